Background: an optimization exercise with open tools, aiming at small area, a short achievable clock period and few clock cycles. Do not read the settings as production practice.
Where RTL was checked, it was by simulation tests only, not by an equivalence proof against the original.
Runs are listed by start time; runs that overlapped did not see each other's results, and the first one shown may already differ from the original design.
The series may have gaps, and a smaller design here may also do less where the tests do not look.
Only the layout flow was run in runs 6, 7 and 18 to 24; the RTL was not checked for function there.
The clock cells of runs 6 to 26 come from the design's own scripts or RTL, not from TritonCTS.
The clock port is modelled as an ideal driver, which makes a skipped or thinned clock tree look cheaper than it is; a real chip needs a root buffer or a tree.
Power and IR drop assume default switching activity.

===== flow/constraint.sdc =====
create_clock -name core_clock -period 8.5 [get_ports {clk}]
set_input_delay 1.7000 -clock core_clock [delete_from_list [all_inputs] [get_ports {clk}]]
set_output_delay 1.7000 -clock core_clock [all_outputs]
set_load 0.01 [all_outputs]

===== flow/design.v =====
`timescale 1ns/10ps
module ELA(clk, rst, ready, in_data, data_rd, req, wen, addr, data_wr, done);
	input				clk;
	input				rst;
	input				ready;
	input		[7:0]	in_data;
	input		[7:0]	data_rd;
	output reg			req;
	output reg			wen;
	output reg	[12:0]	addr;
	output reg	[7:0]	data_wr;
	output reg			done;
localparam IDLE = 2'd0, STR = 2'd1, ODD = 2'd2, FIN = 2'd3;
reg [1:0] mode;
reg [7:0] k;		 
reg [1:0] p;		 
reg [4:0] cur;		 
reg       rdL;		 
reg [1:0] mode_n;
reg [7:0] k_n;
reg [1:0] p_n;
reg [4:0] cur_n;
always @(*) begin
	mode_n = mode;
	k_n = k;
	p_n = p;
	cur_n = cur;
	case(mode)
		IDLE: if(ready) begin
			mode_n = STR;
			k_n = 8'd0;
		end
		STR: begin
			k_n = k + 8'd1;
			if(k[6:0] == 7'd127) begin
				k_n = 8'd0;
				p_n = 2'd0;
				if(cur == 5'd0)
					cur_n = 5'd1;
				else
					mode_n = ODD;
			end
		end
		ODD: begin
			if(p == 2'd0)
				p_n = 2'd1;
			else if(p == 2'd1 && k[7:1] != 7'd0)
				p_n = 2'd2;
			else begin
				p_n = 2'd0;
				k_n = k + 8'd1;
				if(k == 8'd129) begin
					k_n = 8'd0;
					if(cur == 5'd31)
						mode_n = FIN;
					else begin
						mode_n = STR;
						cur_n = cur + 5'd1;
					end
				end
			end
		end
		default: ;
	endcase
end
always @(posedge clk or posedge rst) begin
	if(rst) begin
		mode <= IDLE;
		k <= 8'd0;
		p <= 2'd0;
		cur <= 5'd0;
		req <= 1'b0;
		wen <= 1'b0;
		done <= 1'b0;
		rdL <= 1'b0;
	end
	else begin
		mode <= mode_n;
		k <= k_n;
		p <= p_n;
		cur <= cur_n;
		req <= (mode_n == STR) && (k_n == 8'd0);
		wen <= (mode == STR) || (mode == ODD && p == 2'd2);
		done <= (mode == FIN);
		rdL <= (mode == ODD) && (p == 2'd1) && (k <= 8'd128);
	end
end
wire [4:0] prev = cur - 5'd1;
wire [6:0] wcol = k[6:0] - 7'd2;
always @(posedge clk) begin
	if(mode == STR)
		addr <= {cur, 1'b0, k[6:0]};
	else if(p == 2'd0)
		addr <= {prev, 1'b0, k[6:0]};
	else if(p == 2'd1)
		addr <= {cur, 1'b0, k[6:0]};
	else
		addr <= {prev, 1'b1, wcol};
end
function [7:0] avg;
	input [7:0] a, b;
	reg [8:0] s;
	begin
		s = {1'b0, a} + {1'b0, b};
		avg = s[8:1];
	end
endfunction
function [7:0] absd;
	input [7:0] a, b;
	begin
		absd = (a >= b) ? a - b : b - a;
	end
endfunction
reg [7:0] T;				 
reg [7:0] U0, U1, U2;		 
reg [7:0] L0, L1, L2;		 
reg [7:0] D1, D2, D3;
reg       xlty;
reg [7:0] m;
always @(posedge clk) begin
	T <= data_rd;
	if(rdL) begin
		U0 <= U1; U1 <= U2; U2 <= T;
		L0 <= L1; L1 <= L2; L2 <= data_rd;
	end
	D1 <= absd(U0, L2);
	D2 <= absd(U1, L1);
	D3 <= absd(U2, L0);
	xlty <= (U1 < L1);
end
wire edge_col = (k == 8'd2) || (k == 8'd129);
always @(posedge clk) begin
	if(edge_col || ((D2 <= D1) && (D2 <= D3)))
		m <= avg(U1, L1);
	else if(D1 <= D3)
		m <= avg(U0, L2);
	else
		m <= avg(U2, L0);
end
wire [7:0] x = U1, y = L1;
wire xgem = (x >= m);
wire ygem = (y >= m);
wire xeqy = (D2 == 8'd0);
wire yltx = !xlty && !xeqy;
reg [7:0] blue;
always @(*) begin
	if(xgem == xlty)
		blue = x;
	else if(ygem == yltx)
		blue = y;
	else
		blue = m;
end
always @(posedge clk) begin
	if(mode == STR)
		data_wr <= in_data;
	else
		data_wr <= blue;
end
endmodule

===== flow/run.sh =====
#!/bin/bash
# synth_recipe.tcl (not shown) runs the flow's synth.tcl, then flattens the netlist and writes it again
# the make line also repeats each setting of config.mk as NAME=value (left out here)
make -C /OpenROAD-flow-scripts/flow DESIGN_CONFIG=/design/flow/config.mk WORK_HOME=/design/flow/orfs CLKGATE_MAP_FILE= SYNTH_SCRIPT=/design/flow/synth_recipe.tcl finish

===== flow/config.mk =====
export PLATFORM = sky130hd
export DESIGN_NAME = ELA
export DESIGN_NICKNAME = ELA
export VERILOG_FILES = /design/flow/design.v
export SDC_FILE = /design/flow/constraint.sdc
export NUM_CORES = 4
export LEC_CHECK = 0
export CAP_MARGIN = 20
export CORE_MARGIN = 2
export CORE_UTILIZATION = 40
export SLEW_MARGIN = 20

==> results of run 1 <==
-- final cells by class --
cell class | count | area (um^2) | share of cell area [%]
sequential | 131 | 3209 | 33.45
clock buffer | 20 | 436.7 | 4.551
clock inverter | 12 | 110.1 | 1.147
timing repair buffer | 45 | 455.4 | 4.746
inverter | 100 | 375.4 | 3.912
tap | 270 | 337.8 | 3.521
multi-input combinational | 574 | 4671 | 48.68
-- state kept, by name, summed over array words and instances (netlist names), 5 cells and up --
name	count
D1	8
D2	8
D3	8
L0	8
L1	8
L2	8
T	8
U0	8
U1	8
U2	8
addr	13
cur	5
data_wr	8
k	8
m	8
-- layer usage --
metal	routed length, um	vias up	part of all wire (%)
li1	-	2991	-
met1	8602	2729	47
met2	8737	74	48
met3	489	20	2.7
met4	327	0	1.8
met5	0	-	0
-- kinds of logic after synthesis --
family | Yosys count | share of synthesized area (%)
buffers and inverters | 126 | 5.947
flip-flops | 131 | 38.31
adder cells (fa/ha/maj) | 128 | 19.93
AO/OA/AOI/OAI | 175 | 14.33
AND/OR/NAND/NOR | 180 | 11.18
multiplexers | 48 | 5.798
XOR/XNOR | 43 | 4.498
-- power by group --
part | leakage, nW | internal [mW] | switching, mW
Combinational | 2.83 | 0.157 | 0.146
Clock | 0.265 | 0.403 | 0.283
Sequential | 1.21 | 0.712 | 0.0678
Total | 4.31 | 1.27 | 0.497
-- through the flow --
stage                     setup WS (ps)  power [mW]  std cells  cell area, um^2
final                              5325       1.768       1152             9595
after CTS                          5335       1.783       1151             9572
after floorplan                    5480      0.9670        831             8373
after detailed placement           4887       1.095       1119             9025
after global placement             4916       1.097       1119             9025
after global routing               5121       1.854       1152             9595
-- path summary, 6_finish.rpt --
path                       cells after the start   from    end
max in group asynchronous                      2    rst    rdL
max                                            7  ready    req
min in group asynchronous                      2    rst   k[2]
min reg2reg                                    0   T[4]  U2[4]
max reg2reg                                   11  U2[0]  D3[6]
min                                            0   T[4]  U2[4]
-- cell usage in the layout (no fill, tap or decap), types with 5 or more instances in the layout --
master           netlist  routed
ha_1                 119     119
inv_1                100     100
dfxtp_1               62      62
edfxtp_1              48      48
nand2_1               47      47
mux2i_1               44      44
a21oi_1               43      42
clkdlybuf4s50_1        0      42
nor2_1                40      40
o21ai_0               37      37
xnor2_1               30      30
o211ai_1              21      21
dfrtp_1               21      20
clkbuf_16              0      17
a21o_1                15      15
nand3_1               14      14
xor2_1                13      13
nand2b_1              12      12
nor3_1                12      12
nor2b_1               12      12
nand4_1               11      11
fa_1                   9       9
o21a_1                 8       8
o21bai_1               7       7
o31ai_1                5       5
==> qor.yml, run 1 <==
start_kind: "input pin"
period_share_pct: 37.35
dp_hpwl_um: 14300
syn-num-nets: 978
ctsHtreeMaxLevel: 4
top_usage_layer: "met2"
synth_area_um2: 8373
finalHoldViolCount: 0
layout.nets: 1016
peakVddDrop_uv: 177.1
path_clk_slew_ps: 60
fmax_ghz: 0.3149
critical_path_required_ps: 8860
p_per_area_nw_per_um2: 184.3
synthesis.instances: 831
path_buf_inv: 1
port_buffers: 42
cts.sinks: 131
ys_ff_latch: 131
crit_chain: "clkdlybuf4s50_1 > nor3_1 > or3_4 > a22o_1 > or3b_1 > nor3_2 > and4b_1"
antenna_found_initial: 0
drt_iter0_drc: 309
globalRouteTotalUtil_pct: 17.18
synth.largest_area_cell: "ha_1"
antenna_cells: 0
fin_skew_ps: 8.233
antenna_left: 0
worstSetupEndpointType: "flip-flop"
synth_top_area_share_pct: 17.78
synth_flop_cell: "dfxtp_1"
synthToLayoutAreaGrowth_pct: 14.60
gp_congestion: 0.8688
setup_viol: 0
die_x_um: 148.7
clock_path_buffers: 2
cts_root_buffer: "clkbuf_16"
r2r_setup_slack_ps: 5330
utilization_pct: 47.12
cts_resized: 0
grt-ovfl-total: 0
cts_setup_buffers: 0
rsz0062_at_grt: "no"
hold_slack_ps: 403.5
grt_max_degree: 49
use_met1_pct: 22.40
synth_common_cells: "119 x ha_1, 100 x inv_1, 62 x dfxtp_1"
setup_tns_ps: 0
clkLatencyLatePin_ps: 420
drv_slew: 0
synthArstFlopShare_pct: 16.03
max_stage_delay_ps: 480
cts_tree: "built"
drive_gt1_share_pct: 6.463
vias: 5814
grt_pass1_wl_um: 29660
cts_buffers: 17
fillers: 1919
grtUsageMet3_pct: 3.282
wire_per_inst_um: 15.76
path_delay_family: "simple AND/OR/NAND/NOR gates"
start_util_pct: 41.12
yosysSeqAreaShare_pct: 38.31
cp_slowest_cell: "clkdlybuf4s50_1"
globalRouteMet2Util_pct: 28.82
routed_wl_um: 18160
drcViolationCount: 0
yosysUniqueCellTypes: 69
die-area_um2: 22110
drt_pass1_iterations: 4
synth_area_leaders: "ha_1 18%, edfxtp_1 17%, dfxtp_1 15%, dfrtp_1 6.3%, mux2i_1 5.3%"
ys_warn_count: 1
die_h_um: 148.7
core_area_um2: 20360
arrival_ps: 3530
viasPerCell: 5.047
cap_violations: 0
avgSynthCellArea_um2: 10.08
grt_pass1_vias: 5764
p_leak_nw: 4.307
io_pins: 43
synth_edf_count: 48
period_needed_ps: 3175
path_class: "input pin to flip-flop"
cts_hold_buf: 0
tightest_slew_ps: 1023
status: "no timing/DRC/antenna violations"
num_rows: 52
yosysMostFrequentCell: "ha_1"
path_max_fanout: 4
hold_class: "flip-flop to flip-flop"
slew_headroom_pct: 31.59
Testbench counts, summed over its fixed seeds: cycles 258,032.
==> run 2: changes to the inputs <==
==> flow/design.v (replaced) <==
`timescale 1ns/10ps
module ELA(clk, rst, ready, in_data, data_rd, req, wen, addr, data_wr, done);
	input				clk;
	input				rst;
	input				ready;
	input		[7:0]	in_data;
	input		[7:0]	data_rd;
	output reg			req;
	output reg			wen;
	output reg	[12:0]	addr;
	output reg	[7:0]	data_wr;
	output reg			done;
localparam IDLE = 2'd0, STR = 2'd1, ODD = 2'd2, FIN = 2'd3;
localparam [11:0] LAST_GROUP = 12'd3970;	 
reg [1:0]  mode;
reg [11:0] n;		 
reg [1:0]  s;		 
wire str_row_end = (n[6:0] == 7'd127);
wire odd_end     = (n == LAST_GROUP) && (s == 2'd1);
always @(posedge clk or posedge rst) begin
	if(rst) begin
		mode <= IDLE;
		n <= 12'd0;
		s <= 2'd0;
		req <= 1'b0;
		wen <= 1'b0;
		done <= 1'b0;
	end
	else begin
		req <= 1'b0;
		wen <= 1'b0;
		done <= 1'b0;
		case(mode)
			IDLE: if(ready) begin
				mode <= STR;
				req <= 1'b1;
			end
			STR: begin
				wen <= 1'b1;
				n <= n + 12'd1;
				if(str_row_end && n[11:7] != 5'd31)
					req <= 1'b1;
				if(n == 12'd4095)
					mode <= ODD;
			end
			ODD: begin
				wen <= (s == 2'd1) && (n >= 12'd3);
				if(odd_end)
					mode <= FIN;
				if(s == 2'd2) begin
					s <= 2'd0;
					n <= n + 12'd1;
				end
				else
					s <= s + 2'd1;
			end
			default: done <= 1'b1;
		endcase
	end
end
wire [11:0] w = n - 12'd3;
wire [4:0]  lrow = n[11:7] + 5'd1;
always @(posedge clk) begin
	if(mode == STR || s == 2'd0)
		addr <= {n[11:7], 1'b0, n[6:0]};
	else if(s == 2'd1)
		addr <= {w[11:7], 1'b1, w[6:0]};
	else
		addr <= {lrow, 1'b0, n[6:0]};
end
reg       pu, pw, pl;	 
reg       ed1;		 
always @(posedge clk) begin
	pu <= (mode == ODD) && (s == 2'd0);
	pw <= (mode == ODD) && (s == 2'd1);
	pl <= (mode == ODD) && (s == 2'd2);
	ed1  <= (n[6:0] == 7'd2) || (n[6:0] == 7'd3);
end
function [7:0] avg;
	input [7:0] a, b;
	reg [8:0] t;
	begin
		t = {1'b0, a} + {1'b0, b};
		avg = t[8:1];
	end
endfunction
reg [7:0] T;			 
reg [7:0] A, B, C;		 
reg [7:0] X, Y, Z;		 
always @(posedge clk) begin
	if(pu)
		T <= data_rd;
	if(pl) begin
		A <= T; B <= A; C <= B;
		Y <= data_rd;
	end
	else begin
		A <= B; B <= C; C <= A;
		X <= Y; Y <= Z; Z <= X;
	end
end
wire [8:0] sd = {1'b0, A} - {1'b0, X};
wire [7:0] ad = sd[8] ? (8'd0 - sd[7:0]) : sd[7:0];
reg [7:0] Dp, Mp;		 
reg [7:0] Dmin, M;		 
reg       xlty, xeqy;	 
always @(posedge clk) begin
	Dp <= ad;
	Mp <= avg(A, X);
	xlty <= sd[8];
	xeqy <= (sd == 9'd0);
end
always @(posedge clk) begin
	if(pw || (pl && (Dp <= Dmin))) begin
		Dmin <= Dp;
		M <= Mp;
	end
end
wire vert = ed1 || (Dp <= Dmin);
wire [7:0] x = B, y = X;
wire yltx = !xlty && !xeqy;
reg [7:0] med;
always @(*) begin
	if((x >= M) == xlty)
		med = x;
	else if((y >= M) == yltx)
		med = y;
	else
		med = M;
end
wire [7:0] blue = vert ? Mp : med;
always @(posedge clk) begin
	if(mode == STR)
		data_wr <= in_data;
	else
		data_wr <= blue;
end
endmodule
==> qor.yml, run 2 <==
largest_reg_flops: 13  # unchanged
synth_area_leaders: "dfxtp_1 25%, edfxtp_1 20%, ha_1 10%, dfrtp_1 7.8%, mux2_2 5.5%"
port_buffers: 42  # unchanged
grt_pass1_wl_um: 20560  # -31%
die-area_um2: 16300  # -26%
ctsHtreeMaxLevel: 4  # unchanged
synth.largest_area_cell: "dfxtp_1"
ys_warn_count: 1  # unchanged
period_share_pct: 35.25  # -2.1 points
setup_tns_ps: 0  # unchanged
hold_class: "flip-flop to flip-flop"
tightest_slew_ps: 773.0  # -249.7 ps
dp_hpwl_um: 8856  # -38%
synth_common_cells: "75 x dfxtp_1, 53 x inv_1, 51 x ha_1"
cts_root_buffer: "clkbuf_16"
globalRouteTotalUtil_pct: 16.26  # -0.92 points
fin_skew_ps: 10.29  # +2.060 ps
slew_headroom_pct: 48.47  # +17 points
status: "no timing/DRC/antenna violations"
worstSetupEndpointType: "output port"
syn-num-nets: 608  # -38%
critical_path_required_ps: 6800  # -2060 ps
max_stage_delay_ps: 540  # +60 ps
avgSynthCellArea_um2: 11.41  # +13%
cap_violations: 0  # unchanged
regMostFlops: "addr"
cts_hold_buf: 0  # unchanged
clock_path_buffers: 2  # unchanged
arrival_ps: 1300  # -2230 ps
io_pins: 43  # unchanged
antenna_found_initial: 0  # unchanged
wire_per_inst_um: 15.61  # -0.94%
synthArstFlopShare_pct: 14.18  # -1.9 points
path_class: "flip-flop to output port"
vias: 3964  # -32%
path_delay_family: "buffers and inverters"
cts_tree: "built"
crit_chain: "clkdlybuf4s50_1"
path_clk_slew_ps: 60  # about the same
yosysUniqueCellTypes: 59  # -14%
num_rows: 45  # -13%
synth_flop_cell: "dfxtp_1"
drv_slew: 0  # unchanged
cts.sinks: 134  # +2.3%
start_kind: "flip-flop"
setup_viol: 0  # unchanged
drt_iter0_drc: 247  # -20%
drive_gt1_share_pct: 14.62  # +8.2 points
gp_congestion: 0.8272  # -4.8%
reg.largest.list: "addr: 13 flops, n: 12 flops"
antenna_left: 0  # unchanged
grt-ovfl-total: 0  # unchanged
path_max_fanout: 1  # -3
viasPerCell: 5.063  # +0.31%
synth_area_um2: 6117  # -27%
synth_top_area_share_pct: 24.54  # +6.8 points
final_common_cell: "dfxtp_1"
layout.nets: 654  # -36%
ys_ff_latch: 134  # +2.3%
core_area_um2: 15090  # -26%
drt_pass1_iterations: 4  # unchanged
synthToLayoutAreaGrowth_pct: 18.65
cp_slowest_cell: "clkdlybuf4s50_1"
yosysMostFrequentCell: "dfxtp_1"
die_h_um: 127.7  # -14%
antenna_cells: 0  # unchanged
fmax_ghz: 0.3338  # +6.0%
synth_edf_count: 40  # -17%
path_buf_inv: 1  # unchanged
yosysSeqAreaShare_pct: 51.95  # +14 points
period_needed_ps: 2996  # -179.1 ps
die_x_um: 127.7  # -14%
cts_setup_buffers: 0  # unchanged
routed_wl_um: 12220  # -33%
grt_pass1_vias: 4166  # -28%
cts_buffers: 17  # unchanged
rsz0062_at_grt: "no"
grt_max_degree: 37  # -24%
finalHoldViolCount: 0  # unchanged
cts_resized: 0  # unchanged
start_util_pct: 40.54  # -0.58 points
drcViolationCount: 0  # unchanged
final_cell_mix: "75 x dfxtp_1, 53 x inv_1, 51 x ha_1"
clkLatencyLatePin_ps: 420  # about the same
synthesis.instances: 536  # -35%
==> run 2: final timing paths <==
kind | start | to | slack [ps] | cells after the start
setup / recovery | data_wr[3] | data_wr[3] | 5500 | 1
max in group asynchronous | rst | mode[0] | 6290 | 2
hold / removal | Y[0] | X[0] | 400 | 0
hold reg to reg | Y[0] | X[0] | 400 | 0
min in group asynchronous | rst | n[6] | 1720 | 2
setup reg to reg | X[0] | data_wr[7] | 5780 | 8
==> run 2: cells by family (layout without fill, tap and decap cells) <==
kind of cell	after synthesis	after routing	share of synthesized area (%)
AO/OA/AOI/OAI	92	92	10.33
adder cells (fa/ha/maj)	53	53	11.09
XOR/XNOR	38	38	5.564
buffers and inverters	70	129	4.623
AND/OR/NAND/NOR	109	109	9.205
flip-flops	134	134	51.95
multiplexers	40	40	7.241
==> run 2: final cells by class <==
type | count | area (um^2)
Clock buffer | 17 | 425.4
Tap cell | 188 | 235.2
Timing Repair Buffer | 44 | 435.4
Inverter | 53 | 198.9
Clock inverter | 15 | 128.9
Multi-Input combinational cell | 332 | 2656
Fill cell | 1382 | 7831
Sequential cell | 134 | 3178
==> run 2: per-stage QoR <==
step           hold slack (ps)  setup slack (ps)  std cells  cell area, um^2  util, %
3_5_place_dp             391.1              5535        751             6704    44.43
6_report                 397.6              5504        783             7258    48.10
3_3_place_gp             386.4              5550        751             6704    44.43
2_1_floorplan            385.5              6095        536             6117        -
4_1_cts                  399.2              5481        783             7258    48.10
5_1_grt                  401.9              5447        783             7258    48.10
==> run 2: metal layers <==
| metal | share of wire (%) | vias up | GRT usage, % |
|---|---|---|---|
| met2 | 49 | 73 | 26.93 |
| met3 | 3.9 | 16 | 4.967 |
| met1 | 46 | 1910 | 19.87 |
| li1 | - | 1965 | - |
| met5 | 0 | - | 0 |
| met4 | 1.9 | 0 | 6.529 |
Testbench counts for the RTL of run 2, summed over its fixed seeds: cycles 256,176.
Power of run 2 is not shown: the default activity estimate is doubtful for this run.
==> run 3: changes to the inputs <==
==> flow/flow/run.sh (new file) <==
#!/bin/bash
# Layout flow: the standard flow (standard synthesis unchanged), with
# small port buffers and a small clock tree. Each step's output goes to a
# log file of its own in this folder; ORFS keeps its own logs under orfs/logs.
set -euo pipefail
bash standard.sh synth > synth.log 2>&1
bash standard.sh \
  BUFFER_PORTS_ARGS="-buffer_cell sky130_fd_sc_hd__buf_2" \
  CTS_ARGS="-sink_clustering_enable -repair_clock_nets -buf_list sky130_fd_sc_hd__clkbuf_8 -dont_use_dummy_load" \
  finish > layout.log 2>&1
==> flow/standard.sh (new file) <==
#!/bin/bash
# synth_recipe.tcl (not shown) runs the flow's synth.tcl, then flattens the netlist and writes it again
# the make line also repeats each setting of config.mk as NAME=value (left out here)
make -C /OpenROAD-flow-scripts/flow DESIGN_CONFIG=/design/flow/config.mk WORK_HOME=/design/flow/orfs CLKGATE_MAP_FILE= SYNTH_SCRIPT=/design/flow/synth_recipe.tcl "${@:-finish}"
removed: flow/run.sh
==> qor.yml, run 3 <==
rsz0062_at_grt: "no"
synth_edf_count: 40  # unchanged
start_kind: "flip-flop"
grt_max_degree: 38  # +2.7%
met3_length_um: 517  # +9.1%
path_max_fanout: 8  # +7
drv_slew: 0  # unchanged
ys_ff_latch: 134  # unchanged
antenna_left: 0  # unchanged
gp_congestion: 0.8392  # +1.5%
synthToLayoutAreaGrowth_pct: 9.941
cts_tree: "built"
port_buffers: 42  # unchanged
synth_area_um2: 6117  # unchanged
grt_pass1_vias: 4064  # -2.4%
drt_pass1_iterations: 4  # unchanged
critical_path_required_ps: 8830  # +2030 ps
synthArstFlopShare_pct: 14.18  # unchanged
grt-ovfl-total: 0  # unchanged
io_pins: 43  # unchanged
regMostFlops: "addr"
wl_met2_um: 5956  # +0.30%
globalRouteTotalUtil_pct: 15.94  # -0.33 points
tightest_slew_ps: 791.1  # +18.12 ps
synthesis.instances: 536  # unchanged
antenna_cells: 0  # unchanged
synth_common_cells: "75 x dfxtp_1, 53 x inv_1, 51 x ha_1"
cts.sinks: 134  # unchanged
pre_cts_ws_ps: 5828  # +293.2 ps
worstSetupEndpointType: "flip-flop"
setup_viol: 0  # unchanged
yosysSeqAreaShare_pct: 51.95  # unchanged
cts_hold_buf: 0  # unchanged
reg.largest.list: "addr: 13 flops, n: 12 flops"
synth.largest_area_cell: "dfxtp_1"
synth_top_area_share_pct: 24.54  # unchanged
fin_ws_ps: 5747  # +243.1 ps
ys_warn_count: 1  # unchanged
synth_flop_cell: "dfxtp_1"
ctsHtreeMaxLevel: 4  # unchanged
final_cell_mix: "75 x dfxtp_1, 53 x inv_1, 51 x ha_1"
routed.top_layer: "met4"
slew_headroom_pct: 47.26  # -1.2 points
synth_area_leaders: "dfxtp_1 25%, edfxtp_1 20%, ha_1 10%, dfrtp_1 7.8%, mux2_2 5.5%"
cap_violations: 0  # unchanged
path_delay_family: "compound AO/OA/AOI/OAI gates"
vias: 3959  # -0.13%
utilization_pct: 44.57  # -3.5 points
path_clk_slew_ps: 70  # about the same
max_stage_delay_ps: 550  # about the same
period_share_pct: 32.39  # -2.9 points
fin_skew_ps: 29.57  # +19.27 ps
cp_slowest_cell: "xor2_2"
antenna_found_initial: 0  # unchanged
fmax_ghz: 0.3633  # +8.8%
arrival_ps: 3080  # +1780 ps
routed_wl_um: 12150  # -0.59%
drive_gt1_share_pct: 19.86  # +5.2 points
hold_slack_ps: 400.0  # +2.328 ps
clock_path_buffers: 2  # unchanged
drt-met1-wl_um: 5499  # -1.5%
yosysUniqueCellTypes: 59  # unchanged
die_x_um: 127.7  # unchanged
final_common_cell: "dfxtp_1"
num_rows: 45  # unchanged
cts_setup_buffers: 0  # unchanged
yosysMostFrequentCell: "dfxtp_1"
layout.nets: 653  # -0.15%
syn-num-nets: 608  # unchanged
status: "no timing/DRC/antenna violations"
core_area_um2: 15090  # unchanged
die_h_um: 127.7  # unchanged
cts_buffers: 17  # unchanged
die-area_um2: 16300  # unchanged
avgSynthCellArea_um2: 11.41  # unchanged
setup_tns_ps: 0  # unchanged
dp_hpwl_um: 8925  # +0.78%
drt_iter0_drc: 180  # -27%
drcViolationCount: 0  # unchanged
hold_class: "flip-flop to flip-flop"
grt_pass1_wl_um: 20090  # -2.3%
crit_chain: "inv_1 > ha_1 > nand2b_1 > a2111oi_0 > o31ai_2 > xor2_2 > mux2i_1 > a221oi_1"
period_needed_ps: 2753  # -243.1 ps
finalHoldViolCount: 0  # unchanged
path_buf_inv: 1  # unchanged
clkLatencyLatePin_ps: 440  # +20 ps
path_class: "flip-flop to flip-flop"
cts_resized: 0  # unchanged
viasPerCell: 5.162  # +2.0%
wire_per_inst_um: 15.84  # +1.5%
start_util_pct: 40.54  # unchanged
cts_root_buffer: "clkbuf_8"
largest_reg_flops: 13  # unchanged
run 3: cell counts after synthesis:
No cell type changed its count.
run 3: worst register-to-register path, delay by kind of cell (launching register included):
kind,cells,cell delay [ps]
simple gates,1,140
buf+inv,1,90
mux,1,180
flops,1,470
xor+xnor,1,550
compound gates,3,1000
fa+ha+maj,1,220
run 3: worst paths after layout:
path	start	end	slack, ps	depth (start not counted)
worst max-delay path	X[0]	data_wr[7]	5750	8
max in group asynchronous	rst	mode[1]	6600	2
worst min register to register	Y[1]	X[1]	400	0
min in group asynchronous	rst	n[2]	1390	2
worst min-delay path	Y[1]	X[1]	400	0
worst max register to register	X[0]	data_wr[7]	5750	8
run 3: logic make-up (layout without fill, tap and decap cells):
group | after synthesis | count (layout) | synth area share [%]
XOR/XNOR | 38 | 38 | 5.564
AO/OA/AOI/OAI | 92 | 92 | 10.33
adder cells (fa/ha/maj) | 53 | 53 | 11.09
multiplexers | 40 | 40 | 7.241
AND/OR/NAND/NOR | 109 | 109 | 9.205
flip-flops | 134 | 134 | 51.95
buffers and inverters | 70 | 113 | 4.623
run 3: final cells by class:
cell class,count,area (um^2)
flip-flops and latches,134,3178
inverters,53,198.9
repair buffers,43,217.7
clock buffers,17,234.0
well taps,188,235.2
fillers,1434,8364
multi-input cells,332,2661
run 3: through the flow:
| step | area [um^2] | cells |
|---|---|---|
| global placement | 6486 | 750 |
| floorplan | 6117 | 536 |
| global route | 6725 | 767 |
| CTS | 6720 | 767 |
| finish | 6725 | 767 |
| detailed placement | 6486 | 750 |
run 3: routing by layer:
layer,up-vias,track usage [%]
met3,18,5.676
met5,-,0
li1,1943,-
met2,82,26.08
met4,0,5.236
met1,1916,19.69
Power of run 3 is not shown: the default activity estimate is doubtful for this run.
==> run 4: changes to the inputs <==
==> flow/flow/run.sh (replaced) <==
#!/bin/bash
# Layout flow: the standard flow (standard synthesis unchanged), with
# small port buffers, a small clock tree and timing repair aimed below the
# clock period. Each step's output goes to a log file of its own in this
# folder; ORFS keeps its own logs under orfs/logs.
set -euo pipefail
bash standard.sh synth > synth.log 2>&1
bash standard.sh \
  BUFFER_PORTS_ARGS="-buffer_cell sky130_fd_sc_hd__buf_2" \
  CTS_ARGS="-sink_clustering_enable -repair_clock_nets -buf_list sky130_fd_sc_hd__clkbuf_8 -dont_use_dummy_load -sink_clustering_size 40 -sink_clustering_max_diameter 200" \
  SETUP_SLACK_MARGIN=6.1 \
  finish > layout.log 2>&1
==> qor.yml, run 4 <==
synthArstFlopShare_pct: 14.18  # unchanged
grt-ovfl-total: 0  # unchanged
ys_warn_count: 1  # unchanged
drv_slew: 0  # unchanged
cts_hold_buf: 0  # unchanged
synthesis.instances: 536  # unchanged
drcViolationCount: 0  # unchanged
start_util_pct: 40.54  # unchanged
ys_ff_latch: 134  # unchanged
hold_path_depth: 0  # unchanged
path_delay_family: "flip-flops"
slew_headroom_pct: 47.86  # +0.61 points
cts_tree: "built"
cts_buffers: 17  # unchanged
routed_wl_um: 12510  # +2.9%
rsz0062_at_grt: "yes"
hold_class: "flip-flop to flip-flop"
viasPerCell: 5.186  # +0.48%
arrival_ps: 960  # -2120 ps
final_common_cell: "dfxtp_1"
path_class: "flip-flop to output port"
ctsHtreeMaxLevel: 4  # unchanged
synthToLayoutAreaGrowth_pct: 14.17
crit_chain: "buf_2"
grt_max_degree: 37  # -2.6%
io_pins: 43  # unchanged
synth_edf_count: 40  # unchanged
period_share_pct: 31.28  # -1.1 points
largest_reg_flops: 13  # unchanged
die_x_um: 127.7  # unchanged
yosysUniqueCellTypes: 59  # unchanged
synth_area_um2: 6117  # unchanged
avgSynthCellArea_um2: 11.41  # unchanged
worstSetupEndpointType: "output port"
core_area_um2: 15090  # unchanged
globalRouteTotalUtil_pct: 15.89  # -0.049 points
synth_common_cells: "75 x dfxtp_1, 53 x inv_1, 51 x ha_1"
worstRegToRegCells: 8  # unchanged
cp_slowest_cell: "dfrtp_1"
crit_cells: 1  # -7
layout.nets: 664  # +1.7%
yosysMostFrequentCell: "dfxtp_1"
cap_violations: 0  # unchanged
antenna_cells: 0  # unchanged
path_max_fanout: 1  # -7
die_h_um: 127.7  # unchanged
die-area_um2: 16300  # unchanged
antenna_found_initial: 0  # unchanged
drt_pass1_iterations: 6  # +2
cts_root_buffer: "clkbuf_8"
path_clk_slew_ps: 80  # about the same
setup_tns_ps: 0  # unchanged
vias: 4035  # +1.9%
num_rows: 45  # unchanged
synth_top_area_share_pct: 24.54  # unchanged
synth_area_leaders: "dfxtp_1 25%, edfxtp_1 20%, ha_1 10%, dfrtp_1 7.8%, mux2_2 5.5%"
cts.sinks: 134  # unchanged
wire_per_inst_um: 16.07  # +1.4%
path_buf_inv: 1  # unchanged
grt_pass1_vias: 4099  # +0.86%
finalHoldViolCount: 0  # unchanged
synth_flop_cell: "dfxtp_1"
drt_iter0_drc: 207  # +15%
clock_path_buffers: 2  # unchanged
yosysSeqAreaShare_pct: 51.95  # unchanged
grt_pass1_wl_um: 19930  # -0.82%
placed_area_um2: 6495  # +0.14%
syn-num-nets: 608  # unchanged
status: "no timing/DRC/antenna violations"
dp_hpwl_um: 9013  # +0.99%
fillers: 1381  # -3.7%
period_needed_ps: 2659  # -94.33 ps
port_buffers: 42  # unchanged
start_kind: "flip-flop"
reg.largest.list: "addr: 13 flops, n: 12 flops"
fin_skew_ps: 33.41  # +3.845 ps
synth.largest_area_cell: "dfxtp_1"
fmax_ghz: 0.3761  # +3.5%
antenna_left: 0  # unchanged
gp_congestion: 0.8168  # -2.7%
setup_viol: 0  # unchanged
tightest_slew_ps: 781.2  # -9.935 ps
final_cell_mix: "66 x dfxtp_1, 52 x inv_1, 47 x ha_1"
critical_path_required_ps: 6800  # -2030 ps
drive_gt1_share_pct: 25.76  # +5.9 points
clkLatencyLatePin_ps: 450  # about the same
max_stage_delay_ps: 370  # -180 ps
regMostFlops: "addr"
final_area_um2: 6984  # +3.9%
-- run 4: cell counts after synthesis --
No cell type changed its count.
-- run 4: logic make-up (layout without fill, tap and decap cells) --
family / count (synthesis) / count (layout) / synth area share (%)
AOI/OAI and AO/OA: 92 / 92 / 10.33
xor gates and xnor gates: 38 / 38 / 5.564
adders and majority gates: 53 / 53 / 11.09
buffers and inverters: 70 / 124 / 4.623
DFF: 134 / 134 / 51.95
muxes: 40 / 40 / 7.241
and+or+nand+nor: 109 / 109 / 9.205
-- run 4: worst reg2reg max path: stages (launching register included) --
cell      delay (ps)
edfxtp_1         510
inv_1            100
ha_2             320
or2_2            320
o211a_1          150
o31a_1           260
a31o_2           260
a21oi_1          200
xnor2_1          150
-- run 4: worst paths after layout --
path                               to  slack [ps]  startpoint
worst max register to register  Dp[6]        6140        X[2]
min in group asynchronous        n[2]        1380         rst
worst min register to register   X[0]         400        Y[0]
worst min-delay path             X[0]         400        Y[0]
max in group asynchronous        n[8]        6600         rst
worst max-delay path             done        5840        done
-- run 4: timing repair --
| item | CTS | global route |
|---|---|---|
| setup buffers | 5 | 5 |
| resized for setup | 17 | 26 |
| endpoints found under the setup margin | 42 | 42 |
| pin swaps | 0 | 9 |
| hold endpoints to repair | 0 | 0 |
-- run 4: area by class of cell --
class                   instances  area [um^2]  area share [%]
flip-flops and latches        134         3189           45.66
multi-input cells             332         2773           39.70
repair buffers                 54        354.1           5.070
well taps                     188        235.2           3.368
clock buffers                  17        234.0           3.350
inverters                      53        198.9           2.848
-- run 4: metal layers --
layer / wire (um) / global-route usage, % / vias up / part of all wire, %
li1: - / - / 1968 / -
met5: 0 / 0 / - / 0
met2: 6224 / 26.83 / 95 / 50
met4: 312 / 6.917 / 0 / 2.5
met1: 5452 / 18.79 / 1945 / 44
met3: 515 / 4.758 / 27 / 4.1
-- run 4: stage by stage --
stage	hold WS (ps)	setup slack, ps	std cells	utilization (%)
global placement	385.6	5939	750	43.01
CTS	403.3	5795	773	45.29
global route	413.2	5779	778	46.29
floorplan	385.5	6118	536	-
finish	403.0	5841	778	46.29
detailed placement	388.7	5840	751	43.04
Power of run 4 is not shown: the default activity estimate is doubtful for this run.
==> run 5: changes to the inputs <==
--- a/flow/flow/run.sh
+++ b/flow/flow/run.sh
@@ -9,3 +9,3 @@
   BUFFER_PORTS_ARGS="-buffer_cell sky130_fd_sc_hd__buf_2" \
-  CTS_ARGS="-sink_clustering_enable -repair_clock_nets -buf_list sky130_fd_sc_hd__clkbuf_8 -dont_use_dummy_load -sink_clustering_size 40 -sink_clustering_max_diameter 200" \
+  CTS_ARGS="-sink_clustering_enable -repair_clock_nets -buf_list sky130_fd_sc_hd__clkbuf_8 -dont_use_dummy_load" \
   SETUP_SLACK_MARGIN=6.1 \
==> qor.yml, run 5 <==
cts.sinks: 134  # unchanged
cts_root_buffer: "clkbuf_8"
cts_hold_buf: 0  # unchanged
wire_per_inst_um: 16.07  # unchanged
final_cell_mix: "66 x dfxtp_1, 52 x inv_1, 47 x ha_1"
period_needed_ps: 2659  # unchanged
tightest_slew_ps: 781.2  # unchanged
path_class: "flip-flop to output port"
drive_gt1_share_pct: 25.76  # unchanged
syn-num-nets: 608  # unchanged
ys_ff_latch: 134  # unchanged
drcViolationCount: 0  # unchanged
grt_pass1_wl_um: 19930  # unchanged
start_util_pct: 40.54  # unchanged
max_stage_delay_ps: 370  # about the same
grtUsageMet3_pct: 4.758  # unchanged
synth_edf_count: 40  # unchanged
critical_path_required_ps: 6800  # about the same
synthArstFlopShare_pct: 14.18  # unchanged
globalRouteMet2Util_pct: 26.83  # unchanged
synthesis.instances: 536  # unchanged
die-area_um2: 16300  # unchanged
rsz0062_at_grt: "yes"
layout.nets: 664  # unchanged
gp_congestion: 0.8168  # unchanged
start_kind: "flip-flop"
clock_path_buffers: 2  # unchanged
fillers: 1381  # unchanged
die_h_um: 127.7  # unchanged
period_share_pct: 31.28  # unchanged
fmax_ghz: 0.3761  # unchanged
yosysUniqueCellTypes: 59  # unchanged
synth_area_um2: 6117  # unchanged
grt-ovfl-total: 0  # unchanged
drt_pass1_iterations: 6  # unchanged
path_buf_inv: 1  # unchanged
num_rows: 45  # unchanged
use_met1_pct: 18.79  # unchanged
worstSetupEndpointType: "output port"
ys_warn_count: 1  # unchanged
utilization_pct: 46.29  # unchanged
final_area_um2: 6984  # unchanged
routed_wl_um: 12510  # unchanged
synth_top_area_share_pct: 24.54  # unchanged
crit_chain: "buf_2"
r2r-start: "X[2]"
vias: 4035  # unchanged
grt_pass1_vias: 4099  # unchanged
path_max_fanout: 1  # unchanged
yosysSeqAreaShare_pct: 51.95  # unchanged
arrival_ps: 960  # about the same
die_x_um: 127.7  # unchanged
path_delay_family: "flip-flops"
path_clk_slew_ps: 80  # about the same
dp_hpwl_um: 9013  # unchanged
min_from: "Y[0]"
fin_skew_ps: 33.41  # unchanged
ctsHtreeMaxLevel: 4  # unchanged
reg.largest.list: "addr: 13 flops, n: 12 flops"
synth_common_cells: "75 x dfxtp_1, 53 x inv_1, 51 x ha_1"
instances_no_fill: 778  # unchanged
drv_slew: 0  # unchanged
cts_buffers: 17  # unchanged
cp_slowest_cell: "dfrtp_1"
avgSynthCellArea_um2: 11.41  # unchanged
dp.cells: 751  # unchanged
final_common_cell: "dfxtp_1"
synth_area_leaders: "dfxtp_1 25%, edfxtp_1 20%, ha_1 10%, dfrtp_1 7.8%, mux2_2 5.5%"
synth_flop_cell: "dfxtp_1"
finalHoldViolCount: 0  # unchanged
placed_area_um2: 6495  # unchanged
seq_area_um2: 3189  # unchanged
io_pins: 43  # unchanged
yosysMostFrequentCell: "dfxtp_1"
largest_reg_flops: 13  # unchanged
cap_violations: 0  # unchanged
synth.largest_area_cell: "dfxtp_1"
antenna_found_initial: 0  # unchanged
setup_tns_ps: 0  # unchanged
antenna_cells: 0  # unchanged
synthToLayoutAreaGrowth_pct: 14.17  # unchanged
multi_input_area_um2: 2773  # unchanged
viasPerCell: 5.186  # unchanged
top_usage_layer: "met2"
drt_iter0_drc: 207  # unchanged
hold_class: "flip-flop to flip-flop"
status: "no timing/DRC/antenna violations"
slew_headroom_pct: 47.86  # unchanged
startpoint: "done"
antenna_left: 0  # unchanged
clkLatencyLatePin_ps: 450  # about the same
regMostFlops: "addr"
globalRouteTotalUtil_pct: 15.89  # unchanged
cts_tree: "built"
grt_max_degree: 37  # unchanged
port_buffers: 42  # unchanged
core_area_um2: 15090  # unchanged
setup_viol: 0  # unchanged
-- run 5: cell counts after synthesis --
No cell type changed its count.
-- run 5: path summary, 6_finish.rpt --
check,to,slack (ps),depth (start not counted)
max,done,5840,1
min,X[0],400,0
max reg2reg,Dp[6],6140,8
min reg2reg,X[0],400,0
max in group asynchronous,n[8],6600,2
min in group asynchronous,n[2],1380,2
-- run 5: repair_timing --
item,4_1_cts,5_1_grt
endpoints found under the setup margin,42,42
setup buffers,5,5
pin swaps,0,9
resized for setup,17,26
-- run 5: cell families after synthesis --
logic type / after synthesis / share of synthesized area [%]
compound gates: 92 / 10.33
xor+xnor: 38 / 5.564
fa+ha+maj: 53 / 11.09
buf+inv: 70 / 4.623
flops: 134 / 51.95
mux: 40 / 7.241
simple gates: 109 / 9.205
-- run 5: cell type report --
cell class,count,share of cell area (%)
inverters,53,2.848
clock buffers,17,3.350
repair buffers,54,5.070
multi-input cells,332,39.70
flip-flops and latches,134,45.66
well taps,188,3.368
-- run 5: metal layers --
metal | part of all wire, % | up-vias | wire, um
li1 | - | 1968 | -
met1 | 44 | 1945 | 5452
met3 | 4.1 | 27 | 515
met2 | 50 | 95 | 6224
met4 | 2.5 | 0 | 312
met5 | 0 | - | 0
-- run 5: through the flow --
step | hold WS [ps] | setup slack (ps)
2_1_floorplan | 385.5 | 6118
3_3_place_gp | 385.6 | 5939
3_5_place_dp | 388.7 | 5840
4_1_cts | 403.3 | 5795
5_1_grt | 413.2 | 5779
6_report | 403.0 | 5841
Power of run 5 is not shown: the default activity estimate is doubtful for this run.
==> run 6: changes to the inputs <==
--- a/flow/design.v
+++ b/flow/design.v
@@ -17,4 +17,2 @@
 reg [1:0]  s;		 
-wire str_row_end = (n[6:0] == 7'd127);
-wire odd_end     = (n == LAST_GROUP) && (s == 2'd1);
 always @(posedge clk or posedge rst) begin
@@ -22,4 +20,2 @@
 		mode <= IDLE;
-		n <= 12'd0;
-		s <= 2'd0;
 		req <= 1'b0;
@@ -39,4 +35,3 @@
 				wen <= 1'b1;
-				n <= n + 12'd1;
-				if(str_row_end && n[11:7] != 5'd31)
+				if(n[6:0] == 7'd127 && n[11:7] != 5'd31)
 					req <= 1'b1;
@@ -47,10 +42,4 @@
 				wen <= (s == 2'd1) && (n >= 12'd3);
-				if(odd_end)
+				if(n == LAST_GROUP && s == 2'd1)
 					mode <= FIN;
-				if(s == 2'd2) begin
-					s <= 2'd0;
-					n <= n + 12'd1;
-				end
-				else
-					s <= s + 2'd1;
 			end
@@ -59,2 +48,14 @@
 	end
+end
+always @(posedge clk) begin
+	if(mode == IDLE) begin
+		n <= 12'd0;
+		s <= 2'd0;
+	end
+	else if(mode == STR || s == 2'd2) begin
+		n <= n + 12'd1;
+		s <= 2'd0;
+	end
+	else
+		s <= s + 2'd1;
 end
@@ -70,4 +71,3 @@
 end
-reg       pu, pw, pl;	 
-reg       ed1;		 
+reg pu, pw, pl;		 
 always @(posedge clk) begin
@@ -76,4 +76,4 @@
 	pl <= (mode == ODD) && (s == 2'd2);
-	ed1  <= (n[6:0] == 7'd2) || (n[6:0] == 7'd3);
 end
+wire edge_col = (n[6:1] == 6'd1);
 function [7:0] avg;
@@ -105,3 +105,3 @@
 reg [7:0] Dmin, M;		 
-reg       xlty, xeqy;	 
+reg       xlty;			 
 always @(posedge clk) begin
@@ -110,6 +110,6 @@
 	xlty <= sd[8];
-	xeqy <= (sd == 9'd0);
 end
+wire vle = (Dp <= Dmin);
 always @(posedge clk) begin
-	if(pw || (pl && (Dp <= Dmin))) begin
+	if(pw || (pl && vle)) begin
 		Dmin <= Dp;
@@ -118,14 +118,9 @@
 end
-wire vert = ed1 || (Dp <= Dmin);
+wire vert = edge_col || vle;
 wire [7:0] x = B, y = X;
-wire yltx = !xlty && !xeqy;
-reg [7:0] med;
-always @(*) begin
-	if((x >= M) == xlty)
-		med = x;
-	else if((y >= M) == yltx)
-		med = y;
-	else
-		med = M;
-end
+wire gx = (x >= M);
+wire gy = (y >= M);
+wire pick_x = xlty ? gx : !(gx || gy);
+wire pick_y = xlty ? !(gx || gy) : gy;
+wire [7:0] med = pick_x ? x : pick_y ? y : M;
 wire [7:0] blue = vert ? Mp : med;
==> flow/flow/run.sh (replaced) <==
#!/bin/bash
# Layout flow: the standard flow with the standard synthesis unchanged,
# small port buffers, a one-level clock tree (flow/post_cts.tcl) and timing
# repair aimed below the clock period. Each step's output goes to a log file
# of its own in this folder; ORFS keeps its own logs under orfs/logs.
set -euo pipefail
here=$(pwd)
bash standard.sh synth > synth.log 2>&1
bash standard.sh \
  BUFFER_PORTS_ARGS="-buffer_cell sky130_fd_sc_hd__buf_2" \
  CTS_ARGS="-sink_clustering_enable -repair_clock_nets -buf_list sky130_fd_sc_hd__clkbuf_16 -dont_use_dummy_load" \
  POST_CTS_TCL="$here/flow/post_cts.tcl" \
  SETUP_SLACK_MARGIN=0 SKIP_CTS_REPAIR_TIMING=1 \
  finish > layout.log 2>&1
==> flow/flow/clocktree.tcl (new file) <==
# Replace the clock tree with one level of buffers driven by the clock port:
# the clock's register pins are split into NBUF groups by position, each
# driven by its own buffer placed at the group's centre.
proc my_flat_clock_tree { nbuf bufname } {
  set db [ord::get_db]
  set block [ord::get_db_block]
  set master [$db findMaster $bufname]
  set clkport [$block findBTerm clk]
  set clknet [$clkport getNet]
  # clock sinks: every register clock pin reached from the port through buffers
  set sinks {}
  set bufs {}
  set todo [list $clknet]
  while {[llength $todo]} {
    set net [lindex $todo 0]
    set todo [lrange $todo 1 end]
    foreach it [$net getITerms] {
      if {[$it isOutputSignal]} { continue }
      set inst [$it getInst]
      set mname [[$inst getMaster] getName]
      if {[string match "*clkbuf*" $mname] || [string match "*clkinv*" $mname] || [string match "sky130_fd_sc_hd__buf_*" $mname]} {
        lappend bufs $inst
        foreach o [$inst getITerms] {
          if {[$o isOutputSignal] && [$o getNet] ne "NULL"} { lappend todo [$o getNet] }
        }
      } else {
        lappend sinks $it
      }
    }
  }
  puts "flat clock tree: [llength $sinks] sinks, removing [llength $bufs] buffers"
  foreach it $sinks { $it disconnect }
  foreach inst $bufs {
    foreach o [$inst getITerms] {
      if {[$o isOutputSignal] && [$o getNet] ne "NULL"} {
        set n [$o getNet]
        $o disconnect
        if {[llength [$n getITerms]] == 0} { odb::dbNet_destroy $n }
      }
    }
    odb::dbInst_destroy $inst
  }
  set pts {}
  foreach it $sinks {
    set b [[$it getInst] getBBox]
    lappend pts [list $it [expr {([$b xMin]+[$b xMax])/2}] [expr {([$b yMin]+[$b yMax])/2}]]
  }
  # split sinks into nbuf groups of equal size by recursive bisection,
  # alternating x and y, larger spread first
  set groups [list $pts]
  while {[llength $groups] < $nbuf} {
    set g [lindex $groups 0]
    set groups [lrange $groups 1 end]
    set xs [lsort -real [lmap p $g {lindex $p 1}]]
    set ys [lsort -real [lmap p $g {lindex $p 2}]]
    set ax [expr {[lindex $xs end] - [lindex $xs 0] >= [lindex $ys end] - [lindex $ys 0] ? 1 : 2}]
    set g [lsort -real -index $ax $g]
    set h [expr {[llength $g] / 2}]
    lappend groups [lrange $g 0 [expr {$h - 1}]] [lrange $g $h end]
  }
  set cs {}
  set asg {}
  set k 0
  foreach g $groups {
    set sx 0.0; set sy 0.0
    foreach p $g { set sx [expr {$sx + [lindex $p 1]}]; set sy [expr {$sy + [lindex $p 2]}] }
    set sc($k) [llength $g]
    lappend cs [list [expr {$sx / $sc($k)}] [expr {$sy / $sc($k)}]]
    incr k
  }
  set pts {}
  set k 0
  foreach g $groups { foreach p $g { lappend pts $p; lappend asg $k }; incr k }
  for {set k 0} {$k < $nbuf} {incr k} {
    set inst [odb::dbInst_create $block $master "clkbuf_flat_$k"]
    set net [odb::dbNet_create $block "clknet_flat_$k"]
    $net setSigType CLOCK
    foreach it [$inst getITerms] {
      set mt [[$it getMTerm] getName]
      if {$mt eq "A"} { $it connect $clknet }
      if {$mt eq "X"} { $it connect $net; set out($k) $net }
    }
    set c [lindex $cs $k]
    $inst setLocation [expr {int([lindex $c 0])}] [expr {int([lindex $c 1])}]
    $inst setPlacementStatus PLACED
    puts "buffer $k: $sc($k) sinks at $c"
  }
  foreach p $pts k $asg { [lindex $p 0] connect $out($k) }
}
==> flow/flow/post_cts.tcl (new file) <==
# After CTS: replace the clock tree with one level of four buffers driven by
# the clock port, then legalize.
source [file join [file dirname [info script]] clocktree.tcl]
my_flat_clock_tree 4 sky130_fd_sc_hd__clkbuf_16
detailed_placement
check_placement -verbose
estimate_parasitics -placement
report_clock_latency
==> qor.yml, run 6 <==
drive_gt1_share_pct: 15.49  # -10 points
hold_path_depth: 0  # unchanged
ys_ff_latch: 132  # -1.5%
path_delay_family: "compound AO/OA/AOI/OAI gates"
r2r_setup_slack_ps: 5890  # -250 ps
arrival_ps: 2690  # +1730 ps
clkPwrFrac_pct: 25.2
tightest_slew_ps: 798.6  # +17.36 ps
period_share_pct: 30.71  # -0.56 points
io_pins: 43  # unchanged
synthArstFlopShare_pct: 3.788  # -10 points
ys_warn_count: 1  # unchanged
p_leak_nw: 2.787
die_h_um: 127.4  # -0.19%
p_per_area_nw_per_um2: 147.5
synth_area_leaders: "dfxtp_1 29%, edfxtp_1 20%, ha_1 11%, mux2_2 5.5%, inv_1 3.2%"
min_from: "Y[5]"
core_area_um2: 15030  # -0.37%
cts.sinks: 132  # -1.5%
power_frac_comb_pct: 5.2
p_int_mw: 0.7732
start_util_pct: 40.53  # about the same
rsz0062_at_grt: "no"
utilization_pct: 43.65  # -2.6 points
swShare_pct: 20.10
die_x_um: 127.4  # -0.19%
finalPower_mw: 0.9677
drt_pass1_iterations: 4  # -2
crit_chain: "ha_1 > inv_1 > fa_1 > a211oi_1 > o21ai_1 > o211a_1 > o21ai_1 > nand2b_1 > inv_1 > mux2_1"
largest_reg_flops: 13  # unchanged
drcViolationCount: 0  # unchanged
drv_slew: 0  # unchanged
hold_path_end: "X[5]"
critical_path_required_ps: 8580  # +1780 ps
finalHoldViolCount: 0  # unchanged
hold_class: "flip-flop to flip-flop"
syn-num-nets: 641  # +5.4%
grt_pass1_wl_um: 20220  # +1.5%
port_buffers: 42  # unchanged
wire_per_inst_um: 15.25  # -5.1%
layout.nets: 672  # +1.2%
sequentialPowerShare_pct: 69.6
viasPerCell: 5.095  # -1.8%
fin_skew_ps: 14.29  # -19.12 ps
antenna_left: 0  # unchanged
path_class: "flip-flop to flip-flop"
avgSynthCellArea_um2: 10.77  # -5.7%
yosysSeqAreaShare_pct: 50.35  # -1.6 points
peakVddDrop_uv: 97.35
clkLatencyLatePin_ps: 180  # -270 ps
worst_r2r_endpoint: "Dp[1]"
yosysMostFrequentCell: "dfxtp_1"
die-area_um2: 16240  # -0.38%
globalRouteTotalUtil_pct: 15.31  # -0.58 points
drt_iter0_drc: 212  # +2.4%
synth_common_cells: "87 x dfxtp_1, 54 x ha_1, 52 x inv_1"
r2r-start: "X[0]"
path_buf_inv: 2  # +1
period_needed_ps: 2611  # -47.99 ps
grt-ovfl-total: 0  # unchanged
synth.largest_area_cell: "dfxtp_1"
antenna_found_initial: 0  # unchanged
setup_tns_ps: 0  # unchanged
synth_area_um2: 6093  # -0.39%
routed_wl_um: 11930  # -4.6%
status: "no timing/DRC/antenna violations"
cap_violations: 0  # unchanged
pre_cts_ws_ps: 5858  # +18.08 ps
path_max_fanout: 6  # +5
synth_top_area_share_pct: 28.58  # +4.0 points
seq_area_um2: 3068  # -3.8%
worstSetupEndpointType: "flip-flop"
grt_pass1_vias: 4072  # -0.66%
start_kind: "flip-flop"
reg.largest.list: "addr: 13 flops, n: 12 flops"
antenna_cells: 0  # unchanged
synth_edf_count: 40  # unchanged
p_sw_mw: 0.1945
path_clk_slew_ps: 120  # +40 ps
final_common_cell: "dfxtp_1"
setup_viol: 0  # unchanged
cp_slowest_cell: "edfxtp_1"
multi_input_area_um2: 2745  # -0.99%
fmax_ghz: 0.3831  # +1.8%
grt_max_degree: 37  # unchanged
yosysUniqueCellTypes: 58  # -1.7%
num_rows: 45  # unchanged
gp_congestion: 0.8544  # +4.6%
regMostFlops: "addr"
synth_flop_cell: "dfxtp_1"
worstRegToRegCells: 10  # +2
synthToLayoutAreaGrowth_pct: 7.680
max_stage_delay_ps: 470  # +100 ps
fillers: 1441  # +4.3%
final_cell_mix: "87 x dfxtp_1, 54 x ha_1, 52 x inv_1"
fin_ws_ps: 5889  # +47.99 ps
synthesis.instances: 566  # +5.6%
vias: 3984  # -1.3%
dp_hpwl_um: 9062  # +0.54%
slew_headroom_pct: 46.76  # -1.1 points
## run 6: worst reg2reg max path, delay by kind of cell, from the launching register on
family,cells,cell delay [ps]
simple gates,1,160
mux,1,320
fa+ha+maj,2,610
flops,1,470
compound gates,4,780
buf+inv,2,190
## run 6: worst max-delay path by stage
stage | startpoint | end | slack (ps) | cells after the start
final | X[0] | Dp[1] | 5890 | 10
after global routing | mode[1] | n[11] | 5690 | 9
after detailed placement | ready | mode[1] | 5860 | 5
after global placement | ready | mode[0] | 5890 | 6
after floorplan | ready | mode[0] | 6030 | 5
## run 6: cell families after synthesis
family | after synthesis | synth area share [%]
AND/OR/NAND/NOR | 140 | 11.73
flip-flops | 132 | 50.35
AO/OA/AOI/OAI | 100 | 10.58
buffers and inverters | 71 | 4.600
adder cells (fa/ha/maj) | 56 | 11.75
XOR/XNOR | 35 | 5.031
multiplexers | 32 | 5.975
## run 6: cell type report
type,count,share of cell area [%]
repair buffers,43,3.318
flip-flops and latches,132,46.76
multi-input cells,363,41.84
well taps,188,3.585
plain buffers,4,1.526
inverters,52,2.975
## run 6: metal layers
layer,wire length (um),global-route usage (%),vias up
li1,-,-,2013
met1,5654,20.49,1894
met2,5727,25.98,68
met3,435,2.680,9
met4,108,3.491,0
met5,0,0,-
## run 6: power by group through the flow
stage               sequential [mW]  clock [mW]  combinational, mW
finish                        0.673       0.244             0.0503
global route                  0.675       0.271             0.0568
detailed placement            0.688           0             0.0508
global placement              0.687           0             0.0495
floorplan                     0.685           0             0.0338
## run 6: per-stage QoR
| stage | cell area [um^2] | std cells | hold slack (ps) |
|---|---|---|---|
| floorplan | 6093 | 566 | 385.5 |
| global placement | 6461 | 778 | 386.8 |
| detailed placement | 6461 | 778 | 388.7 |
| global route | 6561 | 782 | 423.9 |
| finish | 6561 | 782 | 417.4 |
==> run 7: changes to the inputs <==
--- a/flow/flow/run.sh
+++ b/flow/flow/run.sh
@@ -12,3 +12,3 @@
   POST_CTS_TCL="$here/flow/post_cts.tcl" \
-  SETUP_SLACK_MARGIN=0 SKIP_CTS_REPAIR_TIMING=1 \
+  SETUP_SLACK_MARGIN=6.0 SKIP_CTS_REPAIR_TIMING=1 \
   finish > layout.log 2>&1
==> qor.yml, run 7 <==
antenna_found_initial: 0  # unchanged
yosysSeqAreaShare_pct: 50.35  # unchanged
synthToLayoutAreaGrowth_pct: 8.768
yosysUniqueCellTypes: 58  # unchanged
wire_per_inst_um: 15.30  # +0.31%
avgSynthCellArea_um2: 10.77  # unchanged
cts.sinks: 132  # unchanged
drt_pass1_iterations: 5  # +1
synth_top_area_share_pct: 28.58  # unchanged
hold_class: "flip-flop to flip-flop"
synth_edf_count: 40  # unchanged
globalRouteTotalUtil_pct: 15.31  # unchanged
slew_headroom_pct: 50.64  # +3.9 points
cap_violations: 0  # unchanged
drt_iter0_drc: 244  # +15%
grt_pass1_wl_um: 20220  # unchanged
worstSetupEndpointType: "flip-flop"
io_pins: 43  # unchanged
synthesis.instances: 566  # unchanged
synth_flop_cell: "dfxtp_1"
critical_path_required_ps: 8590  # about the same
yosysMostFrequentCell: "dfxtp_1"
p_per_area_nw_per_um2: 145.7  # -1.2%
path_class: "flip-flop to flip-flop"
rsz0062_at_grt: "yes"
layout.nets: 675  # +0.45%
final_common_cell: "dfxtp_1"
synth.largest_area_cell: "dfxtp_1"
largest_reg_flops: 13  # unchanged
synth_common_cells: "87 x dfxtp_1, 54 x ha_1, 52 x inv_1"
synth_area_leaders: "dfxtp_1 29%, edfxtp_1 20%, ha_1 11%, mux2_2 5.5%, inv_1 3.2%"
max_stage_delay_ps: 440  # -30 ps
tightest_slew_ps: 740.4  # -58.13 ps
die_h_um: 127.4  # unchanged
crit_chain: "inv_1 > ha_1 > a211oi_1 > o21ai_0 > a21o_2 > nor3_2 > mux2_2 > nand2_1 > a31oi_1"
utilization_pct: 44.09  # +0.44 points
regMostFlops: "addr"
core_area_um2: 15030  # unchanged
period_share_pct: 29.49  # -1.2 points
p_leak_nw: 2.804  # +0.61%
viasPerCell: 5.148  # +1.0%
fmax_ghz: 0.3989  # +4.1%
path_delay_family: "compound AO/OA/AOI/OAI gates"
drcViolationCount: 0  # unchanged
synthArstFlopShare_pct: 3.788  # unchanged
arrival_ps: 2600  # -90 ps
synth_area_um2: 6093  # unchanged
status: "no timing/DRC/antenna violations"
drv_slew: 0  # unchanged
start_kind: "flip-flop"
die_x_um: 127.4  # unchanged
reg.largest.list: "addr: 13 flops, n: 12 flops"
path_buf_inv: 1  # -1
grt-ovfl-total: 0  # unchanged
ys_warn_count: 1  # unchanged
period_needed_ps: 2507  # -103.7 ps
drive_gt1_share_pct: 17.76  # +2.3 points
die-area_um2: 16240  # unchanged
grt_max_degree: 37  # unchanged
cp_slowest_cell: "edfxtp_1"
dp_hpwl_um: 9062  # unchanged
fin_skew_ps: 11.42  # -2.866 ps
setup_viol: 0  # unchanged
setup_tns_ps: 0  # unchanged
antenna_cells: 0  # unchanged
start_util_pct: 40.53  # unchanged
final_cell_mix: "87 x dfxtp_1, 52 x ha_1, 50 x inv_1"
vias: 4041  # +1.4%
grt_pass1_vias: 4072  # unchanged
path_max_fanout: 7  # +1
clkLatencyLatePin_ps: 180  # about the same
ys_ff_latch: 132  # unchanged
finalHoldViolCount: 0  # unchanged
antenna_left: 0  # unchanged
num_rows: 45  # unchanged
routed_wl_um: 12010  # +0.70%
peakVddDrop_uv: 97.00  # -0.36%
gp_congestion: 0.8544  # unchanged
path_clk_slew_ps: 120  # about the same
port_buffers: 42  # unchanged
syn-num-nets: 641  # unchanged
## run 7: cells by family (layout without fill, tap and decap cells)
kind of cell / count (synthesis) / after routing / synth area share [%]
DFF: 132 / 132 / 50.35
xor gates and xnor gates: 35 / 35 / 5.031
adders and majority gates: 56 / 56 / 11.75
AOI/OAI and AO/OA: 100 / 100 / 10.58
buffers and inverters: 71 / 102 / 4.600
muxes: 32 / 32 / 5.975
and+or+nand+nor: 140 / 140 / 11.73
## run 7: worst paths after layout
path	from	to	slack (ps)	cells after the start
max in group asynchronous	rst	wen	6930	2
min in group asynchronous	rst	req	1400	2
worst max-delay path	M[2]	data_wr[3]	5990	9
worst min register to register	Y[5]	X[5]	420	0
worst max register to register	M[2]	data_wr[3]	5990	9
worst min-delay path	Y[5]	X[5]	420	0
## run 7: area by class of cell
cell class	count	area (um^2)
well taps	188	235.2
multi-input cells	363	2789
fillers	1443	8406
flip-flops and latches	132	3068
repair buffers	46	240.2
inverters	52	195.2
plain buffers	4	100.1
## run 7: where the power goes
group / total [mW] / leakage [nW] / internal, mW / switching, mW
clock: 0.242 / 0.0493 / 0.0882 / 0.154
combinational: 0.0504 / 1.59 / 0.0189 / 0.0315
sequential: 0.673 / 1.17 / 0.666 / 0.00718
## run 7: metrics by stage
| step | power, mW | hold WS (ps) | std cells | instance area, um^2 | worst slack (ps) |
|---|---|---|---|---|---|
| 6_report | 0.9659 | 417.4 | 785 | 6628 | 5993 |
| 5_1_grt | 1.003 | 423.9 | 785 | 6628 | 5828 |
| 3_5_place_dp | 0.7384 | 388.7 | 778 | 6461 | 5858 |
| 3_3_place_gp | 0.7365 | 386.8 | 778 | 6461 | 5893 |
| 2_1_floorplan | 0.7185 | 385.5 | 566 | 6093 | 6025 |
## run 7: worst register-to-register path, cell delays in order (launching register included)
cell,delay (ps)
edfxtp_1,440
inv_1,120
ha_1,240
a211oi_1,230
o21ai_0,210
a21o_2,290
nor3_2,260
mux2_2,330
nand2_1,80
a31oi_1,230
## run 7: per-layer routing
metal | part of all wire (%) | vias to the layer above | global-route usage [%]
li1 | - | 2025 | -
met1 | 48 | 1933 | 20.49
met2 | 48 | 70 | 25.98
met3 | 3.1 | 13 | 2.680
met4 | 1.2 | 0 | 3.491
met5 | 0 | - | 0
==> run 8: changes to the inputs <==
--- a/flow/design.v
+++ b/flow/design.v
@@ -16,3 +16,3 @@
 reg [11:0] n;		 
-reg [1:0]  s;		 
+reg        pu, pw, pl;
 always @(posedge clk or posedge rst) begin
@@ -41,4 +41,4 @@
 			ODD: begin
-				wen <= (s == 2'd1) && (n >= 12'd3);
-				if(n == LAST_GROUP && s == 2'd1)
+				wen <= pu && (n >= 12'd3);
+				if(n == LAST_GROUP && pu)
 					mode <= FIN;
@@ -50,19 +50,27 @@
 always @(posedge clk) begin
-	if(mode == IDLE) begin
+	if(mode == ODD) begin
+		pu <= pl;
+		pw <= pu;
+		pl <= pw;
+	end
+	else begin
+		pu <= 1'b0;
+		pw <= 1'b0;
+		pl <= 1'b1;
+	end
+end
+always @(posedge clk) begin
+	if(mode == IDLE)
 		n <= 12'd0;
-		s <= 2'd0;
-	end
-	else if(mode == STR || s == 2'd2) begin
+	else if(mode == STR || pw)
 		n <= n + 12'd1;
-		s <= 2'd0;
-	end
-	else
-		s <= s + 2'd1;
 end
-wire [11:0] w = n - 12'd3;
+wire [6:0]  wc = n[6:0] - 7'd3;
+wire [4:0]  wr = n[11:7] - {4'd0, (n[6:2] == 5'd0) && (n[1:0] != 2'd3)};
+wire [11:0] w = {wr, wc};
 wire [4:0]  lrow = n[11:7] + 5'd1;
 always @(posedge clk) begin
-	if(mode == STR || s == 2'd0)
+	if(mode != ODD || pl)
 		addr <= {n[11:7], 1'b0, n[6:0]};
-	else if(s == 2'd1)
+	else if(pu)
 		addr <= {w[11:7], 1'b1, w[6:0]};
@@ -70,8 +78,2 @@
 		addr <= {lrow, 1'b0, n[6:0]};
-end
-reg pu, pw, pl;		 
-always @(posedge clk) begin
-	pu <= (mode == ODD) && (s == 2'd0);
-	pw <= (mode == ODD) && (s == 2'd1);
-	pl <= (mode == ODD) && (s == 2'd2);
 end
@@ -86,18 +88,14 @@
 endfunction
-reg [7:0] T;			 
-reg [7:0] A, B, C;		 
-reg [7:0] X, Y, Z;		 
+reg [7:0] U0, U1, U2;
+reg [7:0] L0, L1, L2;
 always @(posedge clk) begin
-	if(pu)
-		T <= data_rd;
-	if(pl) begin
-		A <= T; B <= A; C <= B;
-		Y <= data_rd;
-	end
-	else begin
-		A <= B; B <= C; C <= A;
-		X <= Y; Y <= Z; Z <= X;
-	end
+	U0 <= pu ? U1 : U0;
+	U1 <= U2;
+	U2 <= pu ? data_rd : U1;
+	L0 <= L1;
+	L1 <= pu ? L2 : L0;
+	L2 <= pl ? data_rd : L0;
 end
-wire [8:0] sd = {1'b0, A} - {1'b0, X};
+wire [7:0] ut = pw ? U1 : U0;
+wire [8:0] sd = {1'b0, ut} - {1'b0, L2};
 wire [7:0] ad = sd[8] ? (8'd0 - sd[7:0]) : sd[7:0];
@@ -108,8 +106,9 @@
 	Dp <= ad;
-	Mp <= avg(A, X);
+	Mp <= avg(ut, L2);
 	xlty <= sd[8];
 end
-wire vle = (Dp <= Dmin);
+wire [8:0] cmp = {1'b0, Dmin} + {1'b0, ~Dp} + {8'd0, !pl};
+wire better = cmp[8];
 always @(posedge clk) begin
-	if(pw || (pl && vle)) begin
+	if(pw || (pl && better)) begin
 		Dmin <= Dp;
@@ -118,4 +117,4 @@
 end
-wire vert = edge_col || vle;
-wire [7:0] x = B, y = X;
+wire vert = edge_col || better;
+wire [7:0] x = U0, y = L0;
 wire gx = (x >= M);
==> qor.yml, run 8 <==
critical_path_required_ps: 8560  # -30 ps
fin_skew_ps: 16.66  # +5.239 ps
drt_pass1_iterations: 4  # -1
grt_pass1_vias: 3757  # -7.7%
worstSetupEndpointType: "flip-flop"
avgSynthCellArea_um2: 10.46  # -2.8%
num_rows: 43  # -4.4%
rsz0062_at_grt: "yes"
synth_area_um2: 5670  # -6.9%
setup_viol: 0  # unchanged
start_util_pct: 40.85  # +0.32 points
synth_common_cells: "93 x dfxtp_1, 53 x inv_1, 52 x ha_1"
hold_class: "flip-flop to flip-flop"
drcViolationCount: 0  # unchanged
routed_wl_um: 11550  # -3.8%
vias: 3821  # -5.4%
synthArstFlopShare_pct: 4.098  # +0.31 points
die_h_um: 123.1  # -3.4%
reg.largest.list: "addr: 13 flops, n: 12 flops"
grt_max_degree: 34  # -8.1%
final_common_cell: "dfxtp_1"
setup_tns_ps: 0  # unchanged
globalRouteTotalUtil_pct: 15.97  # +0.66 points
drt_iter0_drc: 174  # -29%
antenna_left: 0  # unchanged
synth_flop_cell: "dfxtp_1"
period_share_pct: 29.07  # -0.42 points
synthToLayoutAreaGrowth_pct: 10.94
layout.nets: 656  # -2.8%
port_buffers: 42  # unchanged
path_max_fanout: 2  # -5
antenna_cells: 0  # unchanged
drv_slew: 0  # unchanged
regMostFlops: "addr"
ys_warn_count: 1  # unchanged
syn-num-nets: 616  # -3.9%
yosysSeqAreaShare_pct: 47.75  # -2.6 points
cts.sinks: 122  # -7.6%
finalHoldViolCount: 0  # unchanged
gp_congestion: 0.8823  # +3.3%
start_kind: "input pin"
synth_edf_count: 24  # -40%
wire_per_inst_um: 15.21  # -0.55%
grt_pass1_wl_um: 18780  # -7.1%
drive_gt1_share_pct: 19.00  # +1.2 points
dp_hpwl_um: 8695  # -4.1%
r2r_setup_slack_ps: 6040  # +50 ps
final_cell_mix: "88 x dfxtp_1, 52 x inv_1, 51 x ha_1"
path_class: "input pin to flip-flop"
ys_ff_latch: 122  # -7.6%
die-area_um2: 15150  # -6.7%
yosysMostFrequentCell: "dfxtp_1"
die_x_um: 123.1  # -3.4%
synth_top_area_share_pct: 32.83  # +4.3 points
grt-ovfl-total: 0  # unchanged
cap_violations: 0  # unchanged
yosysUniqueCellTypes: 52  # -10%
tightest_slew_ps: 731.8  # -8.629 ps
status: "no timing/DRC/antenna violations"
synth.largest_area_cell: "dfxtp_1"
clkLatencyLatePin_ps: 180  # about the same
synthesis.instances: 542  # -4.2%
slew_headroom_pct: 51.15  # +0.51 points
path_clk_slew_ps: 120  # about the same
antenna_found_initial: 0  # unchanged
io_pins: 43  # unchanged
core_area_um2: 13880  # -7.7%
largest_reg_flops: 13  # unchanged
fmax_ghz: 0.4047  # +1.5%
viasPerCell: 5.034  # -2.2%
period_needed_ps: 2471  # -36.03 ps
arrival_ps: 2530  # -70 ps
synth_area_leaders: "dfxtp_1 33%, edfxtp_1 13%, ha_1 11%, mux2_2 6.0%, inv_1 3.5%"
## run 8: changes by cell type after synthesis, sizes merged, moves of 6 or more
cell,before,now
dfxtp,87,93
nand3,14,7
a31oi,11,2
nand2,30,23
edfxtp,40,24
nand4,8,2
nor3,10,21
## run 8: stage by stage
step | hold slack (ps) | cells | setup slack, ps | area (um^2) | util, %
2_1_floorplan | 309.6 | 542 | 5983 | 5683 | -
3_3_place_gp | 309.7 | 746 | 5748 | 6047 | 43.56
3_5_place_dp | 312.1 | 746 | 5654 | 6047 | 43.56
5_1_grt | 329.5 | 759 | 5894 | 6291 | 45.32
6_report | 324.6 | 759 | 6029 | 6291 | 45.32
## run 8: cell families (layout without fill, tap and decap cells)
| logic type | after synthesis | after routing | share of synthesized area, % |
|---|---|---|---|
| simple gates | 131 | 131 | 11.54 |
| flops | 122 | 122 | 47.75 |
| compound gates | 92 | 92 | 11.14 |
| buf+inv | 72 | 109 | 4.854 |
| fa+ha+maj | 55 | 55 | 12.53 |
| xor+xnor | 38 | 38 | 5.869 |
| mux | 32 | 32 | 6.311 |
## run 8: final cells by class
class,count,area [um^2]
plain buffers,4,100.1
fillers,1294,7590
inverters,53,198.9
multi-input cells,348,2753
flip-flops and latches,122,2719
well taps,180,225.2
repair buffers,52,295.3
## run 8: worst max-delay path, stage by stage
cell,delay (ps)
buf_2,100
inv_1,40
a21oi_1,150
and3_4,210
mux2_2,320
## run 8: final timing paths
check	cells past startpoint	endpoint	from
worst max register to register	11	Dp[7]	U0[0]
worst min-delay path	0	L0[4]	L1[4]
max in group asynchronous	2	mode[0]	rst
min in group asynchronous	2	req	rst
worst min register to register	0	L0[4]	L1[4]
worst max-delay path	5	mode[1]	ready
## run 8: per-layer routing
metal | vias up | routed length, um | global-route usage [%] | share of wire (%)
met5 | - | 0 | 0 | 0
met4 | 0 | 93 | 3.480 | 0.81
met3 | 5 | 501 | 2.675 | 4.3
met2 | 50 | 5131 | 25.38 | 44
met1 | 1827 | 5822 | 22.88 | 50
li1 | 1939 | - | - | -
Testbench counts for the RTL of run 8, summed over its fixed seeds: cycles 256,176.
Power of run 8 is not shown: the default activity estimate is doubtful for this run.
==> run 9: changes to the inputs <==
--- a/flow/flow/run.sh
+++ b/flow/flow/run.sh
@@ -12,3 +12,3 @@
   POST_CTS_TCL="$here/flow/post_cts.tcl" \
-  SETUP_SLACK_MARGIN=6.0 SKIP_CTS_REPAIR_TIMING=1 \
+  SETUP_SLACK_MARGIN=6.25 SKIP_CTS_REPAIR_TIMING=1 \
   finish > layout.log 2>&1
==> qor.yml, run 9 <==
max_stage_delay_ps: 410  # +90 ps
yosysUniqueCellTypes: 52  # unchanged
cap_violations: 0  # unchanged
synth.largest_area_cell: "dfxtp_1"
worstSetupEndpointType: "output port"
yosysSeqAreaShare_pct: 47.75  # unchanged
final_common_cell: "dfxtp_1"
gp_congestion: 0.8403  # -4.8%
grt_pass1_wl_um: 19030  # +1.3%
drcViolationCount: 0  # unchanged
synthesis.instances: 542  # unchanged
drive_gt1_share_pct: 34.23  # +15 points
rsz0062_at_grt: "yes"
routed_wl_um: 12470  # +8.0%
reg.largest.list: "addr: 13 flops, n: 12 flops"
antenna_found_initial: 0  # unchanged
synth_area_leaders: "dfxtp_1 33%, edfxtp_1 13%, ha_1 11%, mux2_2 6.0%, inv_1 3.5%"
port_buffers: 42  # unchanged
antenna_left: 0  # unchanged
hold_class: "flip-flop to flip-flop"
slew_headroom_pct: 47.81  # -3.3 points
critical_path_required_ps: 6800  # -1760 ps
final_cell_mix: "79 x dfxtp_1, 46 x inv_1, 39 x ha_1"
ys_ff_latch: 122  # unchanged
drv_slew: 0  # unchanged
grt_max_degree: 34  # unchanged
path_buf_inv: 1  # -1
vias: 3955  # +3.5%
synthArstFlopShare_pct: 4.098  # unchanged
grt_pass1_vias: 3771  # +0.37%
status: "no timing/DRC/antenna violations"
grt-ovfl-total: 0  # unchanged
die_x_um: 123.1  # unchanged
tightest_slew_ps: 781.8  # +50.04 ps
synth_area_um2: 5670  # unchanged
synth_top_area_share_pct: 32.83  # unchanged
viasPerCell: 5.097  # +1.2%
path_clk_slew_ps: 110  # about the same
cp_slowest_cell: "dfrtp_1"
start_util_pct: 40.85  # unchanged
synthToLayoutAreaGrowth_pct: 22.79
die_h_um: 123.1  # unchanged
setup_tns_ps: 0  # unchanged
path_class: "flip-flop to output port"
drt_pass1_iterations: 4  # unchanged
path_delay_family: "flip-flops"
synth_common_cells: "93 x dfxtp_1, 53 x inv_1, 52 x ha_1"
ys_warn_count: 1  # unchanged
path_max_fanout: 1  # -1
largest_reg_flops: 13  # unchanged
die-area_um2: 15150  # unchanged
layout.nets: 673  # +2.6%
finalHoldViolCount: 0  # unchanged
syn-num-nets: 616  # unchanged
antenna_cells: 0  # unchanged
synth_edf_count: 24  # unchanged
dp_hpwl_um: 8952  # +3.0%
yosysMostFrequentCell: "dfxtp_1"
drt_iter0_drc: 168  # -3.4%
globalRouteTotalUtil_pct: 16.10  # +0.14 points
period_share_pct: 28.52  # -0.55 points
io_pins: 43  # unchanged
start_kind: "flip-flop"
period_needed_ps: 2424  # -46.68 ps
clkLatencyLatePin_ps: 180  # about the same
core_area_um2: 13880  # unchanged
setup_viol: 0  # unchanged
fin_skew_ps: 16.00  # -0.6601 ps
num_rows: 43  # unchanged
wire_per_inst_um: 16.07  # +5.6%
regMostFlops: "addr"
cts.sinks: 122  # unchanged
avgSynthCellArea_um2: 10.46  # unchanged
crit_chain: "buf_2"
fmax_ghz: 0.4125  # +1.9%
arrival_ps: 720  # -1810 ps
synth_flop_cell: "dfxtp_1"
[run 9: changes by cell type in the layout (fill, tap and decap cells not counted), moves of 7 or more]
cell | before | now
nor3_1 | 21 | 8
buf_4 | 8 | 22
a21oi_1 | 18 | 11
nor3_4 | 0 | 7
dfxtp_2 | 3 | 12
buf_6 | 0 | 9
dfxtp_1 | 88 | 79
o21ai_0 | 20 | 13
ha_1 | 51 | 39
ha_4 | 0 | 9
buf_2 | 43 | 35
[run 9: layout make-up]
| class | instances | area (um^2) |
|---|---|---|
| buffer | 4 | 100.1 |
| sequential | 122 | 2730 |
| timing repair buffer | 69 | 484.2 |
| tap | 180 | 225.2 |
| fill | 1244 | 6918 |
| multi-input combinational | 348 | 3217 |
| inverter | 53 | 206.4 |
[run 9: path summary, 6_finish.rpt]
path / from / end / slack (ps) / depth (start not counted)
worst min-delay path: L1[4] / L0[4] / 340 / 0
worst min register to register: L1[4] / L0[4] / 340 / 0
min in group asynchronous: rst / mode[0] / 1410 / 2
worst max register to register: U0[0] / Dp[7] / 6090 / 11
worst max-delay path: wen / wen / 6080 / 1
max in group asynchronous: rst / mode[1] / 6900 / 2
[run 9: cell families after synthesis]
logic type | Yosys count | synth area share, %
XOR/XNOR | 38 | 5.869
AO/OA/AOI/OAI | 92 | 11.14
multiplexers | 32 | 6.311
buffers and inverters | 72 | 4.854
adder cells (fa/ha/maj) | 55 | 12.53
AND/OR/NAND/NOR | 131 | 11.54
flip-flops | 122 | 47.75
[run 9: routing by layer]
metal  track usage (%)  vias to the layer above  part of all wire [%]
li1                  -                     1977                     -
met3             2.675                        4                   2.8
met2             26.28                       47                    48
met1             22.70                     1927                    48
met5                 0                        -                     0
met4             3.054                        0                  0.58
[run 9: worst reg2reg max path, cell delays in order (launching register included)]
cell and delay, ps:
edfxtp_1 420, inv_2 90, o21a_1 140, ha_2 190, inv_2 40, fa_2 370
a211oi_4 270, o21bai_1 110, a21oi_1 180, xor2_1 230, a31oi_1 130, xnor2_1 130
[run 9: metrics by stage]
| stage | utilization [%] | hold WS [ps] | setup slack (ps) | instance area, um^2 | std cells |
|---|---|---|---|---|---|
| floorplan | - | 309.6 | 6095 | 5766 | 542 |
| global placement | 44.00 | 310.0 | 5915 | 6107 | 746 |
| detailed placement | 44.00 | 312.1 | 5898 | 6107 | 746 |
| global route | 50.16 | 340.8 | 5957 | 6963 | 776 |
| finish | 50.16 | 335.4 | 6076 | 6963 | 776 |
Power of run 9 is not shown: the default activity estimate is doubtful for this run.
==> run 10: changes to the inputs <==
--- a/flow/flow/run.sh
+++ b/flow/flow/run.sh
@@ -12,3 +12,3 @@
   POST_CTS_TCL="$here/flow/post_cts.tcl" \
-  SETUP_SLACK_MARGIN=6.25 SKIP_CTS_REPAIR_TIMING=1 \
+  SETUP_SLACK_MARGIN=6.1 SKIP_CTS_REPAIR_TIMING=1 \
   finish > layout.log 2>&1
==> qor.yml, run 10 <==
reg.largest.list: "addr: 13 flops, n: 12 flops"
start_kind: "flip-flop"
globalRouteTotalUtil_pct: 16.19  # +0.087 points
tightest_slew_ps: 736.4  # -45.45 ps
antenna_found_initial: 0  # unchanged
layout.nets: 660  # -1.9%
cap_violations: 0  # unchanged
grt_max_degree: 34  # unchanged
yosysMostFrequentCell: "dfxtp_1"
synth_area_um2: 5670  # unchanged
synth_area_leaders: "dfxtp_1 33%, edfxtp_1 13%, ha_1 11%, mux2_2 6.0%, inv_1 3.5%"
vias: 3884  # -1.8%
path_class: "flip-flop to flip-flop"
final_common_cell: "dfxtp_1"
setup_tns_ps: 0  # unchanged
path_clk_slew_ps: 120  # about the same
num_rows: 43  # unchanged
synth_edf_count: 24  # unchanged
antenna_left: 0  # unchanged
synth_top_area_share_pct: 32.83  # unchanged
synth_flop_cell: "dfxtp_1"
fin_ws_ps: 6058  # -17.58 ps
synthArstFlopShare_pct: 4.098  # unchanged
wire_per_inst_um: 15.91  # -0.97%
hold_class: "flip-flop to flip-flop"
seq_area_um2: 2721  # -0.32%
setup_viol: 0  # unchanged
critical_path_required_ps: 8580  # +1780 ps
antenna_cells: 0  # unchanged
synthesis.instances: 542  # unchanged
cts.sinks: 122  # unchanged
start_util_pct: 40.85  # unchanged
largest_reg_flops: 13  # unchanged
synthToLayoutAreaGrowth_pct: 13.59
fmax_ghz: 0.4096  # -0.72%
gp_congestion: 0.8696  # +3.5%
fillers: 1284  # +3.2%
finalHoldViolCount: 0  # unchanged
ys_ff_latch: 122  # unchanged
die_h_um: 123.1  # unchanged
period_share_pct: 28.73  # +0.21 points
yosysSeqAreaShare_pct: 47.75  # unchanged
die_x_um: 123.1  # unchanged
grt_pass1_wl_um: 19240  # +1.1%
dp_hpwl_um: 8918  # -0.38%
final_cell_mix: "88 x dfxtp_1, 50 x inv_1, 47 x ha_1"
ys_warn_count: 1  # unchanged
drt_iter0_drc: 171  # +1.8%
synth_common_cells: "93 x dfxtp_1, 53 x inv_1, 52 x ha_1"
viasPerCell: 5.090  # -0.12%
drv_slew: 0  # unchanged
drive_gt1_share_pct: 22.47  # -12 points
syn-num-nets: 616  # unchanged
yosysUniqueCellTypes: 52  # unchanged
pre_cts_ws_ps: 5674  # -223.5 ps
grt-ovfl-total: 0  # unchanged
fin_skew_ps: 14.88  # -1.123 ps
period_needed_ps: 2442  # +17.58 ps
die-area_um2: 15150  # unchanged
rsz0062_at_grt: "yes"
synth.largest_area_cell: "dfxtp_1"
grt_pass1_vias: 3929  # +4.2%
worstSetupEndpointType: "flip-flop"
arrival_ps: 2520  # +1800 ps
io_pins: 43  # unchanged
drt_pass1_iterations: 5  # +1
port_buffers: 42  # unchanged
multi_input_area_um2: 2860  # -11%
path_max_fanout: 3  # +2
core_area_um2: 13880  # unchanged
drcViolationCount: 0  # unchanged
avgSynthCellArea_um2: 10.46  # unchanged
routed_wl_um: 12140  # -2.6%
slew_headroom_pct: 50.84  # +3.0 points
clkLatencyLatePin_ps: 170  # about the same
status: "no timing/DRC/antenna violations"
regMostFlops: "addr"
## run 10: cell counts after synthesis
No cell type changed its count.
## run 10: per-layer routing
metal | part of all wire, % | wire length (um) | GRT usage, %
met2 | 48 | 5827 | 27.80
met4 | 1.5 | 185 | 4.048
met3 | 2.5 | 302 | 1.753
met5 | 0 | 0 | 0
met1 | 48 | 5826 | 21.83
## run 10: final timing paths
kind / start / to / slack, ps / cells past startpoint
setup / recovery: U0[0] / Dp[7] / 6060 / 11
hold / removal: U2[2] / U1[2] / 340 / 0
setup reg to reg: U0[0] / Dp[7] / 6060 / 11
hold reg to reg: U2[2] / U1[2] / 340 / 0
max in group asynchronous: rst / mode[0] / 6920 / 2
min in group asynchronous: rst / wen / 1400 / 2
## run 10: per-stage QoR
step	hold slack, ps	utilization, %	std cells	area, um^2
floorplan	309.6	-	542	5732
global placement	309.9	43.83	746	6083
detailed placement	312.1	43.83	746	6083
global route	345.7	46.40	763	6441
finish	336.2	46.40	763	6441
## run 10: area by class of cell
cell class,count,area share [%]
flip-flops and latches,122,42.25
plain buffers,4,1.554
well taps,180,3.497
repair buffers,56,5.089
inverters,53,3.205
multi-input cells,348,44.41
## run 10: cells by family after synthesis
family / share of synthesized area, %
AND/OR/NAND/NOR: 11.54
flip-flops: 47.75
AO/OA/AOI/OAI: 11.14
buffers and inverters: 4.854
adder cells (fa/ha/maj): 12.53
XOR/XNOR: 5.869
multiplexers: 6.311
## run 10: critical path, cell delays in order (launching register included)
cell and delay (ps):
edfxtp_1 420, inv_2 90, o21a_1 150, ha_2 190, inv_2 40, fa_2 400
a211oi_4 300, nor2_1 90, xor2_1 170, nor3b_2 230, a31oi_1 130, xnor2_1 140
Power of run 10 is not shown: the default activity estimate is doubtful for this run.
==> run 11: changes to the inputs <==
--- a/flow/flow/run.sh
+++ b/flow/flow/run.sh
@@ -12,3 +12,3 @@
   POST_CTS_TCL="$here/flow/post_cts.tcl" \
-  SETUP_SLACK_MARGIN=6.1 SKIP_CTS_REPAIR_TIMING=1 \
+  SETUP_SLACK_MARGIN=6.0 SKIP_CTS_REPAIR_TIMING=1 \
   finish > layout.log 2>&1
--- a/flow/config.mk
+++ b/flow/config.mk
@@ -7,2 +7,3 @@
 export LEC_CHECK = 0
+export ABC_AREA = 1
 export CAP_MARGIN = 20
==> qor.yml, run 11 <==
cap_violations: 0  # unchanged
synth_top_area_share_pct: 32.06  # -0.78 points
port_buffers: 42  # unchanged
start_kind: "flip-flop"
finalHoldViolCount: 0  # unchanged
critical_path_required_ps: 6800  # -1780 ps
antenna_left: 0  # unchanged
r2r-start: "pw"
tightest_slew_ps: 734.9  # -1.497 ps
status: "no timing/DRC/antenna violations"
synth_flop_cell: "dfxtp_1"
grt_pass1_wl_um: 20760  # +7.9%
layout.nets: 802  # +22%
rsz0062_at_grt: "yes"
synthArstFlopShare_pct: 4.098  # unchanged
synth.largest_area_cell: "dfxtp_1"
wire_per_inst_um: 13.98  # -12%
reg.largest.list: "addr: 13 flops, n: 12 flops"
drive_gt1_share_pct: 12.00  # -10 points
setup_viol: 0  # unchanged
path_buf_inv: 1  # -1
worst_r2r_endpoint: "Mp[7]"
path_max_fanout: 1  # -2
period_share_pct: 28.54  # -0.18 points
core_area_um2: 14370  # +3.5%
worstRegToRegCells: 10  # -1
period_needed_ps: 2426  # -15.56 ps
yosysSeqAreaShare_pct: 46.62  # -1.1 points
fin_skew_ps: 18.32  # +3.440 ps
cts.sinks: 122  # unchanged
cp_slowest_cell: "dfrtp_1"
regMostFlops: "addr"
synthesis.instances: 687  # +27%
io_pins: 43  # unchanged
hold_path_depth: 0  # unchanged
viasPerCell: 4.894  # -3.9%
num_rows: 44  # +2.3%
final_common_cell: "nand2_1"
clkLatencyLatePin_ps: 180  # about the same
die_x_um: 124.5  # +1.2%
die_h_um: 124.5  # +1.2%
hold_class: "flip-flop to flip-flop"
synth_area_um2: 5808  # +2.4%
path_class: "flip-flop to output port"
path_clk_slew_ps: 120  # about the same
synth_edf_count: 24  # unchanged
drt_pass1_iterations: 5  # unchanged
synth_area_leaders: "dfxtp_1 32%, edfxtp_1 12%, ha_1 11%, nand2_1 10%, inv_1 6.6%"
avgSynthCellArea_um2: 8.454  # -19%
crit_chain: "buf_2"
worstSetupEndpointType: "output port"
r2r_setup_slack_ps: 6180  # +120 ps
grt_pass1_vias: 4343  # +11%
largest_reg_flops: 13  # unchanged
min_from: "U2[5]"
setup_tns_ps: 0  # unchanged
ys_warn_count: 1  # unchanged
antenna_found_initial: 0  # unchanged
vias: 4449  # +15%
synthToLayoutAreaGrowth_pct: 9.651
dp_hpwl_um: 9831  # +10%
yosysUniqueCellTypes: 39  # -25%
antenna_cells: 0  # unchanged
syn-num-nets: 761  # +24%
start_util_pct: 40.42  # -0.43 points
drcViolationCount: 0  # unchanged
grt-ovfl-total: 0  # unchanged
grt_max_degree: 47  # +38%
final_cell_mix: "160 x nand2_1, 99 x inv_1, 92 x dfxtp_1"
arrival_ps: 730  # -1790 ps
path_delay_family: "flip-flops"
synth_common_cells: "160 x nand2_1, 102 x inv_1, 93 x dfxtp_1"
routed_wl_um: 12710  # +4.7%
ys_ff_latch: 122  # unchanged
yosysMostFrequentCell: "nand2_1"
gp_congestion: 0.9049  # +4.1%
die-area_um2: 15500  # +2.3%
hold_path_end: "U1[5]"
slew_headroom_pct: 50.94  # +0.10 points
fmax_ghz: 0.4122  # +0.64%
drv_slew: 0  # unchanged
max_stage_delay_ps: 410  # about the same
hold_slack_ps: 324.2  # -11.99 ps
globalRouteTotalUtil_pct: 16.45  # +0.26 points
drt_iter0_drc: 276  # +61%
-- run 11: changes by cell type in the layout (fill, tap and decap cells not counted), moves of 9 or more --
cell / delta
o21ai_0: +31
a21oi_1: +14
nor2_1: -10
nand2_1: +137
nand3_1: +38
buf_4: -9
nand2b_1: -12
nor3_1: -17
mux2_2: -27
xnor2_1: -17
inv_1: +49
-- run 11: kinds of logic after synthesis --
| family | share of synthesized area (%) |
|---|---|
| simple gates | 19.35 |
| flops | 46.62 |
| buf+inv | 7.928 |
| compound gates | 11.16 |
| fa+ha+maj | 12.24 |
| xor+xnor | 2.714 |
-- run 11: metal layers --
| layer | vias up | routed length [um] | GRT usage (%) | share of wire [%] |
|---|---|---|---|---|
| li1 | 2290 | - | - | - |
| met1 | 2053 | 5813 | 20.94 | 46 |
| met2 | 96 | 6266 | 29.19 | 49 |
| met3 | 10 | 496 | 2.620 | 3.9 |
| met4 | 0 | 134 | 3.966 | 1.1 |
| met5 | - | 0 | 0 | 0 |
-- run 11: area by class of cell --
class                   count  area (um^2)
well taps                 184        230.2
fillers                  1422         8000
inverters                 105        399.1
repair buffers             47        245.2
flip-flops and latches    122         2709
multi-input cells         447         2685
plain buffers               4        100.1
-- run 11: metrics by stage --
step           utilization, %  cell area (um^2)  worst slack (ps)  instances
6_report                44.32              6369              6074        909
5_1_grt                 44.32              6369              5964        909
3_5_place_dp            43.09              6191              6046        901
3_3_place_gp            43.09              6191              6093        901
2_1_floorplan               -              5808              6224        687
-- run 11: how the worst max path moves through the flow --
stage               startpoint       end  slack [ps]  cells past startpoint
detailed placement          pw     Dp[6]        6050                     14
floorplan                   pu  addr[12]        6220                     11
finish                    done      done        6070                      1
global placement            pw     Dp[7]        6090                     13
global route                pw     Mp[7]        5960                     10
Power of run 11 is not shown: the default activity estimate is doubtful for this run.
==> run 12: changes to the inputs <==
--- a/flow/design.v
+++ b/flow/design.v
@@ -17,2 +17,3 @@
 reg        pu, pw, pl;
+reg        rdy;		 
 always @(posedge clk or posedge rst) begin
@@ -20,2 +21,3 @@
 		mode <= IDLE;
+		rdy <= 1'b0;
 		req <= 1'b0;
@@ -25,2 +27,3 @@
 	else begin
+		rdy <= ready;
 		req <= 1'b0;
@@ -29,3 +32,3 @@
 		case(mode)
-			IDLE: if(ready) begin
+			IDLE: if(rdy) begin
 				mode <= STR;
--- a/flow/config.mk
+++ b/flow/config.mk
@@ -7,3 +7,2 @@
 export LEC_CHECK = 0
-export ABC_AREA = 1
 export CAP_MARGIN = 20
==> qor.yml, run 12 <==
status: "no timing/DRC/antenna violations"
drt_pass1_iterations: 4  # -1
period_share_pct: 28.24  # -0.30 points
path_buf_inv: 1  # unchanged
synth_edf_count: 24  # unchanged
yosysSeqAreaShare_pct: 47.98  # +1.4 points
routed_wl_um: 11860  # -6.7%
slew_headroom_pct: 53.79  # +2.8 points
grt_pass1_vias: 3643  # -16%
reg.largest.list: "addr: 13 flops, n: 12 flops"
setup_tns_ps: 0  # unchanged
start_util_pct: 41.03  # +0.61 points
synthToLayoutAreaGrowth_pct: 11.75
path_max_fanout: 1  # unchanged
grt_max_degree: 34  # -28%
tightest_slew_ps: 692.2  # -42.69 ps
num_rows: 43  # -2.3%
cap_violations: 0  # unchanged
viasPerCell: 5.029  # +2.8%
path_clk_slew_ps: 110  # about the same
min_from: "L1[4]"
seq_area_um2: 2745  # +1.3%
antenna_cells: 0  # unchanged
cts.sinks: 123  # +0.82%
synth.largest_area_cell: "dfxtp_1"
vias: 3817  # -14%
die_x_um: 123.3  # -0.94%
regMostFlops: "addr"
drt_iter0_drc: 168  # -39%
syn-num-nets: 617  # -19%
yosysMostFrequentCell: "dfxtp_1"
yosysUniqueCellTypes: 52  # +33%
arrival_ps: 700  # -30 ps
core_area_um2: 13880  # -3.4%
avgSynthCellArea_um2: 10.49  # +24%
synth_top_area_share_pct: 32.69  # +0.63 points
antenna_found_initial: 0  # unchanged
multi_input_area_um2: 2828  # +5.3%
drcViolationCount: 0  # unchanged
r2r-start: "U0[0]"
start_kind: "flip-flop"
critical_path_required_ps: 6800  # about the same
final_cell_mix: "87 x dfxtp_1, 52 x inv_1, 50 x ha_1"
die-area_um2: 15210  # -1.9%
ys_ff_latch: 123  # +0.82%
synth_common_cells: "93 x dfxtp_1, 53 x inv_1, 52 x ha_1"
synth_area_um2: 5695  # -1.9%
globalRouteTotalUtil_pct: 15.73  # -0.72 points
grt_pass1_wl_um: 18570  # -11%
fin_skew_ps: 13.77  # -4.548 ps
cp_slowest_cell: "dfrtp_1"
synth_area_leaders: "dfxtp_1 33%, edfxtp_1 13%, ha_1 11%, mux2_2 5.9%, inv_1 3.5%"
finalHoldViolCount: 0  # unchanged
io_pins: 43  # unchanged
final_area_um2: 6365  # about the same
dp_hpwl_um: 8822  # -10%
gp_congestion: 0.8392  # -7.3%
fmax_ghz: 0.4166  # +1.1%
rsz0062_at_grt: "yes"
drive_gt1_share_pct: 19.34  # +7.3 points
startpoint: "wen"
r2r_setup_slack_ps: 6100  # -80 ps
max_stage_delay_ps: 390  # -20 ps
ys_warn_count: 1  # unchanged
grt-ovfl-total: 0  # unchanged
fillers: 1309  # -7.9%
period_needed_ps: 2400  # -25.70 ps
clkLatencyLatePin_ps: 170  # about the same
drv_slew: 0  # unchanged
wire_per_inst_um: 15.62  # +12%
synthesis.instances: 543  # -21%
worstSetupEndpointType: "output port"
port_buffers: 42  # unchanged
setup_viol: 0  # unchanged
antenna_left: 0  # unchanged
largest_reg_flops: 13  # unchanged
synth_flop_cell: "dfxtp_1"
path_class: "flip-flop to output port"
crit_chain: "buf_2"
final_common_cell: "dfxtp_1"
die_h_um: 123.3  # -0.94%
hold_class: "flip-flop to flip-flop"
layout.nets: 656  # -18%
synthArstFlopShare_pct: 4.878  # +0.78 points
placed_area_um2: 6072  # -1.9%
path_delay_family: "flip-flops"
## run 12: cell types whose count changed in the layout (fill, tap and decap cells not counted), sizes merged, moves of 12 or more
cell / delta
xnor2: +18
mux2: +30
nand2b: +12
nand2: -142
nand3: -41
inv: -50
nor3: +16
a21oi: -15
o21ai: -36
## run 12: stage by stage
step | util, % | hold slack [ps] | instances | setup WS, ps
6_report | 45.85 | 329.9 | 759 | 6100
5_1_grt | 45.85 | 345.6 | 759 | 5922
3_5_place_dp | 43.74 | 312.1 | 747 | 5650
3_3_place_gp | 43.74 | 309.8 | 747 | 5733
2_1_floorplan | - | 309.6 | 543 | 5983
## run 12: worst paths after layout
kind                            cells after the start      end
worst min register to register                      0    L0[4]
max in group asynchronous                           2  mode[0]
worst min-delay path                                0    L0[4]
worst max-delay path                                1      wen
min in group asynchronous                           2     done
worst max register to register                     11    Dp[7]
## run 12: cell families after synthesis
kind of cell / after synthesis / share of synthesized area [%]
adder cells (fa/ha/maj): 55 / 12.48
AO/OA/AOI/OAI: 92 / 11.09
flip-flops: 123 / 47.98
XOR/XNOR: 38 / 5.844
buffers and inverters: 72 / 4.833
AND/OR/NAND/NOR: 131 / 11.49
multiplexers: 32 / 6.283
## run 12: area by class of cell
class | count | area share, %
Buffer | 4 | 1.573
Inverter | 53 | 3.126
Multi-Input combinational cell | 349 | 44.43
Sequential cell | 123 | 43.13
Tap cell | 180 | 3.538
Timing Repair Buffer | 50 | 4.207
## run 12: worst reg2reg max path: stages (launching register included)
cell and delay [ps]:
edfxtp_1 400, inv_1 120, o21a_1 140, ha_1 160, inv_1 50, fa_2 370, a211oi_4 280, o21bai_1 100
a21oi_1 170, xor2_1 230, a31oi_1 130, xnor2_1 140
## run 12: routing by layer
layer  vias to the layer above  part of all wire, %  wire length (um)  track usage (%)
met5                         -                    0                 0                0
li1                       1938                    -                 -                -
met2                        72                   46              5448            24.18
met3                        11                  3.2               385            1.614
met4                         0                  1.2               142            4.688
met1                      1796                   50              5882            23.31
Testbench counts for the RTL of run 12, summed over its fixed seeds: cycles 256,192.
Power of run 12 is not shown: the default activity estimate is doubtful for this run.
==> run 13: changes to the inputs <==
--- a/flow/design.v
+++ b/flow/design.v
@@ -17,3 +17,2 @@
 reg        pu, pw, pl;
-reg        rdy;		 
 always @(posedge clk or posedge rst) begin
@@ -21,3 +20,2 @@
 		mode <= IDLE;
-		rdy <= 1'b0;
 		req <= 1'b0;
@@ -27,3 +25,2 @@
 	else begin
-		rdy <= ready;
 		req <= 1'b0;
@@ -32,3 +29,3 @@
 		case(mode)
-			IDLE: if(rdy) begin
+			IDLE: if(ready) begin
 				mode <= STR;
--- a/flow/config.mk
+++ b/flow/config.mk
@@ -9,3 +9,3 @@
 export CORE_MARGIN = 2
-export CORE_UTILIZATION = 40
+export CORE_UTILIZATION = 65
 export SLEW_MARGIN = 20
==> qor.yml, run 13 <==
grt_pass1_vias: 4079  # +12%
wire_per_inst_um: 17.03  # +9.0%
die_x_um: 97.40  # -21%
synth.largest_area_cell: "dfxtp_1"
port_buffers: 42  # unchanged
io_pins: 43  # unchanged
arrival_ps: 2510  # +1810 ps
avgSynthCellArea_um2: 10.46  # -0.26%
synth_common_cells: "93 x dfxtp_1, 53 x inv_1, 52 x ha_1"
antenna_left: 0  # unchanged
synth_top_area_share_pct: 32.83  # +0.14 points
viasPerCell: 5.692  # +13%
setup_tns_ps: 0  # unchanged
grt-ovfl-total: 0  # unchanged
yosysMostFrequentCell: "dfxtp_1"
slew_headroom_pct: 55.99  # +2.2 points
critical_path_required_ps: 8570  # +1770 ps
drive_gt1_share_pct: 19.58  # +0.24 points
yosysSeqAreaShare_pct: 47.75  # -0.23 points
synth_flop_cell: "dfxtp_1"
rsz0062_at_grt: "yes"
path_max_fanout: 3  # +2
synthesis.instances: 542  # -0.18%
synth_edf_count: 24  # unchanged
period_needed_ps: 2441  # +40.23 ps
drt_pass1_iterations: 4  # unchanged
instances_no_fill: 685  # -9.7%
start_kind: "flip-flop"
antenna_found_initial: 0  # unchanged
dp.cells: 674  # -9.8%
startpoint: "U0[0]"
die-area_um2: 9487  # -38%
fillers: 642  # -51%
crit_chain: "inv_2 > o21a_1 > ha_1 > inv_1 > fa_2 > a211oi_4 > o21bai_1 > a21oi_1 > xor2_1 > a31oi_1 > xnor2_1"
globalRouteTotalUtil_pct: 24.75  # +9.0 points
path_class: "flip-flop to flip-flop"
synth_xor_area_share_pct: 5.869  # +0.026 points
gp_congestion: 0.8930  # +6.4%
status: "no timing/DRC/antenna violations"
core_area_um2: 8593  # -38%
synth_simple_gate_area_share_pct: 11.54  # +0.051 points
synthArstFlopShare_pct: 4.098  # -0.78 points
path_delay_family: "compound AO/OA/AOI/OAI gates"
synth_area_um2: 5670  # -0.44%
grt_pass1_wl_um: 19020  # +2.5%
antenna_cells: 0  # unchanged
die_h_um: 97.40  # -21%
yosysUniqueCellTypes: 52  # unchanged
synthAdderAreaFrac_pct: 12.53  # +0.055 points
syn-num-nets: 616  # -0.16%
synth_top_family_by_area: "adder cells"
regMostFlops: "addr"
fmax_ghz: 0.4097  # -1.6%
worstSetupEndpointType: "flip-flop"
final_common_cell: "dfxtp_1"
ys_ff_latch: 122  # -0.81%
path_clk_slew_ps: 110  # about the same
hold_class: "flip-flop to flip-flop"
min_from: "L1[4]"
dp_hpwl_um: 8488  # -3.8%
final_cell_mix: "90 x dfxtp_1, 52 x inv_1, 49 x ha_1"
routed_wl_um: 11660  # -1.6%
vias: 3899  # +2.1%
num_rows: 34  # -21%
cts.sinks: 122  # -0.81%
tightest_slew_ps: 659.2  # -32.96 ps
grt_max_degree: 34  # unchanged
largest_reg_flops: 13  # unchanged
path_buf_inv: 2  # +1
fin_ws_ps: 6059  # -40.23 ps
fin_skew_ps: 15.20  # +1.430 ps
cap_violations: 0  # unchanged
cp_slowest_cell: "edfxtp_1"
synthToLayoutAreaGrowth_pct: 9.951
ys_warn_count: 1  # unchanged
r2r-start: "U0[0]"
clkLatencyLatePin_ps: 170  # about the same
drt_iter0_drc: 170  # +1.2%
drcViolationCount: 0  # unchanged
synth_mux_area_share_pct: 6.311  # +0.028 points
reg.largest.list: "addr: 13 flops, n: 12 flops"
finalHoldViolCount: 0  # unchanged
drv_slew: 0  # unchanged
synth_area_leaders: "dfxtp_1 33%, edfxtp_1 13%, ha_1 11%, mux2_2 6.0%, inv_1 3.5%"
pre_cts_ws_ps: 5681  # +30.66 ps
start_util_pct: 65.99  # +25 points
period_share_pct: 28.71  # +0.47 points
setup_viol: 0  # unchanged
synth_compound_area_share_pct: 11.14  # +0.049 points
layout.nets: 654  # -0.30%
max_stage_delay_ps: 430  # +40 ps
run 13: changes by cell type after synthesis, sizes merged:
cell	delta
dfrtp	-1
run 13: cell type report:
class                      instances  area, um^2  share of cell area [%]
multi-input combinational        348        2804                   44.97
inverter                          53       198.9                   3.191
buffer                             4       100.1                   1.605
timing repair buffer              50       280.3                   4.495
sequential                       122        2716                   43.57
tap                              108       135.1                   2.167
run 13: worst paths after layout:
check | end | slack (ps) | cells after the start
worst max-delay path | Dp[7] | 6060 | 11
worst min-delay path | L0[4] | 330 | 0
worst max register to register | Dp[7] | 6060 | 11
worst min register to register | L0[4] | 330 | 0
max in group asynchronous | mode[1] | 6910 | 2
min in group asynchronous | mode[0] | 1410 | 2
run 13: cells by family (layout without fill, tap and decap cells):
| logic type | after synthesis | count (layout) |
|---|---|---|
| AO/OA/AOI/OAI | 92 | 92 |
| XOR/XNOR | 38 | 38 |
| adder cells (fa/ha/maj) | 55 | 55 |
| buffers and inverters | 72 | 107 |
| flip-flops | 122 | 122 |
| multiplexers | 32 | 32 |
| AND/OR/NAND/NOR | 131 | 131 |
run 13: worst reg2reg max path, cell delays in order (launching register included):
cell	delay [ps]
edfxtp_1	430
inv_2	100
o21a_1	140
ha_1	160
inv_1	50
fa_2	390
a211oi_4	290
o21bai_1	110
a21oi_1	190
xor2_1	210
a31oi_1	120
xnor2_1	150
run 13: metal layers:
metal  GRT usage [%]  share of wire [%]  up-vias
met5               0                  0        -
met4           11.32                3.0        0
met3           2.662                2.9       24
met2           41.38                 48       74
met1           32.50                 46     1860
li1                -                  -     1941
run 13: stage by stage:
step | utilization (%) | area (um^2) | hold WS, ps
after floorplan | - | 5683 | 309.6
after global placement | 69.32 | 5957 | 310.0
after detailed placement | 69.32 | 5957 | 313.6
after global routing | 72.55 | 6235 | 343.9
final | 72.55 | 6235 | 326.4
Testbench counts for the RTL of run 13, summed over its fixed seeds: cycles 256,176.
Power of run 13 is not shown: the default activity estimate is doubtful for this run.
==> run 14: changes to the inputs <==
--- a/flow/design.v
+++ b/flow/design.v
@@ -17,2 +17,3 @@
 reg        pu, pw, pl;
+reg        rdy;		 
 always @(posedge clk or posedge rst) begin
@@ -20,2 +21,3 @@
 		mode <= IDLE;
+		rdy <= 1'b0;
 		req <= 1'b0;
@@ -25,2 +27,3 @@
 	else begin
+		rdy <= ready;
 		req <= 1'b0;
@@ -29,3 +32,3 @@
 		case(mode)
-			IDLE: if(ready) begin
+			IDLE: if(rdy) begin
 				mode <= STR;
--- a/flow/config.mk
+++ b/flow/config.mk
@@ -7,5 +7,6 @@
 export LEC_CHECK = 0
+export ABC_AREA = 1
 export CAP_MARGIN = 20
 export CORE_MARGIN = 2
-export CORE_UTILIZATION = 65
+export CORE_UTILIZATION = 40
 export SLEW_MARGIN = 20
==> qor.yml, run 14 <==
status: "no timing/DRC/antenna violations"
synthesis.instances: 688  # +27%
cts.sinks: 123  # +0.82%
crit_chain: "buf_2"
avgSynthCellArea_um2: 8.478  # -19%
synth_area_um2: 5833  # +2.9%
routed.top_layer: "met4"
synth_common_cells: "160 x nand2_1, 102 x inv_1, 93 x dfxtp_1"
final_common_cell: "nand2_1"
drt-met1-wl_um: 5644  # +5.7%
ys_warn_count: 1  # unchanged
fin_skew_ps: 18.26  # +3.055 ps
cap_violations: 0  # unchanged
antenna_cells: 0  # unchanged
grt_pass1_wl_um: 20670  # +8.6%
core_area_um2: 14370  # +67%
yosysUniqueCellTypes: 39  # -25%
io_pins: 43  # unchanged
slew_headroom_pct: 45.62  # -10 points
rsz0062_at_grt: "yes"
path_delay_family: "flip-flops"
reg.largest.list: "addr: 13 flops, n: 12 flops"
setup_tns_ps: 0  # unchanged
vias: 4394  # +13%
grt_max_degree: 47  # +38%
layout.nets: 807  # +23%
path_max_fanout: 1  # -2
met3_length_um: 489  # +45%
hold_path_end: "L0[1]"
port_buffers: 42  # unchanged
worstSetupEndpointType: "output port"
synth_area_leaders: "dfxtp_1 32%, edfxtp_1 12%, ha_1 11%, nand2_1 10%, inv_1 6.6%"
ys_ff_latch: 123  # +0.82%
fmax_ghz: 0.4182  # +2.1%
drv_slew: 0  # unchanged
placed_area_um2: 6216  # +4.3%
grt-ovfl-total: 0  # unchanged
synthToLayoutAreaGrowth_pct: 9.974  # about the same
dp_hpwl_um: 9571  # +13%
final_area_um2: 6415  # +2.9%
synth_xor_area_share_pct: 2.703  # -3.2 points
globalRouteTotalUtil_pct: 16.18  # -8.6 points
synthArstFlopShare_pct: 4.878  # +0.78 points
synth_top_family_by_area: "simple AND/OR/NAND/NOR gates"
yosysMostFrequentCell: "nand2_1"
synth_flop_cell: "dfxtp_1"
worst_r2r_endpoint: "Dp[6]"
wire_per_inst_um: 13.68  # -20%
grt_pass1_vias: 4370  # +7.1%
synth_edf_count: 24  # unchanged
finalHoldViolCount: 0  # unchanged
synth_compound_area_share_pct: 11.11  # -0.032 points
start_util_pct: 40.60  # -25 points
period_share_pct: 28.13  # -0.58 points
drcViolationCount: 0  # unchanged
path_class: "flip-flop to output port"
start_kind: "flip-flop"
routed_wl_um: 12500  # +7.2%
hold_path_depth: 0  # unchanged
cp_slowest_cell: "dfrtp_1"
viasPerCell: 4.807  # -16%
r2r_setup_slack_ps: 6160  # +100 ps
r2r-start: "pw"
path_buf_inv: 1  # -1
syn-num-nets: 762  # +24%
path_clk_slew_ps: 120  # about the same
setup_viol: 0  # unchanged
gp_congestion: 0.9220  # +3.2%
synth.largest_area_cell: "dfxtp_1"
drt_iter0_drc: 201  # +18%
synth_top_area_share_pct: 31.92  # -0.92 points
worstRegToRegCells: 11  # unchanged
die_x_um: 124.8  # +28%
largest_reg_flops: 13  # unchanged
hold_class: "flip-flop to flip-flop"
period_needed_ps: 2391  # -49.55 ps
drt_pass1_iterations: 4  # unchanged
synth_simple_gate_area_share_pct: 19.26  # +7.7 points
critical_path_required_ps: 6800  # -1770 ps
clkLatencyLatePin_ps: 180  # about the same
wl_met2_um: 6173  # +9.6%
tightest_slew_ps: 813.7  # +154.5 ps
regMostFlops: "addr"
antenna_left: 0  # unchanged
max_stage_delay_ps: 380  # -50 ps
min_from: "L1[1]"
die_h_um: 124.8  # +28%
yosysSeqAreaShare_pct: 46.85  # -0.90 points
num_rows: 44  # +29%
final_cell_mix: "160 x nand2_1, 101 x inv_1, 91 x dfxtp_1"
synthAdderAreaFrac_pct: 12.18  # -0.35 points
die-area_um2: 15570  # +64%
synth_mux_area_share_pct: 0  # -6.3 points
arrival_ps: 690  # -1820 ps
drive_gt1_share_pct: 12.05  # -7.5 points
antenna_found_initial: 0  # unchanged
==> run 14: cell types whose count changed after synthesis, sizes merged, moves of 4 or more <==
| cell | change |
|---|---|
| clkbuf | -4 |
| nand3 | +41 |
| nor3 | -16 |
| nand2b | -12 |
| a21oi | +15 |
| o21ai | +36 |
| nand2 | +142 |
| o31ai | -8 |
| a21o | -5 |
| xnor2 | -18 |
| inv | +51 |
| nor2 | -8 |
| and3 | -5 |
| mux2 | -30 |
==> run 14: area by class of cell <==
type	count	area [um^2]
timing repair inverter	1	5.005
inverter	105	399.1
fill	1409	7954
timing repair buffer	50	270.3
multi-input combinational	447	2673
buffer	4	100.1
sequential	123	2738
tap	184	230.2
==> run 14: worst max path at each step <==
stage	from	endpoint	slack (ps)	cells after the start
detailed placement	pw	Dp[7]	6040	13
floorplan	pu	addr[12]	6220	11
finish	done	done	6110	1
global route	pw	Dp[7]	5990	15
global placement	pw	Dp[7]	6100	13
==> run 14: logic make-up (layout without fill, tap and decap cells) <==
family                     count (synthesis)  in the layout
and+or+nand+nor                          260            260
DFF                                      123            123
buffers and inverters                    118            160
AOI/OAI and AO/OA                        114            114
adders and majority gates                 55             55
xor gates and xnor gates                  18             18
==> run 14: per-stage QoR <==
stage	utilization, %	std cells	hold WS (ps)	setup slack [ps]
floorplan	-	688	309.6	6224
global placement	43.26	902	310.5	6098
detailed placement	43.26	902	312.1	6043
global route	44.64	914	339.8	5989
finish	44.64	914	321.2	6109
==> run 14: metal layers <==
metal	global-route usage [%]	vias up
li1	-	2294
met3	2.706	16
met5	0	-
met1	20.15	2014
met2	28.99	70
met4	4.164	0
Testbench counts for the RTL of run 14, summed over its fixed seeds: cycles 256,192.
Power of run 14 is not shown: the default activity estimate is doubtful for this run.
==> run 15: changes to the inputs <==
--- a/flow/flow/run.sh
+++ b/flow/flow/run.sh
@@ -12,3 +12,3 @@
   POST_CTS_TCL="$here/flow/post_cts.tcl" \
-  SETUP_SLACK_MARGIN=6.0 SKIP_CTS_REPAIR_TIMING=1 \
+  SETUP_SLACK_MARGIN=5.9 SKIP_CTS_REPAIR_TIMING=1 \
   finish > layout.log 2>&1
--- a/flow/flow/clocktree.tcl
+++ b/flow/flow/clocktree.tcl
@@ -32,11 +32,12 @@
   foreach it $sinks { $it disconnect }
+  set oldnets {}
   foreach inst $bufs {
     foreach o [$inst getITerms] {
-      if {[$o isOutputSignal] && [$o getNet] ne "NULL"} {
-        set n [$o getNet]
-        $o disconnect
-        if {[llength [$n getITerms]] == 0} { odb::dbNet_destroy $n }
-      }
+      if {[$o isOutputSignal] && [$o getNet] ne "NULL"} { lappend oldnets [$o getNet] }
     }
     odb::dbInst_destroy $inst
+  }
+  # nets of the old tree are left without pins: remove them
+  foreach n $oldnets {
+    if {[llength [$n getITerms]] == 0 && [llength [$n getBTerms]] == 0} { odb::dbNet_destroy $n }
   }
==> qor.yml, run 15 <==
grt_pass1_vias: 4370  # unchanged
port_buffers: 42  # unchanged
hold_slack_ps: 321.4  # +0.1890 ps
use_met1_pct: 20.15  # unchanged
startpoint: "done"
cp_slowest_cell: "dfrtp_1"
ys_warn_count: 1  # unchanged
globalRouteTotalUtil_pct: 16.18  # unchanged
synthToLayoutAreaGrowth_pct: 9.073
antenna_cells: 0  # unchanged
wire_per_inst_um: 13.60  # -0.55%
min_from: "L1[1]"
dp.cells: 902  # unchanged
num_rows: 44  # unchanged
grtUsageMet3_pct: 2.706  # unchanged
antenna_found_initial: 0  # unchanged
path_buf_inv: 1  # unchanged
status: "no timing/DRC/antenna violations"
avgSynthCellArea_um2: 8.478  # unchanged
reg.largest.list: "addr: 13 flops, n: 12 flops"
start_util_pct: 40.60  # unchanged
path_class: "flip-flop to output port"
instances_no_fill: 910  # -0.44%
globalRouteMet2Util_pct: 28.99  # unchanged
synth_flop_cell: "dfxtp_1"
synth_area_leaders: "dfxtp_1 32%, edfxtp_1 12%, ha_1 11%, nand2_1 10%, inv_1 6.6%"
final_cell_mix: "160 x nand2_1, 101 x inv_1, 92 x dfxtp_1"
synth_common_cells: "160 x nand2_1, 102 x inv_1, 93 x dfxtp_1"
slew_headroom_pct: 46.17  # +0.54 points
viasPerCell: 4.796  # -0.25%
hold_class: "flip-flop to flip-flop"
synth_edf_count: 24  # unchanged
drive_gt1_share_pct: 10.88  # -1.2 points
rsz0062_at_grt: "no"
start_kind: "flip-flop"
top_usage_layer: "met2"
synth.largest_area_cell: "dfxtp_1"
drv_slew: 0  # unchanged
die_x_um: 124.8  # unchanged
synthArstFlopShare_pct: 4.878  # unchanged
routed_wl_um: 12380  # -0.98%
arrival_ps: 690  # about the same
syn-num-nets: 762  # unchanged
drcViolationCount: 0  # unchanged
grt_pass1_wl_um: 20670  # unchanged
regMostFlops: "addr"
antenna_left: 0  # unchanged
cts.sinks: 123  # unchanged
io_pins: 43  # unchanged
synth_area_um2: 5833  # unchanged
vias: 4364  # -0.68%
layout.nets: 802  # -0.62%
setup_tns_ps: 0  # unchanged
period_needed_ps: 2389  # -1.830 ps
dp_hpwl_um: 9571  # unchanged
path_max_fanout: 1  # unchanged
die-area_um2: 15570  # unchanged
yosysSeqAreaShare_pct: 46.85  # unchanged
crit_chain: "buf_2"
synth_top_area_share_pct: 31.92  # unchanged
path_delay_family: "flip-flops"
setup_viol: 0  # unchanged
fin_skew_ps: 18.06  # -0.1950 ps
worstSetupEndpointType: "output port"
period_share_pct: 28.11  # about the same
max_stage_delay_ps: 380  # about the same
yosysMostFrequentCell: "nand2_1"
final_common_cell: "nand2_1"
grt_max_degree: 47  # unchanged
synthesis.instances: 688  # unchanged
drt_pass1_iterations: 4  # unchanged
cap_violations: 0  # unchanged
path_clk_slew_ps: 120  # about the same
clkLatencyLatePin_ps: 180  # about the same
tightest_slew_ps: 805.6  # -8.138 ps
yosysUniqueCellTypes: 39  # unchanged
finalHoldViolCount: 0  # unchanged
fmax_ghz: 0.4185  # about the same
r2r-start: "pw"
grt-ovfl-total: 0  # unchanged
largest_reg_flops: 13  # unchanged
core_area_um2: 14370  # unchanged
drt_iter0_drc: 183  # -9.0%
ys_ff_latch: 123  # unchanged
die_h_um: 124.8  # unchanged
critical_path_required_ps: 6800  # about the same
gp_congestion: 0.9220  # unchanged
## run 15: cell counts after synthesis
No cell type changed its count.
## run 15: logic make-up (layout without fill, tap and decap cells)
family          count (synthesis)  count (layout)  share of synthesized area (%)
simple gates                  260             260                          19.26
flops                         123             123                          46.85
buf+inv                       118             156                          7.894
xor+xnor                       18              18                          2.703
fa+ha+maj                      55              55                          12.18
compound gates                114             114                          11.11
## run 15: final cells by class
| cell class | count | area [um^2] |
|---|---|---|
| inverters | 105 | 399.1 |
| fillers | 1412 | 8006 |
| flip-flops and latches | 123 | 2736 |
| plain buffers | 4 | 100.1 |
| repair inverters | 1 | 5.005 |
| multi-input cells | 447 | 2651 |
| repair buffers | 46 | 240.2 |
| well taps | 184 | 230.2 |
## run 15: routing by layer
| metal | vias to the layer above | part of all wire, % | wire length, um |
|---|---|---|---|
| li1 | 2288 | - | - |
| met1 | 1981 | 45 | 5587 |
| met2 | 79 | 49 | 6103 |
| met3 | 16 | 4.0 | 493 |
| met4 | 0 | 1.6 | 194 |
| met5 | - | 0 | 0 |
## run 15: worst paths after layout
| path | end | slack, ps | depth (start not counted) |
|---|---|---|---|
| setup / recovery | done | 6110 | 1 |
| hold / removal | L0[1] | 320 | 0 |
| min in group asynchronous | req | 1400 | 2 |
| hold reg to reg | L0[1] | 320 | 0 |
| max in group asynchronous | mode[0] | 6930 | 2 |
| setup reg to reg | Dp[6] | 6110 | 14 |
## run 15: through the flow
stage	area, um^2	setup slack, ps	util (%)
after floorplan	5833	6224	-
after global routing	6362	5931	44.28
after global placement	6216	6098	43.26
final	6362	6111	44.28
after detailed placement	6216	6043	43.26
Power of run 15 is not shown: the default activity estimate is doubtful for this run.
==> run 16: changes to the inputs <==
--- a/flow/flow/run.sh
+++ b/flow/flow/run.sh
@@ -12,3 +12,3 @@
   POST_CTS_TCL="$here/flow/post_cts.tcl" \
-  SETUP_SLACK_MARGIN=5.9 SKIP_CTS_REPAIR_TIMING=1 \
+  SETUP_SLACK_MARGIN=0 SKIP_CTS_REPAIR_TIMING=1 \
   finish > layout.log 2>&1
==> qor.yml, run 16 <==
wire_per_inst_um: 13.59  # about the same
drive_gt1_share_pct: 9.695  # -1.2 points
startpoint: "pw"
drv_slew: 0  # unchanged
syn-num-nets: 762  # unchanged
core_area_um2: 14370  # unchanged
critical_path_required_ps: 8580  # +1780 ps
start_kind: "flip-flop"
path_class: "flip-flop to flip-flop"
synthToLayoutAreaGrowth_pct: 8.280
cpMostUsedCell: "nand2_1"
cap_violations: 0  # unchanged
drt_pass1_iterations: 4  # unchanged
setup_tns_ps: 0  # unchanged
fmax_ghz: 0.4011  # -4.2%
yosysUniqueCellTypes: 39  # unchanged
drcViolationCount: 0  # unchanged
period_share_pct: 29.33  # +1.2 points
antenna_cells: 0  # unchanged
arrival_ps: 2580  # +1890 ps
die_h_um: 124.8  # unchanged
ys_warn_count: 1  # unchanged
finalHoldViolCount: 0  # unchanged
avgSynthCellArea_um2: 8.478  # unchanged
crit_cells: 12  # +11
path_delay_family: "simple AND/OR/NAND/NOR gates"
synth_common_cells: "160 x nand2_1, 102 x inv_1, 93 x dfxtp_1"
path_max_fanout: 14  # +13
viasPerCell: 4.820  # +0.51%
path_clk_slew_ps: 120  # about the same
reg.largest.list: "addr: 13 flops, n: 12 flops"
grt_pass1_vias: 4370  # unchanged
die_x_um: 124.8  # unchanged
synth_area_um2: 5833  # unchanged
rsz0062_at_grt: "no"
synth_top_area_share_pct: 31.92  # unchanged
worstRegToRegCells: 12  # -2
largest_reg_flops: 13  # unchanged
fin_skew_ps: 17.90  # -0.1590 ps
max_stage_delay_ps: 430  # +50 ps
path_buf_inv: 3  # +2
synth.largest_area_cell: "dfxtp_1"
globalRouteTotalUtil_pct: 16.18  # unchanged
crit_chain: "inv_1 > o21ai_0 > ha_1 > inv_1 > nor4_1 > nand2_1 > nand2_2 > inv_2 > nand2_2 > nand2_1 > nand2_1 > nand2_1"
drt_iter0_drc: 164  # -10%
slew_headroom_pct: 45.42  # -0.75 points
final_common_cell: "nand2_1"
gp_congestion: 0.9220  # unchanged
port_buffers: 42  # unchanged
start_util_pct: 40.60  # unchanged
hold_class: "flip-flop to flip-flop"
min_from: "L1[1]"
synth_edf_count: 24  # unchanged
tightest_slew_ps: 816.7  # +11.15 ps
hold_path_depth: 0  # unchanged
r2r-start: "pw"
cts.sinks: 123  # unchanged
antenna_left: 0  # unchanged
clkLatencyLatePin_ps: 180  # about the same
antenna_found_initial: 0  # unchanged
vias: 4367  # +0.069%
die-area_um2: 15570  # unchanged
num_rows: 44  # unchanged
layout.nets: 798  # -0.50%
final_cell_mix: "160 x nand2_1, 102 x inv_1, 93 x dfxtp_1"
regMostFlops: "addr"
yosysSeqAreaShare_pct: 46.85  # unchanged
synth_area_leaders: "dfxtp_1 32%, edfxtp_1 12%, ha_1 11%, nand2_1 10%, inv_1 6.6%"
cp_slowest_cell: "ha_1"
io_pins: 43  # unchanged
period_needed_ps: 2493  # +103.8 ps
utilization_pct: 43.96  # -0.32 points
grt-ovfl-total: 0  # unchanged
ys_ff_latch: 123  # unchanged
grt_max_degree: 47  # unchanged
grt_pass1_wl_um: 20670  # unchanged
synthesis.instances: 688  # unchanged
synthArstFlopShare_pct: 4.878  # unchanged
setup_viol: 0  # unchanged
dp_hpwl_um: 9571  # unchanged
worstSetupEndpointType: "flip-flop"
status: "no timing/DRC/antenna violations"
yosysMostFrequentCell: "nand2_1"
synth_flop_cell: "dfxtp_1"
routed_wl_um: 12320  # -0.49%
## run 16: worst register-to-register path, cell delays in order, from the launching register on
cell and delay, ps:
dfxtp_1 360, inv_1 340, o21ai_0 230, ha_1 430, inv_1 140, nor4_1 320
nand2_1 110, nand2_2 120, inv_2 90, nand2_2 100, nand2_1 60, nand2_1 60
nand2_1 50
## run 16: per-layer routing
layer	GRT usage [%]	vias to the layer above	part of all wire [%]
li1	-	2280	-
met1	20.15	2002	46
met2	28.99	70	49
met3	2.706	15	3.6
met4	4.164	0	1.4
met5	0	-	0
## run 16: kinds of logic (layout without fill, tap and decap cells)
logic type,count (synthesis),in the layout,share of synthesized area [%]
and+or+nand+nor,260,260,19.26
AOI/OAI and AO/OA,114,114,11.11
xor gates and xnor gates,18,18,2.703
buffers and inverters,118,152,7.894
DFF,123,123,46.85
adders and majority gates,55,55,12.18
## run 16: through the flow
stage	cell area, um^2	hold slack [ps]	std cells	worst slack [ps]
after global placement	6216	310.5	902	6098
after floorplan	5833	309.6	688	6224
after global routing	6316	339.8	906	5734
after detailed placement	6216	312.1	902	6043
final	6316	321.8	906	6007
## run 16: area by class of cell
cell class | instances | area [um^2]
fillers | 1410 | 8053
multi-input cells | 447 | 2640
flip-flops and latches | 123 | 2733
inverters | 105 | 395.4
repair buffers | 43 | 217.7
well taps | 184 | 230.2
plain buffers | 4 | 100.1
## run 16: path summary, 6_finish.rpt
path | to | slack (ps)
hold reg to reg | L0[1] | 320
hold / removal | L0[1] | 320
min in group asynchronous | req | 1400
setup / recovery | Dp[6] | 6010
max in group asynchronous | mode[0] | 6930
setup reg to reg | Dp[6] | 6010
Power of run 16 is not shown: the default activity estimate is doubtful for this run.
==> run 17: changes to the inputs <==
--- a/flow/flow/run.sh
+++ b/flow/flow/run.sh
@@ -12,3 +12,3 @@
   POST_CTS_TCL="$here/flow/post_cts.tcl" \
-  SETUP_SLACK_MARGIN=0 SKIP_CTS_REPAIR_TIMING=1 \
+  SETUP_SLACK_MARGIN=6.0 SKIP_CTS_REPAIR_TIMING=1 \
   finish > layout.log 2>&1
==> qor.yml, run 17 <==
status: "no timing/DRC/antenna violations"
finalHoldViolCount: 0  # unchanged
drcViolationCount: 0  # unchanged
vias: 4394  # +0.62%
final_area_um2: 6415  # +1.6%
startpoint: "done"
synthArstFlopShare_pct: 4.878  # unchanged
path_clk_slew_ps: 120  # about the same
final_cell_mix: "160 x nand2_1, 101 x inv_1, 91 x dfxtp_1"
antenna_cells: 0  # unchanged
gp_congestion: 0.9220  # unchanged
core_area_um2: 14370  # unchanged
port_buffers: 42  # unchanged
period_share_pct: 28.13  # -1.2 points
dp_hpwl_um: 9571  # unchanged
grt_max_degree: 47  # unchanged
crit_chain: "buf_2"
hold_path_depth: 0  # unchanged
ys_warn_count: 1  # unchanged
drv_slew: 0  # unchanged
antenna_found_initial: 0  # unchanged
die-area_um2: 15570  # unchanged
rsz0062_at_grt: "yes"
cap_violations: 0  # unchanged
setup_tns_ps: 0  # unchanged
utilization_pct: 44.64  # +0.69 points
grt-ovfl-total: 0  # unchanged
synth_flop_cell: "dfxtp_1"
setup_viol: 0  # unchanged
die_x_um: 124.8  # unchanged
crit_cells: 1  # -11
start_util_pct: 40.60  # unchanged
synth_common_cells: "160 x nand2_1, 102 x inv_1, 93 x dfxtp_1"
reg.largest.list: "addr: 13 flops, n: 12 flops"
path_buf_inv: 1  # -2
synth_area_leaders: "dfxtp_1 32%, edfxtp_1 12%, ha_1 11%, nand2_1 10%, inv_1 6.6%"
slew_headroom_pct: 45.62  # +0.20 points
yosysSeqAreaShare_pct: 46.85  # unchanged
avgSynthCellArea_um2: 8.478  # unchanged
arrival_ps: 690  # -1890 ps
max_stage_delay_ps: 380  # -50 ps
ys_ff_latch: 123  # unchanged
yosysUniqueCellTypes: 39  # unchanged
period_needed_ps: 2391  # -102.0 ps
wire_per_inst_um: 13.68  # +0.61%
synth.largest_area_cell: "dfxtp_1"
viasPerCell: 4.807  # -0.26%
regMostFlops: "addr"
synthToLayoutAreaGrowth_pct: 9.974
clkLatencyLatePin_ps: 180  # about the same
grt_pass1_vias: 4370  # unchanged
synthesis.instances: 688  # unchanged
synth_top_area_share_pct: 31.92  # unchanged
start_kind: "flip-flop"
drt_iter0_drc: 201  # +23%
drive_gt1_share_pct: 12.05  # +2.4 points
worstRegToRegCells: 11  # -1
synth_edf_count: 24  # unchanged
num_rows: 44  # unchanged
layout.nets: 806  # +1.0%
cp-endpoint: "done"
fin_skew_ps: 18.26  # +0.3540 ps
final_common_cell: "nand2_1"
path_delay_family: "flip-flops"
path_class: "flip-flop to output port"
largest_reg_flops: 13  # unchanged
cts.sinks: 123  # unchanged
fillers: 1409  # -0.071%
grt_pass1_wl_um: 20670  # unchanged
r2r_setup_slack_ps: 6160  # +150 ps
r2r-start: "pw"
hold_class: "flip-flop to flip-flop"
antenna_left: 0  # unchanged
syn-num-nets: 762  # unchanged
cp_slowest_cell: "dfrtp_1"
globalRouteTotalUtil_pct: 16.18  # unchanged
io_pins: 43  # unchanged
critical_path_required_ps: 6800  # -1780 ps
worst_r2r_endpoint: "Dp[6]"
drt_pass1_iterations: 4  # unchanged
routed_wl_um: 12500  # +1.5%
yosysMostFrequentCell: "nand2_1"
die_h_um: 124.8  # unchanged
worstSetupEndpointType: "output port"
fmax_ghz: 0.4182  # +4.3%
hold_slack_ps: 321.2  # -0.6090 ps
synth_area_um2: 5833  # unchanged
path_max_fanout: 1  # -13
tightest_slew_ps: 813.7  # -3.017 ps
placed_area_um2: 6216  # unchanged
run 17: layer usage:
metal  routed length [um]  share of wire (%)  global-route usage, %
met5                    0                  0                      0
met4                  194                1.6                  4.164
met3                  489                3.9                  2.706
met2                 6173                 49                  28.99
met1                 5644                 45                  20.15
run 17: cells by family after synthesis:
kind of cell | share of synthesized area (%)
adders and majority gates | 12.18
buffers and inverters | 7.894
xor gates and xnor gates | 2.703
DFF | 46.85
AOI/OAI and AO/OA | 11.11
and+or+nand+nor | 19.26
run 17: how the worst min path moves through the flow:
| stage | from | end | slack, ps |
|---|---|---|---|
| floorplan | L1[0] | L0[0] | 310 |
| finish | L1[1] | L0[1] | 320 |
| global placement | U2[7] | U1[7] | 310 |
| detailed placement | L1[5] | L0[5] | 310 |
| global route | L1[1] | L0[1] | 340 |
run 17: area by class of cell:
class                      instances  area [um^2]  share of cell area (%)
buffer                             4        100.1                   1.560
inverter                         105        399.1                   6.222
multi-input combinational        447         2673                   41.66
sequential                       123         2738                   42.68
tap                              184        230.2                   3.589
timing repair buffer              50        270.3                   4.213
timing repair inverter             1        5.005                 0.07802
run 17: worst reg2reg max path, delay by kind of cell, from the launching register on:
family / cells / cell delay [ps]
AND/OR/NAND/NOR: 4 / 340
buffers and inverters: 4 / 670
AO/OA/AOI/OAI: 2 / 490
flip-flops: 1 / 420
adder cells (fa/ha/maj): 1 / 320
run 17: per-stage QoR:
| stage | setup slack [ps] | cells |
|---|---|---|
| final | 6109 | 914 |
| after global routing | 5989 | 914 |
| after detailed placement | 6043 | 902 |
| after global placement | 6098 | 902 |
| after floorplan | 6224 | 688 |
Power of run 17 is not shown: the default activity estimate is doubtful for this run.
==> run 18: changes to the inputs <==
--- a/flow/design.v
+++ b/flow/design.v
@@ -105,3 +105,3 @@
 reg [7:0] Dp, Mp;		 
-reg [7:0] Dmin, M;		 
+reg [7:0] Dmin;			 
 reg       xlty;			 
@@ -114,8 +114,8 @@
 wire better = cmp[8];
+wire keep = pw || (pl && better);	 
 always @(posedge clk) begin
-	if(pw || (pl && better)) begin
+	if(keep)
 		Dmin <= Dp;
-		M <= Mp;
-	end
 end
+wire [7:0] M = data_wr;
 wire vert = edge_col || better;
@@ -131,3 +131,5 @@
 		data_wr <= in_data;
-	else
+	else if(keep)
+		data_wr <= Mp;
+	else if(pu)
 		data_wr <= blue;
--- a/flow/config.mk
+++ b/flow/config.mk
@@ -7,3 +7,3 @@
 export LEC_CHECK = 0
-export ABC_AREA = 1
+export ABC_AREA = 0
 export CAP_MARGIN = 20
==> qor.yml, run 18 <==
reg.largest.list: "addr: 13 flops, n: 12 flops"
period_share_pct: 29.39  # +1.3 points
cap_violations: 0  # unchanged
yosysMostFrequentCell: "dfxtp_1"
drt_iter0_drc: 224  # +11%
drcViolationCount: 0  # unchanged
hold_class: "flip-flop to flip-flop"
min_from: "U2[1]"
synthToLayoutAreaGrowth_pct: 12.36
seq_area_um2: 2577  # -5.9%
synth_area_leaders: "dfxtp_1 31%, edfxtp_1 13%, ha_1 12%, mux2_2 7.2%, inv_1 3.4%"
max_stage_delay_ps: 460  # +80 ps
synth_top_area_share_pct: 31.12  # -0.80 points
grt-ovfl-total: 0  # unchanged
antenna_found_initial: 0  # unchanged
wire_per_inst_um: 15.01  # +9.7%
cts.sinks: 115  # -6.5%
num_rows: 42  # -4.5%
drive_gt1_share_pct: 23.77  # +12 points
die_h_um: 120.9  # -3.1%
instances_no_fill: 727  # -20%
rsz0062_at_grt: "yes"
layout.nets: 628  # -22%
fillers: 1254  # -11%
dp.cells: 714  # -21%
synthArstFlopShare_pct: 5.217  # +0.34 points
yosysSeqAreaShare_pct: 47.05  # +0.20 points
ys_warn_count: 1  # unchanged
synth_common_cells: "85 x dfxtp_1, 53 x ha_1, 49 x inv_1"
r2r_setup_slack_ps: 6090  # -70 ps
start_kind: "flip-flop"
port_buffers: 42  # unchanged
path_class: "flip-flop to output port"
ys_ff_latch: 115  # -6.5%
drt_pass1_iterations: 4  # unchanged
die_x_um: 120.9  # -3.1%
crit_chain: "buf_2"
synth_edf_count: 24  # unchanged
critical_path_required_ps: 6800  # about the same
core_area_um2: 13300  # -7.5%
routed_wl_um: 10910  # -13%
syn-num-nets: 588  # -23%
period_needed_ps: 2498  # +107.3 ps
regMostFlops: "addr"
worstSetupEndpointType: "output port"
setup_tns_ps: 0  # unchanged
io_pins: 43  # unchanged
synthesis.instances: 513  # -25%
synth_flop_cell: "dfxtp_1"
drv_slew: 0  # unchanged
yosysUniqueCellTypes: 52  # +33%
grt_pass1_vias: 3553  # -19%
path_delay_family: "flip-flops"
tightest_slew_ps: 503.5  # -310.2 ps
vias: 3573  # -19%
die-area_um2: 14620  # -6.1%
setup_viol: 0  # unchanged
final_common_cell: "dfxtp_1"
path_max_fanout: 2  # +1
dp_hpwl_um: 8279  # -14%
largest_reg_flops: 13  # unchanged
grt_max_degree: 32  # -32%
start_util_pct: 41.13  # +0.53 points
status: "no timing/DRC/antenna violations"
synth_area_um2: 5468  # -6.3%
grt_pass1_wl_um: 17310  # -16%
arrival_ps: 800  # +110 ps
antenna_left: 0  # unchanged
fmax_ghz: 0.4002  # -4.3%
fin_skew_ps: 13.00  # -5.253 ps
startpoint: "data_wr[5]"
clkLatencyLatePin_ps: 170  # about the same
finalHoldViolCount: 0  # unchanged
viasPerCell: 4.915  # +2.2%
avgSynthCellArea_um2: 10.66  # +26%
antenna_cells: 0  # unchanged
final_cell_mix: "83 x dfxtp_1, 48 x ha_1, 46 x inv_1"
path_clk_slew_ps: 110  # about the same
gp_congestion: 0.8219  # -11%
synth.largest_area_cell: "dfxtp_1"
globalRouteTotalUtil_pct: 15.04  # -1.1 points
slew_headroom_pct: 66.43  # +21 points
r2r-start: "U0[0]"
path_buf_inv: 1  # unchanged
multi_input_area_um2: 2765  # +3.5%
cp_slowest_cell: "edfxtp_1"
-- run 18: changes by cell type after synthesis, sizes merged, moves of 16 or more --
cell	previous run	this run
xnor2	3	19
nand2	165	29
nand3	48	7
mux2	0	35
o21ai	58	27
a21oi	35	19
inv	104	49
-- run 18: final cells by class --
cell class / count / share of cell area (%)
Tap cell: 176 / 3.585
Sequential cell: 115 / 41.96
Inverter: 49 / 2.994
Buffer: 4 / 1.629
Timing Repair Buffer: 52 / 4.827
Multi-Input combinational cell: 331 / 45.01
-- run 18: cells by family after synthesis --
group | count (synthesis) | share of synthesized area [%]
AO/OA/AOI/OAI | 83 | 10.00
multiplexers | 46 | 9.451
XOR/XNOR | 37 | 5.927
buffers and inverters | 67 | 4.782
adder cells (fa/ha/maj) | 56 | 13.23
flip-flops | 115 | 47.05
AND/OR/NAND/NOR | 109 | 9.565
-- run 18: worst paths after layout --
kind,depth (start not counted),endpoint
min in group asynchronous,2,mode[0]
max reg2reg,11,Dp[7]
max in group asynchronous,2,wen
max,1,data_wr[5]
min reg2reg,0,U1[1]
min,0,U1[1]
-- run 18: metrics by stage --
step	cell area (um^2)	setup WS, ps	utilization [%]	hold slack [ps]
after floorplan	5470	5927	-	309.6
after detailed placement	5828	5713	43.84	312.8
after global routing	6143	5934	46.21	336.3
final	6143	6002	46.21	324.5
after global placement	5828	5772	43.84	310.4
-- run 18: metal layers --
layer  global-route usage [%]  wire [um]  vias to the layer above
met5                        0          0                        -
met4                    3.125        110                        0
met3                    3.008        338                        7
met2                    27.77       5652                       46
met1                    17.97       4812                     1704
li1                         -          -                     1816
Power of run 18 is not shown: the default activity estimate is doubtful for this run.
==> run 19: changes to the inputs <==
--- a/flow/config.mk
+++ b/flow/config.mk
@@ -7,3 +7,3 @@
 export LEC_CHECK = 0
-export ABC_AREA = 0
+export ABC_AREA = 1
 export CAP_MARGIN = 20
==> qor.yml, run 19 <==
io_pins: 43  # unchanged
status: "no timing/DRC/antenna violations"
period_share_pct: 29.25  # -0.14 points
synth_flop_cell: "dfxtp_1"
routed_wl_um: 12410  # +14%
largest_reg_flops: 13  # unchanged
fin_skew_ps: 15.87  # +2.864 ps
die_x_um: 123.0  # +1.7%
grt_pass1_wl_um: 19970  # +15%
drive_gt1_share_pct: 14.18  # -9.6 points
synth_common_cells: "135 x nand2_1, 95 x inv_1, 85 x dfxtp_1"
setup_tns_ps: 0  # unchanged
tightest_slew_ps: 582.5  # +79.02 ps
start_kind: "flip-flop"
final_common_cell: "nand2_1"
synthArstFlopShare_pct: 5.217  # unchanged
slew_headroom_pct: 61.17  # -5.3 points
die_h_um: 123.0  # +1.7%
cp_slowest_cell: "edfxtp_1"
rsz0062_at_grt: "yes"
fin_ws_ps: 6014  # +12.30 ps
wl_met2_um: 5940  # +5.1%
viasPerCell: 4.905  # -0.20%
synth_area_leaders: "dfxtp_1 30%, edfxtp_1 13%, ha_1 12%, nand2_1 8.9%, inv_1 6.3%"
worstSetupEndpointType: "output port"
max_stage_delay_ps: 450  # about the same
layout.nets: 782  # +25%
yosysMostFrequentCell: "nand2_1"
start_util_pct: 40.81  # -0.32 points
globalRouteTotalUtil_pct: 16.81  # +1.8 points
port_buffers: 42  # unchanged
antenna_cells: 0  # unchanged
gp_congestion: 0.9382  # +14%
setup_viol: 0  # unchanged
grt_pass1_vias: 4160  # +17%
path_max_fanout: 3  # +1
hold_slack_ps: 329.9  # +5.353 ps
yosysSeqAreaShare_pct: 45.42  # -1.6 points
drcViolationCount: 0  # unchanged
ys_ff_latch: 115  # unchanged
cap_violations: 0  # unchanged
synth_top_area_share_pct: 30.04  # -1.1 points
pre_cts_ws_ps: 5520  # -192.8 ps
crit_chain: "buf_2"
dp_hpwl_um: 9587  # +16%
arrival_ps: 790  # about the same
num_rows: 43  # +2.4%
drt_iter0_drc: 256  # +14%
critical_path_required_ps: 6800  # about the same
routed.top_layer: "met4"
avgSynthCellArea_um2: 8.595  # -19%
path_delay_family: "flip-flops"
synthToLayoutAreaGrowth_pct: 10.78
drt_pass1_iterations: 5  # +1
regMostFlops: "addr"
finalHoldViolCount: 0  # unchanged
reg.largest.list: "addr: 13 flops, n: 12 flops"
grt_max_degree: 42  # +31%
antenna_found_initial: 0  # unchanged
drv_slew: 0  # unchanged
fmax_ghz: 0.4022  # +0.49%
yosysUniqueCellTypes: 46  # -12%
synth_edf_count: 24  # unchanged
placed_area_um2: 6048  # +3.8%
synth_area_um2: 5664  # +3.6%
synthesis.instances: 659  # +28%
hold_class: "flip-flop to flip-flop"
cts.sinks: 115  # unchanged
period_needed_ps: 2486  # -12.30 ps
grt-ovfl-total: 0  # unchanged
final_cell_mix: "134 x nand2_1, 94 x inv_1, 83 x dfxtp_1"
ys_warn_count: 1  # unchanged
fillers: 1370  # +9.3%
wire_per_inst_um: 14.03  # -6.5%
die-area_um2: 15130  # +3.5%
final_area_um2: 6275  # +2.1%
core_area_um2: 13880  # +4.4%
drt-met1-wl_um: 5751  # +20%
met3_length_um: 526  # +56%
clkLatencyLatePin_ps: 180  # about the same
synth.largest_area_cell: "dfxtp_1"
path_buf_inv: 1  # unchanged
vias: 4341  # +21%
syn-num-nets: 734  # +25%
path_class: "flip-flop to output port"
antenna_left: 0  # unchanged
path_clk_slew_ps: 110  # about the same
## run 19: through the flow
stage / instances / util (%)
floorplan: 659 / -
finish: 885 / 45.20
global placement: 871 / 43.57
detailed placement: 871 / 43.57
global route: 885 / 45.20
## run 19: cells by family (layout without fill, tap and decap cells)
kind of cell               count (synthesis)  count (layout)  share of synthesized area (%)
and+or+nand+nor                          241             241                          19.39
buffers and inverters                    116             162                          8.063
DFF                                      115             115                          45.42
AOI/OAI and AO/OA                        109             109                          10.56
adders and majority gates                 56              56                          12.77
xor gates and xnor gates                  22              22                          3.799
## run 19: layout make-up
class                      instances  area [um^2]  share of cell area [%]
timing repair buffer              53        287.8                   4.586
multi-input combinational        428         2686                   42.81
inverter                         105        397.9                   6.341
sequential                       115         2577                   41.08
tap                              180        225.2                   3.589
buffer                             4        100.1                   1.595
## run 19: per-layer routing
metal / GRT usage [%] / up-vias
met3: 2.030 / 13
met5: 0 / -
li1: - / 2221
met1: 22.02 / 2024
met4: 4.901 / 0
met2: 29.14 / 83
## run 19: path summary, 6_finish.rpt
check / from / to / slack, ps / depth (start not counted)
worst max-delay path: data_wr[0] / data_wr[0] / 6010 / 1
worst min register to register: U2[5] / U1[5] / 330 / 0
worst min-delay path: U2[5] / U1[5] / 330 / 0
min in group asynchronous: rst / req / 1400 / 2
worst max register to register: pw / Dp[7] / 6090 / 14
max in group asynchronous: rst / mode[0] / 6910 / 2
Power of run 19 is not shown: the default activity estimate is doubtful for this run.
==> run 20: changes to the inputs <==
--- a/flow/flow/run.sh
+++ b/flow/flow/run.sh
@@ -12,3 +12,3 @@
   POST_CTS_TCL="$here/flow/post_cts.tcl" \
-  SETUP_SLACK_MARGIN=6.0 SKIP_CTS_REPAIR_TIMING=1 \
+  SETUP_SLACK_MARGIN=6.1 SKIP_CTS_REPAIR_TIMING=1 \
   finish > layout.log 2>&1
--- a/flow/config.mk
+++ b/flow/config.mk
@@ -7,3 +7,2 @@
 export LEC_CHECK = 0
-export ABC_AREA = 1
 export CAP_MARGIN = 20
==> qor.yml, run 20 <==
drv_slew: 0  # unchanged
reg.largest.list: "addr: 13 flops, n: 12 flops"
syn-num-nets: 588  # -20%
tightest_slew_ps: 527.1  # -55.45 ps
drt_pass1_iterations: 4  # -1
slew_headroom_pct: 64.86  # +3.7 points
hold_path_depth: 0  # unchanged
die_x_um: 120.9  # -1.7%
cap_violations: 0  # unchanged
wire_per_inst_um: 15.53  # +11%
viasPerCell: 4.988  # +1.7%
core_area_um2: 13300  # -4.2%
antenna_left: 0  # unchanged
synth_common_cells: "85 x dfxtp_1, 53 x ha_1, 49 x inv_1"
drcViolationCount: 0  # unchanged
arrival_ps: 870  # +80 ps
largest_reg_flops: 13  # unchanged
path_max_fanout: 2  # -1
yosysUniqueCellTypes: 52  # +13%
synth_compound_area_share_pct: 10.00  # -0.56 points
synthAdderAreaFrac_pct: 13.23  # +0.46 points
finalHoldViolCount: 0  # unchanged
cpMostUsedCell: "buf_6"
num_rows: 42  # -2.3%
grt_pass1_vias: 3649  # -12%
ys_ff_latch: 115  # unchanged
cp_slowest_cell: "edfxtp_1"
drive_gt1_share_pct: 26.41  # +12 points
hold_class: "flip-flop to flip-flop"
synth_xor_area_share_pct: 5.927  # +2.1 points
crit_chain: "buf_6 > buf_6"
die-area_um2: 14620  # -3.4%
synth_simple_gate_area_share_pct: 9.565  # -9.8 points
yosysSeqAreaShare_pct: 47.05  # +1.6 points
rsz0062_at_grt: "yes"
dp.cells: 713  # -18%
die_h_um: 120.9  # -1.7%
synth_area_leaders: "dfxtp_1 31%, edfxtp_1 13%, ha_1 12%, mux2_2 7.2%, inv_1 3.4%"
dp_hpwl_um: 8324  # -13%
antenna_cells: 0  # unchanged
avgSynthCellArea_um2: 10.66  # +24%
drt_iter0_drc: 146  # -43%
ys_warn_count: 1  # unchanged
yosysMostFrequentCell: "dfxtp_1"
gp_congestion: 0.8098  # -14%
cts.sinks: 115  # unchanged
globalRouteTotalUtil_pct: 15.56  # -1.2 points
final_common_cell: "dfxtp_1"
final_area_um2: 6296  # +0.34%
synthesis.instances: 513  # -22%
path_clk_slew_ps: 110  # about the same
synth_mux_area_share_pct: 9.451  # +9.5 points
synth.largest_area_cell: "dfxtp_1"
synth_flop_cell: "dfxtp_1"
grt_pass1_wl_um: 17890  # -10%
synth_edf_count: 24  # unchanged
fmax_ghz: 0.3895  # -3.2%
clkLatencyLatePin_ps: 170  # about the same
start_util_pct: 41.13  # +0.32 points
period_needed_ps: 2568  # +81.47 ps
grt-ovfl-total: 0  # unchanged
max_stage_delay_ps: 450  # about the same
placed_area_um2: 5833  # -3.6%
vias: 3616  # -17%
critical_path_required_ps: 6800  # about the same
synthArstFlopShare_pct: 5.217  # unchanged
fin_skew_ps: 17.06  # +1.188 ps
io_pins: 43  # unchanged
synthToLayoutAreaGrowth_pct: 15.15
synth_top_family_by_area: "adder cells"
layout.nets: 626  # -20%
period_share_pct: 30.21  # +0.96 points
synth_area_um2: 5468  # -3.5%
setup_viol: 0  # unchanged
final_cell_mix: "80 x dfxtp_1, 47 x ha_1, 46 x inv_1"
start_kind: "flip-flop"
grt_max_degree: 34  # -19%
routed_wl_um: 11260  # -9.3%
synth_top_area_share_pct: 31.12  # +1.1 points
path_class: "flip-flop to output port"
setup_tns_ps: 0  # unchanged
antenna_found_initial: 0  # unchanged
port_buffers: 42  # unchanged
status: "no timing/DRC/antenna violations"
instances_no_fill: 725  # -18%
utilization_pct: 47.36  # +2.2 points
regMostFlops: "addr"
worstSetupEndpointType: "output port"
worstRegToRegCells: 10  # -4
==> run 20: changes by cell type after synthesis, sizes merged, moves of 23 or more <==
cell	change
mux2	+35
o21ai	-27
nand3	-33
inv	-53
a21oi	-23
nand2	-111
==> run 20: cell families (layout without fill, tap and decap cells) <==
family                     after synthesis  after routing
buffers and inverters                   67            103
and+or+nand+nor                        109            109
adders and majority gates               56             56
xor gates and xnor gates                37             37
AOI/OAI and AO/OA                       83             83
DFF                                    115            115
muxes                                   46             46
==> run 20: path summary, 6_finish.rpt <==
kind	startpoint	end	slack [ps]
worst max-delay path	data_wr[2]	data_wr[2]	5930
worst min-delay path	U2[1]	U1[1]	330
worst max register to register	U0[0]	Dp[1]	6010
worst min register to register	U2[1]	U1[1]	330
max in group asynchronous	rst	wen	6890
min in group asynchronous	rst	mode[0]	1420
==> run 20: through the flow <==
| stage | worst slack (ps) | hold WS (ps) |
|---|---|---|
| 2_1_floorplan | 6118 | 309.6 |
| 6_report | 5932 | 330.9 |
| 3_3_place_gp | 5689 | 310.5 |
| 3_5_place_dp | 5636 | 313.2 |
| 5_1_grt | 5879 | 343.8 |
==> run 20: area by class of cell <==
cell class | instances | area [um^2]
fill | 1231 | 6999
timing repair buffer | 50 | 296.5
inverter | 49 | 183.9
buffer | 4 | 100.1
tap | 176 | 220.2
multi-input combinational | 331 | 2912
sequential | 115 | 2584
==> run 20: routing by layer <==
layer | vias to the layer above | GRT usage [%] | share of wire, %
li1 | 1813 | - | -
met1 | 1745 | 19.07 | 44
met2 | 51 | 28.23 | 51
met3 | 7 | 3.055 | 2.9
met4 | 0 | 3.198 | 1.3
met5 | - | 0 | 0
==> run 20: worst max-delay path: cells and delay by family, from the launching register on <==
family	cells	cell delay, ps
buffers and inverters	2	260
flip-flops	1	450
Power of run 20 is not shown: the default activity estimate is doubtful for this run.
==> run 21: changes to the inputs <==
--- a/flow/flow/run.sh
+++ b/flow/flow/run.sh
@@ -12,3 +12,3 @@
   POST_CTS_TCL="$here/flow/post_cts.tcl" \
-  SETUP_SLACK_MARGIN=6.1 SKIP_CTS_REPAIR_TIMING=1 \
+  SETUP_SLACK_MARGIN=6.2 SKIP_CTS_REPAIR_TIMING=1 \
   finish > layout.log 2>&1
==> qor.yml, run 21 <==
max_stage_delay_ps: 440  # about the same
tightest_slew_ps: 544.7  # +17.61 ps
placed_area_um2: 5874  # +0.71%
clkLatencyLatePin_ps: 170  # about the same
synth_flop_cell: "dfxtp_1"
io_pins: 43  # unchanged
drive_gt1_share_pct: 30.55  # +4.1 points
viasPerCell: 5.019  # +0.63%
synthesis.instances: 513  # unchanged
synthToLayoutAreaGrowth_pct: 18.17
crit_chain: "buf_2"
rsz0062_at_grt: "yes"
hold_class: "flip-flop to flip-flop"
ys_ff_latch: 115  # unchanged
hold_slack_ps: 336.1  # +5.211 ps
die_x_um: 120.9  # unchanged
period_needed_ps: 2471  # -96.33 ps
path_clk_slew_ps: 110  # about the same
routed.top_layer: "met4"
finalHoldViolCount: 0  # unchanged
worstSetupEndpointType: "output port"
arrival_ps: 770  # -100 ps
drt_iter0_drc: 119  # -18%
drt-met1-wl_um: 5049  # +1.1%
syn-num-nets: 588  # unchanged
die-area_um2: 14620  # unchanged
fin_skew_ps: 13.17  # -3.887 ps
core_area_um2: 13300  # unchanged
path_max_fanout: 2  # unchanged
antenna_cells: 0  # unchanged
start_util_pct: 41.13  # unchanged
die_h_um: 120.9  # unchanged
worst_r2r_endpoint: "Dp[7]"
synth_common_cells: "85 x dfxtp_1, 53 x ha_1, 49 x inv_1"
grt_max_degree: 34  # unchanged
drt_pass1_iterations: 6  # +2
r2r-start: "U0[0]"
gp_congestion: 0.8423  # +4.0%
slew_headroom_pct: 63.69  # -1.2 points
grt_pass1_wl_um: 17920  # +0.16%
final_common_cell: "dfxtp_1"
startpoint: "data_wr[1]"
avgSynthCellArea_um2: 10.66  # unchanged
status: "no timing/DRC/antenna violations"
largest_reg_flops: 13  # unchanged
dp_hpwl_um: 8396  # +0.86%
final_area_um2: 6461  # +2.6%
cp-endpoint: "data_wr[1]"
fmax_ghz: 0.4046  # +3.9%
synth_area_um2: 5468  # unchanged
vias: 3709  # +2.6%
reg.largest.list: "addr: 13 flops, n: 12 flops"
wire_per_inst_um: 15.37  # -0.98%
wl_met2_um: 5736  # -0.80%
antenna_left: 0  # unchanged
r2r_setup_slack_ps: 6080  # +70 ps
layout.nets: 640  # +2.2%
path_class: "flip-flop to output port"
grt_pass1_vias: 3582  # -1.8%
antenna_found_initial: 0  # unchanged
met3_length_um: 412  # +24%
period_share_pct: 29.07  # -1.1 points
worstRegToRegCells: 11  # +1
cap_violations: 0  # unchanged
synthArstFlopShare_pct: 5.217  # unchanged
path_delay_family: "flip-flops"
globalRouteTotalUtil_pct: 15.49  # -0.065 points
num_rows: 42  # unchanged
port_buffers: 42  # unchanged
fillers: 1208  # -1.9%
path_buf_inv: 1  # -1
yosysUniqueCellTypes: 52  # unchanged
synth_edf_count: 24  # unchanged
routed_wl_um: 11360  # +0.93%
final_cell_mix: "76 x dfxtp_1, 45 x inv_1, 43 x ha_1"
ys_warn_count: 1  # unchanged
start_kind: "flip-flop"
synth_top_area_share_pct: 31.12  # unchanged
drcViolationCount: 0  # unchanged
cts.sinks: 115  # unchanged
synth.largest_area_cell: "dfxtp_1"
cp_slowest_cell: "edfxtp_1"
setup_tns_ps: 0  # unchanged
crit_cells: 1  # -1
yosysSeqAreaShare_pct: 47.05  # unchanged
grt-ovfl-total: 0  # unchanged
critical_path_required_ps: 6800  # about the same
regMostFlops: "addr"
yosysMostFrequentCell: "dfxtp_1"
setup_viol: 0  # unchanged
synth_area_leaders: "dfxtp_1 31%, edfxtp_1 13%, ha_1 12%, mux2_2 7.2%, inv_1 3.4%"
drv_slew: 0  # unchanged
[run 21: logic make-up (layout without fill, tap and decap cells)]
| family | after synthesis | in the layout | share of synthesized area (%) |
|---|---|---|---|
| flops | 115 | 115 | 47.05 |
| simple gates | 109 | 109 | 9.565 |
| compound gates | 83 | 83 | 10.00 |
| buf+inv | 67 | 117 | 4.782 |
| fa+ha+maj | 56 | 56 | 13.23 |
| mux | 46 | 46 | 9.451 |
| xor+xnor | 37 | 37 | 5.927 |
[run 21: worst min path at each step]
stage	from	end	slack (ps)	cells past startpoint
finish	L1[3]	L0[3]	340	0
global route	L1[3]	L0[3]	340	0
detailed placement	L1[4]	L0[4]	310	0
global placement	L1[1]	L0[1]	310	0
floorplan	L1[0]	L0[0]	310	0
[run 21: layout make-up]
| type | instances | area [um^2] | area share (%) |
|---|---|---|---|
| timing repair buffer | 64 | 426.7 | 6.603 |
| sequential | 115 | 2589 | 40.07 |
| buffer | 4 | 100.1 | 1.549 |
| tap | 176 | 220.2 | 3.408 |
| inverter | 49 | 183.9 | 2.847 |
| multi-input combinational | 331 | 2942 | 45.53 |
[run 21: metal layers]
layer  up-vias  global-route usage, %
met4         0                  5.451
met2        69                  27.32
met1      1786                  19.10
li1       1846                      -
met5         -                      0
met3         8                  2.444
[run 21: stage by stage]
stage | instances | util (%) | worst slack [ps]
floorplan | 513 | - | 6176
global placement | 714 | 44.18 | 5673
detailed placement | 714 | 44.18 | 5633
global route | 739 | 48.60 | 5938
finish | 739 | 48.60 | 6029
Power of run 21 is not shown: the default activity estimate is doubtful for this run.
==> run 22: changes to the inputs <==
--- a/flow/design.v
+++ b/flow/design.v
@@ -22,5 +22,2 @@
 		rdy <= 1'b0;
-		req <= 1'b0;
-		wen <= 1'b0;
-		done <= 1'b0;
 	end
@@ -28,25 +25,18 @@
 		rdy <= ready;
-		req <= 1'b0;
-		wen <= 1'b0;
-		done <= 1'b0;
 		case(mode)
-			IDLE: if(rdy) begin
+			IDLE: if(rdy)
 				mode <= STR;
-				req <= 1'b1;
-			end
-			STR: begin
-				wen <= 1'b1;
-				if(n[6:0] == 7'd127 && n[11:7] != 5'd31)
-					req <= 1'b1;
-				if(n == 12'd4095)
-					mode <= ODD;
-			end
-			ODD: begin
-				wen <= pu && (n >= 12'd3);
-				if(n == LAST_GROUP && pu)
-					mode <= FIN;
-			end
-			default: done <= 1'b1;
+			STR: if(n == 12'd4095)
+				mode <= ODD;
+			ODD: if(n == LAST_GROUP && pu)
+				mode <= FIN;
+			default: ;
 		endcase
 	end
+end
+always @(posedge clk) begin
+	req <= ((mode == IDLE) && rdy) ||
+	       ((mode == STR) && (n[6:0] == 7'd127) && (n[11:7] != 5'd31));
+	wen <= (mode == STR) || ((mode == ODD) && pu && (n >= 12'd3));
+	done <= (mode == FIN);
 end
@@ -105,3 +95,3 @@
 reg [7:0] Dp, Mp;		 
-reg [7:0] Dmin;			 
+reg [7:0] Dmin, M;		 
 reg       xlty;			 
@@ -114,8 +104,8 @@
 wire better = cmp[8];
-wire keep = pw || (pl && better);	 
 always @(posedge clk) begin
-	if(keep)
+	if(pw || (pl && better)) begin
 		Dmin <= Dp;
+		M <= Mp;
+	end
 end
-wire [7:0] M = data_wr;
 wire vert = edge_col || better;
@@ -131,5 +121,3 @@
 		data_wr <= in_data;
-	else if(keep)
-		data_wr <= Mp;
-	else if(pu)
+	else
 		data_wr <= blue;
--- a/flow/flow/run.sh
+++ b/flow/flow/run.sh
@@ -12,3 +12,3 @@
   POST_CTS_TCL="$here/flow/post_cts.tcl" \
-  SETUP_SLACK_MARGIN=6.2 SKIP_CTS_REPAIR_TIMING=1 \
+  SETUP_SLACK_MARGIN=6.0 SKIP_CTS_REPAIR_TIMING=1 \
   finish > layout.log 2>&1
--- a/flow/config.mk
+++ b/flow/config.mk
@@ -7,2 +7,3 @@
 export LEC_CHECK = 0
+export ABC_AREA = 1
 export CAP_MARGIN = 20
==> qor.yml, run 22 <==
status: "no timing/DRC/antenna violations"
synthesis.instances: 682  # +33%
synth.largest_area_cell: "dfxtp_1"
path_clk_slew_ps: 110  # about the same
worstSetupEndpointType: "flip-flop"
r2r-start: "pw"
grt_pass1_wl_um: 20610  # +15%
die_h_um: 125.2  # +3.5%
drive_gt1_share_pct: 14.60  # -16 points
final_cell_mix: "156 x nand2_1, 98 x inv_1, 90 x dfxtp_1"
period_share_pct: 28.47  # -0.61 points
hold_class: "flip-flop to flip-flop"
regMostFlops: "addr"
grt_max_degree: 43  # +26%
core_area_um2: 14420  # +8.5%
fmax_ghz: 0.4133  # +2.1%
ys_warn_count: 1  # unchanged
worstRegToRegCells: 13  # +2
start_util_pct: 40.74  # -0.39 points
dp_hpwl_um: 9828  # +17%
yosysSeqAreaShare_pct: 46.25  # -0.80 points
reg.largest.list: "addr: 13 flops, n: 12 flops"
synth_area_um2: 5876  # +7.5%
ys_ff_latch: 123  # +7.0%
finalHoldViolCount: 0  # unchanged
synthArstFlopShare_pct: 2.439  # -2.8 points
drt_iter0_drc: 273  # +130%
antenna_cells: 0  # unchanged
yosysUniqueCellTypes: 46  # -12%
antenna_left: 0  # unchanged
synthToLayoutAreaGrowth_pct: 10.37
die-area_um2: 15680  # +7.2%
wire_per_inst_um: 13.95  # -9.2%
hold_path_depth: 0  # unchanged
synth_common_cells: "156 x nand2_1, 99 x inv_1, 96 x dfxtp_1"
arrival_ps: 2500  # +1730 ps
synth_area_leaders: "dfxtp_1 33%, edfxtp_1 12%, ha_1 11%, nand2_1 10%, inv_1 6.3%"
syn-num-nets: 758  # +29%
critical_path_required_ps: 8580  # +1780 ps
clkLatencyLatePin_ps: 170  # about the same
start_kind: "flip-flop"
rsz0062_at_grt: "no"
vias: 4415  # +19%
routed_wl_um: 12700  # +12%
cts.sinks: 123  # +7.0%
drt_pass1_iterations: 5  # -1
fin_skew_ps: 9.072  # -4.096 ps
synth_flop_cell: "dfxtp_1"
layout.nets: 804  # +26%
synth_top_area_share_pct: 32.71  # +1.6 points
yosysMostFrequentCell: "nand2_1"
path_max_fanout: 9  # +7
slew_headroom_pct: 49.91  # -14 points
port_buffers: 42  # unchanged
setup_tns_ps: 0  # unchanged
period_needed_ps: 2420  # -51.50 ps
num_rows: 44  # +4.8%
avgSynthCellArea_um2: 8.615  # -19%
antenna_found_initial: 0  # unchanged
grt_pass1_vias: 4270  # +19%
min_from: "U2[5]"
die_x_um: 125.2  # +3.5%
gp_congestion: 0.9222  # +9.5%
io_pins: 43  # unchanged
cap_violations: 0  # unchanged
tightest_slew_ps: 749.5  # +204.8 ps
setup_viol: 0  # unchanged
path_class: "flip-flop to flip-flop"
largest_reg_flops: 13  # unchanged
grt-ovfl-total: 0  # unchanged
r2r_setup_slack_ps: 6080  # about the same
final_common_cell: "nand2_1"
worst_r2r_endpoint: "Dp[5]"
drcViolationCount: 0  # unchanged
viasPerCell: 4.852  # -3.3%
hold_path_end: "U1[5]"
synth_edf_count: 24  # unchanged
drv_slew: 0  # unchanged
globalRouteTotalUtil_pct: 16.27  # +0.77 points
## run 22: changes by cell type in the layout (fill, tap and decap cells not counted), moves of 17 or more
| cell | change |
|---|---|
| o21ai_0 | +34 |
| a21oi_1 | +17 |
| nand2_1 | +127 |
| nand3_1 | +41 |
| mux2_2 | -31 |
| inv_1 | +53 |
## run 22: metrics by stage
stage | instances | hold slack (ps) | instance area [um^2] | setup WS [ps] | util, %
global route | 910 | 345.9 | 6485 | 5942 | 44.96
floorplan | 682 | 309.6 | 5876 | 6267 | -
detailed placement | 898 | 312.1 | 6261 | 5960 | 43.41
finish | 910 | 333.4 | 6485 | 6080 | 44.96
global placement | 898 | 309.7 | 6261 | 6014 | 43.41
## run 22: kinds of logic (layout without fill, tap and decap cells)
family	Yosys count	in the layout	share of synthesized area, %
and+or+nand+nor	253	253	19.19
DFF	123	123	46.25
buffers and inverters	117	161	7.879
AOI/OAI and AO/OA	114	114	11.35
adders and majority gates	57	57	12.52
xor gates and xnor gates	18	18	2.811
## run 22: critical path, cell delays in order (launching register included)
cell and delay, ps:
dfxtp_4 400, clkinvlp_4 150, buf_12 170, nand2_1 50
o21ai_1 140, ha_1 410, inv_1 110, nor4_1 310
nand2_1 110, nand2_1 130, inv_2 90, nand2_1 90
xnor2_1 110, inv_1 50
## run 22: worst max path at each step
stage	start	end	slack, ps	cells after the start
2_1_floorplan	pu	addr[12]	6270	11
3_3_place_gp	pw	Dp[5]	6010	13
3_5_place_dp	pw	Dp[7]	5960	14
5_1_grt	pw	Dp[5]	5940	12
6_report	pw	Dp[5]	6080	13
## run 22: final cells by class
type                       instances  area [um^2]
buffer                             4        100.1
timing repair buffer              51        290.3
fill                            1422         7939
sequential                       123         2728
multi-input combinational        442         2729
tap                              184        230.2
inverter                         106        407.9
## run 22: routing by layer
metal	vias up	share of wire, %	global-route usage [%]
met1	2022	45	20.57
met4	0	2.2	4.641
li1	2288	-	-
met2	87	48	28.23
met3	18	4.9	3.295
met5	-	0	0
Power of run 22 is not shown: the default activity estimate is doubtful for this run.
==> run 23: changes to the inputs <==
--- a/flow/design.v
+++ b/flow/design.v
@@ -22,2 +22,5 @@
 		rdy <= 1'b0;
+		req <= 1'b0;
+		wen <= 1'b0;
+		done <= 1'b0;
 	end
@@ -25,18 +28,25 @@
 		rdy <= ready;
+		req <= 1'b0;
+		wen <= 1'b0;
+		done <= 1'b0;
 		case(mode)
-			IDLE: if(rdy)
+			IDLE: if(rdy) begin
 				mode <= STR;
-			STR: if(n == 12'd4095)
-				mode <= ODD;
-			ODD: if(n == LAST_GROUP && pu)
-				mode <= FIN;
-			default: ;
+				req <= 1'b1;
+			end
+			STR: begin
+				wen <= 1'b1;
+				if(n[6:0] == 7'd127 && n[11:7] != 5'd31)
+					req <= 1'b1;
+				if(n == 12'd4095)
+					mode <= ODD;
+			end
+			ODD: begin
+				wen <= pu && (n >= 12'd3);
+				if(n == LAST_GROUP && pu)
+					mode <= FIN;
+			end
+			default: done <= 1'b1;
 		endcase
 	end
-end
-always @(posedge clk) begin
-	req <= ((mode == IDLE) && rdy) ||
-	       ((mode == STR) && (n[6:0] == 7'd127) && (n[11:7] != 5'd31));
-	wen <= (mode == STR) || ((mode == ODD) && pu && (n >= 12'd3));
-	done <= (mode == FIN);
 end
@@ -84,5 +94,5 @@
 always @(posedge clk) begin
-	U0 <= pu ? U1 : U0;
-	U1 <= U2;
-	U2 <= pu ? data_rd : U1;
+	U0 <= U1;
+	U1 <= pu ? U2 : U0;
+	U2 <= pu ? data_rd : U2;
 	L0 <= L1;
@@ -91,3 +101,3 @@
 end
-wire [7:0] ut = pw ? U1 : U0;
+wire [7:0] ut = pu ? U0 : U1;
 wire [8:0] sd = {1'b0, ut} - {1'b0, L2};
--- a/flow/config.mk
+++ b/flow/config.mk
@@ -7,3 +7,3 @@
 export LEC_CHECK = 0
-export ABC_AREA = 1
+export ABC_AREA = 0
 export CAP_MARGIN = 20
==> qor.yml, run 23 <==
status: "no timing/DRC/antenna violations"
reg.largest.list: "addr: 13 flops, n: 12 flops"
dp_hpwl_um: 8998  # -8.5%
synth_area_um2: 5869  # -0.11%
drive_gt1_share_pct: 24.46  # +9.9 points
drv_slew: 0  # unchanged
grt-ovfl-total: 0  # unchanged
largest_reg_flops: 13  # unchanged
fmax_ghz: 0.3977  # -3.8%
synth_top_area_share_pct: 31.72  # -0.99 points
yosysMostFrequentCell: "dfxtp_1"
fin_skew_ps: 11.96  # +2.884 ps
ys_warn_count: 1  # unchanged
arrival_ps: 2590  # +90 ps
cap_violations: 0  # unchanged
worstSetupEndpointType: "flip-flop"
final_cell_mix: "89 x dfxtp_1, 53 x inv_1, 47 x ha_1"
synthToLayoutAreaGrowth_pct: 13.92
ys_ff_latch: 123  # unchanged
setup_viol: 0  # unchanged
routed_wl_um: 12620  # -0.65%
clkLatencyLatePin_ps: 180  # about the same
synth_edf_count: 24  # unchanged
wire_per_inst_um: 15.99  # +15%
synthesis.instances: 557  # -18%
drt_pass1_iterations: 6  # +1
drcViolationCount: 0  # unchanged
finalHoldViolCount: 0  # unchanged
path_buf_inv: 1  # -4
globalRouteTotalUtil_pct: 15.51  # -0.76 points
path_clk_slew_ps: 120  # about the same
grt_max_degree: 44  # +2.3%
drt_iter0_drc: 154  # -44%
port_buffers: 42  # unchanged
yosysUniqueCellTypes: 65  # +41%
r2r_setup_slack_ps: 5990  # -90 ps
hold_class: "flip-flop to flip-flop"
cts.sinks: 123  # unchanged
io_pins: 43  # unchanged
layout.nets: 681  # -15%
die-area_um2: 15660  # -0.10%
syn-num-nets: 631  # -17%
period_needed_ps: 2515  # +94.70 ps
start_kind: "flip-flop"
path_class: "flip-flop to flip-flop"
gp_congestion: 0.8116  # -12%
critical_path_required_ps: 8580  # about the same
vias: 4029  # -8.7%
grt_pass1_wl_um: 19900  # -3.4%
crit_chain: "mux2i_4 > ha_2 > inv_2 > fa_2 > a211oi_4 > o21bai_1 > a21oi_1 > xor2_1 > a31oi_1 > xnor2_1"
yosysSeqAreaShare_pct: 46.56  # +0.31 points
antenna_cells: 0  # unchanged
antenna_left: 0  # unchanged
synth.largest_area_cell: "dfxtp_1"
start_util_pct: 40.69  # -0.043 points
die_x_um: 125.1  # about the same
synth_flop_cell: "dfxtp_1"
slew_headroom_pct: 58.41  # +8.5 points
antenna_found_initial: 0  # unchanged
avgSynthCellArea_um2: 10.54  # +22%
path_max_fanout: 7  # -2
num_rows: 44  # unchanged
final_common_cell: "dfxtp_1"
setup_tns_ps: 0  # unchanged
viasPerCell: 5.106  # +5.3%
period_share_pct: 29.58  # +1.1 points
path_delay_family: "compound AO/OA/AOI/OAI gates"
regMostFlops: "addr"
tightest_slew_ps: 617.3  # -132.2 ps
rsz0062_at_grt: "yes"
cp_slowest_cell: "dfxtp_4"
synthArstFlopShare_pct: 4.878  # +2.4 points
synth_area_leaders: "dfxtp_1 32%, edfxtp_1 12%, ha_1 11%, mux2_2 4.8%, inv_1 3.5%"
synth_common_cells: "93 x dfxtp_1, 55 x inv_1, 52 x ha_1"
max_stage_delay_ps: 450  # +40 ps
fillers: 1344  # -5.5%
die_h_um: 125.1  # about the same
core_area_um2: 14420  # unchanged
grt_pass1_vias: 4017  # -5.9%
==> run 23: changes by cell type in the layout (fill, tap and decap cells not counted), sizes merged, moves of 9 or more <==
cell and delta:
nor3 +19, inv -47, nor2 +13, o21ai -29, nand2 -131, buf +10
mux2 +26, nand3 -41, a21oi -19, nand2b +9, xnor2 +17
==> run 23: logic make-up (layout without fill, tap and decap cells) <==
| logic type | after synthesis | after routing | share of synthesized area, % |
|---|---|---|---|
| adders and majority gates | 55 | 55 | 12.11 |
| DFF | 123 | 123 | 46.56 |
| and+or+nand+nor | 143 | 143 | 12.45 |
| AOI/OAI and AO/OA | 93 | 93 | 11.62 |
| xor gates and xnor gates | 37 | 37 | 5.521 |
| muxes | 33 | 33 | 6.182 |
| buffers and inverters | 73 | 121 | 5.564 |
==> run 23: final cells by class <==
class	instances	area, um^2	share of cell area, %
repair buffers	62	396.6	5.932
plain buffers	4	100.1	1.497
well taps	184	230.2	3.443
flip-flops and latches	123	2740	40.98
inverters	55	206.4	3.088
multi-input cells	361	3013	45.06
==> run 23: layer usage <==
metal	global-route usage (%)	part of all wire [%]
met5	0	0
met4	4.379	1.3
met3	3.038	3.7
met2	26.05	48
met1	20.42	47
==> run 23: through the flow <==
stage / cells / utilization (%) / setup WS [ps] / instance area (um^2) / hold slack [ps]
3_3_place_gp: 765 / 43.08 / 5715 / 6213 / 310.4
3_5_place_dp: 765 / 43.08 / 5578 / 6213 / 313.5
5_1_grt: 789 / 46.36 / 5845 / 6686 / 344.8
2_1_floorplan: 557 / - / 6011 / 5919 / 309.6
6_report: 789 / 46.36 / 5986 / 6686 / 331.3
==> run 23: path summary, 6_finish.rpt <==
| kind | end | depth (start not counted) | startpoint |
|---|---|---|---|
| min | L0[2] | 0 | L1[2] |
| min in group asynchronous | rdy | 2 | rst |
| min reg2reg | L0[2] | 0 | L1[2] |
| max reg2reg | Dp[7] | 10 | pu |
| max in group asynchronous | done | 2 | rst |
| max | Dp[7] | 10 | pu |
Power of run 23 is not shown: the default activity estimate is doubtful for this run.
==> run 24: changes to the inputs <==
--- a/flow/config.mk
+++ b/flow/config.mk
@@ -7,3 +7,3 @@
 export LEC_CHECK = 0
-export ABC_AREA = 0
+export ABC_AREA = 1
 export CAP_MARGIN = 20
==> qor.yml, run 24 <==
start_util_pct: 40.51  # -0.18 points
cts.sinks: 123  # unchanged
synth_common_cells: "155 x nand2_1, 101 x inv_1, 93 x dfxtp_1"
clkLatencyLatePin_ps: 180  # about the same
status: "no timing/DRC/antenna violations"
cap_violations: 0  # unchanged
largest_reg_flops: 13  # unchanged
antenna_cells: 0  # unchanged
drv_slew: 0  # unchanged
period_needed_ps: 2373  # -141.4 ps
synth_area_leaders: "dfxtp_1 32%, edfxtp_1 12%, ha_1 11%, nand2_1 10%, inv_1 6.5%"
top_usage_layer: "met2"
critical_path_required_ps: 6800  # -1780 ps
drive_gt1_share_pct: 12.88  # -12 points
path_clk_slew_ps: 120  # about the same
avgSynthCellArea_um2: 8.535  # -19%
fmax_ghz: 0.4214  # +6.0%
grt_pass1_vias: 4150  # +3.3%
port_buffers: 42  # unchanged
fin_skew_ps: 13.81  # +1.850 ps
globalRouteMet2Util_pct: 25.75  # -0.31 points
arrival_ps: 670  # -1920 ps
max_stage_delay_ps: 370  # -80 ps
yosysMostFrequentCell: "nand2_1"
ys_ff_latch: 123  # unchanged
rsz0062_at_grt: "no"
final_cell_mix: "154 x nand2_1, 99 x inv_1, 91 x dfxtp_1"
worstSetupEndpointType: "output port"
yosysSeqAreaShare_pct: 46.95  # +0.39 points
synthesis.instances: 682  # +22%
synth_edf_count: 24  # unchanged
syn-num-nets: 756  # +20%
path_class: "flip-flop to output port"
synth_area_um2: 5821  # -0.83%
wire_per_inst_um: 14.62  # -8.6%
globalRouteTotalUtil_pct: 16.93  # +1.4 points
layout.nets: 806  # +18%
use_met1_pct: 25.11  # +4.7 points
tightest_slew_ps: 557.6  # -59.71 ps
synthToLayoutAreaGrowth_pct: 10.90
die-area_um2: 15530  # -0.81%
setup_tns_ps: 0  # unchanged
viasPerCell: 4.902  # -4.0%
period_share_pct: 27.92  # -1.7 points
drt_pass1_iterations: 5  # -1
crit_chain: "buf_2"
synth_flop_cell: "dfxtp_1"
grtUsageMet3_pct: 3.308  # +0.27 points
reg.largest.list: "addr: 13 flops, n: 12 flops"
die_h_um: 124.6  # -0.40%
cp_slowest_cell: "dfrtp_1"
regMostFlops: "addr"
dp_hpwl_um: 10240  # +14%
setup_viol: 0  # unchanged
path_buf_inv: 1  # unchanged
finalHoldViolCount: 0  # unchanged
path_delay_family: "flip-flops"
start_kind: "flip-flop"
ys_warn_count: 1  # unchanged
synth.largest_area_cell: "dfxtp_1"
vias: 4480  # +11%
slew_headroom_pct: 62.34  # +3.9 points
drt_iter0_drc: 293  # +90%
synthArstFlopShare_pct: 4.878  # unchanged
routed_wl_um: 13360  # +5.9%
antenna_found_initial: 0  # unchanged
gp_congestion: 0.8964  # +10%
grt_max_degree: 52  # +18%
path_max_fanout: 1  # -6
hold_class: "flip-flop to flip-flop"
grt-ovfl-total: 0  # unchanged
die_x_um: 124.6  # -0.40%
final_common_cell: "nand2_1"
synth_top_area_share_pct: 31.99  # +0.27 points
grt_pass1_wl_um: 21360  # +7.4%
antenna_left: 0  # unchanged
core_area_um2: 14370  # -0.38%
yosysUniqueCellTypes: 46  # -29%
io_pins: 43  # unchanged
drcViolationCount: 0  # unchanged
num_rows: 44  # unchanged
run 24: cell types whose count changed in the layout (fill, tap and decap cells not counted), moves of 8 or more:
cell	previous run	this run
o31ai_1	8	0
nand2_1	30	154
o21ai_0	23	52
nand3_1	5	48
a21oi_1	16	30
nand2b_1	9	0
xnor2_1	18	3
nor3_1	22	2
nor2_1	41	28
mux2_2	25	0
inv_1	53	99
run 24: final cells by class:
class,instances,area (um^2)
Buffer,4,100.1
Fill cell,1406,7914
Timing Repair Buffer,54,311.5
Sequential cell,123,2738
Multi-Input combinational cell,440,2655
Timing Repair inverter,1,7.507
Inverter,108,412.9
Tap cell,184,230.2
run 24: metal layers:
layer,part of all wire (%),up-vias
met5,0,-
met4,1.3,0
met3,4.4,11
met2,44,94
met1,50,2084
li1,-,2291
run 24: path summary, 6_finish.rpt:
check,from,to,slack (ps),cells after the start
setup / recovery,req,req,6130,1
hold / removal,L1[3],L0[3],330,0
setup reg to reg,pu,Dp[5],6150,13
hold reg to reg,L1[3],L0[3],330,0
max in group asynchronous,rst,wen,6900,2
min in group asynchronous,rst,mode[1],1420,2
run 24: cell families (layout without fill, tap and decap cells):
| group | Yosys count | after routing | synth area share [%] |
|---|---|---|---|
| and+or+nand+nor | 253 | 253 | 18.74 |
| DFF | 123 | 123 | 46.95 |
| buffers and inverters | 119 | 167 | 7.889 |
| AOI/OAI and AO/OA | 114 | 114 | 11.37 |
| adders and majority gates | 55 | 55 | 12.21 |
| xor gates and xnor gates | 18 | 18 | 2.838 |
run 24: stage by stage:
stage	std cells	hold slack, ps	setup WS [ps]	utilization [%]	area [um^2]
6_report	914	329.1	6127	44.92	6455
3_5_place_dp	897	313.6	5309	43.21	6208
2_1_floorplan	682	309.6	6057	-	5822
3_3_place_gp	897	311.3	5394	43.21	6208
5_1_grt	914	331.3	6008	44.92	6455
Power of run 24 is not shown: the default activity estimate is doubtful for this run.
==> run 25: changes to the inputs <==
--- a/flow/design.v
+++ b/flow/design.v
@@ -94,5 +94,5 @@
 always @(posedge clk) begin
-	U0 <= U1;
-	U1 <= pu ? U2 : U0;
-	U2 <= pu ? data_rd : U2;
+	U0 <= pu ? U1 : U0;
+	U1 <= U2;
+	U2 <= pu ? data_rd : U1;
 	L0 <= L1;
@@ -101,3 +101,3 @@
 end
-wire [7:0] ut = pu ? U0 : U1;
+wire [7:0] ut = pw ? U1 : U0;
 wire [8:0] sd = {1'b0, ut} - {1'b0, L2};
--- a/flow/config.mk
+++ b/flow/config.mk
@@ -12 +12,2 @@
 export SLEW_MARGIN = 20
+export TNS_END_PERCENT = 0
==> qor.yml, run 25 <==
hold_path_end: "L0[1]"
grt_max_degree: 47  # -9.6%
worstSetupEndpointType: "output port"
period_needed_ps: 2389  # +16.18 ps
synth_flop_cell: "dfxtp_1"
start_util_pct: 40.60  # +0.087 points
drt_pass1_iterations: 4  # -1
reg.largest.list: "addr: 13 flops, n: 12 flops"
routed_wl_um: 12370  # -7.4%
finalHoldViolCount: 0  # unchanged
vias: 4361  # -2.7%
yosysUniqueCellTypes: 39  # -15%
period_share_pct: 28.11  # +0.19 points
avgSynthCellArea_um2: 8.478  # -0.66%
hold_path_depth: 0  # unchanged
drive_gt1_share_pct: 11.02  # -1.9 points
die-area_um2: 15570  # +0.21%
syn-num-nets: 762  # +0.79%
fmax_ghz: 0.4185  # -0.68%
synth_area_um2: 5833  # +0.21%
synth.largest_area_cell: "dfxtp_1"
top_usage_layer: "met2"
layout.nets: 802  # -0.50%
final_cell_mix: "160 x nand2_1, 101 x inv_1, 91 x dfxtp_1"
status: "no timing/DRC/antenna violations"
worstRegToRegCells: 14  # +1
grt_pass1_wl_um: 20670  # -3.3%
path_delay_family: "flip-flops"
largest_reg_flops: 13  # unchanged
crit_chain: "buf_2"
path_class: "flip-flop to output port"
synthesis.instances: 688  # +0.88%
grtUsageMet3_pct: 2.706  # -0.60 points
antenna_cells: 0  # unchanged
fillers: 1411  # +0.36%
tightest_slew_ps: 807.8  # +250.2 ps
setup_viol: 0  # unchanged
globalRouteMet2Util_pct: 28.99  # +3.2 points
synth_common_cells: "160 x nand2_1, 102 x inv_1, 93 x dfxtp_1"
synthToLayoutAreaGrowth_pct: 9.095
drt_iter0_drc: 183  # -38%
port_buffers: 42  # unchanged
rsz0062_at_grt: "yes"
num_rows: 44  # unchanged
path_max_fanout: 1  # unchanged
viasPerCell: 4.792  # -2.2%
setup_tns_ps: 0  # unchanged
core_area_um2: 14370  # unchanged
path_clk_slew_ps: 120  # about the same
ys_warn_count: 1  # unchanged
synth_area_leaders: "dfxtp_1 32%, edfxtp_1 12%, ha_1 11%, nand2_1 10%, inv_1 6.6%"
drv_slew: 0  # unchanged
synthArstFlopShare_pct: 4.878  # unchanged
antenna_left: 0  # unchanged
seq_area_um2: 2738  # unchanged
critical_path_required_ps: 6800  # about the same
hold_slack_ps: 321.3  # -7.828 ps
dp_hpwl_um: 9571  # -6.5%
cap_violations: 0  # unchanged
start_kind: "flip-flop"
worst_r2r_endpoint: "Dp[6]"
slew_headroom_pct: 46.02  # -16 points
clkLatencyLatePin_ps: 180  # about the same
fin_skew_ps: 18.13  # +4.325 ps
yosysMostFrequentCell: "nand2_1"
multi_input_area_um2: 2651  # -0.14%
gp_congestion: 0.9220  # +2.9%
path_buf_inv: 1  # unchanged
grt-ovfl-total: 0  # unchanged
die_x_um: 124.8  # +0.10%
die_h_um: 124.8  # +0.10%
grt_pass1_vias: 4370  # +5.3%
max_stage_delay_ps: 380  # about the same
cp_slowest_cell: "dfrtp_1"
use_met1_pct: 20.15  # -5.0 points
hold_class: "flip-flop to flip-flop"
antenna_found_initial: 0  # unchanged
wire_per_inst_um: 13.60  # -7.0%
globalRouteTotalUtil_pct: 16.18  # -0.75 points
synth_edf_count: 24  # unchanged
synth_top_area_share_pct: 31.92  # -0.069 points
drcViolationCount: 0  # unchanged
r2r-start: "pw"
arrival_ps: 690  # +20 ps
regMostFlops: "addr"
yosysSeqAreaShare_pct: 46.85  # -0.10 points
final_common_cell: "nand2_1"
io_pins: 43  # unchanged
r2r_setup_slack_ps: 6110  # -40 ps
min_from: "L1[1]"
cts.sinks: 123  # unchanged
ys_ff_latch: 123  # unchanged
==> run 25: changes by cell type in the layout (fill, tap and decap cells not counted), sizes merged, moves of 2 or more <==
cell and delta:
nand2 +6, inv -3, nor4 +2, buf -7, a21oi +2
==> run 25: cells by family after synthesis <==
| logic type | Yosys count | synth area share [%] |
|---|---|---|
| AOI/OAI and AO/OA | 114 | 11.11 |
| xor gates and xnor gates | 18 | 2.703 |
| adders and majority gates | 55 | 12.18 |
| buffers and inverters | 118 | 7.894 |
| DFF | 123 | 46.85 |
| and+or+nand+nor | 260 | 19.26 |
==> run 25: area by class of cell <==
| cell class | instances | share of cell area (%) |
|---|---|---|
| inverters | 105 | 6.272 |
| repair inverters | 1 | 0.07865 |
| plain buffers | 4 | 1.573 |
| flip-flops and latches | 123 | 43.02 |
| multi-input cells | 447 | 41.66 |
| repair buffers | 46 | 3.775 |
| well taps | 184 | 3.618 |
==> run 25: per-stage QoR <==
| stage | setup slack [ps] | util [%] | cell area [um^2] | cells |
|---|---|---|---|---|
| floorplan | 6224 | - | 5833 | 688 |
| global placement | 6098 | 43.26 | 6216 | 902 |
| detailed placement | 6043 | 43.26 | 6216 | 902 |
| global route | 5935 | 44.29 | 6364 | 910 |
| finish | 6111 | 44.29 | 6364 | 910 |
==> run 25: worst max-delay path by stage <==
stage	startpoint	end	slack [ps]	depth (start not counted)
after floorplan	pu	addr[12]	6220	11
after global placement	pw	Dp[7]	6100	13
after detailed placement	pw	Dp[7]	6040	13
after global routing	U0[1]	Dp[7]	5940	13
final	done	done	6110	1
==> run 25: metal layers <==
layer  share of wire [%]  wire length, um
met5                   0                0
met4                 1.6              194
met3                 4.1              509
met2                  49             6102
met1                  45             5566
Testbench counts for the RTL of run 25, summed over its fixed seeds: cycles 256,192.
Power of run 25 is not shown: the default activity estimate is doubtful for this run.
==> run 26: changes to the inputs <==
--- a/flow/config.mk
+++ b/flow/config.mk
@@ -12,2 +12,2 @@
 export SLEW_MARGIN = 20
-export TNS_END_PERCENT = 0
+export TNS_END_PERCENT = 20
==> qor.yml, run 26 <==
fmax_ghz: 0.4182  # about the same
setup_tns_ps: 0  # unchanged
fin_ws_ps: 6109  # -1.830 ps
synthesis.instances: 688  # unchanged
setup_viol: 0  # unchanged
synth_top_area_share_pct: 31.92  # unchanged
finalHoldViolCount: 0  # unchanged
synth_edf_count: 24  # unchanged
tightest_slew_ps: 785.1  # -22.74 ps
yosysUniqueCellTypes: 39  # unchanged
reg.largest.list: "addr: 13 flops, n: 12 flops"
final_area_um2: 6410  # +0.73%
grt-ovfl-total: 0  # unchanged
final_cell_mix: "160 x nand2_1, 101 x inv_1, 91 x dfxtp_1"
pre_cts_ws_ps: 6043  # unchanged
die_x_um: 124.8  # unchanged
avgSynthCellArea_um2: 8.478  # unchanged
cts.sinks: 123  # unchanged
die_h_um: 124.8  # unchanged
utilization_pct: 44.61  # +0.32 points
dp_hpwl_um: 9571  # unchanged
grtUsageMet3_pct: 2.706  # unchanged
synth_area_um2: 5833  # unchanged
die-area_um2: 15570  # unchanged
syn-num-nets: 762  # unchanged
path_clk_slew_ps: 120  # about the same
num_rows: 44  # unchanged
drt_iter0_drc: 201  # +9.8%
crit_chain: "buf_2"
layout.nets: 806  # +0.50%
synth_common_cells: "160 x nand2_1, 102 x inv_1, 93 x dfxtp_1"
worstSetupEndpointType: "output port"
globalRouteTotalUtil_pct: 16.18  # unchanged
routed_wl_um: 12480  # +0.90%
grt_max_degree: 47  # unchanged
drt_pass1_iterations: 4  # unchanged
viasPerCell: 4.806  # +0.29%
start_util_pct: 40.60  # unchanged
status: "no timing/DRC/antenna violations"
period_share_pct: 28.13  # about the same
antenna_cells: 0  # unchanged
rsz0062_at_grt: "yes"
drive_gt1_share_pct: 11.92  # +0.90 points
period_needed_ps: 2391  # +1.830 ps
synth_area_leaders: "dfxtp_1 32%, edfxtp_1 12%, ha_1 11%, nand2_1 10%, inv_1 6.6%"
largest_reg_flops: 13  # unchanged
ys_ff_latch: 123  # unchanged
fin_skew_ps: 19.19  # +1.060 ps
path_class: "flip-flop to output port"
use_met1_pct: 20.15  # unchanged
drcViolationCount: 0  # unchanged
yosysMostFrequentCell: "nand2_1"
fillers: 1410  # -0.071%
grt_pass1_wl_um: 20670  # unchanged
hold_class: "flip-flop to flip-flop"
ys_warn_count: 1  # unchanged
gp_congestion: 0.9220  # unchanged
io_pins: 43  # unchanged
antenna_left: 0  # unchanged
synthArstFlopShare_pct: 4.878  # unchanged
cp_slowest_cell: "dfrtp_1"
placed_area_um2: 6216  # unchanged
slew_headroom_pct: 47.53  # +1.5 points
critical_path_required_ps: 6800  # about the same
final_common_cell: "nand2_1"
max_stage_delay_ps: 380  # about the same
antenna_found_initial: 0  # unchanged
top_usage_layer: "met2"
path_max_fanout: 1  # unchanged
synthToLayoutAreaGrowth_pct: 9.889
yosysSeqAreaShare_pct: 46.85  # unchanged
regMostFlops: "addr"
synth_flop_cell: "dfxtp_1"
cap_violations: 0  # unchanged
vias: 4393  # +0.73%
synth.largest_area_cell: "dfxtp_1"
grt_pass1_vias: 4370  # unchanged
globalRouteMet2Util_pct: 28.99  # unchanged
core_area_um2: 14370  # unchanged
clkLatencyLatePin_ps: 180  # about the same
wire_per_inst_um: 13.66  # +0.46%
port_buffers: 42  # unchanged
path_delay_family: "flip-flops"
drv_slew: 0  # unchanged
arrival_ps: 690  # about the same
path_buf_inv: 1  # unchanged
start_kind: "flip-flop"
-- run 26: cell counts after synthesis --
Identical to the previous run, type by type.
-- run 26: kinds of logic after synthesis --
| family | Yosys count | share of synthesized area (%) |
|---|---|---|
| DFF | 123 | 46.85 |
| adders and majority gates | 55 | 12.18 |
| buffers and inverters | 118 | 7.894 |
| AOI/OAI and AO/OA | 114 | 11.11 |
| and+or+nand+nor | 260 | 19.26 |
| xor gates and xnor gates | 18 | 2.703 |
-- run 26: layer usage --
metal	share of wire, %	up-vias	routed length (um)
li1	-	2294	-
met1	45	2012	5630
met2	49	71	6157
met3	4.0	16	501
met4	1.6	0	194
met5	0	-	0
-- run 26: final cells by class --
cell class | instances | area, um^2 | area share [%]
repair buffers | 50 | 270.3 | 4.216
repair inverters | 1 | 5.005 | 0.07808
inverters | 105 | 399.1 | 6.227
multi-input cells | 447 | 2668 | 41.62
well taps | 184 | 230.2 | 3.592
plain buffers | 4 | 100.1 | 1.562
flip-flops and latches | 123 | 2738 | 42.71
-- run 26: per-stage QoR --
step / instances / hold WS (ps)
2_1_floorplan: 688 / 309.6
3_3_place_gp: 902 / 310.5
3_5_place_dp: 902 / 312.1
5_1_grt: 914 / 339.8
6_report: 914 / 321.8
-- run 26: final timing paths --
| kind | from | to | slack, ps | cells past startpoint |
|---|---|---|---|---|
| setup / recovery | done | done | 6110 | 1 |
| hold reg to reg | L1[1] | L0[1] | 320 | 0 |
| setup reg to reg | pw | Dp[6] | 6160 | 11 |
| hold / removal | L1[1] | L0[1] | 320 | 0 |
| min in group asynchronous | rst | req | 1400 | 2 |
| max in group asynchronous | rst | mode[0] | 6930 | 2 |
Power of run 26 is not shown: the default activity estimate is doubtful for this run.

what the ideal ports hide:
No port has a modelled driver above. Below, the same layouts with a new extraction and two added sets of constraints. Step 1, drivers: a clkbuf_16 drives clk and a buf_2 each remaining input, both assumed. Step 2 times the ports against the registers' clock, not the clock port: input delays grow and output delays shrink by t, the midpoint of the rising clock arrivals with the driver on. Slacks: ideal / step 1 / step 2; pairs: ideal / step 1.
run	t, ns	setup slack, ns	worst setup path at the end	worst data-port slew with drivers (ns)	cell pins on the clock port's net
run 1	0.460	5.325 / 5.326 / 4.883	input to register	0.03	1
run 2	0.457	5.504 / 5.463 / 5.524	input to register	0.05	1
run 3	0.460	5.747 / 5.747 / 5.747	register to register	0.04	1
run 4	0.469	5.841 / 5.805 / 5.965	input to register	0.04	1
run 5	0.469	5.841 / 5.805 / 5.965	input to register	0.04	1
run 6	0.260	5.889 / 5.889 / 5.848	input to register	0.04	4
run 7	0.261	5.993 / 5.993 / 5.837	input to register	0.04	4
run 8	0.256	6.029 / 6.026 / 5.838	input to register	0.04	4
run 9	0.252	6.076 / 5.991 / 5.938	input to register	0.05	4
run 10	0.248	6.058 / 6.012 / 5.933	input to register	0.04	4
run 11	0.257	6.074 / 5.988 / 6.069	input to register	0.03	4
run 12	0.252	6.100 / 6.014 / 6.097	input to register	0.03	4
run 13	0.246	6.059 / 6.007 / 5.885	input to register	0.04	4
run 14	0.255	6.109 / 6.023 / 6.161	register to register	0.03	4
run 15	0.254	6.111 / 6.025 / 6.114	register to register	0.03	4
run 16	0.255	6.007 / 6.007 / 6.007	register to register	0.03	4
run 17	0.255	6.109 / 6.023 / 6.161	register to register	0.03	4
run 18	0.248	6.002 / 5.916 / 5.986	input to register	0.03	4
run 19	0.249	6.014 / 5.934 / 6.089	register to register	0.03	4
run 20	0.255	5.932 / 5.841 / 6.006	input to register	0.04	4
run 21	0.252	6.029 / 5.941 / 6.041	input to register	0.04	4
run 22	0.254	6.080 / 6.079 / 6.080	register to register	0.04	4
run 23	0.255	5.986 / 5.985 / 5.985	register to register	0.04	4
run 24	0.262	6.127 / 6.035 / 6.147	register to register	0.05	4
run 25	0.255	6.111 / 6.025 / 6.114	register to register	0.03	4
run 26	0.255	6.109 / 6.023 / 6.161	register to register	0.03	4
After both steps every run listed still meets setup and hold. For run 1, which loses most, drivers alone change the setup slack by +0.001 ns; drivers and shift together by -0.442 ns.
